Source: an optimization exercise on an open RTL-to-GDS flow (aim: small area, a short achievable clock period and few clock cycles). Production flows keep margins and buffers that such runs may drop.
RTL that was checked went through simulation tests only; none was proved equivalent to the original.
Runs are listed by start time; runs that overlapped did not see each other's results, and the first one shown may already differ from the original design.
Not every run is shown, and edits may drop behaviour that the tests do not exercise.
For runs 2 to 7, 12, 13, 15, 16 and 26, only the layout was checked, not whether the RTL still works.
Power and IR drop assume default switching activity.

[flow/config.mk]
export PLATFORM = sky130hd
export DESIGN_NAME = zig_zag_traversal
export DESIGN_NICKNAME = zig_zag_traversal
export VERILOG_FILES = /design/flow/design.v
export SDC_FILE = /design/flow/constraint.sdc
export NUM_CORES = 4
export LEC_CHECK = 0
export CAP_MARGIN = 20
export CORE_MARGIN = 2
export CORE_UTILIZATION = 40
export SLEW_MARGIN = 20
[flow/design.v]
`timescale 1ns / 1ps
module zig_zag_traversal (
    input clk,
    input reset,
    output reg done,
    input [5:0] ram_read_addr,       
    output [7:0] ram_read_data,
    output [5:0] rom_addr,            
    input  [7:0] rom_data             
);
  reg [5:0] ram_write_addr;   
  reg [7:0] ram [0:63];
  assign ram_read_data = ram[ram_read_addr]; 
  reg [3:0] diag;
  reg [3:0] r;      
  parameter S_INIT    = 2'b00;
  parameter S_PROCESS = 2'b01;
  parameter S_DONE    = 2'b10;
  reg [1:0] state;
  reg [3:0] r_min;
  reg [3:0] r_max;
  assign rom_addr = r * 8 + (diag - r);
  always @(posedge clk or posedge reset) begin
    if (reset) begin
      state           <= S_INIT;
      diag            <= 0;
      ram_write_addr  <= 0;
      done            <= 0;
    end else begin
      case (state)
        S_INIT: begin
          if (diag < 8) begin
            r_min <= 0;
            r_max <= diag;
          end else begin
            r_min <= diag - 7;
            r_max <= 7;
          end
          if (diag[0] == 1) begin
            r <= (diag < 8) ? diag : 4'd7;
          end else begin
            r <= (diag < 8) ? 4'd0 : diag - 4'd7;
          end
          state <= S_PROCESS;
        end
        S_PROCESS: begin
          ram[ram_write_addr] <= rom_data;
          ram_write_addr <= ram_write_addr + 1;
          if (diag[0] == 1) begin
            if (r > r_min) begin
              r <= r - 1;
            end else begin
              if (diag < 14) begin
                diag <= diag + 1;
                state <= S_INIT;
              end else begin
                state <= S_DONE;
              end
            end
          end else begin
            if (r < r_max) begin
              r <= r + 1;
            end else begin
              if (diag < 14) begin
                diag <= diag + 1;
                state <= S_INIT;
              end else begin
                state <= S_DONE;
              end
            end
          end
        end
        S_DONE: begin
          done <= 1;
        end
        default: state <= S_INIT;
      endcase
    end
  end
endmodule
[flow/constraint.sdc]
create_clock -name core_clock -period 7.5 [get_ports {clk}]
set_input_delay 1.5000 -clock core_clock [delete_from_list [all_inputs] [get_ports {clk}]]
set_output_delay 1.5000 -clock core_clock [all_outputs]
set_load 0.01 [all_outputs]
[flow/run.sh]
#!/bin/bash
# synth_recipe.tcl (not shown) runs the flow's synth.tcl, then flattens the netlist and writes it again
# the make line also repeats each setting of config.mk as NAME=value (left out here)
make -C /OpenROAD-flow-scripts/flow DESIGN_CONFIG=/design/flow/config.mk WORK_HOME=/design/flow/orfs CLKGATE_MAP_FILE= SYNTH_SCRIPT=/design/flow/synth_recipe.tcl finish
==> impl_metrics.env, run 1 <==
export IMPL_track_usage_pct=29.8
export IMPL_max_cap_violations=0
export IMPL_drt_pass1_iter_count=6
export IMPL_synth_cells=1335
export IMPL_synth_edf_count=524
export IMPL_worst_slew_margin_rel_pct=17.4
export IMPL_sw_frac_of_total_pct=26.5
export IMPL_timing_fmax_mhz=140
export IMPL_clock_tree_from_tritoncts="built"
export IMPL_syn_cell_area_mm2=0.0212
export IMPL_yosys_cell_count_top_type="edfxtp_1"
export IMPL_yosysUniqueCellTypes=64
export IMPL_cts_setup_buffers=0
export IMPL_finalCriticalPeriod_ns=7.14
export IMPL_die_w_um=234
export IMPL_cts_htree_levels=2
export IMPL_worstPathRequired_ns=6.00
export IMPL_vertical_die_dimension_um=234
export IMPL_synth_largest_type_area_fraction_pct=74.2
export IMPL_switching_power_summed_over_all_nets_mw=1.97
export IMPL_resized_gates_after_cts=0
export IMPL_pwr_density_cell_mw_per_mm2=302
export IMPL_power_frac_comb_pct=14.8
export IMPL_setup_worst_path_start_class="input pin"
export IMPL_setup_repair_after_global_routing_missed_its_margin="false"
export IMPL_drt_total_wl_um=81300
export IMPL_synth_top_cells_by_area="edfxtp_1 74%, a32oi_1 3.9%, a22oi_1 2.5%"
export IMPL_layout_cells_non_filler=2158
export IMPL_antenna_violating_nets_post_route=0
export IMPL_worst_pin_slew_ns=1.24
export IMPL_detailed_place_hpwl_um=53100
export IMPL_count_of_state_elements_after_synthesis=537
export IMPL_grt_pass1_wl_um=111000
export IMPL_clockPowerShare_pct=37.5
export IMPL_area_growth_syn_to_layout_pct=16.5
export IMPL_setup_violations_final=0
export IMPL_path_buf_inv=3
export IMPL_rows=84
export IMPL_cts_inserted_buffers=55
export IMPL_cpLargestDelayFamily="simple AND/OR/NAND/NOR gates"
export IMPL_critPathMaxStageDelay_ns=0.66
export IMPL_globalplace_congestion=0.984
export IMPL_grt_pass1_vias=13502
export IMPL_cts_buffer_depth=3
export IMPL_coreArea_mm2=0.0524
export IMPL_critPathCaptureType="output port"
export IMPL_synth_largest_area_cell="edfxtp_1"
export IMPL_sequential_power_share_pct=47.7
export IMPL_placed_cells=2054
export IMPL_initial_antenna_violation_count=6
export IMPL_numClockSinks=537
export IMPL_ios=31
export IMPL_total_number_of_vias=14484
export IMPL_globalRouteMet2Util_pct=42.8
export IMPL_cts_hold_buffers=0
export IMPL_die_area_mm2=0.0549
export IMPL_synth_fp_nets=1374
export IMPL_hp_class="reg -> reg"
export IMPL_grt_busiest_layer="met2"
export IMPL_fill_cell_instance_count_of_the_final_layout=4453
export IMPL_globalRouteOverflowTotal=0
export IMPL_synthesis_warning_total=2
export IMPL_fin_setup_tns_ns=0
export IMPL_timing_hold_violations_final=0
export IMPL_post_route_cells_drive_above_1_share_pct=15.8
export IMPL_worst_path_max_fanout=25
export IMPL_initial_utilization_pct=40.4
export IMPL_power_ir_vdd_worst_v=0.000198
export IMPL_synth_avg_cell_area_um2=15.9
export IMPL_clock_root_buffer="clkbuf_16"
export IMPL_slowest_stage="a2111oi_0"
export IMPL_cp_cell_sequence="clkdlybuf4s50_1, buf_4, and2_2, and2_1, a2111oi_0, nand4_1, nor4_1, a21oi_1, clkdlybuf4s50_1"
export IMPL_ys_seq_area_share_pct=75.7
export IMPL_fin_worst_skew_ns=0.0370
export IMPL_fin_nets=1464
export IMPL_grt_util_met3_pct=9.19
export IMPL_internal_power_mw=5.48
export IMPL_critical_path_class="in -> out"
export IMPL_routedWlPerCell_um=37.7
export IMPL_largest_net_degree_at_the_start_of_global_routing=65
export IMPL_final_max_slew_violation_count=0
export IMPL_drt_iter0_markers=2847
export IMPL_detail_route_vias_per_cell=6.71
export IMPL_postSynth_asyncResetShare_pct=2.42
export IMPL_dominantRegCellSynth="edfxtp_1"
export IMPL_path_clk_slew_ns=0.06
export IMPL_post_route_period_util_pct=95.1
export IMPL_route_detailed_drc=0
export IMPL_synth_top_cells_by_count="524 x edfxtp_1, 94 x a32oi_1, 88 x nor2_1, 72 x a22oi_1, 69 x clkbuf_1"
export IMPL_leakage_nw=8.15
export IMPL_number_of_port_buffers=30
export IMPL_clkLatencyLatePin_ns=0.64
export IMPL_cp_common_cell="clkdlybuf4s50_1"
export IMPL_globalRouteMet1Util_pct=39.8
export IMPL_arrival_ns=5.64
export IMPL_outcome="complete, no violations"
-- cell families after synthesis --
family                   share of synthesized area (%)
adder cells (fa/ha/maj)                           1.46
AO/OA/AOI/OAI                                     9.95
multiplexers                                     0.661
AND/OR/NAND/NOR                                   9.42
XOR/XNOR                                         0.496
flip-flops                                        75.7
buffers and inverters                             2.25
other                                           0.0177
-- through the flow --
stage	utilization, %	hold WS [ns]	power (mW)	instance area, um2	setup slack (ns)
6_report	47.1	0.474	7.46	24700	0.364
5_1_grt	47.1	0.497	7.67	24700	0.348
4_1_cts	47.0	0.483	7.44	24700	0.402
3_5_place_dp	43.6	0.456	4.71	22800	0.400
3_3_place_gp	43.5	0.463	4.68	22800	0.510
2_1_floorplan	-	0.489	4.20	21200	2.55
-- metal layers --
layer	up-vias	share of wire, %
met3	274	14
met5	-	0.031
met4	6	7.2
met1	7279	36
met2	1317	42
li1	5608	-
-- layout make-up --
type                    count  area, um2  area share (%)
flip-flops and latches    537      16100            65.0
well taps                 688        861            3.48
repair buffers            128       1040            4.23
clock inverters            37        378            1.53
inverters                  22       82.6           0.334
diodes                      1       2.50          0.0101
multi-input cells         681       4840            19.6
clock buffers              64       1430            5.79
-- worst paths after layout --
check	from	endpoint	slack [ns]	cells after the start
worst max-delay path	ram_read_addr[5]	ram_read_data[1]	0.36	9
worst min-delay path	done$_DFFE_PP0N_	done$_DFFE_PP0N_	0.47	1
worst max register to register	state[1]$_DFFE_PP0P_	ram[30][6]$_DFFE_PP_	4.11	4
worst min register to register	done$_DFFE_PP0N_	done$_DFFE_PP0N_	0.47	1
max in group asynchronous	reset	ram_write_addr[4]$_DFFE_PP0P_	5.88	2
min in group asynchronous	reset	diag[3]$_DFFE_PP0P_	1.28	2
-- cell usage in the layout, fill, tap and decap left out, drive strengths merged, types with 17 or more instances in the layout --
cell / n
and2: 36
a31oi: 17
nand3: 53
clkinv: 29
a22oi: 72
nand4: 50
nand2: 41
clkdlybuf4s50: 22
inv: 23
ha: 20
edfxtp: 524
clkbuf: 64
buf: 106
and3: 36
nor2: 88
a32oi: 94
-- flip-flops by register name (all words and copies together), names as in the netlist --
register	count
ram	512
state	2
done	1
ram_write_addr	6
r	4
r_max	4
r_min	4
diag	4
-- power groups by stage --
stage | combinational [mW] | sequential [mW] | clock, mW
final | 1.11 | 3.55 | 2.80
after detailed placement | 1.09 | 3.62 | 0
after global placement | 1.06 | 3.61 | 0
after global routing | 1.19 | 3.57 | 2.91
after CTS | 1.10 | 3.55 | 2.79
after floorplan | 0.633 | 3.57 | 0
-- worst reg2reg max path, cell delays in order, from the launching register on --
cell and delay [ns]:
dfrtp_1 0.45, nor2_1 0.26, nand4b_1 0.90, nor2_1 1.15, buf_4 0.31
Testbench counts, summed over its fixed seeds: cycles 15,360.
==> run 2, diff against run 1 <==
==> flow/design.v (replaced) <==
`timescale 1ns / 1ps
module zig_zag_traversal (
    input clk,
    input reset,
    output reg done,
    input [5:0] ram_read_addr,
    output [7:0] ram_read_data,
    output [5:0] rom_addr,            
    input  [7:0] rom_data             
);
  reg [5:0] t;         
  reg       load;      
  function [5:0] zz;
    input [5:0] k;
    integer d, r, n, rmin, rmax;
    begin
      zz = 6'd0;
      n = 0;
      for (d = 0; d < 15; d = d + 1) begin
        rmin = (d < 8) ? 0 : d - 7;
        rmax = (d < 8) ? d : 7;
        for (r = 0; r < 8; r = r + 1) begin
          if (r >= rmin && r <= rmax) begin
            if (n + ((d % 2 == 1) ? (rmax - r) : (r - rmin)) == k)
              zz = r * 8 + (d - r);
          end
        end
        n = n + rmax - rmin + 1;
      end
    end
  endfunction
  assign rom_addr = zz(t);
  reg  [7:0] c [0:63];
  wire [7:0] c_in = load ? rom_data : c[63];
  integer i;
  always @(posedge clk) begin
    c[0] <= c_in;
    for (i = 1; i < 64; i = i + 1)
      c[i] <= c[i-1];
  end
  wire [5:0] p = t + ~ram_read_addr;
  wire [7:0] v [0:63];
  genvar g;
  generate
    for (g = 0; g < 63; g = g + 1) begin : rd
      assign v[g] = c[g];
    end
  endgenerate
  assign v[63] = c_in;
  assign ram_read_data = v[p];
  always @(posedge clk or posedge reset) begin
    if (reset) begin
      t    <= 6'd0;
      done <= 1'b0;
      load <= 1'b1;
    end else begin
      t    <= t + 6'd1;
      done <= done | (t == 6'd62);
      load <= ~done;
    end
  end
endmodule
==> run 2 against run 1 <==
Compared with the run above: still clean; register-to-register slack better by 1.8 ns; clock skew is 0.023 ns lower; sequential share of layout area is 12 points lower; synthesized cell count is 12% higher; combinational power is 58% lower; clock power is 13% lower; area after synthesis is 21% lower; critical path depth is 7 higher.
==> impl_metrics.env, run 2 <==
export IMPL_outcome="complete, no violations"
export IMPL_routedWlPerCell_um=25.3
export IMPL_hp_class="reg -> reg"
export IMPL_sequential_power_share_pct=50.4
export IMPL_power_frac_comb_pct=7.9
export IMPL_synth_cells=1498
export IMPL_finalPower_mw=5.83
export IMPL_dr_wl_met2_um=23400
export IMPL_largest_net_degree_at_the_start_of_global_routing=59
export IMPL_synth_avg_cell_area_um2=11.2
export IMPL_setup_violations_final=0
export IMPL_post_route_period_util_pct=97.8
export IMPL_critical_path_class="in -> out"
export IMPL_fin_setup_tns_ns=0
export IMPL_util_after_layout_pct=48.5
export IMPL_ys_seq_area_share_pct=62.5
export IMPL_final_max_slew_violation_count=0
export IMPL_dpl_instance_area_mm2=0.0183
export IMPL_synth_top_cells_by_count="512 x dfxtp_1, 102 x nand2_1, 72 x a22oi_1, 70 x a21oi_1, 62 x clkbuf_1"
export IMPL_detailed_place_hpwl_um=36800
export IMPL_route_detailed_drc=0
export IMPL_count_of_state_elements_after_synthesis=520
export IMPL_worst_slew_margin_rel_pct=35.1
export IMPL_resized_gates_after_cts=0
export IMPL_arrival_ns=5.83
export IMPL_post_route_worst_setup_slack_ns=0.167
export IMPL_drt_pass1_iter_count=12
export IMPL_initial_utilization_pct=40.8
export IMPL_layout_top_registers="c: 512 flops, t: 6 flops"
export IMPL_number_of_port_buffers=30
export IMPL_synth_fp_nets=1524
export IMPL_post_route_cells_drive_above_1_share_pct=15.0
export IMPL_power_ir_vdd_worst_v=0.000160
export IMPL_m1WireLength_um=24200
export IMPL_die_area_mm2=0.0435
export IMPL_worst_pin_slew_ns=0.974
export IMPL_cts_hold_buffers=0
export IMPL_clock_tree_from_tritoncts="built"
export IMPL_fin_worst_skew_ns=0.0139
export IMPL_synth_largest_area_cell="dfxtp_1"
export IMPL_rows=74
export IMPL_numClockSinks=520
export IMPL_setup_worst_path_start_class="input pin"
export IMPL_layout_cells_non_filler=2155
export IMPL_fill_cell_instance_count_of_the_final_layout=3695
export IMPL_area_growth_syn_to_layout_pct=18.8
export IMPL_switching_power_summed_over_all_nets_mw=1.38
export IMPL_track_usage_pct=24.7
export IMPL_highest_signal_layer="met4"
export IMPL_vertical_die_dimension_um=208
export IMPL_wl_met3_um=5100
export IMPL_timing_fmax_mhz=136
export IMPL_worst_hold_slack_ns=0.340
export IMPL_clock_root_buffer="clkbuf_16"
export IMPL_antenna_violating_nets_post_route=0
export IMPL_drt_iter0_markers=1533
export IMPL_total_number_of_vias=13069
export IMPL_path_clk_slew_ns=0.06
export IMPL_critPathCaptureType="output port"
export IMPL_max_cap_violations=0
export IMPL_synth_top_cells_by_area="dfxtp_1 61%, a22oi_1 3.2%, nand2_1 2.3%"
export IMPL_synth_largest_type_area_fraction_pct=61.3
export IMPL_dominantRegCellSynth="dfxtp_1"
export IMPL_postSynth_asyncResetShare_pct=1.54
export IMPL_clkLatencyLatePin_ns=0.57
export IMPL_initial_antenna_violation_count=0
export IMPL_cts_htree_levels=2
export IMPL_grt_pass1_wl_um=81300
export IMPL_detail_route_vias_per_cell=6.06
export IMPL_yosysUniqueCellTypes=91
export IMPL_synth_edf_count=0
export IMPL_sw_frac_of_total_pct=23.7
export IMPL_worst_path_max_fanout=9
export IMPL_leakage_nw=7.61
export IMPL_pwr_density_cell_mw_per_mm2=293
export IMPL_clockPowerShare_pct=41.7
export IMPL_internal_power_mw=4.45
export IMPL_die_w_um=208
export IMPL_coreArea_mm2=0.0410
export IMPL_syn_cell_area_mm2=0.0167
export IMPL_setup_repair_after_global_routing_missed_its_margin="false"
export IMPL_globalRouteOverflowTotal=0
export IMPL_worstPathRequired_ns=6.00
export IMPL_yosys_cell_count_top_type="dfxtp_1"
export IMPL_ios=31
export IMPL_multi_input_area_mm2=0.00586
export IMPL_drt_total_wl_um=54500
export IMPL_most_common_layout_cells="512 x dfxtp_1, 107 x buf_4, 102 x nand2_1"
export IMPL_timing_hold_violations_final=0
export IMPL_cts_inserted_buffers=49
export IMPL_finalCriticalPeriod_ns=7.33
export IMPL_largest_register_by_flop_count="c"
export IMPL_placed_cells=2072
export IMPL_cts_buffer_depth=3
export IMPL_cts_setup_buffers=0
export IMPL_design_area_mm2=0.0199
export IMPL_fin_nets=1617
export IMPL_register_area_mm2=0.0105
export IMPL_inserted_diodes=0
export IMPL_final_common_cell="dfxtp_1"
export IMPL_globalplace_congestion=0.936
export IMPL_post_place_ws_ns=0.160
export IMPL_grt_pass1_vias=12888
export IMPL_largest_register_ff_count=512
export IMPL_synthesis_warning_total=2
[run 2: changes by cell type in the layout (fill, tap and decap cells not counted), moves of 20 or more]
cell	previous run	this run
a221oi_1	6	26
a21oi_1	15	69
a31oi_1	17	43
nand2_1	41	102
a22o_1	11	38
edfxtp_1	524	0
o21ai_0	6	46
a32oi_1	94	13
and2_1	28	2
nand4_1	50	8
dfxtp_1	0	512
[run 2: layout make-up]
type / instances / area share (%)
timing repair buffer: 144 / 6.26
tap: 532 / 3.35
inverter: 19 / 0.359
clock buffer: 69 / 7.22
multi-input combinational: 857 / 29.5
sequential: 520 / 52.6
clock inverter: 14 / 0.730
[run 2: final timing paths]
kind                                     to              from  slack (ns)  depth (start not counted)
min reg2reg                c[51][6]$_DFF_P_  c[50][6]$_DFF_P_        0.34                          0
min                        c[51][6]$_DFF_P_  c[50][6]$_DFF_P_        0.34                          0
max reg2reg                  done$_DFF_PP0_    t[0]$_DFF_PP0_        5.86                          5
max in group asynchronous    load$_DFF_PP1_             reset        6.03                          2
min in group asynchronous    t[4]$_DFF_PP0_             reset        1.19                          2
max                        ram_read_data[1]  ram_read_addr[0]        0.17                         16
[run 2: per-layer routing]
metal	GRT usage (%)	vias to the layer above
li1	-	5803
met1	35.1	6384
met2	36.7	732
met3	5.57	150
met4	9.25	0
met5	0	-
[run 2: cell families (layout without fill, tap and decap cells)]
kind of cell	after synthesis	count (layout)	share of synthesized area, %
DFF	520	520	62.5
AOI/OAI and AO/OA	462	462	20.8
and+or+nand+nor	347	347	10.5
buffers and inverters	121	246	3.02
muxes	25	25	1.59
xor gates and xnor gates	13	13	0.883
adders and majority gates	10	10	0.793
[run 2: worst max-delay path: stages]
cell and delay (ns):
clkdlybuf4s50_1 0.40, inv_1 0.07, ha_1 0.24, inv_1 0.08
fa_2 0.66, nand2_1 0.22, buf_4 0.22, nor3_4 0.69
buf_4 0.32, buf_4 0.15, nand2_1 0.05, a21o_1 0.17
o221ai_1 0.08, nor4_1 0.09, a41oi_1 0.31, clkdlybuf4s50_1 0.59
[run 2: power by group through the flow]
stage | logic, mW | clock network [mW] | registers (mW)
floorplan | 0.226 | 0 | 2.97
global placement | 0.447 | 0 | 3.00
detailed placement | 0.447 | 0 | 2.99
CTS | 0.450 | 2.45 | 2.94
global route | 0.479 | 2.56 | 2.95
finish | 0.462 | 2.43 | 2.94
==> run 3, diff against run 2 <==
--- a/flow/design.v
+++ b/flow/design.v
@@ -40,6 +40,13 @@
   end
   wire [5:0] p = t + ~ram_read_addr;
+  wire [7:0] lo_sel, hi_sel;
+  genvar g, b;
+  generate
+    for (g = 0; g < 8; g = g + 1) begin : dec
+      assign lo_sel[g] = (p[2:0] == g);
+      assign hi_sel[g] = (p[5:3] == g);
+    end
+  endgenerate
   wire [7:0] v [0:63];
-  genvar g;
   generate
     for (g = 0; g < 63; g = g + 1) begin : rd
@@ -48,5 +55,21 @@
   endgenerate
   assign v[63] = c_in;
-  assign ram_read_data = v[p];
+  wire [7:0] grp [0:7];
+  generate
+    for (g = 0; g < 8; g = g + 1) begin : lvl1
+      for (b = 0; b < 8; b = b + 1) begin : bt
+        zz_sel8 u (.s(lo_sel),
+                   .d({v[8*g+7][b], v[8*g+6][b], v[8*g+5][b], v[8*g+4][b],
+                       v[8*g+3][b], v[8*g+2][b], v[8*g+1][b], v[8*g][b]}),
+                   .y(grp[g][b]));
+      end
+    end
+    for (b = 0; b < 8; b = b + 1) begin : lvl2
+      zz_sel8 u (.s(hi_sel),
+                 .d({grp[7][b], grp[6][b], grp[5][b], grp[4][b],
+                     grp[3][b], grp[2][b], grp[1][b], grp[0][b]}),
+                 .y(ram_read_data[b]));
+    end
+  endgenerate
   always @(posedge clk or posedge reset) begin
     if (reset) begin
@@ -61,2 +84,22 @@
   end
 endmodule
+module zz_sel8 (
+    input  [7:0] s,
+    input  [7:0] d,
+    output       y
+);
+  wire n0, n1, n2;
+  zz_aoi222 u0 (.a1(s[0]), .a2(d[0]), .b1(s[1]), .b2(d[1]), .c1(s[2]), .c2(d[2]), .y(n0));
+  zz_aoi222 u1 (.a1(s[3]), .a2(d[3]), .b1(s[4]), .b2(d[4]), .c1(s[5]), .c2(d[5]), .y(n1));
+  zz_aoi22  u2 (.a1(s[6]), .a2(d[6]), .b1(s[7]), .b2(d[7]), .y(n2));
+  zz_nand3  u3 (.a(n0), .b(n1), .c(n2), .y(y));
+endmodule
+module zz_aoi222 (input a1, a2, b1, b2, c1, c2, output y);
+  assign y = ~((a1 & a2) | (b1 & b2) | (c1 & c2));
+endmodule
+module zz_aoi22 (input a1, a2, b1, b2, output y);
+  assign y = ~((a1 & a2) | (b1 & b2));
+endmodule
+module zz_nand3 (input a, b, c, output y);
+  assign y = ~(a & b & c);
+endmodule
--- a/flow/config.mk
+++ b/flow/config.mk
@@ -6,6 +6,12 @@
 export NUM_CORES = 4
 export LEC_CHECK = 0
+export ABC_AREA = 1
 export CAP_MARGIN = 20
 export CORE_MARGIN = 2
-export CORE_UTILIZATION = 40
+export CORE_UTILIZATION = 55
+export CTS_BUF_LIST = sky130_fd_sc_hd__clkbuf_8
+export CTS_CLUSTER_SIZE = 30
+export SETUP_SLACK_MARGIN = 2.5
 export SLEW_MARGIN = 20
+export SYNTH_HIERARCHICAL = 1
+export SYNTH_MINIMUM_KEEP_SIZE = 0
==> run 3 against run 2 <==
Compared with the run above: global-route usage up 2.4 points; clock power fell by 2%; final area is 12% higher; wire length is 16% lower; clock-buffer cell count is 38 higher; sequential power hardly changed; area after synthesis increased by 3.9%; maximum frequency grew 30%; total power up 0.38%; sequential share of layout area down 5.8 points; largest cell class unchanged; highest routed layer unchanged.
==> impl_metrics.env, run 3 <==
export IMPL_outcome="complete, no violations"
export IMPL_drt_total_wl_um=45900
export IMPL_rows=65
export IMPL_total_number_of_vias=13595
export IMPL_synth_avg_cell_area_um2=8.12
export IMPL_synth_top_cells_by_area="dfxtp_1 59%, nand2_1 19%, inv_1 6.4%"
export IMPL_cts_inserted_buffers=81
export IMPL_setup_repair_after_global_routing_missed_its_margin="true"
export IMPL_inserted_diodes=0
export IMPL_synth_largest_area_cell="dfxtp_1"
export IMPL_multi_input_area_mm2=0.00634
export IMPL_dominantRegCellSynth="dfxtp_1"
export IMPL_critPathMaxStageDelay_ns=0.47
export IMPL_route_detailed_drc=0
export IMPL_timing_hold_violations_final=0
export IMPL_detail_route_vias_per_cell=4.78
export IMPL_syn_cell_area_mm2=0.0174
export IMPL_worst_pin_slew_ns=0.485
export IMPL_layout_top_registers="c: 512 flops, t: 6 flops"
export IMPL_clock_root_buffer="clkbuf_8"
export IMPL_hp_class="reg -> reg"
export IMPL_drt_iter0_markers=741
export IMPL_numClockSinks=520
export IMPL_antenna_violating_nets_post_route=0
export IMPL_fin_nets=2407
export IMPL_pwr_density_cell_mw_per_mm2=262
export IMPL_largest_net_degree_at_the_start_of_global_routing=44
export IMPL_vertical_die_dimension_um=182
export IMPL_leakage_nw=11.7
export IMPL_slowest_stage="dfrtp_2"
export IMPL_util_after_layout_pct=71.3
export IMPL_finalCriticalPeriod_ns=5.63
export IMPL_finalPower_mw=5.85
export IMPL_synth_largest_type_area_fraction_pct=59.0
export IMPL_grt_pass1_wl_um=69200
export IMPL_hold_depth=0
export IMPL_synthesis_warning_total=9
export IMPL_worst_r2r_path_depth=9
export IMPL_drt_pass1_iter_count=5
export IMPL_reg2reg_from="t[0]$_DFF_PP0_"
export IMPL_critical_path_class="reg -> out"
export IMPL_globalRouteOverflowTotal=0
export IMPL_coreArea_mm2=0.0313
export IMPL_worstPathRequired_ns=6.00
export IMPL_most_common_layout_cells="854 x nand2_1, 512 x dfxtp_1, 287 x inv_1"
export IMPL_post_route_cells_drive_above_1_share_pct=23.4
export IMPL_count_of_state_elements_after_synthesis=520
export IMPL_worst_path_max_fanout=4
export IMPL_dpl_instance_area_mm2=0.0185
export IMPL_cts_htree_levels=3
export IMPL_die_w_um=182
export IMPL_number_of_port_buffers=30
export IMPL_setup_violations_final=0
export IMPL_routedWlPerCell_um=16.1
export IMPL_synth_cells=2141
export IMPL_critPathCaptureType="output port"
export IMPL_arrival_ns=4.13
export IMPL_clock_tree_from_tritoncts="built"
export IMPL_synth_top_cells_by_count="898 x nand2_1, 512 x dfxtp_1, 294 x inv_1, 149 x nor2_2, 94 x nor2_1"
export IMPL_worst_slew_margin_rel_pct=67.6
export IMPL_initial_utilization_pct=55.5
export IMPL_setup_worst_path_start_class="flip-flop"
export IMPL_yosysUniqueCellTypes=39
export IMPL_clkLatencyLatePin_ns=0.61
export IMPL_path_clk_slew_ns=0.07
export IMPL_track_usage_pct=27.2
export IMPL_register_area_mm2=0.0105
export IMPL_timing_fmax_mhz=178
export IMPL_final_common_cell="nand2_1"
export IMPL_grt_pass1_vias=13109
export IMPL_fill_cell_instance_count_of_the_final_layout=2446
export IMPL_detailed_place_hpwl_um=21100
export IMPL_die_area_mm2=0.0330
export IMPL_largest_register_ff_count=512
export IMPL_design_area_mm2=0.0223
export IMPL_largest_register_by_flop_count="c"
export IMPL_fin_setup_tns_ns=0
export IMPL_synth_fp_nets=2167
export IMPL_timing_hold_worst_endpoint="c[32][6]$_DFF_P_"
export IMPL_initial_antenna_violation_count=0
export IMPL_cpLargestDelayFamily="simple AND/OR/NAND/NOR gates"
export IMPL_max_cap_violations=0
export IMPL_yosys_cell_count_top_type="nand2_1"
export IMPL_final_max_slew_violation_count=0
export IMPL_ios=31
export IMPL_cts_buffer_depth=3
export IMPL_globalplace_congestion=0.882
export IMPL_path_buf_inv=4
export IMPL_regToRegSetupSlack_ns=5.90
export IMPL_area_growth_syn_to_layout_pct=28.6
export IMPL_post_route_period_util_pct=75.1
export IMPL_ys_seq_area_share_pct=60.1
export IMPL_postSynth_asyncResetShare_pct=1.54
export IMPL_power_ir_vdd_worst_v=0.000220
export IMPL_fin_worst_skew_ns=0.0224
export IMPL_cts_hold_buffers=0
export IMPL_min_from="c[31][6]$_DFF_P_"
export IMPL_reg2reg_to="done$_DFF_PP0_"
export IMPL_synth_edf_count=0
export IMPL_cp_common_cell="nand2_1"
## run 3: cell count changes after synthesis, sizes merged, moves of 37 or more
cell,delta
buf,-37
nand2,+798
a31oi,-42
nor2,+188
a22o,-38
a22oi,-72
inv,+286
a21oi,-66
o21ai,-39
clkbuf,-60
## run 3: cells by family after synthesis
group,count (synthesis),synth area share (%)
XOR/XNOR,9,0.454
flip-flops,520,60.1
AO/OA/AOI/OAI,25,0.922
buffers and inverters,308,6.68
adder cells (fa/ha/maj),10,0.763
multiplexers,8,0.518
AND/OR/NAND/NOR,1261,30.5
## run 3: where the power goes
group	total, mW	internal [mW]	switching (mW)
Sequential	2.93	2.88	0.0540
Combinational	0.539	0.242	0.297
Clock	2.38	1.31	1.07
## run 3: cell type report
type | instances | area share, %
clock buffers | 107 | 6.59
clock inverters | 39 | 0.857
inverters | 303 | 5.20
well taps | 402 | 2.25
repair buffers | 162 | 9.90
flip-flops and latches | 520 | 46.8
multi-input cells | 1313 | 28.4
## run 3: worst max-delay path by stage
stage | from | to | slack, ns | cells after the start
5_1_grt | t[0]$_DFF_PP0_ | rom_addr[0] | 1.46 | 53
2_1_floorplan | ram_read_addr[0] | ram_read_data[0] | 1.58 | 14
6_report | t[0]$_DFF_PP0_ | rom_addr[3] | 1.87 | 44
4_1_cts | ram_read_addr[0] | ram_read_data[4] | 1.92 | 22
3_3_place_gp | ram_read_addr[2] | ram_read_data[4] | 1.0 | 17
3_5_place_dp | ram_read_addr[2] | ram_read_data[4] | 0.91 | 17
## run 3: through the flow
stage	setup WS [ns]	hold WS, ns	cells
finish	1.87	0.332	2846
global route	1.46	0.341	2846
CTS	1.92	0.327	2805
detailed placement	0.910	0.334	2586
global placement	0.998	0.332	2586
floorplan	1.58	0.331	2141
## run 3: layer usage
metal	global-route usage (%)	routed length [um]	share of wire (%)
met1	35.7	20500	45
met2	44.3	21100	46
met3	4.91	2600	5.7
met4	11.4	1760	3.8
met5	0	0	0
## run 3: timing repair
action / CTS / global route
gates cloned: 19 / 5
hold endpoints to repair: 0 / 0
setup endpoints to repair: 12 / 13
pin swaps: 54 / 87
setup buffers: 54 / 36
resized for setup: 180 / 112
## run 3: per-module statistics from Yosys (local to each module, per instance), excerpt
module,flip-flops and latches,times used,cells inside,area [um2]
zig_zag_traversal,520,1,917,12300
zz_aoi222,0,144,6,25.0
zz_aoi22,0,72,4,15.0
zz_nand3,0,72,1,5.00
==> run 4, diff against run 3 <==
--- a/flow/config.mk
+++ b/flow/config.mk
@@ -6,11 +6,7 @@
 export NUM_CORES = 4
 export LEC_CHECK = 0
-export ABC_AREA = 1
 export CAP_MARGIN = 20
 export CORE_MARGIN = 2
-export CORE_UTILIZATION = 55
-export CTS_BUF_LIST = sky130_fd_sc_hd__clkbuf_8
-export CTS_CLUSTER_SIZE = 30
-export SETUP_SLACK_MARGIN = 2.5
+export CORE_UTILIZATION = 40
 export SLEW_MARGIN = 20
 export SYNTH_HIERARCHICAL = 1
==> run 4 against run 3 <==
Compared with the run above: final area decreased by 19%; total power fell by 3.3%; clock skew down 0.0069 ns; first-iteration DRC count rose by 79%; cell count decreased by 37%.
==> impl_metrics.env, run 4 <==
export IMPL_fin_nets=1261
export IMPL_path_clk_slew_ns=0.06
export IMPL_pwr_density_cell_mw_per_mm2=313
export IMPL_ys_seq_area_share_pct=68.4
export IMPL_cp_cell_sequence="clkdlybuf4s50_1, inv_1, ha_1, inv_1, fa_1, nand2b_1, nor2_4, buf_4, a222oi_1, nand3_1, a222oi_1, nand3_1, clkdlybuf4s50_1"
export IMPL_grt_pass1_vias=10397
export IMPL_critical_path_class="in -> out"
export IMPL_critPathMaxStageDelay_ns=0.65
export IMPL_ios=31
export IMPL_leakage_nw=6.82
export IMPL_cts_setup_buffers=0
export IMPL_timing_hold_violations_final=0
export IMPL_synth_avg_cell_area_um2=13.3
export IMPL_regToRegSetupSlack_ns=5.89
export IMPL_dominantRegCellSynth="dfxtp_1"
export IMPL_routedWlPerCell_um=20.8
export IMPL_postSynth_asyncResetShare_pct=1.54
export IMPL_clkLatencyLatePin_ns=0.55
export IMPL_globalplace_congestion=0.909
export IMPL_cpLargestDelayFamily="buffers and inverters"
export IMPL_detailed_place_hpwl_um=21600
export IMPL_synth_xor_area_share_pct=0.631
export IMPL_slowest_stage="fa_1"
export IMPL_layout_top_registers="c: 512 flops, t: 6 flops"
export IMPL_reg2reg_to="t[4]$_DFF_PP0_"
export IMPL_antenna_violating_nets_post_route=0
export IMPL_synthMuxAreaShare_pct=0.655
export IMPL_initial_utilization_pct=40.5
export IMPL_synth_top_cells_by_area="dfxtp_1 67%, a222oi_1 9.4%, a22oi_2 5.9%"
export IMPL_placed_cells=1696
export IMPL_grt_pass1_wl_um=59100
export IMPL_vertical_die_dimension_um=199
export IMPL_hp_class="reg -> reg"
export IMPL_resized_gates_after_cts=0
export IMPL_timing_fmax_mhz=149
export IMPL_setup_violations_final=0
export IMPL_post_route_period_util_pct=89.2
export IMPL_worst_r2r_path_depth=4
export IMPL_synthesis_warning_total=9
export IMPL_rows=71
export IMPL_yosysUniqueCellTypes=68
export IMPL_synth_top_cells_by_count="512 x dfxtp_1, 144 x a222oi_1, 83 x nand3_1, 72 x a22oi_2, 32 x nor2_1"
export IMPL_most_common_layout_cells="512 x dfxtp_1, 144 x a222oi_1, 83 x nand3_1"
export IMPL_critPathCaptureType="output port"
export IMPL_drt_total_wl_um=37000
export IMPL_detail_route_vias_per_cell=5.81
export IMPL_worstSetupEndpoint="ram_read_data[6]"
export IMPL_fin_worst_skew_ns=0.0155
export IMPL_inserted_diodes=0
export IMPL_die_area_mm2=0.0398
export IMPL_arrival_ns=5.19
export IMPL_worst_pin_slew_ns=0.954
export IMPL_clock_root_buffer="clkbuf_16"
export IMPL_cts_buffer_depth=3
export IMPL_synth_edf_count=0
export IMPL_largest_register_by_flop_count="c"
export IMPL_largest_net_degree_at_the_start_of_global_routing=65
export IMPL_synth_cells=1147
export IMPL_complex_gate_fraction_of_the_synthesized_area_pct=21.4
export IMPL_reg2reg_from="t[2]$_DFF_PP0_"
export IMPL_total_number_of_vias=10340
export IMPL_layout_cells_non_filler=1780
export IMPL_largest_register_ff_count=512
export IMPL_cts_htree_levels=2
export IMPL_syn_cell_area_mm2=0.0153
export IMPL_post_route_cells_drive_above_1_share_pct=16.5
export IMPL_post_synth_and_or_nand_nor_area_fraction_pct=6.24
export IMPL_synth_largest_area_cell="dfxtp_1"
export IMPL_yosys_cell_count_top_type="dfxtp_1"
export IMPL_count_of_state_elements_after_synthesis=520
export IMPL_track_usage_pct=18.8
export IMPL_drt_iter0_markers=1323
export IMPL_hold_depth=0
export IMPL_synth_fp_nets=1173
export IMPL_globalRouteOverflowTotal=0
export IMPL_final_common_cell="dfxtp_1"
export IMPL_route_detailed_drc=0
export IMPL_numClockSinks=520
export IMPL_worst_path_max_fanout=21
export IMPL_max_cap_violations=0
export IMPL_number_of_port_buffers=30
export IMPL_coreArea_mm2=0.0377
export IMPL_path_buf_inv=5
export IMPL_final_max_slew_violation_count=0
export IMPL_fill_cell_instance_count_of_the_final_layout=3397
export IMPL_initial_antenna_violation_count=0
export IMPL_finalCriticalPeriod_ns=6.69
export IMPL_synth_largest_type_area_fraction_pct=67.1
export IMPL_fin_setup_tns_ns=0
export IMPL_cts_inserted_buffers=48
export IMPL_power_ir_vdd_worst_v=0.000177
export IMPL_worst_slew_margin_rel_pct=36.4
export IMPL_drt_pass1_iter_count=8
export IMPL_clock_tree_from_tritoncts="built"
export IMPL_worstPathRequired_ns=6.00
export IMPL_synth_adder_area_share_pct=0.868
export IMPL_synth_top_family_by_area="compound AO/OA/AOI/OAI gates"
export IMPL_setup_worst_path_start_class="input pin"
export IMPL_cp_startpoint="ram_read_addr[0]"
export IMPL_die_w_um=199
export IMPL_cts_hold_buffers=0
export IMPL_worst_path_stages=13
export IMPL_outcome="complete, no violations"
export IMPL_setup_repair_after_global_routing_missed_its_margin="false"
export IMPL_area_growth_syn_to_layout_pct=18.2
-- run 4: cell types whose count changed in the layout (fill, tap and decap cells not counted), moves of 36 or more --
| cell | previous run | this run |
|---|---|---|
| inv_2 | 36 | 0 |
| clkbuf_8 | 107 | 4 |
| a22oi_2 | 0 | 72 |
| clkbuf_16 | 4 | 50 |
| nor2_1 | 78 | 26 |
| nor2_2 | 153 | 0 |
| a222oi_1 | 0 | 144 |
| nand2_1 | 854 | 29 |
| inv_1 | 287 | 18 |
-- run 4: routing by layer --
metal  share of wire, %  global-route usage [%]
met2                 44                    29.1
met5                  0                       0
met3                7.8                    2.70
met4                2.4                    5.82
met1                 46                    27.0
-- run 4: area by class of cell --
type | instances | area [um2] | share of cell area [%]
clock buffers | 67 | 1360 | 7.51
well taps | 511 | 639 | 3.54
flip-flops and latches | 520 | 10500 | 57.9
multi-input cells | 573 | 4620 | 25.6
clock inverters | 17 | 211 | 1.17
repair buffers | 74 | 706 | 3.91
inverters | 18 | 67.6 | 0.374
-- run 4: per-module statistics from Yosys, one instance, submodules excluded, a selection --
module,cells inside,copies in the design
zig_zag_traversal,859,1
zz_aoi22,1,72
zz_aoi222,1,144
zz_nand3,1,72
-- run 4: power breakdown --
part | internal, mW | leakage, nW | total, mW | switching [mW]
Combinational | 0.134 | 1.69 | 0.321 | 0.186
Clock | 1.40 | 0.763 | 2.41 | 1.00
Sequential | 2.87 | 4.37 | 2.93 | 0.0575
Total | 4.41 | 6.82 | 5.66 | 1.25
-- run 4: metrics by stage --
| step | hold slack (ns) | cell area, um2 | worst slack (ns) | power, mW | util, % |
|---|---|---|---|---|---|
| after floorplan | 0.330 | 15300 | 0.822 | 3.15 | - |
| after global placement | 0.332 | 16500 | 0.711 | 3.31 | 43.8 |
| after detailed placement | 0.335 | 16500 | 0.713 | 3.31 | 43.8 |
| after CTS | 0.335 | 18000 | 0.735 | 5.71 | 47.9 |
| after global routing | 0.340 | 18000 | 0.522 | 5.86 | 47.9 |
| final | 0.339 | 18000 | 0.808 | 5.66 | 47.9 |
-- run 4: kinds of logic after synthesis --
| family | count (synthesis) |
|---|---|
| DFF | 520 |
| AOI/OAI and AO/OA | 353 |
| xor gates and xnor gates | 11 |
| and+or+nand+nor | 190 |
| buffers and inverters | 54 |
| adders and majority gates | 10 |
| muxes | 9 |
-- run 4: worst min path at each step --
stage	start	to	slack, ns
4_1_cts	c[36][5]$_DFF_P_	c[37][5]$_DFF_P_	0.34
6_report	c[36][5]$_DFF_P_	c[37][5]$_DFF_P_	0.34
3_5_place_dp	c[60][1]$_DFF_P_	c[61][1]$_DFF_P_	0.34
5_1_grt	c[36][5]$_DFF_P_	c[37][5]$_DFF_P_	0.34
2_1_floorplan	c[11][0]$_DFF_P_	c[12][0]$_DFF_P_	0.33
3_3_place_gp	c[26][0]$_DFF_P_	c[27][0]$_DFF_P_	0.33
==> run 5, diff against run 4 <==
--- a/flow/config.mk
+++ b/flow/config.mk
@@ -9,4 +9,5 @@
 export CORE_MARGIN = 2
 export CORE_UTILIZATION = 40
+export SETUP_SLACK_MARGIN = 2.0
 export SLEW_MARGIN = 20
 export SYNTH_HIERARCHICAL = 1
==> run 5 against run 4 <==
Compared with the run above: still clean; via count is 1.5% higher; setup slack better by 1.1 ns; critical path depth is 2 higher; synthesized cell count stayed put; utilization is 1.9 points higher; total power is 3.3% higher; clock skew is 0.020 ns higher; non-clock buffer count is 13 higher; sequential cell count stayed put; sequential share of layout area is 2.2 points lower; critical endpoint is now ram_read_data[2].
==> impl_metrics.env, run 5 <==
export IMPL_drt_iter0_markers=1352
export IMPL_initial_utilization_pct=40.5
export IMPL_ios=31
export IMPL_fin_worst_skew_ns=0.0358
export IMPL_setup_worst_path_start_class="input pin"
export IMPL_routedWlPerCell_um=23.0
export IMPL_path_clk_slew_ns=0.06
export IMPL_antenna_violating_nets_post_route=0
export IMPL_placed_cells=1680
export IMPL_critPathMaxStageDelay_ns=0.38
export IMPL_detailed_place_hpwl_um=19000
export IMPL_cp_cell_sequence="buf_8, inv_12, ha_4, inv_2, fa_2, buf_6, xor2_4, buf_12, nor2_4, clkbuf_16, a222oi_1, nand3_1, a222oi_1, nand3_2, buf_6"
export IMPL_setup_repair_after_global_routing_missed_its_margin="true"
export IMPL_largest_register_by_flop_count="c"
export IMPL_grt_pass1_wl_um=63100
export IMPL_initial_antenna_violation_count=0
export IMPL_cpLargestDelayFamily="buffers and inverters"
export IMPL_layout_cells_non_filler=1793
export IMPL_dominantRegCellSynth="dfxtp_1"
export IMPL_synth_largest_area_cell="dfxtp_1"
export IMPL_die_area_mm2=0.0398
export IMPL_route_detailed_drc=0
export IMPL_outcome="complete, no violations"
export IMPL_largest_net_degree_at_the_start_of_global_routing=65
export IMPL_globalplace_congestion=0.878
export IMPL_synth_top_cells_by_area="dfxtp_1 67%, a222oi_1 9.4%, a22oi_2 5.9%"
export IMPL_clockPowerShare_pct=43.2
export IMPL_clock_tree_from_tritoncts="built"
export IMPL_timing_hold_worst_endpoint="c[43][4]$_DFF_P_"
export IMPL_rows=71
export IMPL_regToRegSetupSlack_ns=5.61
export IMPL_yosys_cell_count_top_type="dfxtp_1"
export IMPL_most_common_layout_cells="512 x dfxtp_1, 144 x a222oi_1, 76 x nand3_1"
export IMPL_synth_top_cells_by_count="512 x dfxtp_1, 144 x a222oi_1, 83 x nand3_1, 72 x a22oi_2, 32 x nor2_1"
export IMPL_track_usage_pct=20.7
export IMPL_synth_avg_cell_area_um2=13.3
export IMPL_fill_cell_instance_count_of_the_final_layout=3278
export IMPL_drt_pass1_iter_count=7
export IMPL_synth_edf_count=0
export IMPL_arrival_ns=4.11
export IMPL_max_cap_violations=0
export IMPL_fin_setup_tns_ns=0
export IMPL_path_buf_inv=7
export IMPL_finalCriticalPeriod_ns=5.61
export IMPL_total_number_of_vias=10491
export IMPL_min_from="c[42][4]$_DFF_P_"
export IMPL_hp_class="reg -> reg"
export IMPL_slowest_stage="a222oi_1"
export IMPL_worst_slew_margin_rel_pct=49.2
export IMPL_worst_path_max_fanout=32
export IMPL_synth_cells=1147
export IMPL_area_growth_syn_to_layout_pct=22.8
export IMPL_detail_route_vias_per_cell=5.85
export IMPL_sequential_power_share_pct=50.2
export IMPL_reg2reg_to="t[4]$_DFF_PP0_"
export IMPL_timing_hold_violations_final=0
export IMPL_synthesis_warning_total=9
export IMPL_setup_violations_final=0
export IMPL_finalPower_mw=5.84
export IMPL_layout_top_registers="c: 512 flops, t: 6 flops"
export IMPL_grt_pass1_vias=10450
export IMPL_numClockSinks=520
export IMPL_timing_fmax_mhz=178
export IMPL_post_route_cells_drive_above_1_share_pct=20.4
export IMPL_sw_frac_of_total_pct=22.5
export IMPL_critical_path_class="in -> out"
export IMPL_yosysUniqueCellTypes=68
export IMPL_drt_total_wl_um=41200
export IMPL_worst_pin_slew_ns=0.761
export IMPL_count_of_state_elements_after_synthesis=520
export IMPL_cts_buffer_depth=3
export IMPL_critPathCaptureType="output port"
export IMPL_worst_hold_slack_ns=0.322
export IMPL_vertical_die_dimension_um=199
export IMPL_postSynth_asyncResetShare_pct=1.54
export IMPL_clkLatencyLatePin_ns=0.58
export IMPL_number_of_port_buffers=30
export IMPL_final_max_slew_violation_count=0
export IMPL_worst_r2r_path_depth=4
export IMPL_final_common_cell="dfxtp_1"
export IMPL_syn_cell_area_mm2=0.0153
export IMPL_worstPathRequired_ns=6.00
export IMPL_hold_depth=0
export IMPL_switching_power_summed_over_all_nets_mw=1.31
export IMPL_internal_power_mw=4.53
export IMPL_synth_largest_type_area_fraction_pct=67.1
export IMPL_inserted_diodes=0
export IMPL_synth_fp_nets=1173
export IMPL_power_frac_comb_pct=6.6
export IMPL_pwr_density_cell_mw_per_mm2=312
export IMPL_leakage_nw=7.14
export IMPL_cts_htree_levels=2
export IMPL_reg2reg_from="t[0]$_DFF_PP0_"
export IMPL_clock_root_buffer="clkbuf_16"
export IMPL_post_route_period_util_pct=74.8
export IMPL_largest_register_ff_count=512
export IMPL_ys_seq_area_share_pct=68.4
export IMPL_die_w_um=199
export IMPL_fin_nets=1274
export IMPL_coreArea_mm2=0.0377
export IMPL_cts_inserted_buffers=48
export IMPL_globalRouteOverflowTotal=0
export IMPL_power_ir_vdd_worst_v=0.000188
run 5: worst max-delay path by stage:
stage | slack [ns] | end | start | depth (start not counted)
6_report | 1.89 | ram_read_data[2] | ram_read_addr[0] | 15
2_1_floorplan | 1.01 | ram_read_data[0] | ram_read_addr[0] | 10
3_3_place_gp | 0.71 | ram_read_data[2] | ram_read_addr[0] | 13
4_1_cts | 1.89 | ram_read_data[7] | ram_read_addr[0] | 15
5_1_grt | 1.76 | ram_read_data[3] | ram_read_addr[0] | 15
3_5_place_dp | 0.66 | ram_read_data[7] | ram_read_addr[0] | 13
run 5: cells by family (layout without fill, tap and decap cells):
| group | after synthesis | in the layout | share of synthesized area, % |
|---|---|---|---|
| AO/OA/AOI/OAI | 353 | 353 | 21.4 |
| AND/OR/NAND/NOR | 190 | 190 | 6.24 |
| buffers and inverters | 54 | 189 | 1.76 |
| flip-flops | 520 | 520 | 68.4 |
| adder cells (fa/ha/maj) | 10 | 10 | 0.869 |
| XOR/XNOR | 11 | 11 | 0.631 |
| multiplexers | 9 | 9 | 0.655 |
run 5: power groups by stage:
stage / sequential, mW / clock, mW / combinational [mW]
floorplan: 2.97 / 0 / 0.187
global placement: 2.99 / 0 / 0.319
detailed placement: 2.99 / 0 / 0.320
CTS: 2.93 / 2.56 / 0.384
global route: 2.94 / 2.69 / 0.408
finish: 2.93 / 2.52 / 0.387
run 5: what timing repair did:
item / in CTS / in global routing
resized for setup: 79 / 3
gates cloned: 12 / 0
pin swaps: 74 / 22
hold endpoints to repair: 0 / 0
setup buffers: 16 / 1
setup endpoints to repair: 8 / 8
hold buffers: 0 / 0
run 5: modules after synthesis (local to each module, per instance), excerpt:
module             flops+latches  cells inside
zig_zag_traversal            520           859
zz_aoi22                       0             1
zz_aoi222                      0             1
zz_nand3                       0             1
run 5: final cells by class:
type,instances,area (um2),area share (%)
sequential,520,10500,55.7
multi-input combinational,573,4760,25.4
clock buffer,67,1400,7.48
timing repair buffer,87,1150,6.11
tap,511,639,3.41
clock inverter,17,274,1.46
inverter,18,80.1,0.427
run 5: layer usage:
metal  track usage, %  wire length (um)  up-vias  share of wire (%)
met2             32.0             18300      496                 44
met1             29.2             18000     5138                 44
li1                 -                 -     4768                  -
met5                0                 0        -                  0
met3             3.88              3680       89                8.9
met4             7.08              1140        0                2.8
run 5: per-stage QoR:
step	util (%)	setup slack [ns]	instance area [um2]
after detailed placement	43.7	0.659	16500
final	49.8	1.89	18800
after floorplan	-	1.01	15400
after CTS	49.8	1.89	18700
after global routing	49.8	1.76	18800
after global placement	43.7	0.708	16500
==> run 6, diff against run 5 <==
--- a/flow/config.mk
+++ b/flow/config.mk
@@ -8,5 +8,7 @@
 export CAP_MARGIN = 20
 export CORE_MARGIN = 2
-export CORE_UTILIZATION = 40
+export CORE_UTILIZATION = 55
+export CTS_BUF_LIST = sky130_fd_sc_hd__clkbuf_8
+export CTS_CLUSTER_SIZE = 30
 export SETUP_SLACK_MARGIN = 2.0
 export SLEW_MARGIN = 20
==> run 6 against run 5 <==
Compared with the run above: still clean; clock power is 5% lower; critical path depth is 1 lower; register-to-register slack better by 0.32 ns; largest cell class unchanged.
==> impl_metrics.env, run 6 <==
export IMPL_inserted_diodes=0
export IMPL_hp_class="reg -> reg"
export IMPL_dr_wl_met2_um=17600
export IMPL_fill_cell_instance_count_of_the_final_layout=1929
export IMPL_clkLatencyLatePin_ns=0.62
export IMPL_numClockSinks=520
export IMPL_register_area_mm2=0.0105
export IMPL_total_number_of_vias=10750
export IMPL_final_common_cell="dfxtp_1"
export IMPL_initial_antenna_violation_count=0
export IMPL_vertical_die_dimension_um=171
export IMPL_largest_register_by_flop_count="c"
export IMPL_fin_nets=1310
export IMPL_post_route_cells_drive_above_1_share_pct=23.1
export IMPL_yosys_cell_count_top_type="dfxtp_1"
export IMPL_coreArea_mm2=0.0271
export IMPL_util_after_layout_pct=68.7
export IMPL_dominantRegCellSynth="dfxtp_1"
export IMPL_synth_avg_cell_area_um2=13.3
export IMPL_synth_largest_area_cell="dfxtp_1"
export IMPL_track_usage_pct=27.5
export IMPL_final_max_slew_violation_count=0
export IMPL_multi_input_area_mm2=0.00479
export IMPL_grt_pass1_wl_um=61500
export IMPL_initial_utilization_pct=56.3
export IMPL_most_common_layout_cells="512 x dfxtp_1, 144 x a222oi_1, 108 x clkbuf_8"
export IMPL_die_w_um=171
export IMPL_m1WireLength_um=18400
export IMPL_cts_inserted_buffers=78
export IMPL_fin_worst_skew_ns=0.0385
export IMPL_syn_cell_area_mm2=0.0153
export IMPL_synth_top_cells_by_area="dfxtp_1 67%, a222oi_1 9.4%, a22oi_2 5.9%"
export IMPL_die_area_mm2=0.0291
export IMPL_regToRegSetupSlack_ns=5.93
export IMPL_synth_cells=1147
export IMPL_synth_top_cells_by_count="512 x dfxtp_1, 144 x a222oi_1, 83 x nand3_1, 72 x a22oi_2, 32 x nor2_1"
export IMPL_timing_hold_violations_final=0
export IMPL_setup_worst_path_start_class="input pin"
export IMPL_rows=60
export IMPL_pwr_density_cell_mw_per_mm2=307
export IMPL_route_detailed_drc=0
export IMPL_setup_violations_final=0
export IMPL_fin_setup_tns_ns=0
export IMPL_finalCriticalPeriod_ns=5.74
export IMPL_ys_seq_area_share_pct=68.4
export IMPL_highest_signal_layer="met4"
export IMPL_layout_top_registers="c: 512 flops, t: 6 flops"
export IMPL_cts_buffer_depth=3
export IMPL_design_area_mm2=0.0186
export IMPL_drt_pass1_iter_count=8
export IMPL_drt_iter0_markers=1802
export IMPL_largest_net_degree_at_the_start_of_global_routing=53
export IMPL_power_ir_vdd_worst_v=0.000223
export IMPL_synthesis_warning_total=9
export IMPL_postSynth_asyncResetShare_pct=1.54
export IMPL_clock_root_buffer="clkbuf_8"
export IMPL_globalplace_congestion=0.919
export IMPL_worst_pin_slew_ns=0.839
export IMPL_timing_fmax_mhz=174
export IMPL_count_of_state_elements_after_synthesis=520
export IMPL_dpl_instance_area_mm2=0.0163
export IMPL_worst_path_max_fanout=16
export IMPL_worst_slew_margin_rel_pct=44.0
export IMPL_ios=31
export IMPL_cts_hold_buffers=0
export IMPL_yosysUniqueCellTypes=68
export IMPL_synth_fp_nets=1173
export IMPL_clock_tree_from_tritoncts="built"
export IMPL_detailed_place_hpwl_um=20100
export IMPL_critPathCaptureType="output port"
export IMPL_path_clk_slew_ns=0.06
export IMPL_arrival_ns=4.24
export IMPL_antenna_violating_nets_post_route=0
export IMPL_critical_path_class="in -> out"
export IMPL_outcome="complete, no violations"
export IMPL_post_route_period_util_pct=76.5
export IMPL_synth_edf_count=0
export IMPL_drt_total_wl_um=39900
export IMPL_grt_pass1_vias=10725
export IMPL_setup_repair_after_global_routing_missed_its_margin="true"
export IMPL_area_growth_syn_to_layout_pct=22.0
export IMPL_wl_met3_um=3160
export IMPL_number_of_port_buffers=30
export IMPL_globalRouteOverflowTotal=0
export IMPL_leakage_nw=7.27
export IMPL_routedWlPerCell_um=23.3
export IMPL_max_cap_violations=0
export IMPL_largest_register_ff_count=512
export IMPL_cts_htree_levels=3
export IMPL_synth_largest_type_area_fraction_pct=67.1
export IMPL_worstPathRequired_ns=6.00
export IMPL_detail_route_vias_per_cell=6.28
[run 6: cell counts after synthesis]
No cell type changed its count.
[run 6: final cells by class]
class                           count  area share [%]
Clock buffer                      108            7.98
Sequential cell                   520            56.1
Timing Repair Buffer               91            6.12
Clock inverter                     27            1.13
Inverter                           18           0.430
Multi-Input combinational cell    575            25.7
Tap cell                          372            2.50
[run 6: layer usage]
layer	GRT usage, %	vias to the layer above
li1	-	4869
met1	39.7	5299
met2	41.5	516
met3	4.74	66
met4	10.0	0
met5	0	-
[run 6: cells by family (layout without fill, tap and decap cells)]
family / Yosys count / count (layout) / synth area share (%)
fa+ha+maj: 10 / 10 / 0.869
buf+inv: 54 / 244 / 1.76
mux: 9 / 9 / 0.655
xor+xnor: 11 / 11 / 0.631
simple gates: 190 / 192 / 6.24
compound gates: 353 / 353 / 21.4
flops: 520 / 520 / 68.4
[run 6: worst paths after layout]
path	from	end	cells after the start
setup reg to reg	t[0]$_DFF_PP0_	t[4]$_DFF_PP0_	5
hold reg to reg	c[28][7]$_DFF_P_	c[29][7]$_DFF_P_	0
setup / recovery	ram_read_addr[0]	ram_read_data[3]	14
hold / removal	c[28][7]$_DFF_P_	c[29][7]$_DFF_P_	0
max in group asynchronous	reset	load$_DFF_PP1_	2
min in group asynchronous	reset	t[5]$_DFF_PP0_	2
[run 6: worst max-delay path, cell delays in order]
cell and delay (ns):
buf_8 0.11, inv_12 0.04, ha_4 0.12, inv_2 0.04
fa_2 0.44, xor2_4 0.23, buf_4 0.15, nor2_4 0.10
buf_12 0.19, a222oi_1 0.34, nand3_1 0.18, a222oi_1 0.44
nand3_2 0.17, buf_6 0.16
[run 6: what timing repair did]
action                     4_1_cts  5_1_grt
setup endpoints to repair        8        8
gates cloned                    12        0
resized for setup               88        0
pin swaps                       71        6
buffers inserted                17        0
[run 6: Yosys stat by module, one instance, submodules excluded, a selection]
module,cell area (um2),times used,flip-flops and latches
zig_zag_traversal,12600,1,520
zz_aoi22,12.5,72,0
zz_aoi222,10.0,144,0
zz_nand3,5.00,72,0
[run 6: stage by stage]
step / power (mW) / hold slack [ns] / worst slack (ns) / std cells
floorplan: 3.16 / 0.330 / 1.01 / 1147
global route: 5.91 / 0.338 / 1.68 / 1711
detailed placement: 3.31 / 0.335 / 0.412 / 1547
global placement: 3.31 / 0.332 / 0.444 / 1547
finish: 5.72 / 0.326 / 1.76 / 1711
CTS: 5.75 / 0.327 / 1.88 / 1711
[run 6: power by group]
part           internal [mW]  leakage (nW)  switching [mW]  total, mW
Sequential              2.88          4.37          0.0594       2.94
Clock                   1.36         0.935            1.04       2.40
Combinational          0.169          1.97           0.214      0.383
Total                   4.40          7.27            1.32       5.72
==> run 7, diff against run 6 <==
--- a/flow/design.v
+++ b/flow/design.v
@@ -11,24 +11,25 @@
   reg [5:0] t;         
   reg       load;      
-  function [5:0] zz;
-    input [5:0] k;
-    integer d, r, n, rmin, rmax;
-    begin
-      zz = 6'd0;
-      n = 0;
-      for (d = 0; d < 15; d = d + 1) begin
-        rmin = (d < 8) ? 0 : d - 7;
-        rmax = (d < 8) ? d : 7;
-        for (r = 0; r < 8; r = r + 1) begin
-          if (r >= rmin && r <= rmax) begin
-            if (n + ((d % 2 == 1) ? (rmax - r) : (r - rmin)) == k)
-              zz = r * 8 + (d - r);
-          end
-        end
-        n = n + rmax - rmin + 1;
+  reg [2:0] row, col;
+  wire odd = row[0] ^ col[0];
+  assign rom_addr = {row, col};
+  always @(posedge clk or posedge reset) begin
+    if (reset) begin
+      row <= 3'd0;
+      col <= 3'd0;
+    end else if (!odd) begin
+      if (row == 3'd7) col <= col + 3'd1;
+      else begin
+        row <= row + 3'd1;
+        if (col != 3'd0) col <= col - 3'd1;
+      end
+    end else begin
+      if (col == 3'd7) row <= row + 3'd1;
+      else begin
+        col <= col + 3'd1;
+        if (row != 3'd0) row <= row - 3'd1;
       end
     end
-  endfunction
-  assign rom_addr = zz(t);
+  end
   reg  [7:0] c [0:63];
   wire [7:0] c_in = load ? rom_data : c[63];
@@ -39,11 +40,15 @@
       c[i] <= c[i-1];
   end
-  wire [5:0] p = t + ~ram_read_addr;
+  wire [2:0] a_lo = ram_read_addr[2:0];
+  wire [2:0] t_lo = t[2:0];
+  wire       borrow = (t_lo <= a_lo);           
+  wire [2:0] p_hi = t[5:3] - ram_read_addr[5:3] - borrow;
   wire [7:0] lo_sel, hi_sel;
   genvar g, b;
   generate
     for (g = 0; g < 8; g = g + 1) begin : dec
-      assign lo_sel[g] = (p[2:0] == g);
-      assign hi_sel[g] = (p[5:3] == g);
+      wire [2:0] k = t_lo - 3'd1 - g;
+      assign lo_sel[g] = (a_lo == k);
+      assign hi_sel[g] = (p_hi == g);
     end
   endgenerate
--- a/flow/config.mk
+++ b/flow/config.mk
@@ -8,8 +8,6 @@
 export CAP_MARGIN = 20
 export CORE_MARGIN = 2
-export CORE_UTILIZATION = 55
-export CTS_BUF_LIST = sky130_fd_sc_hd__clkbuf_8
-export CTS_CLUSTER_SIZE = 30
-export SETUP_SLACK_MARGIN = 2.0
+export CORE_UTILIZATION = 40
+export SETUP_SLACK_MARGIN = 2.5
 export SLEW_MARGIN = 20
 export SYNTH_HIERARCHICAL = 1
==> run 7 against run 6 <==
Compared with the run above: global-route usage shrank 10 points; sequential share of layout area increased by 4.9 points; clock skew fell by 0.021 ns; critical path depth up 6; utilization shrank 20 points.
==> impl_metrics.env, run 7 <==
export IMPL_count_of_state_elements_after_synthesis=526
export IMPL_cts_hold_buffers=0
export IMPL_path_buf_inv=7
export IMPL_hp_class="reg -> reg"
export IMPL_critPathCaptureType="output port"
export IMPL_detailed_place_hpwl_um=17300
export IMPL_largest_register_ff_count=512
export IMPL_synth_top_cells_by_area="dfxtp_1 72%, a222oi_1 10%, a22oi_2 6.3%"
export IMPL_synth_largest_type_area_fraction_pct=71.8
export IMPL_coreArea_mm2=0.0353
export IMPL_worst_pin_slew_ns=0.956
export IMPL_synth_edf_count=0
export IMPL_setup_worst_path_start_class="input pin"
export IMPL_design_area_mm2=0.0174
export IMPL_finalCriticalPeriod_ns=6.66
export IMPL_track_usage_pct=17.4
export IMPL_path_clk_slew_ns=0.06
export IMPL_numClockSinks=526
export IMPL_power_ir_vdd_worst_v=0.000231
export IMPL_cts_buffer_depth=3
export IMPL_clkLatencyLatePin_ns=0.54
export IMPL_postSynth_asyncResetShare_pct=2.66
export IMPL_arrival_ns=5.16
export IMPL_leakage_nw=6.78
export IMPL_most_common_layout_cells="512 x dfxtp_1, 144 x a222oi_1, 77 x nand3_1"
export IMPL_layout_top_registers="c: 512 flops, t: 6 flops"
export IMPL_dominantRegCellSynth="dfxtp_1"
export IMPL_synth_fp_nets=971
export IMPL_yosysUniqueCellTypes=36
export IMPL_area_growth_syn_to_layout_pct=21.7
export IMPL_inserted_diodes=0
export IMPL_reg2reg_from="row[0]$_DFFE_PP0P_"
export IMPL_initial_utilization_pct=40.4
export IMPL_cts_inserted_buffers=48
export IMPL_ys_seq_area_share_pct=74.3
export IMPL_largest_net_degree_at_the_start_of_global_routing=65
export IMPL_route_detailed_drc=0
export IMPL_outcome="complete, no violations"
export IMPL_timing_fmax_mhz=150
export IMPL_detail_route_vias_per_cell=5.52
export IMPL_synthesis_warning_total=9
export IMPL_yosys_cell_count_top_type="dfxtp_1"
export IMPL_synth_top_cells_by_count="512 x dfxtp_1, 144 x a222oi_1, 77 x nand3_1, 72 x a22oi_2, 20 x ha_1"
export IMPL_post_route_worst_setup_slack_ns=0.838
export IMPL_globalRouteOverflowTotal=0
export IMPL_die_area_mm2=0.0372
export IMPL_worstPathRequired_ns=6.00
export IMPL_die_w_um=193
export IMPL_critical_path_class="in -> out"
export IMPL_drt_iter0_markers=1036
export IMPL_globalplace_congestion=0.734
export IMPL_worst_slew_margin_rel_pct=36.3
export IMPL_final_max_slew_violation_count=0
export IMPL_fin_worst_skew_ns=0.0176
export IMPL_timing_hold_violations_final=0
export IMPL_drt_total_wl_um=31700
export IMPL_syn_cell_area_mm2=0.0143
export IMPL_fin_nets=1079
export IMPL_setup_violations_final=0
export IMPL_routedWlPerCell_um=20.6
export IMPL_regToRegSetupSlack_ns=5.82
export IMPL_synth_cells=933
export IMPL_total_number_of_vias=8505
export IMPL_worst_path_max_fanout=4
export IMPL_dpl_instance_area_mm2=0.0156
export IMPL_grt_pass1_wl_um=50000
export IMPL_initial_antenna_violation_count=0
export IMPL_ios=31
export IMPL_post_route_period_util_pct=88.8
export IMPL_slowest_stage="fa_1"
export IMPL_clock_root_buffer="clkbuf_16"
export IMPL_drt_pass1_iter_count=7
export IMPL_critPathMaxStageDelay_ns=0.53
export IMPL_synth_avg_cell_area_um2=15.3
export IMPL_setup_repair_after_global_routing_missed_its_margin="true"
export IMPL_max_cap_violations=0
export IMPL_fin_setup_tns_ns=0
export IMPL_antenna_violating_nets_post_route=0
export IMPL_cp_cell_sequence="buf_8, inv_8, ha_4, nor2b_1, o21ai_1, a32oi_1, buf_4, fa_1, inv_1, ha_2, or2_4, fa_2, xnor2_4, buf_6, xnor2_4, nor3_4, buf_6, a222oi_1, nand3_1, buf_2"
export IMPL_rows=69
export IMPL_number_of_port_buffers=30
export IMPL_post_route_cells_drive_above_1_share_pct=21.2
export IMPL_cp_startpoint="ram_read_addr[1]"
export IMPL_largest_register_by_flop_count="c"
export IMPL_final_common_cell="dfxtp_1"
export IMPL_cpLargestDelayFamily="adder cells"
export IMPL_grt_pass1_vias=8716
export IMPL_post_place_ws_ns=-0.315
export IMPL_pwr_density_cell_mw_per_mm2=334
export IMPL_synth_largest_area_cell="dfxtp_1"
export IMPL_cts_htree_levels=2
export IMPL_vertical_die_dimension_um=193
export IMPL_clock_tree_from_tritoncts="built"
export IMPL_min_from="c[41][5]$_DFF_P_"
[run 7: cell count changes after synthesis, moves of 11 or more]
cell / delta
ha_1: +11
nor2_1: -22
o21ai_0: -22
buf_2: -26
a21oi_1: -30
nand2_1: -25
[run 7: per-stage QoR]
step	cells	power [mW]	hold slack, ns	utilization [%]
4_1_cts	1541	5.84	0.339	49.2
3_5_place_dp	1441	3.31	0.336	44.1
3_3_place_gp	1441	3.31	0.331	44.1
2_1_floorplan	933	3.17	0.330	-
5_1_grt	1541	6.00	0.346	49.2
6_report	1541	5.79	0.339	49.2
[run 7: logic make-up (layout without fill, tap and decap cells)]
logic type / count (synthesis) / after routing / share of synthesized area, %
muxes: 14 / 14 / 1.05
xor gates and xnor gates: 15 / 15 / 1.17
adders and majority gates: 22 / 22 / 2.03
AOI/OAI and AO/OA: 227 / 227 / 17.0
DFF: 526 / 526 / 74.3
and+or+nand+nor: 111 / 111 / 3.95
buffers and inverters: 18 / 165 / 0.473
[run 7: timing repair]
action,in CTS,in global routing
buffers inserted,11,0
gates cloned,0,0
resized for setup,57,2
setup endpoints to repair,8,8
pin swaps,29,12
endpoints found under the hold margin,0,0
[run 7: area by class of cell]
class / count / area [um2]
Multi-Input combinational cell: 389 / 3830
Fill cell: 2990 / 17900
Clock buffer: 72 / 1410
Inverter: 17 / 71.3
Tap cell: 461 / 577
Clock inverter: 17 / 255
Sequential cell: 526 / 10600
Timing Repair Buffer: 59 / 623
[run 7: worst paths after layout]
path / end / cells after the start
max in group asynchronous: t[0]$_DFF_PP0_ / 2
setup reg to reg: col[0]$_DFFE_PP0P_ / 5
setup / recovery: ram_read_data[7] / 20
hold / removal: c[42][5]$_DFF_P_ / 0
hold reg to reg: c[42][5]$_DFF_P_ / 0
min in group asynchronous: row[0]$_DFFE_PP0P_ / 2
[run 7: report_power, final]
group | switching [mW] | total, mW | internal (mW)
registers | 0.0566 | 2.96 | 2.91
logic | 0.177 | 0.297 | 0.120
clock network | 1.02 | 2.53 | 1.52
[run 7: routing by layer]
layer,up-vias,GRT usage (%),wire length [um]
met4,0,4.32,467
met5,-,0,0
met3,42,3.35,2260
met2,287,26.6,13800
li1,3956,-,-
met1,4220,25.2,15100
[run 7: Yosys stat by module, one instance, submodules excluded, excerpt]
module,flops+latches,times used,cells inside
zz_aoi222,0,144,1
zig_zag_traversal,526,1,645
zz_nand3,0,72,1
zz_aoi22,0,72,1
==> run 8, diff against run 7 <==
--- a/flow/design.v
+++ b/flow/design.v
@@ -41,14 +41,24 @@
   end
   wire [2:0] a_lo = ram_read_addr[2:0];
+  wire [2:0] a_hi = ram_read_addr[5:3];
   wire [2:0] t_lo = t[2:0];
-  wire       borrow = (t_lo <= a_lo);           
-  wire [2:0] p_hi = t[5:3] - ram_read_addr[5:3] - borrow;
+  wire [2:0] t_hi = t[5:3];
+  wire [7:0] ge;         
+  wire [7:0] eq_hi;      
   wire [7:0] lo_sel, hi_sel;
   genvar g, b;
   generate
     for (g = 0; g < 8; g = g + 1) begin : dec
-      wire [2:0] k = t_lo - 3'd1 - g;
-      assign lo_sel[g] = (a_lo == k);
-      assign hi_sel[g] = (p_hi == g);
+      wire [2:0] k_lo = t_lo - 3'd1 - g;
+      wire [2:0] k_hi = t_hi - g;
+      assign lo_sel[g] = (a_lo == k_lo);
+      assign eq_hi[g]  = (a_hi == k_hi);
+      assign ge[g]     = (t_lo <= g);
+    end
+  endgenerate
+  wire borrow = ge[a_lo];
+  generate
+    for (g = 0; g < 8; g = g + 1) begin : dech
+      assign hi_sel[g] = borrow ? eq_hi[(g + 1) % 8] : eq_hi[g];
     end
   endgenerate
==> run 8 against run 7 <==
Compared with the run above: still clean on timing, DRC and antenna; first-iteration DRC count rose by 9.7%; clock power fell by 6%; critical path depth fell by 8; clock skew rose by 0.0011 ns; critical path type unchanged; critical endpoint is now ram_read_data[6].
==> impl_metrics.env, run 8 <==
export IMPL_outcome="complete, no violations"
export IMPL_hp_class="reg -> reg"
export IMPL_largest_net_degree_at_the_start_of_global_routing=65
export IMPL_detail_route_vias_per_cell=5.58
export IMPL_post_route_period_util_pct=72.1
export IMPL_worst_slew_margin_rel_pct=57.1
export IMPL_setup_violations_final=0
export IMPL_pwr_density_cell_mw_per_mm2=313
export IMPL_synth_adder_area_share_pct=1.91
export IMPL_critical_path_class="in -> out"
export IMPL_sw_frac_of_total_pct=21.7
export IMPL_fin_setup_tns_ns=0
export IMPL_leakage_nw=7.06
export IMPL_drt_iter0_markers=1136
export IMPL_cts_htree_levels=2
export IMPL_largest_register_by_flop_count="c"
export IMPL_final_max_slew_violation_count=0
export IMPL_timing_hold_violations_final=0
export IMPL_clock_tree_from_tritoncts="built"
export IMPL_layout_top_registers="c: 512 flops, t: 6 flops"
export IMPL_cp_startpoint="ram_read_addr[2]"
export IMPL_globalplace_congestion=0.753
export IMPL_arrival_ns=3.91
export IMPL_post_synth_and_or_nand_nor_area_fraction_pct=4.04
export IMPL_cts_inserted_buffers=49
export IMPL_setup_worst_path_start_class="input pin"
export IMPL_detailed_place_hpwl_um=16600
export IMPL_critPathCaptureType="output port"
export IMPL_synth_top_family_by_area="compound AO/OA/AOI/OAI gates"
export IMPL_dpl_instance_area_mm2=0.0156
export IMPL_synth_cells=961
export IMPL_syn_cell_area_mm2=0.0144
export IMPL_cts_buffer_depth=3
export IMPL_power_frac_comb_pct=4.6
export IMPL_synth_avg_cell_area_um2=15.0
export IMPL_cts_hold_buffers=0
export IMPL_yosysUniqueCellTypes=41
export IMPL_rows=69
export IMPL_initial_antenna_violation_count=0
export IMPL_post_place_ws_ns=0.844
export IMPL_routedWlPerCell_um=21.8
export IMPL_synthesis_warning_total=9
export IMPL_sequential_power_share_pct=53.0
export IMPL_track_usage_pct=18.5
export IMPL_worst_pin_slew_ns=0.642
export IMPL_clockPowerShare_pct=42.4
export IMPL_die_w_um=194
export IMPL_largest_register_ff_count=512
export IMPL_power_ir_vdd_worst_v=0.000234
export IMPL_ys_seq_area_share_pct=73.5
export IMPL_synth_top_cells_by_count="512 x dfxtp_1, 144 x a222oi_1, 76 x nand3_1, 72 x a22oi_2, 22 x ha_1"
export IMPL_path_clk_slew_ns=0.06
export IMPL_clkLatencyLatePin_ns=0.57
export IMPL_post_route_cells_drive_above_1_share_pct=23.0
export IMPL_yosys_cell_count_top_type="dfxtp_1"
export IMPL_dominantRegCellSynth="dfxtp_1"
export IMPL_finalPower_mw=5.60
export IMPL_most_common_layout_cells="512 x dfxtp_1, 144 x a222oi_1, 72 x a22oi_2"
export IMPL_initial_utilization_pct=40.5
export IMPL_setup_repair_after_global_routing_missed_its_margin="true"
export IMPL_synth_fp_nets=999
export IMPL_grt_pass1_wl_um=54400
export IMPL_design_area_mm2=0.0179
export IMPL_synth_largest_type_area_fraction_pct=71.1
export IMPL_reg2reg_from="col[0]$_DFFE_PP0P_"
export IMPL_die_area_mm2=0.0376
export IMPL_postSynth_asyncResetShare_pct=2.66
export IMPL_area_growth_syn_to_layout_pct=24.0
export IMPL_number_of_port_buffers=30
export IMPL_worstPathRequired_ns=6.00
export IMPL_switching_power_summed_over_all_nets_mw=1.21
export IMPL_antenna_violating_nets_post_route=0
export IMPL_synth_edf_count=0
export IMPL_ios=31
export IMPL_synth_xor_area_share_pct=1.33
export IMPL_numClockSinks=526
export IMPL_fin_worst_skew_ns=0.0187
export IMPL_fin_nets=1140
export IMPL_clock_root_buffer="clkbuf_16"
export IMPL_route_detailed_drc=0
export IMPL_inserted_diodes=0
export IMPL_grt_pass1_vias=9055
export IMPL_synthMuxAreaShare_pct=1.34
export IMPL_complex_gate_fraction_of_the_synthesized_area_pct=17.2
export IMPL_drt_total_wl_um=34900
export IMPL_drt_pass1_iter_count=7
export IMPL_coreArea_mm2=0.0356
export IMPL_synth_largest_area_cell="dfxtp_1"
export IMPL_finalCriticalPeriod_ns=5.41
export IMPL_worst_path_max_fanout=7
export IMPL_vertical_die_dimension_um=194
export IMPL_internal_power_mw=4.39
export IMPL_timing_fmax_mhz=185
export IMPL_post_route_worst_setup_slack_ns=2.09
export IMPL_final_common_cell="dfxtp_1"
export IMPL_count_of_state_elements_after_synthesis=526
export IMPL_synth_top_cells_by_area="dfxtp_1 71%, a222oi_1 10%, a22oi_2 6.2%"
export IMPL_total_number_of_vias=8925
export IMPL_max_cap_violations=0
export IMPL_min_from="c[26][2]$_DFF_P_"
export IMPL_globalRouteOverflowTotal=0
## run 8: changes by cell type after synthesis, moves of 3 or more
| cell | change |
|---|---|
| nand2_1 | +7 |
| a21oi_1 | +6 |
| nor2_1 | +6 |
| inv_1 | -5 |
| nor3_1 | -4 |
| o21ai_0 | +4 |
| xnor2_1 | +4 |
| xor2_1 | +4 |
| a32oi_1 | -3 |
## run 8: cell type report
class | count | area, um2
Fill cell | 3027 | 17700
Sequential cell | 526 | 10600
Multi-Input combinational cell | 418 | 3960
Clock buffer | 77 | 1440
Timing Repair Buffer | 94 | 1130
Tap cell | 461 | 577
Clock inverter | 11 | 110
Inverter | 13 | 51.3
## run 8: worst max-delay path, cell delays in order
cell,delay [ns]
buf_8,0.11
xor2_4,0.19
xnor2_4,0.18
buf_6,0.14
and3_4,0.19
buf_6,0.15
buf_12,0.13
a222oi_1,0.37
nand3_1,0.12
a222oi_1,0.50
nand3_2,0.16
buf_6,0.15
## run 8: per-module statistics from Yosys (local to each module, per instance), excerpt
module,flops+latches,cells
zig_zag_traversal,526,673
zz_aoi22,0,1
zz_aoi222,0,1
zz_nand3,0,1
## run 8: cell families after synthesis
kind of cell / Yosys count
flip-flops: 526
AO/OA/AOI/OAI: 237
AND/OR/NAND/NOR: 118
adder cells (fa/ha/maj): 22
XOR/XNOR: 21
buffers and inverters: 20
multiplexers: 17
## run 8: final timing paths
kind                                       to  slack, ns  cells after the start
setup reg to reg           col[2]$_DFFE_PP0P_       5.77                      5
hold / removal               c[27][2]$_DFF_P_       0.34                      0
max in group asynchronous      t[0]$_DFF_PP0_       5.81                      2
setup / recovery             ram_read_data[6]       2.09                     12
min in group asynchronous      t[1]$_DFF_PP0_       1.29                      2
hold reg to reg              c[27][2]$_DFF_P_       0.34                      0
## run 8: per-stage QoR
stage          hold WS, ns  cells  utilization, %
4_1_cts              0.341   1592            50.0
5_1_grt              0.346   1600            50.3
3_3_place_gp         0.331   1469            44.0
6_report             0.342   1600            50.3
2_1_floorplan        0.330    961               -
3_5_place_dp         0.335   1469            44.0
## run 8: what timing repair did
action / CTS / global route
buffers inserted: 25 / 7
pin swaps: 61 / 31
setup endpoints to repair: 8 / 8
resized for setup: 85 / 4
gates cloned: 10 / 1
## run 8: power groups by stage
stage | sequential, mW | clock, mW | combinational [mW]
finish | 2.97 | 2.38 | 0.258
global route | 2.98 | 2.55 | 0.274
CTS | 2.97 | 2.42 | 0.255
detailed placement | 3.02 | 0 | 0.219
global placement | 3.02 | 0 | 0.218
floorplan | 3.01 | 0 | 0.130
## run 8: routing by layer
metal | GRT usage, % | part of all wire, %
met2 | 28.2 | 44
met3 | 3.11 | 7.4
met4 | 4.88 | 1.8
met1 | 27.1 | 47
met5 | 0 | 0
Testbench counts for the RTL of run 8, summed over its fixed seeds: cycles 12,096.
==> run 9, diff against run 8 <==
--- a/flow/config.mk
+++ b/flow/config.mk
@@ -9,4 +9,6 @@
 export CORE_MARGIN = 2
 export CORE_UTILIZATION = 40
+export CTS_CLUSTER_DIAMETER = 100
+export CTS_CLUSTER_SIZE = 30
 export SETUP_SLACK_MARGIN = 2.5
 export SLEW_MARGIN = 20
==> run 9 against run 8 <==
Compared with the run above: still clean; final area shrank 5.5%; critical path depth did not move; utilization fell by 2.8 points; via count is 2.1% lower.
==> impl_metrics.env, run 9 <==
export IMPL_clock_root_buffer="clkbuf_16"
export IMPL_timing_fmax_mhz=186
export IMPL_fin_worst_skew_ns=0.0113
export IMPL_routedWlPerCell_um=22.2
export IMPL_synth_largest_area_cell="dfxtp_1"
export IMPL_rows=69
export IMPL_layout_cells_non_filler=1546
export IMPL_synth_edf_count=0
export IMPL_dominantRegCellSynth="dfxtp_1"
export IMPL_synth_largest_type_area_fraction_pct=71.1
export IMPL_count_of_state_elements_after_synthesis=526
export IMPL_dpl_instance_area_mm2=0.0156
export IMPL_cts_inserted_buffers=21
export IMPL_finalCriticalPeriod_ns=5.37
export IMPL_most_common_layout_cells="512 x dfxtp_1, 144 x a222oi_1, 72 x a22oi_2"
export IMPL_timing_hold_violations_final=0
export IMPL_area_growth_syn_to_layout_pct=17.1
export IMPL_synth_fp_nets=999
export IMPL_synth_top_cells_by_area="dfxtp_1 71%, a222oi_1 10%, a22oi_2 6.2%"
export IMPL_detail_route_vias_per_cell=5.65
export IMPL_drt_iter0_markers=1160
export IMPL_post_route_period_util_pct=71.6
export IMPL_drt_total_wl_um=34300
export IMPL_setup_repair_after_global_routing_missed_its_margin="true"
export IMPL_fin_nets=1122
export IMPL_grt_util_met3_pct=2.16
export IMPL_largest_register_by_flop_count="c"
export IMPL_cts_htree_levels=1
export IMPL_drt_pass1_iter_count=6
export IMPL_globalRouteMet1Util_pct=26.1
export IMPL_max_cap_violations=0
export IMPL_synth_cells=961
export IMPL_worst_slew_margin_rel_pct=59.8
export IMPL_post_route_cells_drive_above_1_share_pct=20.9
export IMPL_grt_busiest_layer="met2"
export IMPL_util_after_layout_pct=47.5
export IMPL_grt_pass1_wl_um=52200
export IMPL_numClockSinks=526
export IMPL_initial_antenna_violation_count=0
export IMPL_synth_top_cells_by_count="512 x dfxtp_1, 144 x a222oi_1, 76 x nand3_1, 72 x a22oi_2, 22 x ha_1"
export IMPL_worstPathRequired_ns=6.00
export IMPL_ys_seq_area_share_pct=73.5
export IMPL_clock_tree_from_tritoncts="built"
export IMPL_ios=31
export IMPL_syn_cell_area_mm2=0.0144
export IMPL_power_ir_vdd_worst_v=0.000212
export IMPL_die_area_mm2=0.0376
export IMPL_setup_worst_path_start_class="input pin"
export IMPL_largest_net_degree_at_the_start_of_global_routing=65
export IMPL_detailed_place_hpwl_um=16600
export IMPL_cts_buffer_depth=3
export IMPL_yosysUniqueCellTypes=41
export IMPL_post_route_worst_setup_slack_ns=2.13
export IMPL_globalRouteMet2Util_pct=27.9
export IMPL_arrival_ns=3.87
export IMPL_worst_path_max_fanout=7
export IMPL_leakage_nw=6.59
export IMPL_final_common_cell="dfxtp_1"
export IMPL_placed_cells=1469
export IMPL_vertical_die_dimension_um=194
export IMPL_total_number_of_vias=8739
export IMPL_route_detailed_drc=0
export IMPL_cts_hold_buffers=0
export IMPL_pwr_density_cell_mw_per_mm2=269
export IMPL_critPathCaptureType="output port"
export IMPL_die_w_um=194
export IMPL_critical_path_class="in -> out"
export IMPL_initial_utilization_pct=40.5
export IMPL_synth_avg_cell_area_um2=15.0
export IMPL_largest_register_ff_count=512
export IMPL_yosys_cell_count_top_type="dfxtp_1"
export IMPL_worst_pin_slew_ns=0.602
export IMPL_number_of_port_buffers=30
export IMPL_synthesis_warning_total=9
export IMPL_fin_setup_tns_ns=0
export IMPL_antenna_violating_nets_post_route=0
export IMPL_final_max_slew_violation_count=0
export IMPL_globalRouteOverflowTotal=0
export IMPL_hp_class="reg -> reg"
export IMPL_layout_top_registers="c: 512 flops, t: 6 flops"
export IMPL_setup_violations_final=0
export IMPL_fill_cell_instance_count_of_the_final_layout=3103
export IMPL_clkLatencyLatePin_ns=0.55
export IMPL_coreArea_mm2=0.0356
export IMPL_outcome="complete, no violations"
export IMPL_postSynth_asyncResetShare_pct=2.66
export IMPL_grt_pass1_vias=8696
export IMPL_path_clk_slew_ns=0.11
export IMPL_post_place_ws_ns=0.844
export IMPL_track_usage_pct=17.6
export IMPL_design_area_mm2=0.0169
export IMPL_globalplace_congestion=0.753
export IMPL_inserted_diodes=0
[run 9: cell counts after synthesis]
Identical to the previous run, type by type.
[run 9: cell families (layout without fill, tap and decap cells)]
| group | count (synthesis) | in the layout | share of synthesized area [%] |
|---|---|---|---|
| buffers and inverters | 20 | 140 | 0.677 |
| adders and majority gates | 22 | 22 | 1.91 |
| DFF | 526 | 526 | 73.5 |
| muxes | 17 | 17 | 1.34 |
| and+or+nand+nor | 118 | 121 | 4.04 |
| xor gates and xnor gates | 21 | 21 | 1.33 |
| AOI/OAI and AO/OA | 237 | 238 | 17.2 |
[run 9: final timing paths]
| path | start | to | slack [ns] | cells past startpoint |
|---|---|---|---|---|
| max in group asynchronous | reset | t[0]$_DFF_PP0_ | 5.79 | 2 |
| max reg2reg | col[0]$_DFFE_PP0P_ | col[2]$_DFFE_PP0P_ | 5.76 | 5 |
| min in group asynchronous | reset | t[2]$_DFF_PP0_ | 1.30 | 2 |
| min reg2reg | c[18][3]$_DFF_P_ | c[19][3]$_DFF_P_ | 0.35 | 0 |
| min | c[18][3]$_DFF_P_ | c[19][3]$_DFF_P_ | 0.35 | 0 |
| max | ram_read_addr[2] | ram_read_data[6] | 2.13 | 12 |
[run 9: per-module statistics from Yosys, one instance, submodules excluded, a selection]
module | copies in the design | cell area (um2)
zig_zag_traversal | 1 | 11700
zz_aoi22 | 72 | 12.5
zz_aoi222 | 144 | 10.0
zz_nand3 | 72 | 5.00
[run 9: power breakdown]
group / switching, mW / internal [mW] / total [mW]
Clock: 0.800 / 0.515 / 1.32
Combinational: 0.141 / 0.117 / 0.258
Sequential: 0.0589 / 2.90 / 2.96
Total: 1.00 / 3.54 / 4.54
[run 9: what timing repair did]
item / CTS / global route
setup endpoints to repair: 8 / 8
pin swaps: 62 / 43
resized for setup: 89 / 9
hold endpoints to repair: 0 / 0
buffers inserted: 22 / 20
gates cloned: 8 / 3
[run 9: final cells by class]
cell class              instances  area, um2  share of cell area [%]
clock buffers                  21        526                    3.11
clock inverters                 3       26.3                   0.156
inverters                      13       51.3                   0.304
multi-input cells             419       3970                    23.5
flip-flops and latches        526      10600                    62.8
well taps                     461        577                    3.42
repair buffers                103       1130                    6.71
[run 9: layer usage]
| layer | wire length (um) | part of all wire (%) |
|---|---|---|
| met1 | 16600 | 49 |
| met2 | 15000 | 44 |
| met3 | 2030 | 5.9 |
| met4 | 594 | 1.7 |
| met5 | 0 | 0 |
[run 9: metrics by stage]
stage,hold slack (ns),total power [mW]
4_1_cts,0.353,4.56
5_1_grt,0.358,4.70
2_1_floorplan,0.330,3.14
3_5_place_dp,0.335,3.24
6_report,0.348,4.54
3_3_place_gp,0.331,3.24
[run 9: critical path: stages]
cell and delay [ns]:
buf_8 0.11, xor2_4 0.19, xnor2_4 0.18, buf_6 0.14, and3_4 0.18, buf_12 0.14, buf_12 0.13, a222oi_1 0.37
nand3_1 0.12, a222oi_1 0.50, nand3_2 0.15, buf_6 0.16
==> run 10, diff against run 9 <==
--- a/flow/design.v
+++ b/flow/design.v
@@ -52,6 +52,6 @@
       wire [2:0] k_lo = t_lo - 3'd1 - g;
       wire [2:0] k_hi = t_hi - g;
-      assign lo_sel[g] = (a_lo == k_lo);
-      assign eq_hi[g]  = (a_hi == k_hi);
+      zz_eq3 ul (.a(a_lo), .k(k_lo), .y(lo_sel[g]));
+      zz_eq3 uh (.a(a_hi), .k(k_hi), .y(eq_hi[g]));
       assign ge[g]     = (t_lo <= g);
     end
@@ -81,5 +81,5 @@
     end
     for (b = 0; b < 8; b = b + 1) begin : lvl2
-      zz_sel8 u (.s(hi_sel),
+      zz_sel8f u (.s(hi_sel),
                  .d({grp[7][b], grp[6][b], grp[5][b], grp[4][b],
                      grp[3][b], grp[2][b], grp[1][b], grp[0][b]}),
@@ -110,4 +110,22 @@
   zz_nand3  u3 (.a(n0), .b(n1), .c(n2), .y(y));
 endmodule
+module zz_sel8f (
+    input  [7:0] s,
+    input  [7:0] d,
+    output       y
+);
+  wire n0, n1, n2, n3;
+  zz_aoi22 u0 (.a1(s[0]), .a2(d[0]), .b1(s[1]), .b2(d[1]), .y(n0));
+  zz_aoi22 u1 (.a1(s[2]), .a2(d[2]), .b1(s[3]), .b2(d[3]), .y(n1));
+  zz_aoi22 u2 (.a1(s[4]), .a2(d[4]), .b1(s[5]), .b2(d[5]), .y(n2));
+  zz_aoi22 u3 (.a1(s[6]), .a2(d[6]), .b1(s[7]), .b2(d[7]), .y(n3));
+  zz_nand4 u4 (.a(n0), .b(n1), .c(n2), .d(n3), .y(y));
+endmodule
+module zz_eq3 (input [2:0] a, input [2:0] k, output y);
+  assign y = (a == k);
+endmodule
+module zz_nand4 (input a, b, c, d, output y);
+  assign y = ~(a & b & c & d);
+endmodule
 module zz_aoi222 (input a1, a2, b1, b2, c1, c2, output y);
   assign y = ~((a1 & a2) | (b1 & b2) | (c1 & c2));
==> run 10 against run 9 <==
Compared with the run above: still clean; global-route usage decreased by 1.1 points; sequential share of layout area decreased by 0.76 points; utilization decreased by 0.88 points; first-iteration DRC count increased by 2.2%; final area increased by 1.3%; non-clock buffer count decreased by 38; sequential power about the same; cell count increased by 0.91%; area after synthesis increased by 3.7%; clock power about the same; critical path type unchanged; critical endpoint is now ram_read_data[7].
==> impl_metrics.env, run 10 <==
export IMPL_clkLatencyLatePin_ns=0.54
export IMPL_dominantRegCellSynth="dfxtp_1"
export IMPL_fin_nets=1128
export IMPL_critPathMaxStageDelay_ns=0.43
export IMPL_power_ir_vdd_worst_v=0.000144
export IMPL_largest_register_ff_count=512
export IMPL_fin_setup_tns_ns=0
export IMPL_fin_worst_skew_ns=0.0122
export IMPL_cp_cell_sequence="buf_6, nand2_1, o21ai_1, a31oi_1, o2111ai_4, buf_12, mux2_4, a22oi_2, nand4_1, buf_2"
export IMPL_numClockSinks=526
export IMPL_post_place_ws_ns=1.12
export IMPL_detail_route_vias_per_cell=5.51
export IMPL_synth_avg_cell_area_um2=14.9
export IMPL_die_w_um=197
export IMPL_layout_top_registers="c: 512 flops, t: 6 flops"
export IMPL_max_cap_violations=0
export IMPL_largest_register_by_flop_count="c"
export IMPL_most_common_layout_cells="512 x dfxtp_1, 128 x a222oi_1, 96 x a22oi_2"
export IMPL_hp_class="reg -> reg"
export IMPL_synth_fp_nets=1043
export IMPL_worst_pin_slew_ns=0.561
export IMPL_final_max_slew_violation_count=0
export IMPL_post_route_worst_setup_slack_ns=2.57
export IMPL_grt_pass1_vias=8835
export IMPL_drt_pass1_iter_count=8
export IMPL_synth_largest_type_area_fraction_pct=68.5
export IMPL_count_of_state_elements_after_synthesis=526
export IMPL_area_growth_syn_to_layout_pct=14.3
export IMPL_globalplace_congestion=0.724
export IMPL_layout_cells_non_filler=1560
export IMPL_post_route_cells_drive_above_1_share_pct=20.8
export IMPL_arrival_ns=3.43
export IMPL_drt_iter0_markers=1185
export IMPL_clock_tree_from_tritoncts="built"
export IMPL_clock_root_buffer="clkbuf_16"
export IMPL_globalRouteOverflowTotal=0
export IMPL_track_usage_pct=16.5
export IMPL_synthesis_warning_total=9
export IMPL_yosys_cell_count_top_type="dfxtp_1"
export IMPL_timing_hold_violations_final=0
export IMPL_postSynth_asyncResetShare_pct=2.66
export IMPL_synth_largest_area_cell="dfxtp_1"
export IMPL_finalPower_mw=4.52
export IMPL_initial_utilization_pct=40.8
export IMPL_worst_path_max_fanout=15
export IMPL_route_detailed_drc=0
export IMPL_finalCriticalPeriod_ns=4.93
export IMPL_cts_buffer_depth=3
export IMPL_ys_seq_area_share_pct=70.9
export IMPL_fill_cell_instance_count_of_the_final_layout=3168
export IMPL_synth_top_cells_by_count="512 x dfxtp_1, 128 x a222oi_1, 96 x a22oi_2, 66 x nand3_1, 51 x xor2_1"
export IMPL_outcome="complete, no violations"
export IMPL_die_area_mm2=0.0390
export IMPL_setup_repair_after_global_routing_missed_its_margin="true"
export IMPL_design_area_mm2=0.0171
export IMPL_post_route_period_util_pct=65.8
export IMPL_multi_input_area_mm2=0.00453
export IMPL_final_common_cell="dfxtp_1"
export IMPL_setup_violations_final=0
export IMPL_critical_path_class="in -> out"
export IMPL_detailed_place_hpwl_um=17700
export IMPL_synth_top_cells_by_area="dfxtp_1 69%, a222oi_1 8.6%, a22oi_2 8.0%"
export IMPL_slowest_stage="mux2_4"
export IMPL_worstPathRequired_ns=6.00
export IMPL_timing_fmax_mhz=203
export IMPL_register_area_mm2=0.0106
export IMPL_number_of_port_buffers=30
export IMPL_coreArea_mm2=0.0367
export IMPL_synth_edf_count=0
export IMPL_drt_total_wl_um=32600
export IMPL_routedWlPerCell_um=20.9
export IMPL_placed_cells=1518
export IMPL_vertical_die_dimension_um=197
export IMPL_pwr_density_cell_mw_per_mm2=265
export IMPL_leakage_nw=6.52
export IMPL_synth_cells=1005
export IMPL_antenna_violating_nets_post_route=0
export IMPL_yosysUniqueCellTypes=33
export IMPL_inserted_diodes=0
export IMPL_critPathCaptureType="output port"
export IMPL_path_clk_slew_ns=0.11
export IMPL_dpl_instance_area_mm2=0.0161
export IMPL_ios=31
export IMPL_largest_net_degree_at_the_start_of_global_routing=65
export IMPL_initial_antenna_violation_count=0
export IMPL_cts_htree_levels=1
export IMPL_syn_cell_area_mm2=0.0150
export IMPL_worst_hold_slack_ns=0.346
export IMPL_setup_worst_path_start_class="input pin"
export IMPL_total_number_of_vias=8599
export IMPL_grt_pass1_wl_um=50700
export IMPL_util_after_layout_pct=46.6
export IMPL_worst_slew_margin_rel_pct=62.6
export IMPL_cts_inserted_buffers=21
export IMPL_rows=70
==> run 10: metal layers <==
layer | track usage [%] | up-vias | routed length, um
li1 | - | 4053 | -
met1 | 23.5 | 4316 | 15600
met2 | 27.2 | 202 | 15000
met3 | 1.91 | 28 | 1500
met4 | 3.51 | 0 | 502
met5 | 0 | - | 0
==> run 10: cell families (layout without fill, tap and decap cells) <==
logic type / after synthesis / after routing / synth area share (%)
AOI/OAI and AO/OA: 244 / 244 / 17.6
xor gates and xnor gates: 60 / 60 / 3.51
adders and majority gates: 22 / 22 / 1.84
buffers and inverters: 27 / 114 / 0.703
DFF: 526 / 526 / 70.9
muxes: 16 / 16 / 1.20
and+or+nand+nor: 110 / 110 / 4.27
==> run 10: cell type report <==
type | instances | area share [%]
Clock inverter | 2 | 0.146
Clock buffer | 23 | 3.12
Timing Repair Buffer | 65 | 4.24
Sequential cell | 526 | 62.0
Inverter | 24 | 0.571
Tap cell | 468 | 3.42
Multi-Input combinational cell | 452 | 26.5
==> run 10: path summary, 6_finish.rpt <==
path                                    start                 end  slack (ns)  cells past startpoint
max                          ram_read_addr[0]    ram_read_data[7]        2.57                     10
min                          c[41][7]$_DFF_P_    c[42][7]$_DFF_P_        0.35                      0
max reg2reg                row[0]$_DFFE_PP0P_  row[2]$_DFFE_PP0P_        5.62                      7
min reg2reg                  c[41][7]$_DFF_P_    c[42][7]$_DFF_P_        0.35                      0
max in group asynchronous               reset      t[2]$_DFF_PP0_        5.80                      2
min in group asynchronous               reset  row[0]$_DFFE_PP0P_        1.29                      2
==> run 10: repair_timing <==
action                     CTS  global route
gates resized for setup     86            21
setup endpoints to repair    8             8
gates cloned                 0             2
hold endpoints to repair     0             0
buffers inserted            12             3
hold buffers                 0             0
pin swaps                   42            36
==> run 10: Yosys stat by module (local to each module, per instance), excerpt <==
module | times used | cell area (um2) | cells | flip-flops and latches
zz_nand3 | 64 | 5.00 | 1 | 0
zz_eq3 | 16 | 36.3 | 4 | 0
zig_zag_traversal | 1 | 11500 | 645 | 526
zz_aoi22 | 96 | 12.5 | 1 | 0
zz_aoi222 | 128 | 10.0 | 1 | 0
zz_nand4 | 8 | 6.26 | 1 | 0
==> run 10: where the power goes <==
group	total, mW	internal, mW	leakage, nW	switching [mW]
sequential	2.96	2.90	4.43	0.0579
clock	1.32	0.520	0.273	0.801
combinational	0.239	0.0977	1.83	0.142
total	4.52	3.52	6.52	1.00
==> run 10: worst max-delay path: cells and delay by family <==
family	cells	cell delay (ns)
buffers and inverters	3	0.53
AND/OR/NAND/NOR	2	0.29
multiplexers	1	0.43
AO/OA/AOI/OAI	4	0.66
Testbench counts for the RTL of run 10, summed over its fixed seeds: cycles 12,096.
==> run 11, diff against run 10 <==
--- a/flow/config.mk
+++ b/flow/config.mk
@@ -11,5 +11,5 @@
 export CTS_CLUSTER_DIAMETER = 100
 export CTS_CLUSTER_SIZE = 30
-export SETUP_SLACK_MARGIN = 2.5
+export SETUP_SLACK_MARGIN = 3.0
 export SLEW_MARGIN = 20
 export SYNTH_HIERARCHICAL = 1
==> run 11 against run 10 <==
Compared with the run above: still clean; utilization about the same; sequential power about the same; setup slack worse by 0.043 ns; maximum frequency decreased by 0.87%; synthesized cell count did not move; final area barely moved; via count did not move; register-to-register slack about the same; sequential cell count did not move; die area did not move; critical path depth decreased by 1; critical path type unchanged; largest cell class unchanged; largest power group unchanged.
==> impl_metrics.env, run 11 <==
export IMPL_path_clk_slew_ns=0.11
export IMPL_layout_top_registers="c: 512 flops, t: 6 flops"
export IMPL_rows=70
export IMPL_finalCriticalPeriod_ns=4.98
export IMPL_initial_antenna_violation_count=0
export IMPL_globalplace_congestion=0.724
export IMPL_number_of_port_buffers=30
export IMPL_die_w_um=197
export IMPL_drt_iter0_markers=1178
export IMPL_ios=31
export IMPL_largest_register_ff_count=512
export IMPL_initial_utilization_pct=40.8
export IMPL_grt_pass1_vias=8821
export IMPL_yosysUniqueCellTypes=33
export IMPL_max_cap_violations=0
export IMPL_syn_cell_area_mm2=0.0150
export IMPL_numClockSinks=526
export IMPL_fin_nets=1128
export IMPL_critPathCaptureType="output port"
export IMPL_drt_total_wl_um=32500
export IMPL_cp_cell_sequence="buf_6, xor2_2, nor3_4, buf_12, a222oi_1, nand3_1, a22oi_2, nand4_1, buf_2"
export IMPL_slowest_stage="a222oi_1"
export IMPL_count_of_state_elements_after_synthesis=526
export IMPL_area_growth_syn_to_layout_pct=14.4
export IMPL_routedWlPerCell_um=20.8
export IMPL_worstPathRequired_ns=6.00
export IMPL_post_route_cells_drive_above_1_share_pct=20.9
export IMPL_total_number_of_vias=8599
export IMPL_clkLatencyLatePin_ns=0.54
export IMPL_yosys_cell_count_top_type="dfxtp_1"
export IMPL_post_route_period_util_pct=66.4
export IMPL_synthesis_warning_total=9
export IMPL_largest_register_by_flop_count="c"
export IMPL_globalRouteOverflowTotal=0
export IMPL_synth_cells=1005
export IMPL_timing_fmax_mhz=201
export IMPL_ys_seq_area_share_pct=70.9
export IMPL_postSynth_asyncResetShare_pct=2.66
export IMPL_synth_largest_area_cell="dfxtp_1"
export IMPL_dpl_instance_area_mm2=0.0161
export IMPL_synth_edf_count=0
export IMPL_arrival_ns=3.48
export IMPL_leakage_nw=6.53
export IMPL_setup_repair_after_global_routing_missed_its_margin="true"
export IMPL_timing_hold_violations_final=0
export IMPL_cts_htree_levels=1
export IMPL_synth_largest_type_area_fraction_pct=68.5
export IMPL_critPathMaxStageDelay_ns=0.40
export IMPL_outcome="complete, no violations"
export IMPL_die_area_mm2=0.0390
export IMPL_vertical_die_dimension_um=197
export IMPL_power_ir_vdd_worst_v=0.000144
export IMPL_final_max_slew_violation_count=0
export IMPL_final_common_cell="dfxtp_1"
export IMPL_hp_class="reg -> reg"
export IMPL_cts_buffer_depth=3
export IMPL_detailed_place_hpwl_um=17700
export IMPL_clock_tree_from_tritoncts="built"
export IMPL_worst_path_max_fanout=64
export IMPL_antenna_violating_nets_post_route=0
export IMPL_route_detailed_drc=0
export IMPL_cts_inserted_buffers=21
export IMPL_design_area_mm2=0.0171
export IMPL_pwr_density_cell_mw_per_mm2=264
export IMPL_grt_pass1_wl_um=50800
export IMPL_synth_top_cells_by_count="512 x dfxtp_1, 128 x a222oi_1, 96 x a22oi_2, 66 x nand3_1, 51 x xor2_1"
export IMPL_fin_setup_tns_ns=0
export IMPL_setup_violations_final=0
export IMPL_worst_slew_margin_rel_pct=62.7
export IMPL_largest_net_degree_at_the_start_of_global_routing=65
export IMPL_synth_avg_cell_area_um2=14.9
export IMPL_clock_root_buffer="clkbuf_16"
export IMPL_detail_route_vias_per_cell=5.51
export IMPL_setup_worst_path_start_class="input pin"
export IMPL_dominantRegCellSynth="dfxtp_1"
export IMPL_synth_top_cells_by_area="dfxtp_1 69%, a222oi_1 8.6%, a22oi_2 8.0%"
export IMPL_critical_path_class="in -> out"
export IMPL_fin_worst_skew_ns=0.0113
export IMPL_most_common_layout_cells="512 x dfxtp_1, 128 x a222oi_1, 96 x a22oi_2"
export IMPL_fill_cell_instance_count_of_the_final_layout=3170
export IMPL_worst_pin_slew_ns=0.560
export IMPL_synth_fp_nets=1043
export IMPL_coreArea_mm2=0.0367
export IMPL_inserted_diodes=0
export IMPL_drt_pass1_iter_count=8
export IMPL_track_usage_pct=16.5
## run 11: cell counts after synthesis
Identical to the previous run, type by type.
## run 11: final cells by class
class	count	area, um2	share of cell area [%]
clock buffers	23	533	3.11
clock inverters	2	25.0	0.146
inverters	24	97.6	0.570
multi-input cells	452	4530	26.5
flip-flops and latches	526	10600	62.0
well taps	468	586	3.42
repair buffers	65	733	4.28
## run 11: final timing paths
kind | from | endpoint | slack (ns) | cells after the start
max in group asynchronous | reset | t[2]$_DFF_PP0_ | 5.80 | 2
setup reg to reg | row[0]$_DFFE_PP0P_ | row[2]$_DFFE_PP0P_ | 5.62 | 7
hold reg to reg | c[49][7]$_DFF_P_ | c[50][7]$_DFF_P_ | 0.34 | 0
min in group asynchronous | reset | row[0]$_DFFE_PP0P_ | 1.29 | 2
hold / removal | c[49][7]$_DFF_P_ | c[50][7]$_DFF_P_ | 0.34 | 0
setup / recovery | ram_read_addr[2] | ram_read_data[7] | 2.52 | 9
## run 11: cells by family (layout without fill, tap and decap cells)
family	count (synthesis)	after routing	share of synthesized area, %
compound gates	244	244	17.6
mux	16	16	1.20
flops	526	526	70.9
simple gates	110	110	4.27
buf+inv	27	114	0.703
xor+xnor	60	60	3.51
fa+ha+maj	22	22	1.84
## run 11: worst max-delay path: cells and delay by family
kind,cells,cell delay (ns)
AND/OR/NAND/NOR,3,0.46
AO/OA/AOI/OAI,2,0.61
buffers and inverters,3,0.60
XOR/XNOR,1,0.21
## run 11: layer usage
| metal | track usage (%) | vias up | share of wire, % | wire length, um |
|---|---|---|---|---|
| met1 | 23.6 | 4327 | 49 | 15900 |
| met2 | 27.2 | 194 | 46 | 14900 |
| li1 | - | 4050 | - | - |
| met4 | 3.34 | 0 | 1.5 | 483 |
| met5 | 0 | - | 0 | 0 |
| met3 | 1.90 | 28 | 4.0 | 1290 |
## run 11: power breakdown
| group | internal, mW | switching (mW) |
|---|---|---|
| clock | 0.520 | 0.802 |
| sequential | 2.90 | 0.0579 |
| combinational | 0.0980 | 0.142 |
| total | 3.52 | 1.00 |
## run 11: what timing repair did
action,in CTS,in global routing
gates cloned,0,2
setup endpoints to repair,8,8
hold buffers,0,0
resized for setup,87,23
buffers inserted,12,3
pin swaps,68,31
hold endpoints to repair,0,0
## run 11: Yosys stat by module, one instance, submodules excluded, excerpt
module / times used / cell area [um2] / cells
zz_nand3: 64 / 5.00 / 1
zig_zag_traversal: 1 / 11500 / 645
zz_aoi222: 128 / 10.0 / 1
zz_aoi22: 96 / 12.5 / 1
zz_nand4: 8 / 6.26 / 1
zz_eq3: 16 / 36.3 / 4
## run 11: stage by stage
step	instances	utilization [%]	hold WS [ns]	worst slack, ns	power (mW)
final	1560	46.6	0.345	2.52	4.52
after global routing	1560	46.6	0.357	2.40	4.70
after CTS	1555	46.1	0.342	2.48	4.56
after detailed placement	1518	44.0	0.335	1.12	3.26
after global placement	1518	44.0	0.331	1.18	3.26
after floorplan	1005	-	0.330	1.74	3.15
==> run 12, diff against run 11 <==
--- a/flow/design.v
+++ b/flow/design.v
@@ -44,5 +44,4 @@
   wire [2:0] t_lo = t[2:0];
   wire [2:0] t_hi = t[5:3];
-  wire [7:0] ge;         
   wire [7:0] eq_hi;      
   wire [7:0] lo_sel, hi_sel;
@@ -54,11 +53,11 @@
       zz_eq3 ul (.a(a_lo), .k(k_lo), .y(lo_sel[g]));
       zz_eq3 uh (.a(a_hi), .k(k_hi), .y(eq_hi[g]));
-      assign ge[g]     = (t_lo <= g);
     end
   endgenerate
-  wire borrow = ge[a_lo];
+  wire borrow;
+  zz_ge3 ub (.a(a_lo), .t(t_lo), .y(borrow));
   generate
     for (g = 0; g < 8; g = g + 1) begin : dech
-      assign hi_sel[g] = borrow ? eq_hi[(g + 1) % 8] : eq_hi[g];
+      zz_mux2 um (.s(borrow), .d1(eq_hi[(g + 1) % 8]), .d0(eq_hi[g]), .y(hi_sel[g]));
     end
   endgenerate
@@ -125,4 +124,12 @@
   assign y = (a == k);
 endmodule
+module zz_ge3 (input [2:0] a, input [2:0] t, output y);
+  assign y = (a[2] & ~t[2]) |
+             ((a[2] | ~t[2]) & ((a[1] & ~t[1]) |
+                                ((a[1] | ~t[1]) & (a[0] | ~t[0]))));
+endmodule
+module zz_mux2 (input s, d1, d0, output y);
+  assign y = s ? d1 : d0;
+endmodule
 module zz_nand4 (input a, b, c, d, output y);
   assign y = ~(a & b & c & d);
==> flow/flow/run.sh (new file) <==
#!/bin/bash
# Own flow: the standard layout, with one change after synthesis.
# Yosys's mapper gives the first-level AND-OR gates of the read
# multiplexer (a22oi) drive strength 2; they drive a single nand3 next to
# them, so they are set back to drive strength 1 before floorplanning, and
# the layout's timing repair sizes up whatever needs it.
set -euo pipefail
cd "$(dirname "$0")/.."
bash standard.sh synth > synth.log 2>&1
openroad -no_init -exit flow/resize.tcl > resize.log 2>&1
bash standard.sh > layout.log 2>&1
==> flow/flow/resize.tcl (new file) <==
# Set the read multiplexer's first-level a22oi gates to drive strength 1.
set odb orfs/results/sky130hd/zig_zag_traversal/base/1_synth.odb
read_db $odb
set block [ord::get_db_block]
set db [ord::get_db]
set m1 [$db findMaster sky130_fd_sc_hd__a22oi_1]
set n 0
foreach inst [$block getInsts] {
  if {[[$inst getMaster] getName] ne "sky130_fd_sc_hd__a22oi_2"} { continue }
  set y [$inst findITerm Y]
  set net [$y getNet]
  if {$net eq "NULL"} { continue }
  if {[string match {lvl1*} [$net getName]]} {
    $inst swapMaster $m1
    incr n
  }
}
puts "resized $n a22oi gates to drive strength 1"
write_db $odb
==> flow/standard.sh (new file) <==
#!/bin/bash
# synth_recipe.tcl (not shown) runs the flow's synth.tcl, then flattens the netlist and writes it again
# the make line also repeats each setting of config.mk as NAME=value (left out here)
make -C /OpenROAD-flow-scripts/flow DESIGN_CONFIG=/design/flow/config.mk WORK_HOME=/design/flow/orfs CLKGATE_MAP_FILE= SYNTH_SCRIPT=/design/flow/synth_recipe.tcl "${@:-finish}"
--- a/flow/config.mk
+++ b/flow/config.mk
@@ -11,5 +11,5 @@
 export CTS_CLUSTER_DIAMETER = 100
 export CTS_CLUSTER_SIZE = 30
-export SETUP_SLACK_MARGIN = 3.0
+export SETUP_SLACK_MARGIN = 2.5
 export SLEW_MARGIN = 20
 export SYNTH_HIERARCHICAL = 1
removed: flow/run.sh
==> run 12 against run 11 <==
Compared with the run above: still clean on timing, DRC and antenna; first-iteration DRC count down 18%; global-route usage about the same; clock-buffer cell count down 1; total power about the same; wire length up 3.4%; register-to-register slack better by 0.12 ns; clock skew up 0.0054 ns; sequential share of layout area up 1.4 points; final area down 2.2%; maximum frequency down 2.5%; critical endpoint is now ram_read_data[1]; largest power group unchanged.
==> impl_metrics.env, run 12 <==
export IMPL_max_cap_violations=0
export IMPL_final_common_cell="dfxtp_1"
export IMPL_cts_hold_buffers=0
export IMPL_syn_cell_area_mm2=0.0146
export IMPL_slowest_stage="maj3_4"
export IMPL_sequential_power_share_pct=65.4
export IMPL_detailed_place_hpwl_um=16700
export IMPL_internal_power_mw=3.52
export IMPL_setup_violations_final=0
export IMPL_fin_setup_tns_ns=0
export IMPL_largest_net_degree_at_the_start_of_global_routing=65
export IMPL_coreArea_mm2=0.0363
export IMPL_critical_path_class="in -> out"
export IMPL_path_clk_slew_ns=0.11
export IMPL_cts_inserted_buffers=21
export IMPL_die_w_um=195
export IMPL_numClockSinks=526
export IMPL_arrival_ns=3.60
export IMPL_timing_fmax_mhz=196
export IMPL_number_of_port_buffers=30
export IMPL_setup_worst_path_start_class="input pin"
export IMPL_outcome="complete, no violations"
export IMPL_leakage_nw=6.54
export IMPL_path_buf_inv=3
export IMPL_total_number_of_vias=8616
export IMPL_drt_iter0_markers=965
export IMPL_cpLargestDelayFamily="adder cells"
export IMPL_fin_worst_skew_ns=0.0167
export IMPL_initial_utilization_pct=40.3
export IMPL_detail_route_vias_per_cell=5.55
export IMPL_largest_register_by_flop_count="c"
export IMPL_antenna_violating_nets_post_route=0
export IMPL_synth_fp_nets=1026
export IMPL_synthesis_warning_total=9
export IMPL_most_common_layout_cells="512 x dfxtp_1, 128 x a222oi_1, 66 x nand3_1"
export IMPL_worst_slew_margin_rel_pct=63.9
export IMPL_track_usage_pct=16.5
export IMPL_switching_power_summed_over_all_nets_mw=1.00
export IMPL_clkLatencyLatePin_ns=0.55
export IMPL_layout_top_registers="c: 512 flops, t: 6 flops"
export IMPL_clock_root_buffer="clkbuf_16"
export IMPL_sw_frac_of_total_pct=22.2
export IMPL_worstPathRequired_ns=6.00
export IMPL_cp_cell_sequence="buf_12, nand2b_4, maj3_2, maj3_4, mux2_4, buf_4, a22oi_2, nand4_1, buf_2"
export IMPL_power_frac_comb_pct=5.3
export IMPL_clock_tree_from_tritoncts="built"
export IMPL_worst_pin_slew_ns=0.540
export IMPL_critPathMaxStageDelay_ns=0.42
export IMPL_vertical_die_dimension_um=195
export IMPL_hp_class="reg -> reg"
export IMPL_initial_antenna_violation_count=0
export IMPL_grt_pass1_vias=8795
export IMPL_drt_total_wl_um=33600
export IMPL_fill_cell_instance_count_of_the_final_layout=3272
export IMPL_globalRouteOverflowTotal=0
export IMPL_cp_startpoint="ram_read_addr[0]"
export IMPL_final_max_slew_violation_count=0
export IMPL_finalCriticalPeriod_ns=5.10
export IMPL_post_route_period_util_pct=68.0
export IMPL_clockPowerShare_pct=29.3
export IMPL_setup_repair_after_global_routing_missed_its_margin="true"
export IMPL_reg2reg_from="col[0]$_DFFE_PP0P_"
export IMPL_area_growth_syn_to_layout_pct=14.6
export IMPL_fin_nets=1118
export IMPL_min_from="c[38][5]$_DFF_P_"
export IMPL_pwr_density_cell_mw_per_mm2=270
export IMPL_cts_htree_levels=1
export IMPL_finalPower_mw=4.52
export IMPL_post_route_cells_drive_above_1_share_pct=15.4
export IMPL_timing_hold_violations_final=0
export IMPL_regToRegSetupSlack_ns=5.74
export IMPL_drt_pass1_iter_count=8
export IMPL_synth_cells=992
export IMPL_inserted_diodes=0
export IMPL_worst_path_max_fanout=8
export IMPL_ios=31
export IMPL_routedWlPerCell_um=21.7
export IMPL_globalplace_congestion=0.730
export IMPL_largest_register_ff_count=512
export IMPL_grt_pass1_wl_um=50000
export IMPL_rows=70
export IMPL_cts_buffer_depth=3
export IMPL_critPathCaptureType="output port"
export IMPL_synth_avg_cell_area_um2=14.7
export IMPL_die_area_mm2=0.0381
export IMPL_power_ir_vdd_worst_v=0.000119
export IMPL_route_detailed_drc=0
[run 12: worst paths after layout]
path,endpoint,cells past startpoint
worst max-delay path,ram_read_data[1],9
worst min-delay path,c[39][5]$_DFF_P_,0
worst max register to register,row[2]$_DFFE_PP0P_,5
worst min register to register,c[39][5]$_DFF_P_,0
max in group asynchronous,t[0]$_DFF_PP0_,2
min in group asynchronous,col[1]$_DFFE_PP0P_,2
[run 12: power by group through the flow]
stage | registers [mW] | logic, mW | clock network (mW)
6_report | 2.96 | 0.240 | 1.32
5_1_grt | 2.97 | 0.257 | 1.45
4_1_cts | 2.96 | 0.231 | 1.35
3_5_place_dp | 3.02 | 0.227 | 0
3_3_place_gp | 3.02 | 0.228 | 0
2_1_floorplan | 3.00 | 0.130 | 0
[run 12: worst register-to-register path, delay by kind of cell, from the launching register on]
kind,cells,cell delay [ns]
AO/OA/AOI/OAI,1,0.26
adder cells (fa/ha/maj),1,0.42
buffers and inverters,1,0.12
flip-flops,1,0.42
AND/OR/NAND/NOR,2,0.44
[run 12: per-layer routing]
metal | vias to the layer above | routed length, um | part of all wire, % | global-route usage [%]
li1 | 4027 | - | - | -
met1 | 4317 | 16500 | 49 | 24.5
met2 | 234 | 14800 | 44 | 26.2
met3 | 38 | 1770 | 5.3 | 1.93
met4 | 0 | 544 | 1.6 | 3.14
met5 | - | 0 | 0 | 0
[run 12: final cells by class]
class / count / area [um2] / area share, %
repair buffers: 72 / 793 / 4.74
clock buffers: 22 / 529 / 3.16
flip-flops and latches: 526 / 10600 / 63.3
inverters: 26 / 101 / 0.605
clock inverters: 2 / 25.0 / 0.149
multi-input cells: 437 / 4110 / 24.5
well taps: 468 / 586 / 3.50
[run 12: through the flow]
step	std cells	setup slack [ns]	hold WS [ns]	cell area (um2)	util, %
floorplan	992	2.50	0.330	14700	-
detailed placement	1495	1.44	0.335	15700	43.3
CTS	1541	2.43	0.344	16500	45.6
global placement	1495	1.41	0.331	15700	43.3
global route	1553	2.35	0.340	16700	46.2
finish	1553	2.40	0.342	16700	46.2
[run 12: timing repair]
item                                    CTS  global route
pin swaps                                27            32
gates resized for setup                  75            18
buffers inserted                         22             5
endpoints found under the setup margin    8             8
cloned                                    0             7
endpoints found under the hold margin     0             0
==> run 13, diff against run 12 <==
==> flow/run.sh (new file) <==
#!/bin/bash
# synth_recipe.tcl (not shown) runs the flow's synth.tcl, then flattens the netlist and writes it again
# the make line also repeats each setting of config.mk as NAME=value (left out here)
make -C /OpenROAD-flow-scripts/flow DESIGN_CONFIG=/design/flow/config.mk WORK_HOME=/design/flow/orfs CLKGATE_MAP_FILE= SYNTH_SCRIPT=/design/flow/synth_recipe.tcl finish
removed: flow/flow/run.sh
removed: flow/flow/resize.tcl
removed: flow/standard.sh
==> run 13 against run 12 <==
Compared with the run above: critical path depth is the same; register-to-register slack better by 0.05 ns; area after synthesis up 2.2%; sequential power about the same; final area grew 3.6%; worst hold slack better by 0.0044 ns; still clean; clock skew decreased by 0.0031 ns.
==> impl_metrics.env, run 13 <==
export IMPL_layout_top_registers="c: 512 flops, t: 6 flops"
export IMPL_timing_fmax_mhz=199
export IMPL_synth_avg_cell_area_um2=15.1
export IMPL_final_max_slew_violation_count=0
export IMPL_synth_largest_area_cell="dfxtp_1"
export IMPL_cts_htree_levels=1
export IMPL_synthesis_warning_total=9
export IMPL_clkLatencyLatePin_ns=0.54
export IMPL_synth_edf_count=0
export IMPL_cts_buffer_depth=3
export IMPL_largest_register_by_flop_count="c"
export IMPL_finalCriticalPeriod_ns=5.03
export IMPL_die_w_um=197
export IMPL_most_common_layout_cells="512 x dfxtp_1, 128 x a222oi_1, 96 x a22oi_2"
export IMPL_synth_top_cells_by_area="dfxtp_1 69%, a222oi_1 8.6%, a22oi_2 8.0%"
export IMPL_fill_cell_instance_count_of_the_final_layout=3203
export IMPL_setup_violations_final=0
export IMPL_regToRegSetupSlack_ns=5.79
export IMPL_vertical_die_dimension_um=197
export IMPL_detail_route_vias_per_cell=5.53
export IMPL_die_area_mm2=0.0389
export IMPL_coreArea_mm2=0.0367
export IMPL_dominantRegCellSynth="dfxtp_1"
export IMPL_syn_cell_area_mm2=0.0149
export IMPL_worst_path_max_fanout=8
export IMPL_fin_setup_tns_ns=0
export IMPL_clock_tree_from_tritoncts="built"
export IMPL_leakage_nw=6.69
export IMPL_critPathCaptureType="output port"
export IMPL_cts_inserted_buffers=21
export IMPL_initial_utilization_pct=40.7
export IMPL_track_usage_pct=16.3
export IMPL_detailed_place_hpwl_um=17400
export IMPL_synth_fp_nets=1026
export IMPL_numClockSinks=526
export IMPL_slowest_stage="maj3_4"
export IMPL_largest_register_ff_count=512
export IMPL_hp_class="reg -> reg"
export IMPL_postSynth_asyncResetShare_pct=2.66
export IMPL_fin_worst_skew_ns=0.0136
export IMPL_antenna_violating_nets_post_route=0
export IMPL_grt_pass1_vias=8855
export IMPL_final_common_cell="dfxtp_1"
export IMPL_largest_net_degree_at_the_start_of_global_routing=65
export IMPL_synth_top_cells_by_count="512 x dfxtp_1, 128 x a222oi_1, 96 x a22oi_2, 66 x nand3_1, 50 x xor2_1"
export IMPL_globalplace_congestion=0.743
export IMPL_yosys_cell_count_top_type="dfxtp_1"
export IMPL_inserted_diodes=0
export IMPL_post_route_period_util_pct=67.1
export IMPL_pwr_density_cell_mw_per_mm2=262
export IMPL_critPathMaxStageDelay_ns=0.42
export IMPL_drt_iter0_markers=1015
export IMPL_power_ir_vdd_worst_v=0.000138
export IMPL_rows=70
export IMPL_max_cap_violations=0
export IMPL_cp_cell_sequence="buf_12, nand2b_4, maj3_2, maj3_4, mux2_4, buf_4, a22oi_2, nand4_1, buf_2"
export IMPL_drt_pass1_iter_count=6
export IMPL_setup_repair_after_global_routing_missed_its_margin="true"
export IMPL_total_number_of_vias=8689
export IMPL_fin_nets=1134
export IMPL_setup_worst_path_start_class="input pin"
export IMPL_ios=31
export IMPL_outcome="complete, no violations"
export IMPL_clock_root_buffer="clkbuf_16"
export IMPL_placed_cells=1508
export IMPL_post_route_cells_drive_above_1_share_pct=22.7
export IMPL_synth_largest_type_area_fraction_pct=68.6
export IMPL_synth_cells=992
export IMPL_arrival_ns=3.53
export IMPL_initial_antenna_violation_count=0
export IMPL_yosysUniqueCellTypes=37
export IMPL_grt_pass1_wl_um=50100
export IMPL_timing_hold_violations_final=0
export IMPL_routedWlPerCell_um=20.5
export IMPL_ys_seq_area_share_pct=71.0
export IMPL_route_detailed_drc=0
export IMPL_number_of_port_buffers=30
export IMPL_worst_pin_slew_ns=0.552
export IMPL_critical_path_class="in -> out"
export IMPL_count_of_state_elements_after_synthesis=526
export IMPL_globalRouteOverflowTotal=0
export IMPL_worst_slew_margin_rel_pct=63.2
export IMPL_layout_cells_non_filler=1570
export IMPL_area_growth_syn_to_layout_pct=16.2
export IMPL_path_clk_slew_ns=0.11
export IMPL_drt_total_wl_um=32100
export IMPL_cts_hold_buffers=0
export IMPL_worstPathRequired_ns=6.00
==> run 13: logic make-up after synthesis <==
family | Yosys count | synth area share [%]
multiplexers | 20 | 1.68
AND/OR/NAND/NOR | 103 | 4.14
AO/OA/AOI/OAI | 235 | 17.2
XOR/XNOR | 59 | 3.56
flip-flops | 526 | 71.0
adder cells (fa/ha/maj) | 20 | 1.66
buffers and inverters | 29 | 0.762
==> run 13: through the flow <==
stage / setup WS, ns / util (%) / instance area [um2] / power, mW / hold slack, ns
after floorplan: 1.75 / - / 15000 / 3.15 / 0.330
after global placement: 1.18 / 44.0 / 16100 / 3.25 / 0.332
after CTS: 2.48 / 46.7 / 17200 / 4.59 / 0.342
final: 2.47 / 47.3 / 17400 / 4.55 / 0.346
after global routing: 2.42 / 47.3 / 17400 / 4.72 / 0.358
after detailed placement: 1.15 / 44.0 / 16100 / 3.26 / 0.335
==> run 13: repair_timing <==
action	4_1_cts	5_1_grt
gates resized for setup	72	23
pin swaps	17	30
buffers inserted	32	4
setup endpoints to repair	8	8
cloned	0	1
==> run 13: modules after synthesis, one instance, submodules excluded, a selection <==
module,flops+latches,copies in the design,cell area (um2),cells
zz_eq3,0,16,36.3,4
zig_zag_traversal,526,1,11300,619
zz_nand3,0,64,5.00,1
zz_ge3,0,1,36.3,5
zz_aoi22,0,96,12.5,1
zz_mux2,0,8,15.0,1
zz_aoi222,0,128,10.0,1
zz_nand4,0,8,6.26,1
==> run 13: final timing paths <==
kind / from / endpoint / cells past startpoint
setup / recovery: ram_read_addr[0] / ram_read_data[5] / 9
hold / removal: c[29][3]$_DFF_P_ / c[30][3]$_DFF_P_ / 0
setup reg to reg: col[0]$_DFFE_PP0P_ / row[2]$_DFFE_PP0P_ / 5
hold reg to reg: c[29][3]$_DFF_P_ / c[30][3]$_DFF_P_ / 0
max in group asynchronous: reset / t[1]$_DFF_PP0_ / 2
min in group asynchronous: reset / row[1]$_DFFE_PP0P_ / 2
==> run 13: layout make-up <==
class / instances / area, um2 / share of cell area (%)
flip-flops and latches: 526 / 10600 / 61.1
multi-input cells: 437 / 4470 / 25.8
repair buffers: 88 / 1010 / 5.82
well taps: 468 / 586 / 3.37
clock buffers: 22 / 529 / 3.05
inverters: 26 / 101 / 0.584
clock inverters: 3 / 50.0 / 0.288
==> run 13: power by group <==
part / switching [mW] / internal [mW]
Clock: 0.790 / 0.551
Sequential: 0.0579 / 2.90
Combinational: 0.139 / 0.110
Total: 0.987 / 3.57
==> run 13: metal layers <==
metal	part of all wire (%)	global-route usage (%)	up-vias
met5	0	0	-
met4	1.3	2.84	0
met3	5.7	2.29	25
met2	45	25.4	230
met1	48	24.2	4365
li1	-	-	4069
==> run 13: critical path, delay by kind of cell <==
family          cells  cell delay [ns]
compound gates      1             0.19
fa+ha+maj           2             0.73
buf+inv             3             0.46
mux                 1             0.38
simple gates        2             0.26
==> run 14, diff against run 13 <==
--- a/flow/design.v
+++ b/flow/design.v
@@ -33,55 +33,54 @@
   end
   reg  [7:0] c [0:63];
-  wire [7:0] c_in = load ? rom_data : c[63];
-  integer i;
+  wire [7:0] c_in [0:7];
+  genvar g, h, b;
+  generate
+    for (h = 0; h < 8; h = h + 1) begin : ring
+      assign c_in[h] = (load && t[5:3] == h) ? rom_data : c[8*h+7];
+    end
+  endgenerate
+  integer i, j;
   always @(posedge clk) begin
-    c[0] <= c_in;
-    for (i = 1; i < 64; i = i + 1)
-      c[i] <= c[i-1];
+    for (i = 0; i < 8; i = i + 1) begin
+      c[8*i] <= c_in[i];
+      for (j = 1; j < 8; j = j + 1)
+        c[8*i+j] <= c[8*i+j-1];
+    end
   end
+  wire [7:0] v [0:63];
+  generate
+    for (h = 0; h < 8; h = h + 1) begin : rd
+      for (g = 0; g < 7; g = g + 1) begin : pos
+        assign v[8*h+g] = c[8*h+g];
+      end
+      assign v[8*h+7] = c_in[h];
+    end
+  endgenerate
   wire [2:0] a_lo = ram_read_addr[2:0];
   wire [2:0] a_hi = ram_read_addr[5:3];
   wire [2:0] t_lo = t[2:0];
-  wire [2:0] t_hi = t[5:3];
-  wire [7:0] eq_hi;      
-  wire [7:0] lo_sel, hi_sel;
-  genvar g, b;
+  wire [7:0] ring_sel, pos_sel;
   generate
     for (g = 0; g < 8; g = g + 1) begin : dec
       wire [2:0] k_lo = t_lo - 3'd1 - g;
-      wire [2:0] k_hi = t_hi - g;
-      zz_eq3 ul (.a(a_lo), .k(k_lo), .y(lo_sel[g]));
-      zz_eq3 uh (.a(a_hi), .k(k_hi), .y(eq_hi[g]));
+      zz_eq3 ul (.a(a_lo), .k(k_lo), .y(pos_sel[g]));
+      assign ring_sel[g] = (a_hi == g);
     end
   endgenerate
-  wire borrow;
-  zz_ge3 ub (.a(a_lo), .t(t_lo), .y(borrow));
-  generate
-    for (g = 0; g < 8; g = g + 1) begin : dech
-      zz_mux2 um (.s(borrow), .d1(eq_hi[(g + 1) % 8]), .d0(eq_hi[g]), .y(hi_sel[g]));
-    end
-  endgenerate
-  wire [7:0] v [0:63];
-  generate
-    for (g = 0; g < 63; g = g + 1) begin : rd
-      assign v[g] = c[g];
-    end
-  endgenerate
-  assign v[63] = c_in;
-  wire [7:0] grp [0:7];
+  wire [7:0] pos [0:7];
   generate
     for (g = 0; g < 8; g = g + 1) begin : lvl1
       for (b = 0; b < 8; b = b + 1) begin : bt
-        zz_sel8 u (.s(lo_sel),
-                   .d({v[8*g+7][b], v[8*g+6][b], v[8*g+5][b], v[8*g+4][b],
-                       v[8*g+3][b], v[8*g+2][b], v[8*g+1][b], v[8*g][b]}),
-                   .y(grp[g][b]));
+        zz_sel8 u (.s(ring_sel),
+                   .d({v[56+g][b], v[48+g][b], v[40+g][b], v[32+g][b],
+                       v[24+g][b], v[16+g][b], v[8+g][b],  v[g][b]}),
+                   .y(pos[g][b]));
       end
     end
     for (b = 0; b < 8; b = b + 1) begin : lvl2
-      zz_sel8f u (.s(hi_sel),
-                 .d({grp[7][b], grp[6][b], grp[5][b], grp[4][b],
-                     grp[3][b], grp[2][b], grp[1][b], grp[0][b]}),
-                 .y(ram_read_data[b]));
+      zz_sel8f u (.s(pos_sel),
+                  .d({pos[7][b], pos[6][b], pos[5][b], pos[4][b],
+                      pos[3][b], pos[2][b], pos[1][b], pos[0][b]}),
+                  .y(ram_read_data[b]));
     end
   endgenerate
@@ -124,15 +123,4 @@
   assign y = (a == k);
 endmodule
-module zz_ge3 (input [2:0] a, input [2:0] t, output y);
-  assign y = (a[2] & ~t[2]) |
-             ((a[2] | ~t[2]) & ((a[1] & ~t[1]) |
-                                ((a[1] | ~t[1]) & (a[0] | ~t[0]))));
-endmodule
-module zz_mux2 (input s, d1, d0, output y);
-  assign y = s ? d1 : d0;
-endmodule
-module zz_nand4 (input a, b, c, d, output y);
-  assign y = ~(a & b & c & d);
-endmodule
 module zz_aoi222 (input a1, a2, b1, b2, c1, c2, output y);
   assign y = ~((a1 & a2) | (b1 & b2) | (c1 & c2));
@@ -144,2 +132,5 @@
   assign y = ~(a & b & c);
 endmodule
+module zz_nand4 (input a, b, c, d, output y);
+  assign y = ~(a & b & c & d);
+endmodule
==> run 14 against run 13 <==
Compared with the run above: still clean; cell count rose by 3.9%; first-iteration DRC count rose by 19%; sequential power barely moved; setup slack got worse by 0.0066 ns; final area rose by 0.12%; worst hold slack barely moved; clock power barely moved; non-clock buffer count fell by 8; largest cell class unchanged; highest routed layer unchanged.
==> impl_metrics.env, run 14 <==
export IMPL_synth_fp_nets=1048
export IMPL_leakage_nw=6.66
export IMPL_worstPathRequired_ns=6.00
export IMPL_number_of_port_buffers=30
export IMPL_vertical_die_dimension_um=199
export IMPL_postSynth_asyncResetShare_pct=2.66
export IMPL_critical_path_class="in -> out"
export IMPL_largest_register_ff_count=512
export IMPL_fill_cell_instance_count_of_the_final_layout=3320
export IMPL_path_clk_slew_ns=0.11
export IMPL_reg2reg_to="c[32][7]$_DFF_P_"
export IMPL_fin_worst_skew_ns=0.0306
export IMPL_clock_tree_from_tritoncts="built"
export IMPL_globalplace_congestion=0.766
export IMPL_detail_route_vias_per_cell=5.45
export IMPL_detailed_place_hpwl_um=20800
export IMPL_post_place_ws_ns=1.40
export IMPL_clkLatencyLatePin_ns=0.56
export IMPL_util_after_layout_pct=46.2
export IMPL_finalCriticalPeriod_ns=5.04
export IMPL_dpl_instance_area_mm2=0.0164
export IMPL_finalPower_mw=4.54
export IMPL_synthesis_warning_total=9
export IMPL_timing_hold_violations_final=0
export IMPL_reg2reg_from="load$_DFF_PP1_"
export IMPL_cts_htree_levels=1
export IMPL_post_route_period_util_pct=67.1
export IMPL_synth_largest_area_cell="dfxtp_1"
export IMPL_critPathCaptureType="output port"
export IMPL_final_max_slew_violation_count=0
export IMPL_worst_hold_slack_ns=0.346
export IMPL_setup_repair_after_global_routing_missed_its_margin="true"
export IMPL_design_area_mm2=0.0174
export IMPL_drt_pass1_iter_count=9
export IMPL_track_usage_pct=17.9
export IMPL_die_area_mm2=0.0397
export IMPL_post_route_worst_setup_slack_ns=2.46
export IMPL_antenna_violating_nets_post_route=0
export IMPL_worst_path_max_fanout=16
export IMPL_initial_antenna_violation_count=0
export IMPL_most_common_layout_cells="512 x dfxtp_1, 128 x a222oi_1, 96 x a22oi_2"
export IMPL_max_cap_violations=0
export IMPL_sw_frac_of_total_pct=22.2
export IMPL_worst_r2r_path_depth=4
export IMPL_area_growth_syn_to_layout_pct=14.0
export IMPL_total_number_of_vias=8890
export IMPL_power_ir_vdd_worst_v=0.000176
export IMPL_synth_avg_cell_area_um2=15.0
export IMPL_hp_class="reg -> reg"
export IMPL_layout_cells_non_filler=1631
export IMPL_syn_cell_area_mm2=0.0152
export IMPL_routedWlPerCell_um=21.8
export IMPL_count_of_state_elements_after_synthesis=526
export IMPL_largest_register_by_flop_count="c"
export IMPL_ys_seq_area_share_pct=69.6
export IMPL_worst_pin_slew_ns=0.599
export IMPL_setup_violations_final=0
export IMPL_largest_net_degree_at_the_start_of_global_routing=65
export IMPL_yosysUniqueCellTypes=39
export IMPL_synth_largest_type_area_fraction_pct=67.2
export IMPL_initial_utilization_pct=40.6
export IMPL_route_detailed_drc=0
export IMPL_internal_power_mw=3.53
export IMPL_numClockSinks=526
export IMPL_dominantRegCellSynth="dfxtp_1"
export IMPL_clockPowerShare_pct=29.3
export IMPL_fin_nets=1150
export IMPL_synth_cells=1016
export IMPL_drt_total_wl_um=35500
export IMPL_clock_root_buffer="clkbuf_16"
export IMPL_synth_top_cells_by_count="512 x dfxtp_1, 128 x a222oi_1, 96 x a22oi_2, 67 x nand3_1, 62 x mux2_2"
export IMPL_rows=71
export IMPL_min_from="c[29][5]$_DFF_P_"
export IMPL_final_common_cell="dfxtp_1"
export IMPL_regToRegSetupSlack_ns=5.77
export IMPL_timing_fmax_mhz=199
export IMPL_layout_top_registers="c: 512 flops, t: 6 flops"
export IMPL_die_w_um=199
export IMPL_fin_setup_tns_ns=0
export IMPL_outcome="complete, no violations"
export IMPL_arrival_ns=3.54
export IMPL_synth_edf_count=0
export IMPL_timing_hold_worst_endpoint="c[30][5]$_DFF_P_"
export IMPL_hold_depth=0
export IMPL_cts_inserted_buffers=21
export IMPL_worst_slew_margin_rel_pct=60.1
export IMPL_setup_worst_path_start_class="input pin"
export IMPL_grt_pass1_vias=8790
export IMPL_inserted_diodes=0
export IMPL_cts_buffer_depth=3
export IMPL_switching_power_summed_over_all_nets_mw=1.01
export IMPL_synth_top_cells_by_area="dfxtp_1 67%, a222oi_1 8.4%, a22oi_2 7.9%"
export IMPL_drt_iter0_markers=1208
export IMPL_power_frac_comb_pct=5.4
export IMPL_globalRouteOverflowTotal=0
export IMPL_ios=31
export IMPL_sequential_power_share_pct=65.3
export IMPL_post_route_cells_drive_above_1_share_pct=24.2
export IMPL_pwr_density_cell_mw_per_mm2=261
export IMPL_yosys_cell_count_top_type="dfxtp_1"
export IMPL_coreArea_mm2=0.0376
export IMPL_placed_cells=1568
export IMPL_grt_pass1_wl_um=53600
run 14: cell types whose count changed in the layout (fill, tap and decap cells not counted), moves of 4 or more:
cell             delta
buf_4               +4
buf_2               -8
buf_12              -9
xor2_1              -8
clkdlybuf4s50_1     -6
mux2_4              -6
mux2_2             +53
xor2_4              -5
inv_1              -10
dlygate4sd2_1      +10
xor2_2             -10
nand2_1             +4
nor3b_4             +5
run 14: per-layer routing:
layer	global-route usage [%]	wire (um)
met5	0	0
met2	28.2	16000
met1	26.3	17000
met4	3.68	663
met3	2.38	1880
run 14: worst max-delay path by stage:
stage / startpoint / end
floorplan: ram_read_addr[4] / ram_read_data[0]
global placement: ram_read_addr[5] / ram_read_data[2]
detailed placement: ram_read_addr[5] / ram_read_data[2]
CTS: ram_read_addr[4] / ram_read_data[2]
global route: ram_read_addr[3] / ram_read_data[2]
finish: ram_read_addr[3] / ram_read_data[2]
run 14: cell families after synthesis:
kind of cell,share of synthesized area [%]
fa+ha+maj,1.31
flops,69.6
xor+xnor,1.95
simple gates,4.79
compound gates,16.7
mux,5.04
buf+inv,0.673
run 14: critical path: stages:
cell	delay (ns)
buf_6	0.16
nand2_4	0.11
nor2_4	0.07
buf_4	0.14
buf_4	0.19
a222oi_1	0.39
nand3_1	0.14
a22oi_2	0.19
nand4_1	0.14
clkdlybuf4s50_1	0.50
run 14: Yosys stat by module (local to each module, per instance), excerpt:
| module | times used | cell area [um2] | flops+latches |
|---|---|---|---|
| zz_nand3 | 64 | 5.00 | 0 |
| zz_nand4 | 8 | 6.26 | 0 |
| zz_aoi22 | 96 | 12.5 | 0 |
| zz_aoi222 | 128 | 10.0 | 0 |
| zz_eq3 | 8 | 36.3 | 0 |
| zig_zag_traversal | 1 | 12100 | 526 |
run 14: area by class of cell:
type                       instances  area, um2  area share, %
sequential                       526      10600           61.0
tap                              511        639           3.68
clock inverter                     2       25.0          0.144
timing repair buffer              80        831           4.78
multi-input combinational        474       4680           26.9
clock buffer                      23        533           3.07
inverter                          15       60.1          0.346
run 14: what timing repair did:
| action | 4_1_cts | 5_1_grt |
|---|---|---|
| buffers inserted | 33 | 0 |
| pin swaps | 26 | 11 |
| hold buffers | 0 | 0 |
| cloned | 5 | 0 |
| endpoints found under the setup margin | 8 | 7 |
| gates resized for setup | 56 | 7 |
run 14: power by group through the flow:
stage | registers [mW] | clock network, mW | logic [mW]
final | 2.96 | 1.33 | 0.245
after floorplan | 3.01 | 0 | 0.143
after global placement | 3.02 | 0 | 0.233
after detailed placement | 3.03 | 0 | 0.234
after CTS | 2.96 | 1.36 | 0.246
after global routing | 2.98 | 1.46 | 0.262
Testbench counts for the RTL of run 14, summed over its fixed seeds: cycles 12,096.
==> run 15, diff against run 14 <==
==> flow/design.v (replaced) <==
`timescale 1ns / 1ps
module zig_zag_traversal (
    input clk,
    input reset,
    output reg done,
    input [5:0] ram_read_addr,
    output [7:0] ram_read_data,
    output [5:0] rom_addr,            
    input  [7:0] rom_data             
);
  reg [5:0] t;         
  reg       load;      
  reg [2:0] row, col;
  wire odd = row[0] ^ col[0];
  assign rom_addr = {row, col};
  always @(posedge clk or posedge reset) begin
    if (reset) begin
      row <= 3'd0;
      col <= 3'd0;
    end else if (!odd) begin
      if (row == 3'd7) col <= col + 3'd1;
      else begin
        row <= row + 3'd1;
        if (col != 3'd0) col <= col - 3'd1;
      end
    end else begin
      if (col == 3'd7) row <= row + 3'd1;
      else begin
        col <= col + 3'd1;
        if (row != 3'd0) row <= row - 3'd1;
      end
    end
  end
  reg  [7:0] c [0:63];
  wire [7:0] c_in = load ? rom_data : c[63];
  integer i;
  always @(posedge clk) begin
    c[0] <= c_in;
    for (i = 1; i < 64; i = i + 1)
      c[i] <= c[i-1];
  end
  wire [2:0] a_lo = ram_read_addr[2:0];
  wire [2:0] a_hi = ram_read_addr[5:3];
  wire [2:0] t_lo = t[2:0];
  wire [2:0] t_hi = t[5:3];
  wire [7:0] eq_hi;      
  wire [7:0] lo_sel, hi_sel;
  genvar g, b;
  generate
    for (g = 0; g < 8; g = g + 1) begin : dec
      wire [2:0] k_lo = t_lo - 3'd1 - g;
      wire [2:0] k_hi = t_hi - g;
      zz_eq3 ul (.a(a_lo), .k(k_lo), .y(lo_sel[g]));
      zz_eq3 uh (.a(a_hi), .k(k_hi), .y(eq_hi[g]));
    end
  endgenerate
  wire borrow;
  zz_ge3 ub (.a(a_lo), .t(t_lo), .y(borrow));
  generate
    for (g = 0; g < 8; g = g + 1) begin : dech
      zz_mux2 um (.s(borrow), .d1(eq_hi[(g + 1) % 8]), .d0(eq_hi[g]), .y(hi_sel[g]));
    end
  endgenerate
  wire [7:0] v [0:63];
  generate
    for (g = 0; g < 63; g = g + 1) begin : rd
      assign v[g] = c[g];
    end
  endgenerate
  assign v[63] = c_in;
  wire [7:0] grp [0:7];
  generate
    for (g = 0; g < 8; g = g + 1) begin : lvl1
      for (b = 0; b < 8; b = b + 1) begin : bt
        zz_sel8f u (.s(lo_sel),
                   .d({v[8*g+7][b], v[8*g+6][b], v[8*g+5][b], v[8*g+4][b],
                       v[8*g+3][b], v[8*g+2][b], v[8*g+1][b], v[8*g][b]}),
                   .y(grp[g][b]));
      end
    end
    for (b = 0; b < 8; b = b + 1) begin : lvl2
      zz_sel8f u (.s(hi_sel),
                 .d({grp[7][b], grp[6][b], grp[5][b], grp[4][b],
                     grp[3][b], grp[2][b], grp[1][b], grp[0][b]}),
                 .y(ram_read_data[b]));
    end
  endgenerate
  always @(posedge clk or posedge reset) begin
    if (reset) begin
      t    <= 6'd0;
      done <= 1'b0;
      load <= 1'b1;
    end else begin
      t    <= t + 6'd1;
      done <= done | (t == 6'd62);
      load <= ~done;
    end
  end
endmodule
module zz_sel8f (
    input  [7:0] s,
    input  [7:0] d,
    output       y
);
  wire n0, n1, n2, n3;
  zz_aoi22 u0 (.a1(s[0]), .a2(d[0]), .b1(s[1]), .b2(d[1]), .y(n0));
  zz_aoi22 u1 (.a1(s[2]), .a2(d[2]), .b1(s[3]), .b2(d[3]), .y(n1));
  zz_aoi22 u2 (.a1(s[4]), .a2(d[4]), .b1(s[5]), .b2(d[5]), .y(n2));
  zz_aoi22 u3 (.a1(s[6]), .a2(d[6]), .b1(s[7]), .b2(d[7]), .y(n3));
  zz_nand4 u4 (.a(n0), .b(n1), .c(n2), .d(n3), .y(y));
endmodule
module zz_eq3 (input [2:0] a, input [2:0] k, output y);
  assign y = (a == k);
endmodule
module zz_ge3 (input [2:0] a, input [2:0] t, output y);
  assign y = (a[2] & ~t[2]) |
             ((a[2] | ~t[2]) & ((a[1] & ~t[1]) |
                                ((a[1] | ~t[1]) & (a[0] | ~t[0]))));
endmodule
module zz_mux2 (input s, d1, d0, output y);
  assign y = s ? d1 : d0;
endmodule
module zz_nand4 (input a, b, c, d, output y);
  assign y = ~(a & b & c & d);
endmodule
module zz_aoi22 (input a1, a2, b1, b2, output y);
  assign y = ~((a1 & a2) | (b1 & b2));
endmodule
==> flow/flow/run.sh (new file) <==
#!/bin/bash
# Own flow: the standard layout, with one change after synthesis.
# Yosys's mapper gives the first-level AND-OR gates of the read
# multiplexer (a22oi) drive strength 2; they drive a single nand3 next to
# them, so they are set back to drive strength 1 before floorplanning, and
# the layout's timing repair sizes up whatever needs it.
set -euo pipefail
cd "$(dirname "$0")/.."
bash standard.sh synth > synth.log 2>&1
openroad -no_init -exit flow/resize.tcl > resize.log 2>&1
bash standard.sh > layout.log 2>&1
==> flow/flow/resize.tcl (new file) <==
# Set the read multiplexer's first-level a22oi gates to drive strength 1.
set odb orfs/results/sky130hd/zig_zag_traversal/base/1_synth.odb
read_db $odb
set block [ord::get_db_block]
set db [ord::get_db]
set m1 [$db findMaster sky130_fd_sc_hd__a22oi_1]
set n 0
foreach inst [$block getInsts] {
  if {[[$inst getMaster] getName] ne "sky130_fd_sc_hd__a22oi_2"} { continue }
  set y [$inst findITerm Y]
  set net [$y getNet]
  if {$net eq "NULL"} { continue }
  if {[string match {lvl1*} [$net getName]]} {
    $inst swapMaster $m1
    incr n
  }
}
puts "resized $n a22oi gates to drive strength 1"
write_db $odb
==> flow/standard.sh (new file) <==
#!/bin/bash
# synth_recipe.tcl (not shown) runs the flow's synth.tcl, then flattens the netlist and writes it again
# the make line also repeats each setting of config.mk as NAME=value (left out here)
make -C /OpenROAD-flow-scripts/flow DESIGN_CONFIG=/design/flow/config.mk WORK_HOME=/design/flow/orfs CLKGATE_MAP_FILE= SYNTH_SCRIPT=/design/flow/synth_recipe.tcl "${@:-finish}"
removed: flow/run.sh
==> run 15 against run 14 <==
Compared with the run above: total power decreased by 0.38%; synthesized cell count increased by 3.9%; area after synthesis decreased by 2.5%; cell count decreased by 0.31%; sequential share of layout area increased by 1.1 points.
==> impl_metrics.env, run 15 <==
export IMPL_critPathCaptureType="output port"
export IMPL_synth_avg_cell_area_um2=14.1
export IMPL_cp_common_cell="buf_12"
export IMPL_most_common_layout_cells="512 x dfxtp_1, 253 x a22oi_1, 73 x nand4_1"
export IMPL_numClockSinks=526
export IMPL_synth_cells=1056
export IMPL_die_w_um=197
export IMPL_placed_cells=1567
export IMPL_timing_fmax_mhz=198
export IMPL_worst_path_max_fanout=8
export IMPL_synthesis_warning_total=9
export IMPL_post_route_period_util_pct=67.5
export IMPL_clkLatencyLatePin_ns=0.55
export IMPL_clock_tree_from_tritoncts="built"
export IMPL_antenna_violating_nets_post_route=0
export IMPL_worst_hold_slack_ns=0.341
export IMPL_number_of_port_buffers=30
export IMPL_finalCriticalPeriod_ns=5.06
export IMPL_dpl_instance_area_mm2=0.0160
export IMPL_final_max_slew_violation_count=0
export IMPL_area_growth_syn_to_layout_pct=14.8
export IMPL_power_ir_vdd_worst_v=0.000140
export IMPL_globalplace_congestion=0.737
export IMPL_cts_htree_levels=1
export IMPL_cts_buffer_depth=3
export IMPL_detailed_place_hpwl_um=17600
export IMPL_route_detailed_drc=0
export IMPL_grt_pass1_vias=8970
export IMPL_setup_repair_after_global_routing_missed_its_margin="true"
export IMPL_max_cap_violations=0
export IMPL_fin_setup_tns_ns=0
export IMPL_fin_nets=1190
export IMPL_initial_utilization_pct=40.6
export IMPL_design_area_mm2=0.0171
export IMPL_setup_worst_path_start_class="input pin"
export IMPL_inserted_diodes=0
export IMPL_cts_inserted_buffers=21
export IMPL_setup_violations_final=0
export IMPL_largest_register_by_flop_count="c"
export IMPL_arrival_ns=3.56
export IMPL_timing_hold_violations_final=0
export IMPL_die_area_mm2=0.0387
export IMPL_grt_pass1_wl_um=50900
export IMPL_layout_top_registers="c: 512 flops, t: 6 flops"
export IMPL_path_clk_slew_ns=0.11
export IMPL_worst_pin_slew_ns=0.568
export IMPL_synth_fp_nets=1090
export IMPL_pwr_density_cell_mw_per_mm2=265
export IMPL_initial_antenna_violation_count=0
export IMPL_worstPathRequired_ns=6.00
export IMPL_drt_total_wl_um=32600
export IMPL_worst_slew_margin_rel_pct=62.1
export IMPL_slowest_stage="maj3_4"
export IMPL_cts_hold_buffers=0
export IMPL_detail_route_vias_per_cell=5.34
export IMPL_coreArea_mm2=0.0366
export IMPL_total_number_of_vias=8683
export IMPL_globalRouteOverflowTotal=0
export IMPL_fin_worst_skew_ns=0.0209
export IMPL_layout_cells_non_filler=1626
export IMPL_largest_register_ff_count=512
export IMPL_vertical_die_dimension_um=197
export IMPL_critPathMaxStageDelay_ns=0.43
export IMPL_rows=70
export IMPL_leakage_nw=6.53
export IMPL_clock_root_buffer="clkbuf_16"
export IMPL_ios=31
export IMPL_outcome="complete, no violations"
export IMPL_drt_iter0_markers=635
export IMPL_cp_cell_sequence="buf_12, nand2b_4, maj3_2, maj3_4, mux2_4, buf_12, a22oi_2, nand4_1, buf_2"
export IMPL_critical_path_class="in -> out"
export IMPL_post_route_cells_drive_above_1_share_pct=15.3
export IMPL_largest_net_degree_at_the_start_of_global_routing=65
export IMPL_routedWlPerCell_um=20.1
export IMPL_hp_class="reg -> reg"
export IMPL_syn_cell_area_mm2=0.0149
export IMPL_track_usage_pct=16.6
export IMPL_final_common_cell="dfxtp_1"
export IMPL_drt_pass1_iter_count=4
run 15: cell types whose count changed in the layout (fill, tap and decap cells not counted), sizes merged, moves of 6 or more:
cell,previous run,this run
a222oi,128,0
a22oi,96,288
and3b,6,0
buf,53,59
clkdlybuf4s50,10,16
dlygate4sd2,13,3
inv,16,27
mux2,64,17
nand3,67,2
nand4,9,73
xor2,28,51
run 15: repair_timing:
| item | 4_1_cts | 5_1_grt |
|---|---|---|
| endpoints found under the setup margin | 8 | 8 |
| buffers inserted | 29 | 3 |
| gates cloned | 0 | 2 |
| pin swaps | 19 | 25 |
| resized for setup | 71 | 22 |
run 15: layout make-up:
class / instances / area [um2]
fill: 3276 / 19600
sequential: 526 / 10600
multi-input combinational: 501 / 4320
timing repair buffer: 80 / 880
tap: 468 / 586
clock buffer: 23 / 533
inverter: 26 / 101
clock inverter: 2 / 25.0
run 15: path summary, 6_finish.rpt:
check / slack [ns] / startpoint / end / cells past startpoint
min in group asynchronous: 1.29 / reset / row[0]$_DFFE_PP0P_ / 2
hold reg to reg: 0.34 / c[38][6]$_DFF_P_ / c[39][6]$_DFF_P_ / 0
hold / removal: 0.34 / c[38][6]$_DFF_P_ / c[39][6]$_DFF_P_ / 0
setup reg to reg: 5.79 / col[0]$_DFFE_PP0P_ / row[2]$_DFFE_PP0P_ / 5
max in group asynchronous: 5.79 / reset / t[1]$_DFF_PP0_ / 2
setup / recovery: 2.44 / ram_read_addr[0] / ram_read_data[1] / 9
run 15: where the power goes:
group	internal [mW]	switching (mW)
combinational	0.0963	0.143
sequential	2.90	0.0527
clock	0.520	0.806
total	3.52	1.00
run 15: worst max-delay path: cells and delay by family:
| family | cells | cell delay [ns] |
|---|---|---|
| and+or+nand+nor | 2 | 0.32 |
| adders and majority gates | 2 | 0.74 |
| muxes | 1 | 0.39 |
| AOI/OAI and AO/OA | 1 | 0.16 |
| buffers and inverters | 3 | 0.45 |
run 15: per-layer routing:
| metal | up-vias | share of wire [%] | GRT usage, % |
|---|---|---|---|
| met2 | 139 | 44 | 25.8 |
| met1 | 4321 | 51 | 25.0 |
| li1 | 4196 | - | - |
| met3 | 27 | 3.6 | 2.19 |
| met4 | 0 | 1.3 | 3.09 |
| met5 | - | 0 | 0 |
run 15: stage by stage:
stage	setup WS [ns]	util [%]	total power, mW
after floorplan	2.51	-	3.13
after global placement	1.17	43.7	3.24
after detailed placement	1.15	43.7	3.24
after CTS	2.44	46.2	4.55
after global routing	2.39	46.6	4.68
final	2.44	46.6	4.52
==> run 16, diff against run 15 <==
==> flow/design.v (replaced) <==
`timescale 1ns / 1ps
module zig_zag_traversal (
    input clk,
    input reset,
    output reg done,
    input [5:0] ram_read_addr,
    output [7:0] ram_read_data,
    output [5:0] rom_addr,            
    input  [7:0] rom_data             
);
  reg [5:0] t;         
  reg       load;      
  reg [2:0] row, col;
  wire odd = row[0] ^ col[0];
  assign rom_addr = {row, col};
  always @(posedge clk or posedge reset) begin
    if (reset) begin
      row <= 3'd0;
      col <= 3'd0;
    end else if (!odd) begin
      if (row == 3'd7) col <= col + 3'd1;
      else begin
        row <= row + 3'd1;
        if (col != 3'd0) col <= col - 3'd1;
      end
    end else begin
      if (col == 3'd7) row <= row + 3'd1;
      else begin
        col <= col + 3'd1;
        if (row != 3'd0) row <= row - 3'd1;
      end
    end
  end
  reg  [7:0] c [0:63];
  wire [7:0] c_in [0:7];
  genvar g, h, b;
  generate
    for (h = 0; h < 8; h = h + 1) begin : ring
      assign c_in[h] = (load && t[5:3] == h) ? rom_data : c[8*h+7];
    end
  endgenerate
  integer i, j;
  always @(posedge clk) begin
    for (i = 0; i < 8; i = i + 1) begin
      c[8*i] <= c_in[i];
      for (j = 1; j < 8; j = j + 1)
        c[8*i+j] <= c[8*i+j-1];
    end
  end
  wire [7:0] v [0:63];
  generate
    for (h = 0; h < 8; h = h + 1) begin : rd
      for (g = 0; g < 7; g = g + 1) begin : pos
        assign v[8*h+g] = c[8*h+g];
      end
      assign v[8*h+7] = c_in[h];
    end
  endgenerate
  wire [2:0] a_lo = ram_read_addr[2:0];
  wire [2:0] a_hi = ram_read_addr[5:3];
  wire [2:0] t_lo = t[2:0];
  wire [7:0] ring_sel, pos_sel;
  generate
    for (g = 0; g < 8; g = g + 1) begin : dec
      wire [2:0] k_lo = t_lo - 3'd1 - g;
      zz_eq3 ul (.a(a_lo), .k(k_lo), .y(pos_sel[g]));
      assign ring_sel[g] = (a_hi == g);
    end
  endgenerate
  wire [7:0] pos [0:7];
  generate
    for (g = 0; g < 8; g = g + 1) begin : lvl1
      for (b = 0; b < 8; b = b + 1) begin : bt
        zz_sel8f u (.s(ring_sel),
                    .d({v[56+g][b], v[48+g][b], v[40+g][b], v[32+g][b],
                        v[24+g][b], v[16+g][b], v[8+g][b],  v[g][b]}),
                    .y(pos[g][b]));
      end
    end
    for (b = 0; b < 8; b = b + 1) begin : lvl2
      zz_sel8f u (.s(pos_sel),
                  .d({pos[7][b], pos[6][b], pos[5][b], pos[4][b],
                      pos[3][b], pos[2][b], pos[1][b], pos[0][b]}),
                  .y(ram_read_data[b]));
    end
  endgenerate
  always @(posedge clk or posedge reset) begin
    if (reset) begin
      t    <= 6'd0;
      done <= 1'b0;
      load <= 1'b1;
    end else begin
      t    <= t + 6'd1;
      done <= done | (t == 6'd62);
      load <= ~done;
    end
  end
endmodule
module zz_sel8f (
    input  [7:0] s,
    input  [7:0] d,
    output       y
);
  wire n0, n1, n2, n3;
  zz_aoi22 u0 (.a1(s[0]), .a2(d[0]), .b1(s[1]), .b2(d[1]), .y(n0));
  zz_aoi22 u1 (.a1(s[2]), .a2(d[2]), .b1(s[3]), .b2(d[3]), .y(n1));
  zz_aoi22 u2 (.a1(s[4]), .a2(d[4]), .b1(s[5]), .b2(d[5]), .y(n2));
  zz_aoi22 u3 (.a1(s[6]), .a2(d[6]), .b1(s[7]), .b2(d[7]), .y(n3));
  zz_nand4 u4 (.a(n0), .b(n1), .c(n2), .d(n3), .y(y));
endmodule
module zz_eq3 (input [2:0] a, input [2:0] k, output y);
  assign y = (a == k);
endmodule
module zz_aoi22 (input a1, a2, b1, b2, output y);
  assign y = ~((a1 & a2) | (b1 & b2));
endmodule
module zz_nand4 (input a, b, c, d, output y);
  assign y = ~(a & b & c & d);
endmodule
==> flow/flow/run.sh (replaced) <==
#!/bin/bash
# Own flow: the standard layout, with these changes:
# - after synthesis, the read multiplexer's first-level a22oi gates, which
#   Yosys's mapper gives drive strength 2, are set to drive strength 1
#   (each drives one gate next to it); timing repair sizes up what needs it;
# - the port buffers are buf_4 cells, not the slow delay-buffer cells that
#   buffer_ports picks by default;
# - timing repair may size a cell to any strength, not just to cells of the
#   same footprint.
set -euo pipefail
cd "$(dirname "$0")/.."
bash standard.sh synth > synth.log 2>&1
openroad -no_init -exit flow/resize.tcl > resize.log 2>&1
bash standard.sh "BUFFER_PORTS_ARGS=-buffer_cell sky130_fd_sc_hd__buf_4" \
  MATCH_CELL_FOOTPRINT=0 finish > layout.log 2>&1
==> run 16 against run 15 <==
Compared with the run above: sequential share of layout area increased by 0.72 points; worst hold slack improved by 0.0071 ns; area after synthesis increased by 2.1%; non-clock buffer count decreased by 23; via count increased by 3.7%; setup slack improved by 0.13 ns; cell count increased by 2.6%; critical path type unchanged; global-route usage increased by 1.1 points; total power decreased by 0.21%; sequential cell count unchanged.
==> impl_metrics.env, run 16 <==
export IMPL_outcome="complete, no violations"
export IMPL_coreArea_mm2=0.0375
export IMPL_highest_signal_layer="met4"
export IMPL_fin_nets=1189
export IMPL_switching_power_summed_over_all_nets_mw=0.998
export IMPL_clock_root_buffer="clkbuf_16"
export IMPL_cp_common_cell="buf_4"
export IMPL_synth_avg_cell_area_um2=14.0
export IMPL_final_max_slew_violation_count=0
export IMPL_final_common_cell="dfxtp_1"
export IMPL_cpLargestDelayFamily="buffers and inverters"
export IMPL_hold_depth=0
export IMPL_die_w_um=199
export IMPL_critical_path_class="in -> out"
export IMPL_vertical_die_dimension_um=199
export IMPL_worst_pin_slew_ns=0.870
export IMPL_sequential_power_share_pct=65.6
export IMPL_worst_hold_slack_ns=0.348
export IMPL_fin_worst_skew_ns=0.0199
export IMPL_setup_repair_after_global_routing_missed_its_margin="true"
export IMPL_critPathMaxStageDelay_ns=0.61
export IMPL_ios=31
export IMPL_post_route_worst_setup_slack_ns=2.57
export IMPL_post_route_period_util_pct=65.8
export IMPL_path_buf_inv=3
export IMPL_routedWlPerCell_um=21.4
export IMPL_synth_fp_nets=1112
export IMPL_cts_inserted_buffers=21
export IMPL_critPathCaptureType="output port"
export IMPL_syn_cell_area_mm2=0.0152
export IMPL_largest_net_degree_at_the_start_of_global_routing=65
export IMPL_worst_r2r_path_depth=3
export IMPL_path_clk_slew_ns=0.11
export IMPL_finalPower_mw=4.51
export IMPL_drt_total_wl_um=35800
export IMPL_numClockSinks=526
export IMPL_leakage_nw=6.38
export IMPL_globalRouteOverflowTotal=0
export IMPL_globalplace_congestion=0.758
export IMPL_grt_pass1_wl_um=52800
export IMPL_layout_top_registers="c: 512 flops, t: 6 flops"
export IMPL_synthesis_warning_total=9
export IMPL_wl_met3_um=1410
export IMPL_cts_hold_buffers=0
export IMPL_finalCriticalPeriod_ns=4.93
export IMPL_power_frac_comb_pct=5.0
export IMPL_worstPathRequired_ns=6.00
export IMPL_detailed_place_hpwl_um=21500
export IMPL_min_from="c[21][5]$_DFF_P_"
export IMPL_largest_register_by_flop_count="c"
export IMPL_initial_antenna_violation_count=0
export IMPL_grt_pass1_vias=8864
export IMPL_power_ir_vdd_worst_v=0.000172
export IMPL_cp_cell_sequence="buf_4, nor3_4, buf_4, a22oi_1, nand4_1, a22oi_2, nand4_1, buf_4"
export IMPL_largest_register_ff_count=512
export IMPL_clock_tree_from_tritoncts="built"
export IMPL_initial_utilization_pct=40.4
export IMPL_arrival_ns=3.43
export IMPL_post_place_ws_ns=2.27
export IMPL_worst_slew_margin_rel_pct=41.8
export IMPL_drt_pass1_iter_count=5
export IMPL_regToRegSetupSlack_ns=5.53
export IMPL_pwr_density_cell_mw_per_mm2=268
export IMPL_timing_hold_violations_final=0
export IMPL_area_growth_syn_to_layout_pct=11.2
export IMPL_reg2reg_to="c[0][2]$_DFF_P_"
export IMPL_timing_hold_worst_endpoint="c[22][5]$_DFF_P_"
export IMPL_internal_power_mw=3.51
export IMPL_m1WireLength_um=16900
export IMPL_drt_iter0_markers=684
export IMPL_worst_path_max_fanout=64
export IMPL_fin_setup_tns_ns=0
export IMPL_detail_route_vias_per_cell=5.39
export IMPL_max_cap_violations=0
export IMPL_rows=71
export IMPL_clockPowerShare_pct=29.4
export IMPL_antenna_violating_nets_post_route=0
export IMPL_route_detailed_drc=0
export IMPL_number_of_port_buffers=30
export IMPL_clkLatencyLatePin_ns=0.55
export IMPL_cts_buffer_depth=3
export IMPL_reg2reg_from="load$_DFF_PP1_"
export IMPL_die_area_mm2=0.0395
export IMPL_track_usage_pct=17.7
export IMPL_hp_class="reg -> reg"
export IMPL_post_route_cells_drive_above_1_share_pct=17.5
export IMPL_inserted_diodes=0
export IMPL_setup_violations_final=0
export IMPL_timing_fmax_mhz=203
export IMPL_cts_htree_levels=1
export IMPL_dr_wl_met2_um=16800
export IMPL_most_common_layout_cells="512 x dfxtp_1, 256 x a22oi_1, 73 x nand4_1"
export IMPL_setup_worst_path_start_class="input pin"
export IMPL_slowest_stage="buf_4"
export IMPL_sw_frac_of_total_pct=22.1
export IMPL_total_number_of_vias=9002
export IMPL_synth_cells=1080
==> run 16: layer usage <==
layer	vias up	track usage, %
li1	4266	-
met4	0	3.59
met1	4523	25.0
met3	38	2.09
met2	175	29.4
met5	-	0
==> run 16: stage by stage <==
| step | instances | instance area [um2] | util [%] |
|---|---|---|---|
| 5_1_grt | 1669 | 16900 | 45.0 |
| 6_report | 1669 | 16900 | 45.0 |
| 3_5_place_dp | 1631 | 16200 | 43.1 |
| 2_1_floorplan | 1080 | 15200 | - |
| 3_3_place_gp | 1631 | 16200 | 43.1 |
| 4_1_cts | 1657 | 16700 | 44.6 |
==> run 16: worst reg2reg max path, cell delays in order, from the launching register on <==
cell and delay, ns:
dfstp_2 0.62, nand2b_4 0.11, nor3_4 0.67, mux2_2 0.47
==> run 16: worst max-delay path by stage <==
stage / from / to / slack, ns / cells after the start
2_1_floorplan: ram_read_addr[5] / ram_read_data[0] / 2.61 / 5
3_3_place_gp: ram_read_addr[4] / ram_read_data[0] / 2.30 / 9
3_5_place_dp: ram_read_addr[3] / ram_read_data[0] / 2.27 / 9
4_1_cts: t[3]$_DFF_PP0_ / ram_read_data[0] / 2.42 / 7
5_1_grt: ram_read_addr[5] / ram_read_data[0] / 2.50 / 8
6_report: ram_read_addr[5] / ram_read_data[0] / 2.57 / 8
==> run 16: repair_timing <==
action	CTS	global route
pin swaps	2	3
setup endpoints to repair	7	8
setup buffers	1	10
gates resized for setup	3	6
cloned	1	2
==> run 16: area by class of cell <==
class | instances | area, um2
flip-flops and latches | 526 | 10600
fillers | 3421 | 20600
clock buffers | 22 | 529
inverters | 15 | 60.1
multi-input cells | 536 | 4550
well taps | 511 | 639
repair buffers | 57 | 444
clock inverters | 2 | 25.0
==> run 16: power groups by stage <==
stage / sequential, mW / clock, mW / combinational (mW)
2_1_floorplan: 3.01 / 0 / 0.134
3_3_place_gp: 3.02 / 0 / 0.216
3_5_place_dp: 3.03 / 0 / 0.218
4_1_cts: 2.96 / 1.36 / 0.222
5_1_grt: 2.98 / 1.45 / 0.241
6_report: 2.96 / 1.33 / 0.223
==> run 17, diff against run 16 <==
--- a/flow/design.v
+++ b/flow/design.v
@@ -72,8 +72,8 @@
     for (g = 0; g < 8; g = g + 1) begin : lvl1
       for (b = 0; b < 8; b = b + 1) begin : bt
-        zz_sel8f u (.s(ring_sel),
-                    .d({v[56+g][b], v[48+g][b], v[40+g][b], v[32+g][b],
-                        v[24+g][b], v[16+g][b], v[8+g][b],  v[g][b]}),
-                    .y(pos[g][b]));
+        zz_sel8 u (.s(ring_sel),
+                   .d({v[56+g][b], v[48+g][b], v[40+g][b], v[32+g][b],
+                       v[24+g][b], v[16+g][b], v[8+g][b],  v[g][b]}),
+                   .y(pos[g][b]));
       end
     end
@@ -97,4 +97,15 @@
   end
 endmodule
+module zz_sel8 (
+    input  [7:0] s,
+    input  [7:0] d,
+    output       y
+);
+  wire n0, n1, n2;
+  zz_aoi222 u0 (.a1(s[0]), .a2(d[0]), .b1(s[1]), .b2(d[1]), .c1(s[2]), .c2(d[2]), .y(n0));
+  zz_aoi222 u1 (.a1(s[3]), .a2(d[3]), .b1(s[4]), .b2(d[4]), .c1(s[5]), .c2(d[5]), .y(n1));
+  zz_aoi22  u2 (.a1(s[6]), .a2(d[6]), .b1(s[7]), .b2(d[7]), .y(n2));
+  zz_nand3  u3 (.a(n0), .b(n1), .c(n2), .y(y));
+endmodule
 module zz_sel8f (
     input  [7:0] s,
@@ -112,6 +123,12 @@
   assign y = (a == k);
 endmodule
+module zz_aoi222 (input a1, a2, b1, b2, c1, c2, output y);
+  assign y = ~((a1 & a2) | (b1 & b2) | (c1 & c2));
+endmodule
 module zz_aoi22 (input a1, a2, b1, b2, output y);
   assign y = ~((a1 & a2) | (b1 & b2));
+endmodule
+module zz_nand3 (input a, b, c, output y);
+  assign y = ~(a & b & c);
 endmodule
 module zz_nand4 (input a, b, c, d, output y);
==> run 17 against run 16 <==
Compared with the run above: critical path type unchanged; final area down 0.99%; utilization rose by 0.51 points; sequential cell count is the same; sequential share of layout area increased by 0.64 points; highest routed layer unchanged; largest cell class unchanged; clock skew decreased by 0.0092 ns; global-route usage down 0.29 points; die area shrank 1.5%; wire length is 3.3% lower.
==> impl_metrics.env, run 17 <==
export IMPL_hold_depth=0
export IMPL_grt_pass1_vias=8821
export IMPL_layout_top_registers="c: 512 flops, t: 6 flops"
export IMPL_worst_slew_margin_rel_pct=44.2
export IMPL_dr_wl_met2_um=15700
export IMPL_cpLargestDelayFamily="buffers and inverters"
export IMPL_total_number_of_vias=8851
export IMPL_final_max_slew_violation_count=0
export IMPL_post_route_worst_setup_slack_ns=2.60
export IMPL_outcome="complete, no violations"
export IMPL_syn_cell_area_mm2=0.0149
export IMPL_worst_path_stages=8
export IMPL_vertical_die_dimension_um=197
export IMPL_drt_pass1_iter_count=9
export IMPL_antenna_violating_nets_post_route=0
export IMPL_cts_hold_buffers=0
export IMPL_coreArea_mm2=0.0367
export IMPL_hp_class="reg -> reg"
export IMPL_synth_cells=1016
export IMPL_clkLatencyLatePin_ns=0.53
export IMPL_cp_common_cell="buf_4"
export IMPL_clock_root_buffer="clkbuf_16"
export IMPL_cts_htree_levels=1
export IMPL_largest_register_by_flop_count="c"
export IMPL_timing_fmax_mhz=204
export IMPL_final_common_cell="dfxtp_1"
export IMPL_path_clk_slew_ns=0.11
export IMPL_die_area_mm2=0.0389
export IMPL_initial_antenna_violation_count=0
export IMPL_max_cap_violations=0
export IMPL_number_of_port_buffers=30
export IMPL_largest_net_degree_at_the_start_of_global_routing=65
export IMPL_path_buf_inv=3
export IMPL_design_area_mm2=0.0167
export IMPL_leakage_nw=6.48
export IMPL_initial_utilization_pct=40.7
export IMPL_numClockSinks=526
export IMPL_most_common_layout_cells="512 x dfxtp_1, 128 x a222oi_1, 67 x nand3_1"
export IMPL_post_place_ws_ns=2.34
export IMPL_detail_route_vias_per_cell=5.65
export IMPL_finalCriticalPeriod_ns=4.90
export IMPL_clock_tree_from_tritoncts="built"
export IMPL_fin_nets=1131
export IMPL_globalplace_congestion=0.747
export IMPL_fill_cell_instance_count_of_the_final_layout=3280
export IMPL_worst_r2r_path_depth=3
export IMPL_largest_register_ff_count=512
export IMPL_critPathCaptureType="output port"
export IMPL_grt_pass1_wl_um=52100
export IMPL_setup_repair_after_global_routing_missed_its_margin="true"
export IMPL_pwr_density_cell_mw_per_mm2=270
export IMPL_globalRouteOverflowTotal=0
export IMPL_worst_path_max_fanout=64
export IMPL_m1WireLength_um=15900
export IMPL_dpl_instance_area_mm2=0.0159
export IMPL_timing_hold_violations_final=0
export IMPL_routedWlPerCell_um=22.1
export IMPL_cp_cell_sequence="buf_4, and3b_2, buf_6, a222oi_1, nand3_1, a22oi_2, nand4_1, buf_4"
export IMPL_critical_path_class="in -> out"
export IMPL_worstPathRequired_ns=6.00
export IMPL_critPathMaxStageDelay_ns=0.40
export IMPL_post_route_period_util_pct=65.3
export IMPL_inserted_diodes=0
export IMPL_setup_violations_final=0
export IMPL_synth_fp_nets=1048
export IMPL_wl_met3_um=1760
export IMPL_synthesis_warning_total=9
export IMPL_ios=31
export IMPL_setup_worst_path_start_class="input pin"
export IMPL_power_ir_vdd_worst_v=0.000158
export IMPL_die_w_um=197
export IMPL_slowest_stage="a222oi_1"
export IMPL_arrival_ns=3.40
export IMPL_post_route_cells_drive_above_1_share_pct=18.9
export IMPL_drt_total_wl_um=34600
export IMPL_worst_pin_slew_ns=0.837
export IMPL_fin_setup_tns_ns=0
export IMPL_track_usage_pct=17.4
export IMPL_synth_avg_cell_area_um2=14.7
export IMPL_detailed_place_hpwl_um=20600
export IMPL_area_growth_syn_to_layout_pct=11.8
export IMPL_route_detailed_drc=0
export IMPL_fin_worst_skew_ns=0.0107
export IMPL_drt_iter0_markers=1082
export IMPL_cts_inserted_buffers=21
export IMPL_rows=70
export IMPL_highest_signal_layer="met4"
export IMPL_cts_buffer_depth=3
## run 17: what timing repair did
item	4_1_cts	5_1_grt
gates resized for setup	3	6
hold endpoints to repair	0	0
pin swaps	5	3
gates cloned	0	1
endpoints found under the setup margin	8	8
setup buffers	14	6
## run 17: per-stage QoR
stage	util [%]	hold slack, ns	power (mW)	instances
2_1_floorplan	-	0.330	3.14	1016
3_3_place_gp	43.2	0.331	3.24	1523
3_5_place_dp	43.2	0.335	3.25	1523
4_1_cts	45.2	0.351	4.53	1560
5_1_grt	45.5	0.355	4.66	1567
6_report	45.5	0.349	4.51	1567
## run 17: worst paths after layout
| check | start | to | slack (ns) |
|---|---|---|---|
| max in group asynchronous | reset | t[3]$_DFF_PP0_ | 6.07 |
| min in group asynchronous | reset | t[0]$_DFF_PP0_ | 1.02 |
| min reg2reg | c[28][2]$_DFF_P_ | c[29][2]$_DFF_P_ | 0.35 |
| max | ram_read_addr[4] | ram_read_data[1] | 2.60 |
| max reg2reg | load$_DFF_PP1_ | c[32][0]$_DFF_P_ | 5.63 |
| min | c[28][2]$_DFF_P_ | c[29][2]$_DFF_P_ | 0.35 |
## run 17: area by class of cell
cell class | instances | area, um2 | area share (%)
Sequential cell | 526 | 10600 | 63.5
Clock buffer | 22 | 529 | 3.17
Multi-Input combinational cell | 470 | 4300 | 25.8
Inverter | 15 | 60.1 | 0.360
Tap cell | 468 | 586 | 3.51
Clock inverter | 1 | 16.3 | 0.0975
Timing Repair Buffer | 65 | 591 | 3.54
## run 17: layer usage
metal | track usage, % | up-vias
met4 | 6.60 | 0
met3 | 2.08 | 63
li1 | - | 4143
met2 | 27.5 | 261
met1 | 24.6 | 4384
met5 | 0 | -
## run 17: where the power goes
part           switching (mW)  leakage (nW)  total (mW)  internal, mW
Combinational           0.134          1.77       0.227        0.0922
Sequential             0.0530          4.44        2.96          2.91
Clock                   0.802         0.267        1.32         0.516
Testbench counts for the RTL of run 17, summed over its fixed seeds: cycles 12,096.
==> run 18, diff against run 17 <==
--- a/flow/config.mk
+++ b/flow/config.mk
@@ -11,5 +11,5 @@
 export CTS_CLUSTER_DIAMETER = 100
 export CTS_CLUSTER_SIZE = 30
-export SETUP_SLACK_MARGIN = 2.5
+export SETUP_SLACK_MARGIN = 3.5
 export SLEW_MARGIN = 20
 export SYNTH_HIERARCHICAL = 1
==> run 18 against run 17 <==
Compared with the run above: global-route usage is 1.2 points higher; clock-buffer cell count did not move; largest power group unchanged; highest routed layer unchanged; setup slack improved by 0.14 ns; area after synthesis did not move.
==> impl_metrics.env, run 18 <==
export IMPL_power_ir_vdd_worst_v=0.000169
export IMPL_largest_net_degree_at_the_start_of_global_routing=65
export IMPL_cts_inserted_buffers=21
export IMPL_syn_cell_area_mm2=0.0149
export IMPL_synth_avg_cell_area_um2=14.7
export IMPL_detail_route_vias_per_cell=5.68
export IMPL_fin_setup_tns_ns=0
export IMPL_critical_path_class="in -> out"
export IMPL_critPathCaptureType="output port"
export IMPL_outcome="complete, no violations"
export IMPL_worst_pin_slew_ns=0.581
export IMPL_hold_depth=0
export IMPL_synthesis_warning_total=9
export IMPL_antenna_violating_nets_post_route=0
export IMPL_cp_cell_sequence="buf_12, and3b_2, buf_12, clkbuf_16, a222oi_1, nand3_1, a22oi_2, nand4_1, buf_4"
export IMPL_die_area_mm2=0.0389
export IMPL_slowest_stage="a222oi_1"
export IMPL_dr_wl_met2_um=16400
export IMPL_ios=31
export IMPL_routedWlPerCell_um=22.8
export IMPL_timing_hold_worst_endpoint="c[38][0]$_DFF_P_"
export IMPL_total_number_of_vias=9042
export IMPL_fill_cell_instance_count_of_the_final_layout=3220
export IMPL_initial_antenna_violation_count=0
export IMPL_worst_slew_margin_rel_pct=61.2
export IMPL_post_route_cells_drive_above_1_share_pct=21.2
export IMPL_synth_cells=1016
export IMPL_grt_pass1_wl_um=54800
export IMPL_worst_path_max_fanout=8
export IMPL_numClockSinks=526
export IMPL_synth_fp_nets=1048
export IMPL_largest_register_ff_count=512
export IMPL_cpLargestDelayFamily="buffers and inverters"
export IMPL_m1WireLength_um=16900
export IMPL_inserted_diodes=0
export IMPL_highest_signal_layer="met4"
export IMPL_coreArea_mm2=0.0367
export IMPL_final_max_slew_violation_count=0
export IMPL_drt_iter0_markers=1177
export IMPL_pwr_density_cell_mw_per_mm2=265
export IMPL_initial_utilization_pct=40.7
export IMPL_vertical_die_dimension_um=197
export IMPL_drt_pass1_iter_count=9
export IMPL_most_common_layout_cells="512 x dfxtp_1, 128 x a222oi_1, 67 x nand3_1"
export IMPL_number_of_port_buffers=30
export IMPL_track_usage_pct=18.7
export IMPL_clkLatencyLatePin_ns=0.55
export IMPL_placed_cells=1523
export IMPL_timing_hold_violations_final=0
export IMPL_reg2reg_to="row[2]$_DFFE_PP0P_"
export IMPL_hp_class="reg -> reg"
export IMPL_timing_fmax_mhz=210
export IMPL_layout_top_registers="c: 512 flops, t: 6 flops"
export IMPL_min_from="c[37][0]$_DFF_P_"
export IMPL_route_detailed_drc=0
export IMPL_max_cap_violations=0
export IMPL_globalplace_congestion=0.741
export IMPL_fin_nets=1156
export IMPL_regToRegSetupSlack_ns=5.76
export IMPL_globalRouteOverflowTotal=0
export IMPL_setup_repair_after_global_routing_missed_its_margin="true"
export IMPL_fin_worst_skew_ns=0.0200
export IMPL_cts_htree_levels=1
export IMPL_arrival_ns=3.25
export IMPL_largest_register_by_flop_count="c"
export IMPL_setup_worst_path_start_class="input pin"
export IMPL_clock_root_buffer="clkbuf_16"
export IMPL_finalCriticalPeriod_ns=4.75
export IMPL_grt_pass1_vias=8950
export IMPL_worst_hold_slack_ns=0.344
export IMPL_cts_buffer_depth=3
export IMPL_rows=70
export IMPL_wl_met3_um=2250
export IMPL_finalPower_mw=4.53
export IMPL_reg2reg_from="row[0]$_DFFE_PP0P_"
export IMPL_worst_r2r_path_depth=5
export IMPL_die_w_um=197
export IMPL_cp_common_cell="buf_12"
export IMPL_layout_cells_non_filler=1593
export IMPL_setup_violations_final=0
export IMPL_critPathMaxStageDelay_ns=0.31
export IMPL_path_buf_inv=4
export IMPL_drt_total_wl_um=36300
export IMPL_path_clk_slew_ns=0.11
export IMPL_area_growth_syn_to_layout_pct=14.6
export IMPL_final_common_cell="dfxtp_1"
export IMPL_cts_hold_buffers=0
export IMPL_post_route_period_util_pct=63.4
export IMPL_leakage_nw=6.68
export IMPL_clock_tree_from_tritoncts="built"
export IMPL_detailed_place_hpwl_um=20600
export IMPL_worstPathRequired_ns=6.00
## run 18: final cells by class
type	instances	area [um2]	share of cell area, %
clock buffer	22	529	3.09
clock inverter	2	25.0	0.146
inverter	15	60.1	0.351
multi-input combinational	470	4310	25.2
sequential	526	10600	62.0
tap	468	586	3.42
timing repair buffer	90	992	5.80
## run 18: how the worst max path moves through the flow
stage	slack, ns	start	cells after the start	end
6_report	2.75	ram_read_addr[3]	9	ram_read_data[5]
5_1_grt	2.66	ram_read_addr[4]	9	ram_read_data[1]
4_1_cts	2.76	ram_read_addr[3]	8	ram_read_data[5]
3_5_place_dp	2.21	ram_read_addr[4]	9	ram_read_data[5]
3_3_place_gp	2.27	ram_read_addr[3]	9	ram_read_data[5]
2_1_floorplan	2.65	ram_read_addr[4]	5	ram_read_data[0]
## run 18: repair_timing
action | 4_1_cts | 5_1_grt
buffers inserted | 38 | 0
gates resized for setup | 38 | 0
pin swaps | 62 | 6
setup endpoints to repair | 8 | 8
gates cloned | 8 | 0
## run 18: per-stage QoR
step	util, %	area [um2]	setup WS (ns)
detailed placement	43.3	15900	2.21
global placement	43.3	15900	2.27
finish	46.6	17100	2.75
CTS	46.6	17100	2.76
global route	46.6	17100	2.66
floorplan	-	15000	2.65
## run 18: per-layer routing
| layer | GRT usage [%] | up-vias |
|---|---|---|
| met5 | 0 | - |
| met4 | 4.09 | 0 |
| met3 | 2.24 | 44 |
| met2 | 29.9 | 291 |
| met1 | 27.1 | 4504 |
| li1 | - | 4203 |
## run 18: where the power goes
part / internal [mW] / switching [mW]
logic: 0.104 / 0.140
registers: 2.91 / 0.0530
clock network: 0.518 / 0.810
total: 3.53 / 1.00
## run 18: worst register-to-register path, delay by kind of cell, from the launching register on
kind	cells	cell delay, ns
AO/OA/AOI/OAI	2	0.46
AND/OR/NAND/NOR	1	0.18
adder cells (fa/ha/maj)	1	0.43
buffers and inverters	1	0.14
flip-flops	1	0.43
==> run 19, diff against run 18 <==
--- a/flow/config.mk
+++ b/flow/config.mk
@@ -11,5 +11,5 @@
 export CTS_CLUSTER_DIAMETER = 100
 export CTS_CLUSTER_SIZE = 30
-export SETUP_SLACK_MARGIN = 3.5
+export SETUP_SLACK_MARGIN = 3.0
 export SLEW_MARGIN = 20
 export SYNTH_HIERARCHICAL = 1
==> run 19 against run 18 <==
Compared with the run above: critical path type unchanged; synthesized cell count unchanged; worst hold slack unchanged; sequential share of layout area unchanged.
==> impl_metrics.env, run 19 <==
export IMPL_clock_tree_from_tritoncts="built"
export IMPL_cp_startpoint="ram_read_addr[3]"
export IMPL_fin_worst_skew_ns=0.0200
export IMPL_drt_iter0_markers=1177
export IMPL_min_from="c[37][0]$_DFF_P_"
export IMPL_post_route_period_util_pct=63.4
export IMPL_globalRouteOverflowTotal=0
export IMPL_design_area_mm2=0.0171
export IMPL_drt_total_wl_um=36300
export IMPL_timing_hold_violations_final=0
export IMPL_detailed_place_hpwl_um=20600
export IMPL_post_route_cells_drive_above_1_share_pct=21.2
export IMPL_final_max_slew_violation_count=0
export IMPL_setup_repair_after_global_routing_missed_its_margin="true"
export IMPL_cts_inserted_buffers=21
export IMPL_grt_pass1_vias=8950
export IMPL_regToRegSetupSlack_ns=5.76
export IMPL_cts_hold_buffers=0
export IMPL_arrival_ns=3.25
export IMPL_coreArea_mm2=0.0367
export IMPL_cts_htree_levels=1
export IMPL_fill_cell_instance_count_of_the_final_layout=3220
export IMPL_leakage_nw=6.68
export IMPL_worst_pin_slew_ns=0.581
export IMPL_initial_antenna_violation_count=0
export IMPL_track_usage_pct=18.7
export IMPL_area_growth_syn_to_layout_pct=14.6
export IMPL_synth_cells=1016
export IMPL_largest_register_ff_count=512
export IMPL_util_after_layout_pct=46.6
export IMPL_numClockSinks=526
export IMPL_power_ir_vdd_worst_v=0.000169
export IMPL_path_clk_slew_ns=0.11
export IMPL_finalCriticalPeriod_ns=4.75
export IMPL_largest_register_by_flop_count="c"
export IMPL_synth_fp_nets=1048
export IMPL_worstPathRequired_ns=6.00
export IMPL_worst_slew_margin_rel_pct=61.2
export IMPL_max_cap_violations=0
export IMPL_die_area_mm2=0.0389
export IMPL_drt_pass1_iter_count=9
export IMPL_reg2reg_to="row[2]$_DFFE_PP0P_"
export IMPL_layout_cells_non_filler=1593
export IMPL_worst_path_max_fanout=8
export IMPL_detail_route_vias_per_cell=5.68
export IMPL_syn_cell_area_mm2=0.0149
export IMPL_ios=31
export IMPL_initial_utilization_pct=40.7
export IMPL_synth_avg_cell_area_um2=14.7
export IMPL_rows=70
export IMPL_total_number_of_vias=9042
export IMPL_worst_r2r_path_depth=5
export IMPL_reg2reg_from="row[0]$_DFFE_PP0P_"
export IMPL_worstSetupEndpoint="ram_read_data[5]"
export IMPL_number_of_port_buffers=30
export IMPL_critPathCaptureType="output port"
export IMPL_routedWlPerCell_um=22.8
export IMPL_antenna_violating_nets_post_route=0
export IMPL_placed_cells=1523
export IMPL_grt_pass1_wl_um=54800
export IMPL_route_detailed_drc=0
export IMPL_largest_net_degree_at_the_start_of_global_routing=65
export IMPL_inserted_diodes=0
export IMPL_timing_fmax_mhz=210
export IMPL_fin_nets=1156
export IMPL_cts_buffer_depth=3
export IMPL_globalplace_congestion=0.741
export IMPL_clkLatencyLatePin_ns=0.55
export IMPL_fin_setup_tns_ns=0
export IMPL_final_common_cell="dfxtp_1"
export IMPL_layout_top_registers="c: 512 flops, t: 6 flops"
export IMPL_critical_path_class="in -> out"
export IMPL_outcome="complete, no violations"
export IMPL_vertical_die_dimension_um=197
export IMPL_most_common_layout_cells="512 x dfxtp_1, 128 x a222oi_1, 67 x nand3_1"
export IMPL_clock_root_buffer="clkbuf_16"
export IMPL_dpl_instance_area_mm2=0.0159
export IMPL_setup_worst_path_start_class="input pin"
export IMPL_synthesis_warning_total=9
export IMPL_pwr_density_cell_mw_per_mm2=265
export IMPL_die_w_um=197
export IMPL_setup_violations_final=0
export IMPL_hp_class="reg -> reg"
run 19: power breakdown:
part           leakage (nW)  switching (mW)  internal [mW]  total, mW
clock                 0.272           0.810          0.518       1.33
combinational          1.96           0.140          0.104      0.244
sequential             4.44          0.0530           2.91       2.96
total                  6.67            1.00           3.53       4.53
run 19: cell type report:
type	instances	area, um2	share of cell area [%]
clock buffer	22	529	3.09
clock inverter	2	25.0	0.146
inverter	15	60.1	0.351
multi-input combinational	470	4310	25.2
sequential	526	10600	62.0
tap	468	586	3.42
timing repair buffer	90	992	5.80
run 19: metrics by stage:
step / hold WS (ns) / total power, mW / worst slack [ns]
after floorplan: 0.330 / 3.14 / 2.65
after global placement: 0.332 / 3.24 / 2.27
after detailed placement: 0.335 / 3.24 / 2.21
after CTS: 0.350 / 4.56 / 2.76
after global routing: 0.356 / 4.70 / 2.66
final: 0.344 / 4.53 / 2.75
run 19: how the worst min path moves through the flow:
stage,endpoint,cells after the start
2_1_floorplan,c[1][0]$_DFF_P_,0
3_3_place_gp,c[51][5]$_DFF_P_,0
3_5_place_dp,c[29][7]$_DFF_P_,0
4_1_cts,c[38][0]$_DFF_P_,0
5_1_grt,c[47][1]$_DFF_P_,0
6_report,c[38][0]$_DFF_P_,0
run 19: repair_timing:
action,CTS,global route
endpoints found under the setup margin,8,8
cloned,8,0
pin swaps,62,6
setup buffers,38,0
resized for setup,38,0
run 19: per-layer routing:
metal  up-vias  share of wire (%)  track usage [%]
met5         -                  0                0
met4         0                2.1             4.09
met3        44                6.2             2.24
met2       291                 45             29.9
met1      4504                 47             27.1
li1       4203                  -                -
run 19: critical path, cell delays in order:
cell and delay (ns):
buf_12 0.11, and3b_2 0.27, buf_12 0.16, clkbuf_16 0.16
a222oi_1 0.31, nand3_1 0.13, a22oi_2 0.15, nand4_1 0.22
buf_4 0.22
==> run 20, diff against run 19 <==
==> flow/design.v: back to that of run 10 <==
==> run 20 against run 19 <==
Compared with the run above: maximum frequency is 2.6% lower; sequential share of layout area is 0.81 points higher; critical path depth stayed put; clock power hardly changed; combinational power is 2% lower; critical endpoint unchanged; largest cell class unchanged.
==> impl_metrics.env, run 20 <==
export IMPL_outcome="complete, no violations"
export IMPL_design_area_mm2=0.0169
export IMPL_cts_buffer_depth=3
export IMPL_routedWlPerCell_um=22.5
export IMPL_final_max_slew_violation_count=0
export IMPL_drt_iter0_markers=1209
export IMPL_pwr_density_cell_mw_per_mm2=268
export IMPL_die_area_mm2=0.0381
export IMPL_leakage_nw=6.55
export IMPL_max_cap_violations=0
export IMPL_cts_inserted_buffers=21
export IMPL_fin_nets=1129
export IMPL_critical_path_class="in -> out"
export IMPL_die_w_um=195
export IMPL_arrival_ns=3.38
export IMPL_setup_repair_after_global_routing_missed_its_margin="true"
export IMPL_layout_top_registers="c: 512 flops, t: 6 flops"
export IMPL_slowest_stage="a222oi_1"
export IMPL_grt_pass1_vias=8882
export IMPL_synth_fp_nets=1043
export IMPL_synthesis_warning_total=9
export IMPL_worst_path_max_fanout=64
export IMPL_power_ir_vdd_worst_v=0.000152
export IMPL_globalRouteOverflowTotal=0
export IMPL_initial_utilization_pct=40.3
export IMPL_numClockSinks=526
export IMPL_setup_worst_path_start_class="input pin"
export IMPL_post_route_period_util_pct=65.1
export IMPL_largest_register_by_flop_count="c"
export IMPL_timing_hold_violations_final=0
export IMPL_timing_fmax_mhz=205
export IMPL_initial_antenna_violation_count=0
export IMPL_syn_cell_area_mm2=0.0146
export IMPL_worst_slew_margin_rel_pct=52.2
export IMPL_finalCriticalPeriod_ns=4.88
export IMPL_largest_net_degree_at_the_start_of_global_routing=65
export IMPL_worst_hold_slack_ns=0.334
export IMPL_worst_pin_slew_ns=0.717
export IMPL_largest_register_ff_count=512
export IMPL_cts_htree_levels=1
export IMPL_clock_root_buffer="clkbuf_16"
export IMPL_antenna_violating_nets_post_route=0
export IMPL_clock_tree_from_tritoncts="built"
export IMPL_total_number_of_vias=8763
export IMPL_critPathMaxStageDelay_ns=0.42
export IMPL_route_detailed_drc=0
export IMPL_post_route_cells_drive_above_1_share_pct=17.5
export IMPL_finalPower_mw=4.52
export IMPL_detail_route_vias_per_cell=5.61
export IMPL_synth_avg_cell_area_um2=14.6
export IMPL_drt_total_wl_um=35100
export IMPL_path_clk_slew_ns=0.10
export IMPL_critPathCaptureType="output port"
export IMPL_path_buf_inv=3
export IMPL_ios=31
export IMPL_grt_pass1_wl_um=54000
export IMPL_track_usage_pct=18.3
export IMPL_fin_worst_skew_ns=0.0236
export IMPL_fin_setup_tns_ns=0
export IMPL_inserted_diodes=0
export IMPL_area_growth_syn_to_layout_pct=15.4
export IMPL_coreArea_mm2=0.0363
export IMPL_clkLatencyLatePin_ns=0.54
export IMPL_globalplace_congestion=0.711
export IMPL_final_common_cell="dfxtp_1"
export IMPL_hp_class="reg -> reg"
export IMPL_vertical_die_dimension_um=195
export IMPL_detailed_place_hpwl_um=15800
export IMPL_setup_violations_final=0
export IMPL_cpLargestDelayFamily="compound AO/OA/AOI/OAI gates"
export IMPL_drt_pass1_iter_count=8
export IMPL_number_of_port_buffers=30
export IMPL_most_common_layout_cells="512 x dfxtp_1, 128 x a222oi_1, 66 x nand3_1"
export IMPL_cp_cell_sequence="buf_6, xor2_2, nor3_4, buf_12, a222oi_1, nand3_1, a22oi_2, nand4_1, buf_4"
export IMPL_worstPathRequired_ns=6.00
export IMPL_synth_cells=1005
export IMPL_util_after_layout_pct=46.4
export IMPL_rows=70
export IMPL_dpl_instance_area_mm2=0.0156
==> run 20: final timing paths <==
check / startpoint / to / slack (ns) / cells past startpoint
worst max-delay path: ram_read_addr[2] / ram_read_data[5] / 2.62 / 9
worst min-delay path: c[5][5]$_DFF_P_ / c[6][5]$_DFF_P_ / 0.33 / 0
worst max register to register: col[0]$_DFFE_PP0P_ / row[2]$_DFFE_PP0P_ / 5.53 / 7
worst min register to register: c[5][5]$_DFF_P_ / c[6][5]$_DFF_P_ / 0.33 / 0
max in group asynchronous: reset / t[1]$_DFF_PP0_ / 6.03 / 2
min in group asynchronous: reset / col[2]$_DFFE_PP0P_ / 1.03 / 2
==> run 20: power breakdown <==
group	internal, mW	total (mW)	switching (mW)
clock	0.527	1.33	0.800
combinational	0.0973	0.239	0.142
sequential	2.90	2.96	0.0532
total	3.53	4.52	0.996
==> run 20: through the flow <==
step / std cells / setup WS [ns]
after floorplan: 1005 / 2.55
after global placement: 1509 / 2.32
after detailed placement: 1509 / 2.30
after CTS: 1559 / 2.59
after global routing: 1561 / 2.44
final: 1561 / 2.62
==> run 20: what timing repair did <==
item,in CTS,in global routing
gates cloned,10,1
endpoints found under the setup margin,8,8
buffers inserted,15,1
resized for setup,84,9
pin swaps,43,33
hold buffers,0,0
==> run 20: area by class of cell <==
cell class,count,area (um2)
Fill cell,3168,19500
Sequential cell,526,10600
Multi-Input combinational cell,452,4230
Timing Repair Buffer,66,795
Tap cell,468,586
Clock buffer,23,543
Inverter,24,101
Clock inverter,2,25.0
==> run 20: metal layers <==
metal  up-vias  track usage, %  wire (um)
li1       4058               -          -
met1      4452            25.5      16200
met2       230            30.5      16400
met3        23            2.75       2030
met4         0            3.68        480
met5         -               0          0
==> run 20: worst register-to-register path, stage by stage (launching register included) <==
cell and delay, ns:
dfrtp_1 0.45, inv_1 0.13, ha_1 0.38, nand2b_1 0.18
nor3_1 0.06, a22oi_1 0.18, o21ai_0 0.12, a221o_1 0.35
Testbench counts for the RTL of run 20, summed over its fixed seeds: cycles 12,096.
==> run 21, diff against run 20 <==
==> flow/design.v: back to that of run 14 <==
--- a/flow/config.mk
+++ b/flow/config.mk
@@ -8,5 +8,5 @@
 export CAP_MARGIN = 20
 export CORE_MARGIN = 2
-export CORE_UTILIZATION = 40
+export CORE_UTILIZATION = 55
 export CTS_CLUSTER_DIAMETER = 100
 export CTS_CLUSTER_SIZE = 30
==> run 21 against run 20 <==
Compared with the run above: still clean on timing, DRC and antenna; sequential power is essentially flat; total power grew 0.33%; combinational power grew 8.4%; worst hold slack gained 0.014 ns; synthesized cell count grew 1.1%; critical path depth is the same; area after synthesis grew 2.0%; clock power is essentially flat; clock-buffer cell count shrank 1; maximum frequency grew 4.2%; setup slack gained 0.20 ns; critical endpoint is now ram_read_data[1]; highest routed layer unchanged.
==> impl_metrics.env, run 21 <==
export IMPL_initial_utilization_pct=55.7
export IMPL_pwr_density_cell_mw_per_mm2=266
export IMPL_drt_total_wl_um=38400
export IMPL_area_growth_syn_to_layout_pct=14.5
export IMPL_globalplace_congestion=0.754
export IMPL_globalRouteOverflowTotal=0
export IMPL_number_of_port_buffers=30
export IMPL_power_ir_vdd_worst_v=0.000181
export IMPL_path_buf_inv=4
export IMPL_grt_pass1_vias=9132
export IMPL_power_frac_comb_pct=5.7
export IMPL_sequential_power_share_pct=65.2
export IMPL_worst_path_max_fanout=8
export IMPL_worst_pin_slew_ns=0.576
export IMPL_most_common_layout_cells="512 x dfxtp_1, 128 x a222oi_1, 67 x nand3_1"
export IMPL_internal_power_mw=3.54
export IMPL_route_detailed_drc=0
export IMPL_synth_fp_nets=1048
export IMPL_largest_register_by_flop_count="c"
export IMPL_largest_net_degree_at_the_start_of_global_routing=65
export IMPL_ios=31
export IMPL_setup_worst_path_start_class="input pin"
export IMPL_fin_worst_skew_ns=0.0208
export IMPL_fin_nets=1153
export IMPL_syn_cell_area_mm2=0.0149
export IMPL_switching_power_summed_over_all_nets_mw=1.00
export IMPL_cts_inserted_buffers=21
export IMPL_multi_input_area_mm2=0.00437
export IMPL_register_area_mm2=0.0106
export IMPL_path_clk_slew_ns=0.10
export IMPL_worstPathRequired_ns=6.00
export IMPL_detail_route_vias_per_cell=6.25
export IMPL_outcome="complete, no violations"
export IMPL_inserted_diodes=0
export IMPL_largest_register_ff_count=512
export IMPL_detailed_place_hpwl_um=20000
export IMPL_synth_cells=1016
export IMPL_cp_common_cell="buf_12"
export IMPL_setup_repair_after_global_routing_missed_its_margin="true"
export IMPL_track_usage_pct=26.8
export IMPL_util_after_layout_pct=63.8
export IMPL_max_cap_violations=0
export IMPL_sw_frac_of_total_pct=22.1
export IMPL_antenna_violating_nets_post_route=0
export IMPL_setup_violations_final=0
export IMPL_drt_iter0_markers=1290
export IMPL_cts_htree_levels=1
export IMPL_clockPowerShare_pct=29.1
export IMPL_fill_cell_instance_count_of_the_final_layout=2038
export IMPL_cpLargestDelayFamily="buffers and inverters"
export IMPL_routedWlPerCell_um=26.2
export IMPL_slowest_stage="a222oi_1"
export IMPL_cp_cell_sequence="buf_12, nor3b_4, buf_12, clkbuf_16, a222oi_1, nand3_1, a22oi_2, nand4_1, buf_4"
export IMPL_clock_tree_from_tritoncts="built"
export IMPL_total_number_of_vias=9153
export IMPL_timing_fmax_mhz=214
export IMPL_regToRegSetupSlack_ns=5.75
export IMPL_cts_buffer_depth=3
export IMPL_clkLatencyLatePin_ns=0.55
export IMPL_grt_pass1_wl_um=56700
export IMPL_synthesis_warning_total=9
export IMPL_drt_pass1_iter_count=7
export IMPL_coreArea_mm2=0.0268
export IMPL_leakage_nw=6.73
export IMPL_final_common_cell="dfxtp_1"
export IMPL_die_area_mm2=0.0285
export IMPL_worst_slew_margin_rel_pct=61.6
export IMPL_rows=60
export IMPL_final_max_slew_violation_count=0
export IMPL_fin_setup_tns_ns=0
export IMPL_clock_root_buffer="clkbuf_16"
export IMPL_post_route_cells_drive_above_1_share_pct=21.6
export IMPL_layout_top_registers="c: 512 flops, t: 6 flops"
export IMPL_finalCriticalPeriod_ns=4.68
export IMPL_synth_avg_cell_area_um2=14.7
export IMPL_critPathMaxStageDelay_ns=0.29
export IMPL_post_route_period_util_pct=62.4
export IMPL_finalPower_mw=4.54
export IMPL_die_w_um=169
export IMPL_numClockSinks=526
export IMPL_cts_hold_buffers=0
export IMPL_arrival_ns=3.18
export IMPL_initial_antenna_violation_count=0
export IMPL_critPathCaptureType="output port"
export IMPL_vertical_die_dimension_um=169
export IMPL_critical_path_class="in -> out"
export IMPL_timing_hold_violations_final=0
export IMPL_hp_class="reg -> reg"
run 21: cell types whose count changed in the layout (fill, tap and decap cells not counted), sizes merged, moves of 5 or more:
cell,previous run,this run
ha,22,16
o21ai,9,2
nor3,17,12
and3b,0,5
mux2,16,64
xor2,51,28
buf,61,77
inv,23,15
run 21: power groups by stage:
stage               sequential [mW]  combinational, mW  clock (mW)
floorplan                      3.01              0.136           0
global placement               3.02              0.216           0
detailed placement             3.02              0.216           0
CTS                            2.96              0.253        1.35
global route                   2.98              0.273        1.45
finish                         2.96              0.259        1.32
run 21: cell type report:
type | instances | area share (%)
Tap cell | 341 | 2.50
Clock buffer | 22 | 3.10
Timing Repair Buffer | 86 | 6.24
Multi-Input combinational cell | 471 | 25.6
Sequential cell | 526 | 62.1
Clock inverter | 3 | 0.176
Inverter | 15 | 0.351
run 21: stage by stage:
| step | cells | hold slack [ns] | instance area, um2 | setup slack, ns |
|---|---|---|---|---|
| finish | 1464 | 0.347 | 17100 | 2.82 |
| global route | 1464 | 0.355 | 17100 | 2.79 |
| CTS | 1461 | 0.350 | 17000 | 2.91 |
| detailed placement | 1400 | 0.335 | 15700 | 2.47 |
| global placement | 1399 | 0.332 | 15700 | 2.49 |
| floorplan | 1016 | 0.330 | 15000 | 2.65 |
run 21: worst register-to-register path, stage by stage, from the launching register on:
cell	delay [ns]
dfrtp_1	0.43
inv_1	0.13
ha_1	0.44
nor2b_1	0.25
nor2_1	0.09
a221o_1	0.29
run 21: repair_timing:
action	CTS	global route
cloned	15	1
setup buffers	21	2
endpoints found under the setup margin	8	8
pin swaps	65	16
gates resized for setup	55	5
run 21: routing by layer:
layer	up-vias	part of all wire, %	GRT usage, %	routed length, um
met5	-	0	0	0
met4	0	3.1	8.21	1200
met3	62	8.4	4.86	3240
met2	357	44	40.9	16700
met1	4532	45	39.0	17200
li1	4202	-	-	-
run 21: final timing paths:
path / start / to / depth (start not counted)
max in group asynchronous: reset / t[0]$_DFF_PP0_ / 2
max: ram_read_addr[3] / ram_read_data[1] / 9
max reg2reg: row[0]$_DFFE_PP0P_ / row[2]$_DFFE_PP0P_ / 5
min in group asynchronous: reset / col[2]$_DFFE_PP0P_ / 2
min: c[8][4]$_DFF_P_ / c[9][4]$_DFF_P_ / 0
min reg2reg: c[8][4]$_DFF_P_ / c[9][4]$_DFF_P_ / 0
Testbench counts for the RTL of run 21, summed over its fixed seeds: cycles 12,096.
==> run 22, diff against run 21 <==
--- a/flow/config.mk
+++ b/flow/config.mk
@@ -8,7 +8,8 @@
 export CAP_MARGIN = 20
 export CORE_MARGIN = 2
-export CORE_UTILIZATION = 55
+export CORE_UTILIZATION = 40
 export CTS_CLUSTER_DIAMETER = 100
 export CTS_CLUSTER_SIZE = 30
+export GPL_TIMING_DRIVEN = 1
 export SETUP_SLACK_MARGIN = 3.0
 export SLEW_MARGIN = 20
==> run 22 against run 21 <==
Compared with the run above: register-to-register slack about the same; utilization decreased by 17 points; clock power about the same; total power decreased by 0.12%; sequential share of layout area about the same; sequential power about the same; sequential cell count unchanged; cell count increased by 8.8%; non-clock buffer count increased by 4; die area increased by 37%; combinational power decreased by 6%; worst hold slack got worse by 0.0029 ns; critical endpoint is now ram_read_data[5].
==> impl_metrics.env, run 22 <==
export IMPL_fin_nets=1156
export IMPL_clock_root_buffer="clkbuf_16"
export IMPL_reg2reg_to="row[2]$_DFFE_PP0P_"
export IMPL_drt_iter0_markers=1177
export IMPL_largest_net_degree_at_the_start_of_global_routing=65
export IMPL_cts_htree_levels=1
export IMPL_die_area_mm2=0.0389
export IMPL_most_common_layout_cells="512 x dfxtp_1, 128 x a222oi_1, 67 x nand3_1"
export IMPL_worst_path_max_fanout=8
export IMPL_synthesis_warning_total=9
export IMPL_globalplace_congestion=0.741
export IMPL_min_from="c[37][0]$_DFF_P_"
export IMPL_fill_cell_instance_count_of_the_final_layout=3220
export IMPL_arrival_ns=3.25
export IMPL_post_route_period_util_pct=63.4
export IMPL_timing_hold_worst_endpoint="c[38][0]$_DFF_P_"
export IMPL_track_usage_pct=18.7
export IMPL_rows=70
export IMPL_fin_worst_skew_ns=0.0200
export IMPL_initial_utilization_pct=40.7
export IMPL_grt_pass1_vias=8950
export IMPL_regToRegSetupSlack_ns=5.76
export IMPL_finalCriticalPeriod_ns=4.75
export IMPL_clkLatencyLatePin_ns=0.55
export IMPL_globalRouteOverflowTotal=0
export IMPL_clock_tree_from_tritoncts="built"
export IMPL_final_common_cell="dfxtp_1"
export IMPL_initial_antenna_violation_count=0
export IMPL_coreArea_mm2=0.0367
export IMPL_largest_register_by_flop_count="c"
export IMPL_path_clk_slew_ns=0.11
export IMPL_inserted_diodes=0
export IMPL_synth_cells=1016
export IMPL_route_detailed_drc=0
export IMPL_final_max_slew_violation_count=0
export IMPL_antenna_violating_nets_post_route=0
export IMPL_drt_pass1_iter_count=9
export IMPL_critical_path_class="in -> out"
export IMPL_worst_r2r_path_depth=5
export IMPL_fin_setup_tns_ns=0
export IMPL_drt_total_wl_um=36300
export IMPL_timing_hold_violations_final=0
export IMPL_vertical_die_dimension_um=197
export IMPL_worstPathRequired_ns=6.00
export IMPL_syn_cell_area_mm2=0.0149
export IMPL_grt_pass1_wl_um=54800
export IMPL_hp_class="reg -> reg"
export IMPL_finalPower_mw=4.53
export IMPL_area_growth_syn_to_layout_pct=14.6
export IMPL_max_cap_violations=0
export IMPL_worst_slew_margin_rel_pct=61.2
export IMPL_die_w_um=197
export IMPL_detail_route_vias_per_cell=5.68
export IMPL_power_ir_vdd_worst_v=0.000169
export IMPL_numClockSinks=526
export IMPL_routedWlPerCell_um=22.8
export IMPL_layout_top_registers="c: 512 flops, t: 6 flops"
export IMPL_timing_fmax_mhz=210
export IMPL_worst_pin_slew_ns=0.581
export IMPL_pwr_density_cell_mw_per_mm2=265
export IMPL_setup_worst_path_start_class="input pin"
export IMPL_setup_violations_final=0
export IMPL_detailed_place_hpwl_um=20600
export IMPL_hold_depth=0
export IMPL_total_number_of_vias=9042
export IMPL_cts_inserted_buffers=21
export IMPL_synth_avg_cell_area_um2=14.7
export IMPL_outcome="complete, no violations"
export IMPL_cts_buffer_depth=3
export IMPL_post_route_cells_drive_above_1_share_pct=21.2
export IMPL_reg2reg_from="row[0]$_DFFE_PP0P_"
export IMPL_critPathCaptureType="output port"
export IMPL_setup_repair_after_global_routing_missed_its_margin="true"
export IMPL_number_of_port_buffers=30
export IMPL_leakage_nw=6.68
export IMPL_ios=31
export IMPL_largest_register_ff_count=512
export IMPL_synth_fp_nets=1048
[run 22: through the flow]
stage / utilization, % / hold slack (ns) / cells / area (um2) / setup slack, ns
after floorplan: - / 0.330 / 1016 / 15000 / 2.65
after global placement: 43.3 / 0.332 / 1523 / 15900 / 2.27
after detailed placement: 43.3 / 0.335 / 1523 / 15900 / 2.21
after CTS: 46.6 / 0.350 / 1593 / 17100 / 2.76
after global routing: 46.6 / 0.356 / 1593 / 17100 / 2.66
final: 46.6 / 0.344 / 1593 / 17100 / 2.75
[run 22: report_power, final]
part / internal, mW / total [mW] / switching, mW
clock network: 0.518 / 1.33 / 0.810
registers: 2.91 / 2.96 / 0.0530
logic: 0.104 / 0.244 / 0.140
total: 3.53 / 4.53 / 1.00
[run 22: timing repair]
action	in CTS	in global routing
hold buffers	0	0
pin swaps	62	6
gates cloned	8	0
resized for setup	38	0
setup buffers	38	0
endpoints found under the setup margin	8	8
[run 22: worst max path at each step]
stage                startpoint               end  slack [ns]  cells past startpoint
3_3_place_gp   ram_read_addr[3]  ram_read_data[5]        2.27                      9
6_report       ram_read_addr[3]  ram_read_data[5]        2.75                      9
2_1_floorplan  ram_read_addr[4]  ram_read_data[0]        2.65                      5
5_1_grt        ram_read_addr[4]  ram_read_data[1]        2.66                      9
3_5_place_dp   ram_read_addr[4]  ram_read_data[5]        2.21                      9
4_1_cts        ram_read_addr[3]  ram_read_data[5]        2.76                      8
[run 22: cell type report]
cell class / count / area [um2] / share of cell area, %
Clock buffer: 22 / 529 / 3.09
Clock inverter: 2 / 25.0 / 0.146
Inverter: 15 / 60.1 / 0.351
Multi-Input combinational cell: 470 / 4310 / 25.2
Sequential cell: 526 / 10600 / 62.0
Tap cell: 468 / 586 / 3.42
Timing Repair Buffer: 90 / 992 / 5.80
[run 22: critical path, cell delays in order]
cell       delay (ns)
buf_12           0.11
and3b_2          0.27
buf_12           0.16
clkbuf_16        0.16
a222oi_1         0.31
nand3_1          0.13
a22oi_2          0.15
nand4_1          0.22
buf_4            0.22
[run 22: metal layers]
layer,track usage [%],vias up,part of all wire (%)
li1,-,4203,-
met1,27.1,4504,47
met2,29.9,291,45
met3,2.24,44,6.2
met4,4.09,0,2.1
met5,0,-,0
==> run 23, diff against run 22 <==
--- a/flow/config.mk
+++ b/flow/config.mk
@@ -8,8 +8,7 @@
 export CAP_MARGIN = 20
 export CORE_MARGIN = 2
-export CORE_UTILIZATION = 40
+export CORE_UTILIZATION = 65
 export CTS_CLUSTER_DIAMETER = 100
 export CTS_CLUSTER_SIZE = 30
-export GPL_TIMING_DRIVEN = 1
 export SETUP_SLACK_MARGIN = 3.0
 export SLEW_MARGIN = 20
==> run 23 against run 22 <==
Compared with the run above: utilization up 28 points; total power up 0.10%; critical endpoint is now ram_read_data[4]; setup slack better by 0.083 ns; final area down 1.1%; sequential power about the same; critical path type unchanged; die area down 38%; critical path depth down 1.
==> impl_metrics.env, run 23 <==
export IMPL_largest_register_ff_count=512
export IMPL_syn_cell_area_mm2=0.0149
export IMPL_drt_total_wl_um=36300
export IMPL_setup_worst_path_start_class="input pin"
export IMPL_grt_pass1_vias=8975
export IMPL_max_cap_violations=0
export IMPL_post_route_period_util_pct=62.2
export IMPL_arrival_ns=3.17
export IMPL_initial_antenna_violation_count=0
export IMPL_globalRouteOverflowTotal=0
export IMPL_path_clk_slew_ns=0.11
export IMPL_antenna_violating_nets_post_route=0
export IMPL_rows=55
export IMPL_area_growth_syn_to_layout_pct=13.4
export IMPL_hp_class="reg -> reg"
export IMPL_detail_route_vias_per_cell=6.56
export IMPL_fin_worst_skew_ns=0.0148
export IMPL_numClockSinks=526
export IMPL_dpl_instance_area_mm2=0.0156
export IMPL_ios=31
export IMPL_total_number_of_vias=9220
export IMPL_clkLatencyLatePin_ns=0.54
export IMPL_cts_htree_levels=1
export IMPL_inserted_diodes=0
export IMPL_drt_iter0_markers=1244
export IMPL_largest_register_by_flop_count="c"
export IMPL_cts_buffer_depth=3
export IMPL_power_frac_comb_pct=5.6
export IMPL_routedWlPerCell_um=25.8
export IMPL_cts_inserted_buffers=21
export IMPL_pwr_density_cell_mw_per_mm2=268
export IMPL_clock_root_buffer="clkbuf_16"
export IMPL_synth_avg_cell_area_um2=14.7
export IMPL_final_common_cell="dfxtp_1"
export IMPL_switching_power_summed_over_all_nets_mw=1.00
export IMPL_timing_hold_violations_final=0
export IMPL_synth_fp_nets=1048
export IMPL_sw_frac_of_total_pct=22.0
export IMPL_internal_power_mw=3.54
export IMPL_die_area_mm2=0.0242
export IMPL_multi_input_area_mm2=0.00438
export IMPL_timing_fmax_mhz=214
export IMPL_setup_repair_after_global_routing_missed_its_margin="true"
export IMPL_synthesis_warning_total=9
export IMPL_sequential_power_share_pct=65.3
export IMPL_worst_slew_margin_rel_pct=62.6
export IMPL_setup_violations_final=0
export IMPL_grt_pass1_wl_um=53400
export IMPL_number_of_port_buffers=30
export IMPL_outcome="complete, no violations"
export IMPL_initial_utilization_pct=66.1
export IMPL_fin_setup_tns_ns=0
export IMPL_layout_top_registers="c: 512 flops, t: 6 flops"
export IMPL_drt_pass1_iter_count=9
export IMPL_largest_net_degree_at_the_start_of_global_routing=65
export IMPL_fill_cell_instance_count_of_the_final_layout=1473
export IMPL_final_max_slew_violation_count=0
export IMPL_die_w_um=156
export IMPL_most_common_layout_cells="512 x dfxtp_1, 128 x a222oi_1, 67 x nand3_1"
export IMPL_clock_tree_from_tritoncts="built"
export IMPL_route_detailed_drc=0
export IMPL_track_usage_pct=29.5
export IMPL_finalCriticalPeriod_ns=4.67
export IMPL_post_route_cells_drive_above_1_share_pct=21.3
export IMPL_critical_path_class="in -> out"
export IMPL_detailed_place_hpwl_um=19100
export IMPL_clockPowerShare_pct=29.1
export IMPL_design_area_mm2=0.0169
export IMPL_globalplace_congestion=0.794
export IMPL_leakage_nw=6.68
export IMPL_coreArea_mm2=0.0226
export IMPL_synth_cells=1016
export IMPL_worst_path_max_fanout=16
export IMPL_fin_nets=1151
export IMPL_worstPathRequired_ns=6.00
export IMPL_critPathCaptureType="output port"
export IMPL_power_ir_vdd_worst_v=0.000268
export IMPL_register_area_mm2=0.0106
export IMPL_worst_pin_slew_ns=0.561
export IMPL_vertical_die_dimension_um=156
[run 23: changes by cell type in the layout (fill, tap and decap cells not counted), sizes merged]
cell    before  now
buf         86   75
and3b        3    5
and3         1    2
clkbuf      26   30
nor3        12   13
nor2         8    7
[run 23: final timing paths]
kind / depth (start not counted) / startpoint / slack [ns] / to
setup reg to reg: 5 / row[0]$_DFFE_PP0P_ / 5.78 / row[2]$_DFFE_PP0P_
min in group asynchronous: 2 / reset / 0.99 / row[2]$_DFFE_PP0P_
setup / recovery: 8 / ram_read_addr[3] / 2.83 / ram_read_data[4]
max in group asynchronous: 2 / reset / 6.11 / t[3]$_DFF_PP0_
hold / removal: 0 / c[34][5]$_DFF_P_ / 0.34 / c[35][5]$_DFF_P_
hold reg to reg: 0 / c[34][5]$_DFF_P_ / 0.34 / c[35][5]$_DFF_P_
[run 23: power by group through the flow]
stage | clock network [mW] | logic, mW | registers (mW)
final | 1.32 | 0.255 | 2.96
after global routing | 1.43 | 0.268 | 2.98
after CTS | 1.33 | 0.248 | 2.96
after detailed placement | 0 | 0.215 | 3.02
after global placement | 0 | 0.213 | 3.02
after floorplan | 0 | 0.136 | 3.01
[run 23: layer usage]
layer | vias to the layer above | wire length [um] | part of all wire, % | track usage [%]
li1 | 4197 | - | - | -
met3 | 57 | 2660 | 7.3 | 3.43
met5 | - | 0 | 0 | 0
met2 | 371 | 17100 | 47 | 48.6
met4 | 0 | 869 | 2.4 | 7.47
met1 | 4595 | 15600 | 43 | 41.9
[run 23: cell type report]
cell class	count	area share [%]
clock buffer	23	3.15
multi-input combinational	473	25.9
inverter	15	0.355
sequential	526	62.7
timing repair buffer	82	5.66
tap	285	2.11
clock inverter	2	0.148
[run 23: critical path, cell delays in order]
cell       delay (ns)
buf_16           0.11
and3b_4          0.25
clkbuf_16        0.23
a222oi_1         0.42
nand3_1          0.18
a22oi_2          0.16
nand4_1          0.13
buf_4            0.17
[run 23: timing repair]
| action | CTS | global route |
|---|---|---|
| endpoints found under the setup margin | 8 | 8 |
| gates cloned | 11 | 2 |
| buffers inserted | 27 | 1 |
| resized for setup | 54 | 1 |
| pin swaps | 51 | 13 |
| hold buffers | 0 | 0 |
[run 23: through the flow]
step                      total power, mW  instances  worst slack [ns]  hold slack [ns]  utilization (%)
after floorplan                      3.14       1016              2.65            0.330                -
after global placement               3.23       1340              2.14            0.332             69.3
after detailed placement             3.24       1340              2.12            0.335             69.3
after CTS                            4.54       1403              2.85            0.341             74.8
after global routing                 4.67       1406              2.77            0.341             75.0
final                                4.54       1406              2.83            0.336             75.0
==> run 24, diff against run 23 <==
--- a/flow/config.mk
+++ b/flow/config.mk
@@ -8,5 +8,5 @@
 export CAP_MARGIN = 20
 export CORE_MARGIN = 2
-export CORE_UTILIZATION = 65
+export CORE_UTILIZATION = 72
 export CTS_CLUSTER_DIAMETER = 100
 export CTS_CLUSTER_SIZE = 30
==> run 24 against run 23 <==
Compared with the run above: global-route usage up 3.7 points; critical path depth up 1; register-to-register slack worse by 0.03 ns; die area down 9.5%; utilization up 8.9 points; total power about the same; clock power about the same; critical endpoint is now ram_read_data[3]; area after synthesis unchanged.
==> impl_metrics.env, run 24 <==
export IMPL_outcome="complete, no violations"
export IMPL_detailed_place_hpwl_um=20000
export IMPL_util_after_layout_pct=83.9
export IMPL_arrival_ns=3.22
export IMPL_globalplace_congestion=0.815
export IMPL_cts_buffer_depth=3
export IMPL_hp_class="reg -> reg"
export IMPL_fill_cell_instance_count_of_the_final_layout=1043
export IMPL_post_route_cells_drive_above_1_share_pct=22.2
export IMPL_cts_inserted_buffers=21
export IMPL_die_area_mm2=0.0219
export IMPL_fin_setup_tns_ns=0
export IMPL_placed_cells=1328
export IMPL_inserted_diodes=0
export IMPL_rows=52
export IMPL_design_area_mm2=0.0170
export IMPL_globalRouteMet2Util_pct=53.4
export IMPL_setup_repair_after_global_routing_missed_its_margin="true"
export IMPL_initial_utilization_pct=73.5
export IMPL_hold_depth=0
export IMPL_final_common_cell="dfxtp_1"
export IMPL_vertical_die_dimension_um=148
export IMPL_path_clk_slew_ns=0.10
export IMPL_grt_pass1_vias=9348
export IMPL_detail_route_vias_per_cell=6.79
export IMPL_dpl_instance_area_mm2=0.0156
export IMPL_route_detailed_drc=0
export IMPL_grt_busiest_layer="met2"
export IMPL_grt_util_met3_pct=5.80
export IMPL_fin_nets=1163
export IMPL_clkLatencyLatePin_ns=0.54
export IMPL_synthesis_warning_total=9
export IMPL_grt_pass1_wl_um=54600
export IMPL_max_cap_violations=0
export IMPL_post_route_period_util_pct=63.0
export IMPL_layout_cells_non_filler=1402
export IMPL_worst_pin_slew_ns=0.810
export IMPL_coreArea_mm2=0.0203
export IMPL_most_common_layout_cells="512 x dfxtp_1, 128 x a222oi_1, 67 x nand3_1"
export IMPL_track_usage_pct=33.2
export IMPL_cts_htree_levels=1
export IMPL_final_max_slew_violation_count=0
export IMPL_area_growth_syn_to_layout_pct=14.1
export IMPL_clock_root_buffer="clkbuf_16"
export IMPL_worst_r2r_path_depth=5
export IMPL_clock_tree_from_tritoncts="built"
export IMPL_post_place_ws_ns=2.29
export IMPL_routedWlPerCell_um=26.6
export IMPL_largest_register_ff_count=512
export IMPL_setup_worst_path_start_class="input pin"
export IMPL_number_of_port_buffers=30
export IMPL_drt_pass1_iter_count=8
export IMPL_fin_worst_skew_ns=0.00912
export IMPL_post_route_worst_setup_slack_ns=2.78
export IMPL_synth_fp_nets=1048
export IMPL_die_w_um=148
export IMPL_globalRouteMet1Util_pct=44.8
export IMPL_cts_hold_buffers=0
export IMPL_worstPathRequired_ns=6.00
export IMPL_synth_avg_cell_area_um2=14.7
export IMPL_largest_register_by_flop_count="c"
export IMPL_initial_antenna_violation_count=0
export IMPL_critPathCaptureType="output port"
export IMPL_drt_iter0_markers=1241
export IMPL_ios=31
export IMPL_antenna_violating_nets_post_route=0
export IMPL_timing_hold_violations_final=0
export IMPL_worst_path_max_fanout=23
export IMPL_syn_cell_area_mm2=0.0149
export IMPL_synth_cells=1016
export IMPL_finalCriticalPeriod_ns=4.72
export IMPL_globalRouteOverflowTotal=0
export IMPL_worst_slew_margin_rel_pct=45.9
export IMPL_total_number_of_vias=9523
export IMPL_timing_fmax_mhz=212
export IMPL_power_ir_vdd_worst_v=0.000250
export IMPL_setup_violations_final=0
export IMPL_drt_total_wl_um=37400
export IMPL_leakage_nw=6.75
export IMPL_pwr_density_cell_mw_per_mm2=267
export IMPL_numClockSinks=526
export IMPL_layout_top_registers="c: 512 flops, t: 6 flops"
export IMPL_critical_path_class="in -> out"
export IMPL_largest_net_degree_at_the_start_of_global_routing=65
[run 24: worst paths after layout]
path / startpoint / to / slack (ns)
min in group asynchronous: reset / done$_DFF_PP0_ / 1.01
max in group asynchronous: reset / t[4]$_DFF_PP0_ / 6.08
setup / recovery: ram_read_addr[3] / ram_read_data[3] / 2.78
setup reg to reg: row[0]$_DFFE_PP0P_ / row[1]$_DFFE_PP0P_ / 5.75
hold / removal: c[5][2]$_DFF_P_ / c[6][2]$_DFF_P_ / 0.35
hold reg to reg: c[5][2]$_DFF_P_ / c[6][2]$_DFF_P_ / 0.35
[run 24: per-stage QoR]
stage / hold WS, ns / total power, mW
after detailed placement: 0.335 / 3.24
final: 0.349 / 4.54
after floorplan: 0.330 / 3.14
after CTS: 0.336 / 4.52
after global routing: 0.346 / 4.67
after global placement: 0.332 / 3.23
[run 24: critical path: stages]
cell and delay (ns):
buf_12 0.15, nor3_4 0.07, buf_12 0.14, buf_8 0.16, a222oi_1 0.46, nand3_1 0.20
a22oi_2 0.20, nand4_1 0.15, buf_4 0.18
[run 24: layer usage]
metal / wire length [um] / share of wire, % / vias to the layer above
li1: - / - / 4228
met1: 14800 / 40 / 4684
met2: 17700 / 47 / 528
met3: 3500 / 9.4 / 83
met4: 1440 / 3.8 / 0
met5: 0 / 0 / -
[run 24: final cells by class]
| type | count | area, um2 | area share [%] |
|---|---|---|---|
| clock buffer | 22 | 529 | 3.11 |
| timing repair buffer | 91 | 1050 | 6.16 |
| sequential | 526 | 10600 | 62.3 |
| tap | 270 | 338 | 1.98 |
| multi-input combinational | 476 | 4430 | 26.0 |
| clock inverter | 2 | 17.5 | 0.103 |
| inverter | 15 | 60.1 | 0.353 |
[run 24: what timing repair did]
item	CTS	global route
endpoints found under the setup margin	8	8
buffers inserted	25	12
pin swaps	29	31
gates resized for setup	50	18
gates cloned	10	3
[run 24: where the power goes]
group          switching, mW  leakage, nW  internal (mW)
Combinational          0.148         2.04          0.114
Clock                  0.797        0.270          0.516
Sequential            0.0585         4.44           2.91
Total                   1.00         6.75           3.54
==> run 25, diff against run 24 <==
--- a/flow/config.mk
+++ b/flow/config.mk
@@ -8,8 +8,8 @@
 export CAP_MARGIN = 20
 export CORE_MARGIN = 2
-export CORE_UTILIZATION = 72
+export CORE_UTILIZATION = 65
 export CTS_CLUSTER_DIAMETER = 100
 export CTS_CLUSTER_SIZE = 30
-export SETUP_SLACK_MARGIN = 3.0
+export SETUP_SLACK_MARGIN = 2.5
 export SLEW_MARGIN = 20
 export SYNTH_HIERARCHICAL = 1
==> run 25 against run 24 <==
Compared with the run above: non-clock buffer count fell by 30; largest power group unchanged; first-iteration DRC count shrank 13%; critical path depth decreased by 1; sequential power about the same; via count shrank 7.8%; cell count decreased by 1.6%; synthesized cell count unchanged; setup slack got worse by 0.18 ns; die area grew 10%; clock skew increased by 0.0062 ns.
==> impl_metrics.env, run 25 <==
export IMPL_initial_antenna_violation_count=0
export IMPL_synthesis_warning_total=9
export IMPL_vertical_die_dimension_um=156
export IMPL_ios=31
export IMPL_post_place_ws_ns=2.40
export IMPL_power_frac_comb_pct=4.9
export IMPL_switching_power_summed_over_all_nets_mw=0.962
export IMPL_globalRouteOverflowTotal=0
export IMPL_fin_setup_tns_ns=0
export IMPL_drt_iter0_markers=1084
export IMPL_detailed_place_hpwl_um=19500
export IMPL_initial_utilization_pct=66.1
export IMPL_cpLargestDelayFamily="compound AO/OA/AOI/OAI gates"
export IMPL_detail_route_vias_per_cell=6.36
export IMPL_timing_fmax_mhz=204
export IMPL_critical_path_class="in -> out"
export IMPL_layout_cells_non_filler=1380
export IMPL_design_area_mm2=0.0164
export IMPL_post_route_cells_drive_above_1_share_pct=18.8
export IMPL_grt_pass1_wl_um=49100
export IMPL_dpl_instance_area_mm2=0.0156
export IMPL_rows=55
export IMPL_drt_pass1_iter_count=6
export IMPL_clkLatencyLatePin_ns=0.53
export IMPL_post_route_worst_setup_slack_ns=2.59
export IMPL_internal_power_mw=3.52
export IMPL_worst_slew_margin_rel_pct=43.1
export IMPL_timing_hold_violations_final=0
export IMPL_most_common_layout_cells="512 x dfxtp_1, 128 x a222oi_1, 67 x nand3_1"
export IMPL_cts_hold_buffers=0
export IMPL_post_route_period_util_pct=65.4
export IMPL_finalCriticalPeriod_ns=4.91
export IMPL_total_number_of_vias=8778
export IMPL_reg2reg_to="c[48][1]$_DFF_P_"
export IMPL_largest_register_by_flop_count="c"
export IMPL_worst_r2r_path_depth=2
export IMPL_coreArea_mm2=0.0226
export IMPL_finalPower_mw=4.48
export IMPL_routedWlPerCell_um=23.3
export IMPL_cp_common_cell="buf_4"
export IMPL_hp_class="reg -> reg"
export IMPL_final_max_slew_violation_count=0
export IMPL_track_usage_pct=26.5
export IMPL_leakage_nw=6.44
export IMPL_setup_violations_final=0
export IMPL_final_common_cell="dfxtp_1"
export IMPL_clock_root_buffer="clkbuf_16"
export IMPL_inserted_diodes=0
export IMPL_cts_htree_levels=1
export IMPL_pwr_density_cell_mw_per_mm2=274
export IMPL_regToRegSetupSlack_ns=5.38
export IMPL_worstPathRequired_ns=6.00
export IMPL_clockPowerShare_pct=29.0
export IMPL_largest_register_ff_count=512
export IMPL_timing_hold_worst_endpoint="c[30][2]$_DFF_P_"
export IMPL_min_from="c[29][2]$_DFF_P_"
export IMPL_synth_cells=1016
export IMPL_cts_inserted_buffers=21
export IMPL_critPathMaxStageDelay_ns=0.55
export IMPL_fill_cell_instance_count_of_the_final_layout=1543
export IMPL_outcome="complete, no violations"
export IMPL_setup_repair_after_global_routing_missed_its_margin="true"
export IMPL_hold_depth=0
export IMPL_syn_cell_area_mm2=0.0149
export IMPL_synth_fp_nets=1048
export IMPL_worst_pin_slew_ns=0.853
export IMPL_fin_nets=1127
export IMPL_placed_cells=1342
export IMPL_arrival_ns=3.41
export IMPL_power_ir_vdd_worst_v=0.000218
export IMPL_cp_cell_sequence="buf_4, nor3b_4, buf_4, a222oi_1, nand3_1, a22oi_2, nand4_1, buf_4"
export IMPL_util_after_layout_pct=72.4
export IMPL_slowest_stage="a222oi_1"
export IMPL_critPathCaptureType="output port"
export IMPL_sw_frac_of_total_pct=21.5
export IMPL_drt_total_wl_um=32200
export IMPL_synth_avg_cell_area_um2=14.7
export IMPL_largest_net_degree_at_the_start_of_global_routing=65
export IMPL_layout_top_registers="c: 512 flops, t: 6 flops"
export IMPL_setup_worst_path_start_class="input pin"
export IMPL_route_detailed_drc=0
export IMPL_sequential_power_share_pct=66.1
export IMPL_path_clk_slew_ns=0.10
export IMPL_clock_tree_from_tritoncts="built"
export IMPL_die_w_um=156
export IMPL_cts_buffer_depth=3
export IMPL_max_cap_violations=0
export IMPL_globalplace_congestion=0.761
export IMPL_die_area_mm2=0.0242
export IMPL_area_growth_syn_to_layout_pct=9.58
export IMPL_antenna_violating_nets_post_route=0
export IMPL_worst_path_max_fanout=64
export IMPL_reg2reg_from="t[4]$_DFF_PP0_"
export IMPL_worst_hold_slack_ns=0.346
export IMPL_fin_worst_skew_ns=0.0153
export IMPL_path_buf_inv=3
export IMPL_grt_pass1_vias=8623
export IMPL_number_of_port_buffers=30
export IMPL_numClockSinks=526
-- run 25: worst max-delay path by stage --
| stage | from | end | slack (ns) | depth (start not counted) |
|---|---|---|---|---|
| 6_report | ram_read_addr[4] | ram_read_data[7] | 2.59 | 8 |
| 5_1_grt | ram_read_addr[3] | ram_read_data[4] | 2.49 | 8 |
| 4_1_cts | ram_read_addr[5] | ram_read_data[0] | 2.50 | 8 |
| 3_5_place_dp | ram_read_addr[3] | ram_read_data[4] | 2.40 | 9 |
| 3_3_place_gp | ram_read_addr[3] | ram_read_data[4] | 2.44 | 9 |
| 2_1_floorplan | ram_read_addr[4] | ram_read_data[0] | 2.59 | 6 |
-- run 25: metal layers --
metal	up-vias	share of wire (%)	track usage (%)
li1	4130	-	-
met1	4350	45	37.1
met2	242	46	42.6
met3	56	5.9	4.54
met4	0	2.5	7.99
met5	-	0	0
-- run 25: layout make-up --
class / instances / area, um2 / area share [%]
Clock buffer: 22 / 539 / 3.30
Clock inverter: 1 / 16.3 / 0.0995
Inverter: 15 / 60.1 / 0.367
Multi-Input combinational cell: 470 / 4310 / 26.3
Sequential cell: 526 / 10600 / 64.8
Tap cell: 285 / 357 / 2.18
Timing Repair Buffer: 61 / 470 / 2.88
-- run 25: power by group through the flow --
stage / combinational, mW / sequential [mW] / clock [mW]
5_1_grt: 0.236 / 2.98 / 1.42
4_1_cts: 0.218 / 2.96 / 1.32
2_1_floorplan: 0.136 / 3.01 / 0
6_report: 0.219 / 2.96 / 1.30
3_5_place_dp: 0.214 / 3.02 / 0
3_3_place_gp: 0.213 / 3.02 / 0
-- run 25: worst reg2reg max path, cell delays in order (launching register included) --
cell,delay (ns)
dfrtp_1,0.64
nand4b_1,0.76
mux2_2,0.60
-- run 25: what timing repair did --
action	in CTS	in global routing
hold endpoints to repair	0	0
cloned	1	0
gates resized for setup	4	3
buffers inserted	8	6
pin swaps	3	3
setup endpoints to repair	8	8
==> run 26, diff against run 25 <==
--- a/flow/design.v
+++ b/flow/design.v
@@ -37,5 +37,9 @@
   generate
     for (h = 0; h < 8; h = h + 1) begin : ring
-      assign c_in[h] = (load && t[5:3] == h) ? rom_data : c[8*h+7];
+      wire fill = load && t[5:3] == h;
+      for (b = 0; b < 8; b = b + 1) begin : bt
+        zz_ao22 u (.a1(fill), .a2(rom_data[b]), .b1(~fill), .b2(c[8*h+7][b]),
+                   .y(c_in[h][b]));
+      end
     end
   endgenerate
@@ -126,4 +130,7 @@
   assign y = ~((a1 & a2) | (b1 & b2) | (c1 & c2));
 endmodule
+module zz_ao22 (input a1, a2, b1, b2, output y);
+  assign y = (a1 & a2) | (b1 & b2);
+endmodule
 module zz_aoi22 (input a1, a2, b1, b2, output y);
   assign y = ~((a1 & a2) | (b1 & b2));
--- a/flow/config.mk
+++ b/flow/config.mk
@@ -11,5 +11,5 @@
 export CTS_CLUSTER_DIAMETER = 100
 export CTS_CLUSTER_SIZE = 30
-export SETUP_SLACK_MARGIN = 2.5
+export SETUP_SLACK_MARGIN = 3.0
 export SLEW_MARGIN = 20
 export SYNTH_HIERARCHICAL = 1
==> run 26 against run 25 <==
Compared with the run above: clock-buffer cell count up 2; critical endpoint is now ram_read_data[2]; non-clock buffer count up 44; global-route usage up 5.5 points; worst hold slack worse by 0.0084 ns; cell count up 4.5%; synthesized cell count up 0.49%; total power up 1.5%; clock power about the same; area after synthesis down 1.5%; setup slack better by 0.18 ns; utilization up 3.8 points; register-to-register slack better by 0.16 ns.
==> impl_metrics.env, run 26 <==
export IMPL_outcome="complete, no violations"
export IMPL_worst_pin_slew_ns=0.789
export IMPL_drt_pass1_iter_count=8
export IMPL_clock_root_buffer="clkbuf_16"
export IMPL_antenna_violating_nets_post_route=0
export IMPL_worst_slew_margin_rel_pct=47.3
export IMPL_leakage_nw=6.95
export IMPL_worst_path_max_fanout=8
export IMPL_critical_path_class="in -> out"
export IMPL_synthesis_warning_total=9
export IMPL_die_area_mm2=0.0238
export IMPL_vertical_die_dimension_um=154
export IMPL_timing_hold_violations_final=0
export IMPL_largest_register_ff_count=512
export IMPL_cts_hold_buffers=0
export IMPL_cts_inserted_buffers=21
export IMPL_number_of_port_buffers=30
export IMPL_detail_route_vias_per_cell=6.85
export IMPL_max_cap_violations=0
export IMPL_critPathCaptureType="output port"
export IMPL_die_w_um=154
export IMPL_hp_class="reg -> reg"
export IMPL_initial_antenna_violation_count=1
export IMPL_synth_cells=1021
export IMPL_ios=31
export IMPL_post_route_period_util_pct=63.0
export IMPL_clockPowerShare_pct=29.0
export IMPL_finalCriticalPeriod_ns=4.72
export IMPL_clock_tree_from_tritoncts="built"
export IMPL_globalplace_congestion=0.843
export IMPL_cp_common_cell="clkbuf_16"
export IMPL_setup_worst_path_start_class="input pin"
export IMPL_clkLatencyLatePin_ns=0.55
export IMPL_syn_cell_area_mm2=0.0147
export IMPL_fin_worst_skew_ns=0.0160
export IMPL_slowest_stage="a222oi_1"
export IMPL_setup_repair_after_global_routing_missed_its_margin="true"
export IMPL_coreArea_mm2=0.0224
export IMPL_grt_pass1_vias=9553
export IMPL_post_route_cells_drive_above_1_share_pct=18.2
export IMPL_critPathMaxStageDelay_ns=0.36
export IMPL_setup_violations_final=0
export IMPL_sw_frac_of_total_pct=22.1
export IMPL_worst_hold_slack_ns=0.337
export IMPL_area_growth_syn_to_layout_pct=16.5
export IMPL_cts_buffer_depth=3
export IMPL_route_detailed_drc=0
export IMPL_most_common_layout_cells="512 x dfxtp_1, 128 x a222oi_1, 67 x nand3_1, 67 x buf_4"
export IMPL_final_max_slew_violation_count=0
export IMPL_power_frac_comb_pct=6.0
export IMPL_grt_pass1_wl_um=56900
export IMPL_largest_register_by_flop_count="c"
export IMPL_drt_total_wl_um=39700
export IMPL_layout_top_registers="c: 512 flops, t: 6 flops"
export IMPL_track_usage_pct=32.0
export IMPL_numClockSinks=526
export IMPL_sequential_power_share_pct=65.0
export IMPL_initial_utilization_pct=65.5
export IMPL_total_number_of_vias=9884
export IMPL_pwr_density_cell_mw_per_mm2=266
export IMPL_final_common_cell="dfxtp_1"
export IMPL_worstPathRequired_ns=6.00
export IMPL_design_area_mm2=0.0171
export IMPL_fin_nets=1186
export IMPL_cts_htree_levels=1
export IMPL_detailed_place_hpwl_um=21200
export IMPL_timing_fmax_mhz=212
export IMPL_power_ir_vdd_worst_v=0.000213
export IMPL_largest_net_degree_at_the_start_of_global_routing=65
export IMPL_synth_fp_nets=1052
export IMPL_drt_iter0_markers=1541
export IMPL_synth_avg_cell_area_um2=14.4
export IMPL_rows=55
export IMPL_internal_power_mw=3.54
export IMPL_fill_cell_instance_count_of_the_final_layout=1412
export IMPL_globalRouteOverflowTotal=0
export IMPL_inserted_diodes=0
export IMPL_arrival_ns=3.22
export IMPL_routedWlPerCell_um=27.6
export IMPL_path_clk_slew_ns=0.11
export IMPL_switching_power_summed_over_all_nets_mw=1.01
export IMPL_fin_setup_tns_ns=0
export IMPL_cp_cell_sequence="clkbuf_16, nor3b_4, clkbuf_16, a222oi_1, nand3_1, a22oi_2, nand4_1, buf_4"
export IMPL_dpl_instance_area_mm2=0.0155
==> run 26: routing by layer <==
metal,wire [um],vias to the layer above,share of wire [%],GRT usage (%)
li1,-,4346,-,-
met1,16500,4847,41,46.4
met2,17400,581,44,49.0
met3,4320,110,11,4.74
met4,1550,0,3.9,12.3
met5,0,-,0,0
==> run 26: layout make-up <==
class                           instances  area, um2  area share, %
Clock buffer                           24        537           3.14
Multi-Input combinational cell        476       4270           24.9
Timing Repair Buffer                  105       1220           7.13
Clock inverter                          1       16.3         0.0950
Inverter                               25        113          0.658
Tap cell                              285        357           2.08
Sequential cell                       526      10600           62.0
==> run 26: power groups by stage <==
stage / registers [mW] / logic, mW / clock network, mW
global route: 2.97 / 0.285 / 1.42
finish: 2.96 / 0.273 / 1.32
detailed placement: 3.02 / 0.213 / 0
global placement: 3.02 / 0.211 / 0
floorplan: 3.00 / 0.133 / 0
CTS: 2.96 / 0.255 / 1.32
==> run 26: path summary, 6_finish.rpt <==
check | from | end | slack (ns) | depth (start not counted)
worst min-delay path | c[45][7]$_DFF_P_ | c[46][7]$_DFF_P_ | 0.34 | 0
worst max-delay path | ram_read_addr[4] | ram_read_data[2] | 2.78 | 8
worst min register to register | c[45][7]$_DFF_P_ | c[46][7]$_DFF_P_ | 0.34 | 0
max in group asynchronous | reset | t[5]$_DFF_PP0_ | 6.08 | 2
worst max register to register | load$_DFF_PP1_ | c[24][3]$_DFF_P_ | 5.54 | 4
min in group asynchronous | reset | t[1]$_DFF_PP0_ | 1.00 | 2
==> run 26: critical path, delay by kind of cell <==
family | cells | cell delay (ns)
AO/OA/AOI/OAI | 2 | 0.61
buffers and inverters | 3 | 0.53
AND/OR/NAND/NOR | 3 | 0.57
==> run 26: what timing repair did <==
| item | CTS | global route |
|---|---|---|
| resized for setup | 67 | 12 |
| endpoints found under the setup margin | 8 | 8 |
| pin swaps | 23 | 44 |
| cloned | 15 | 5 |
| buffers inserted | 37 | 11 |
==> run 26: metrics by stage <==
stage          util, %  power, mW  setup slack, ns  std cells
2_1_floorplan        -       3.13             2.65       1021
4_1_cts           75.1       4.53             2.85       1426
5_1_grt           76.3       4.68             2.79       1442
3_3_place_gp      69.0       3.23             2.30       1349
3_5_place_dp      69.0       3.23             2.25       1349
6_report          76.3       4.55             2.78       1442
==> run 27, diff against run 26 <==
--- a/flow/design.v
+++ b/flow/design.v
@@ -65,8 +65,9 @@
   wire [2:0] t_lo = t[2:0];
   wire [7:0] ring_sel, pos_sel;
+  wire [2:0] p_lo;
+  zz_pos3 up (.a(a_lo), .t(t_lo), .p(p_lo));
   generate
     for (g = 0; g < 8; g = g + 1) begin : dec
-      wire [2:0] k_lo = t_lo - 3'd1 - g;
-      zz_eq3 ul (.a(a_lo), .k(k_lo), .y(pos_sel[g]));
+      assign pos_sel[g]  = (p_lo == g);
       assign ring_sel[g] = (a_hi == g);
     end
@@ -124,6 +125,11 @@
   zz_nand4 u4 (.a(n0), .b(n1), .c(n2), .d(n3), .y(y));
 endmodule
-module zz_eq3 (input [2:0] a, input [2:0] k, output y);
-  assign y = (a == k);
+module zz_pos3 (input [2:0] a, input [2:0] t, output [2:0] p);
+  wire [2:0] n = ~a;
+  wire c1 = t[0] & n[0];
+  wire c2 = (t[1] & n[1]) | (c1 & (t[1] | n[1]));
+  assign p[0] = t[0] ^ n[0];
+  assign p[1] = t[1] ^ n[1] ^ c1;
+  assign p[2] = t[2] ^ n[2] ^ c2;
 endmodule
 module zz_aoi222 (input a1, a2, b1, b2, c1, c2, output y);
==> run 27 against run 26 <==
Compared with the run above: highest routed layer unchanged; register-to-register slack got worse by 0.14 ns; cell count down 5.8%; setup slack worse by 0.14 ns; critical endpoint is now ram_read_data[0].
==> impl_metrics.env, run 27 <==
export IMPL_outcome="complete, no violations"
export IMPL_fin_nets=1109
export IMPL_cp_common_cell="buf_6"
export IMPL_detailed_place_hpwl_um=21200
export IMPL_syn_cell_area_mm2=0.0145
export IMPL_die_area_mm2=0.0235
export IMPL_cts_buffer_depth=3
export IMPL_power_ir_vdd_worst_v=0.000205
export IMPL_register_area_mm2=0.0106
export IMPL_worst_path_stages=11
export IMPL_finalCriticalPeriod_ns=4.87
export IMPL_pwr_density_cell_mw_per_mm2=280
export IMPL_track_usage_pct=29.7
export IMPL_regToRegSetupSlack_ns=5.40
export IMPL_worstSetupEndpoint="ram_read_data[0]"
export IMPL_number_of_port_buffers=30
export IMPL_reg2reg_to="c[8][6]$_DFF_P_"
export IMPL_inserted_diodes=0
export IMPL_numClockSinks=526
export IMPL_largest_net_degree_at_the_start_of_global_routing=65
export IMPL_largest_register_by_flop_count="c"
export IMPL_util_after_layout_pct=74.0
export IMPL_path_clk_slew_ns=0.10
export IMPL_synthesis_warning_total=9
export IMPL_critical_path_class="in -> out"
export IMPL_arrival_ns=3.37
export IMPL_globalplace_congestion=0.828
export IMPL_most_common_layout_cells="512 x dfxtp_1, 128 x a222oi_1, 67 x nand3_1"
export IMPL_worstPathRequired_ns=6.00
export IMPL_worst_path_max_fanout=8
export IMPL_worst_pin_slew_ns=0.588
export IMPL_final_max_slew_violation_count=0
export IMPL_fin_worst_skew_ns=0.0153
export IMPL_clkLatencyLatePin_ns=0.54
export IMPL_timing_hold_violations_final=0
export IMPL_final_common_cell="dfxtp_1"
export IMPL_cts_htree_levels=1
export IMPL_cts_hold_buffers=0
export IMPL_worst_r2r_path_depth=4
export IMPL_drt_pass1_iter_count=8
export IMPL_post_route_cells_drive_above_1_share_pct=14.9
export IMPL_grt_pass1_wl_um=54200
export IMPL_layout_top_registers="c: 512 flops, t: 6 flops"
export IMPL_synth_fp_nets=1024
export IMPL_fill_cell_instance_count_of_the_final_layout=1461
export IMPL_total_number_of_vias=9233
export IMPL_drt_iter0_markers=1469
export IMPL_multi_input_area_mm2=0.00399
export IMPL_antenna_violating_nets_post_route=0
export IMPL_critPathCaptureType="output port"
export IMPL_slowest_stage="xnor3_2"
export IMPL_critPathMaxStageDelay_ns=0.39
export IMPL_timing_fmax_mhz=205
export IMPL_grt_pass1_vias=9164
export IMPL_synth_avg_cell_area_um2=14.6
export IMPL_cp_startpoint="ram_read_addr[0]"
export IMPL_setup_violations_final=0
export IMPL_setup_worst_path_start_class="input pin"
export IMPL_cpLargestDelayFamily="buffers and inverters"
export IMPL_cp_cell_sequence="buf_6, inv_4, ha_4, fa_2, xnor3_2, buf_6, nor3b_4, buf_6, a22oi_2, nand4_1, buf_4"
export IMPL_leakage_nw=6.48
export IMPL_die_w_um=153
export IMPL_clock_tree_from_tritoncts="built"
export IMPL_route_detailed_drc=0
export IMPL_fin_setup_tns_ns=0
export IMPL_largest_register_ff_count=512
export IMPL_area_growth_syn_to_layout_pct=11.6
export IMPL_synth_cells=993
export IMPL_hp_class="reg -> reg"
export IMPL_path_buf_inv=5
export IMPL_drt_total_wl_um=36000
export IMPL_setup_repair_after_global_routing_missed_its_margin="true"
export IMPL_cts_inserted_buffers=21
export IMPL_clock_root_buffer="clkbuf_16"
export IMPL_worst_slew_margin_rel_pct=60.8
export IMPL_coreArea_mm2=0.0218
export IMPL_reg2reg_from="load$_DFF_PP1_"
export IMPL_detail_route_vias_per_cell=6.79
export IMPL_max_cap_violations=0
export IMPL_initial_utilization_pct=66.3
export IMPL_ios=31
export IMPL_vertical_die_dimension_um=153
export IMPL_rows=54
export IMPL_routedWlPerCell_um=26.5
export IMPL_globalRouteOverflowTotal=0
export IMPL_initial_antenna_violation_count=0
export IMPL_post_route_period_util_pct=64.9
[run 27: cell count changes in the layout (fill, tap and decap cells not counted), moves of 4 or more]
| cell | before | now |
|---|---|---|
| buf_12 | 16 | 2 |
| nor3_4 | 7 | 1 |
| nand2_1 | 2 | 6 |
| buf_4 | 67 | 42 |
| clkbuf_16 | 28 | 21 |
| xor2_1 | 25 | 2 |
[run 27: per-stage QoR]
stage	area (um2)	hold WS [ns]	std cells	total power [mW]	setup slack, ns
4_1_cts	16000	0.344	1351	4.53	2.65
3_3_place_gp	15200	0.332	1315	3.25	2.27
6_report	16100	0.339	1359	4.52	2.63
3_5_place_dp	15200	0.336	1315	3.25	2.22
5_1_grt	16100	0.343	1359	4.66	2.62
2_1_floorplan	14500	0.330	993	3.14	2.65
[run 27: final cells by class]
cell class | count | area share, %
repair buffers | 61 | 3.48
clock inverters | 2 | 0.155
clock buffers | 22 | 3.28
inverters | 19 | 0.504
multi-input cells | 449 | 24.7
well taps | 280 | 2.17
flip-flops and latches | 526 | 65.7
[run 27: what timing repair did]
action	4_1_cts	5_1_grt
pin swaps	32	27
gates cloned	3	1
setup endpoints to repair	8	8
resized for setup	41	21
buffers inserted	9	7
[run 27: layer usage]
| metal | vias to the layer above | share of wire, % | routed length, um | GRT usage, % |
|---|---|---|---|---|
| met2 | 470 | 46 | 16400 | 46.2 |
| li1 | 4140 | - | - | - |
| met3 | 57 | 8.9 | 3190 | 5.27 |
| met4 | 0 | 2.0 | 729 | 9.22 |
| met1 | 4566 | 44 | 15700 | 42.9 |
| met5 | - | 0 | 0 | 0 |
[run 27: power breakdown]
group / switching (mW) / internal, mW
logic: 0.151 / 0.106
registers: 0.0571 / 2.90
clock network: 0.789 / 0.518
[run 27: worst min path at each step]
stage / start / endpoint / depth (start not counted)
6_report: c[3][1]$_DFF_P_ / c[4][1]$_DFF_P_ / 0
5_1_grt: c[18][1]$_DFF_P_ / c[19][1]$_DFF_P_ / 0
4_1_cts: c[3][1]$_DFF_P_ / c[4][1]$_DFF_P_ / 0
3_5_place_dp: c[3][6]$_DFF_P_ / c[4][6]$_DFF_P_ / 0
3_3_place_gp: c[52][5]$_DFF_P_ / c[53][5]$_DFF_P_ / 0
2_1_floorplan: c[0][0]$_DFF_P_ / c[1][0]$_DFF_P_ / 0
[run 27: worst register-to-register path: stages, from the launching register on]
cell and delay [ns]:
dfstp_2 0.61, nor2b_2 0.33, nand2_2 0.29, inv_1 0.51
a22o_1 0.29
Testbench counts for the RTL of run 27, summed over its fixed seeds: cycles 12,096.
==> run 28, diff against run 27 <==
--- a/flow/config.mk
+++ b/flow/config.mk
@@ -8,5 +8,5 @@
 export CAP_MARGIN = 20
 export CORE_MARGIN = 2
-export CORE_UTILIZATION = 65
+export CORE_UTILIZATION = 55
 export CTS_CLUSTER_DIAMETER = 100
 export CTS_CLUSTER_SIZE = 30
==> run 28 against run 27 <==
Compared with the run above: clock-buffer cell count increased by 1; wire length increased by 2.8%; total power increased by 0.23%; critical path depth unchanged; setup slack got worse by 0.0065 ns; final area increased by 0.92%; worst hold slack improved by 0.0071 ns; clock power about the same; sequential cell count unchanged; critical endpoint is now ram_read_data[6]; largest cell class unchanged.
==> impl_metrics.env, run 28 <==
export IMPL_post_route_period_util_pct=65.0
export IMPL_track_usage_pct=26.5
export IMPL_placed_cells=1366
export IMPL_timing_hold_violations_final=0
export IMPL_fin_worst_skew_ns=0.0145
export IMPL_path_clk_slew_ns=0.10
export IMPL_critical_path_class="in -> out"
export IMPL_finalPower_mw=4.53
export IMPL_die_w_um=166
export IMPL_initial_utilization_pct=55.8
export IMPL_multi_input_area_mm2=0.00401
export IMPL_synth_fp_nets=1024
export IMPL_total_number_of_vias=9076
export IMPL_post_route_cells_drive_above_1_share_pct=15.0
export IMPL_register_area_mm2=0.0106
export IMPL_hp_class="reg -> reg"
export IMPL_globalplace_congestion=0.774
export IMPL_coreArea_mm2=0.0259
export IMPL_final_max_slew_violation_count=0
export IMPL_number_of_port_buffers=30
export IMPL_worst_pin_slew_ns=0.791
export IMPL_synth_avg_cell_area_um2=14.6
export IMPL_grt_pass1_wl_um=56300
export IMPL_setup_violations_final=0
export IMPL_clock_root_buffer="clkbuf_16"
export IMPL_clock_tree_from_tritoncts="built"
export IMPL_final_common_cell="dfxtp_1"
export IMPL_fin_setup_tns_ns=0
export IMPL_timing_fmax_mhz=205
export IMPL_worst_slew_margin_rel_pct=47.2
export IMPL_fin_nets=1111
export IMPL_pwr_density_cell_mw_per_mm2=278
export IMPL_leakage_nw=6.52
export IMPL_route_detailed_drc=0
export IMPL_post_place_ws_ns=1.95
export IMPL_grt_pass1_vias=9058
export IMPL_largest_register_by_flop_count="c"
export IMPL_worst_r2r_path_depth=3
export IMPL_cts_htree_levels=1
export IMPL_clkLatencyLatePin_ns=0.54
export IMPL_detail_route_vias_per_cell=6.41
export IMPL_detailed_place_hpwl_um=21400
export IMPL_synth_cells=993
export IMPL_rows=59
export IMPL_area_growth_syn_to_layout_pct=12.6
export IMPL_drt_pass1_iter_count=7
export IMPL_outcome="complete, no violations"
export IMPL_globalRouteOverflowTotal=0
export IMPL_layout_cells_non_filler=1416
export IMPL_initial_antenna_violation_count=0
export IMPL_post_route_worst_setup_slack_ns=2.63
export IMPL_ios=31
export IMPL_drt_iter0_markers=1388
export IMPL_vertical_die_dimension_um=166
export IMPL_setup_repair_after_global_routing_missed_its_margin="true"
export IMPL_syn_cell_area_mm2=0.0145
export IMPL_hold_depth=0
export IMPL_numClockSinks=526
export IMPL_fill_cell_instance_count_of_the_final_layout=1987
export IMPL_setup_worst_path_start_class="input pin"
export IMPL_util_after_layout_pct=62.9
export IMPL_arrival_ns=3.37
export IMPL_cts_hold_buffers=0
export IMPL_die_area_mm2=0.0276
export IMPL_largest_register_ff_count=512
export IMPL_routedWlPerCell_um=26.1
export IMPL_power_ir_vdd_worst_v=0.000307
export IMPL_worst_path_max_fanout=8
export IMPL_synthesis_warning_total=9
export IMPL_inserted_diodes=0
export IMPL_critPathCaptureType="output port"
export IMPL_cts_buffer_depth=3
export IMPL_worstPathRequired_ns=6.00
export IMPL_layout_top_registers="c: 512 flops, t: 6 flops"
export IMPL_antenna_violating_nets_post_route=0
export IMPL_finalCriticalPeriod_ns=4.87
export IMPL_cts_inserted_buffers=21
export IMPL_drt_total_wl_um=37000
export IMPL_most_common_layout_cells="512 x dfxtp_1, 128 x a222oi_1, 67 x nand3_1"
export IMPL_max_cap_violations=0
export IMPL_largest_net_degree_at_the_start_of_global_routing=65
[run 28: report_power, final]
part	internal, mW	switching (mW)
registers	2.90	0.0541
clock network	0.517	0.789
logic	0.112	0.158
[run 28: per-layer routing]
metal  up-vias  track usage [%]  share of wire [%]
li1       4150                -                  -
met1      4523             38.7                 45
met2       347             41.5                 45
met3        56             4.34                7.9
met4         0             6.50                2.4
met5         -                0                  0
[run 28: cell type report]
type                    count  share of cell area, %
clock inverters             1                 0.0999
inverters                  19                  0.499
repair buffers             63                   3.89
flip-flops and latches    526                   65.1
well taps                 335                   2.57
clock buffers              23                   3.27
multi-input cells         449                   24.6
[run 28: critical path: stages]
cell	delay, ns
buf_8	0.07
inv_4	0.03
ha_4	0.14
fa_2	0.32
xnor3_2	0.34
buf_6	0.17
nor3b_4	0.25
buf_6	0.19
a22oi_2	0.09
nand4_1	0.12
buf_4	0.15
[run 28: stage by stage]
step	hold slack (ns)	instance area, um2
detailed placement	0.335	15300
finish	0.346	16300
global placement	0.333	15200
global route	0.356	16300
CTS	0.352	16200
floorplan	0.330	14500
[run 28: repair_timing]
item,4_1_cts,5_1_grt
setup endpoints to repair,8,8
gates resized for setup,44,12
gates cloned,7,0
pin swaps,31,19
setup buffers,13,6
[run 28: path summary, 6_finish.rpt]
kind | start | to | slack (ns)
max | ram_read_addr[0] | ram_read_data[6] | 2.63
max in group asynchronous | reset | load$_DFF_PP1_ | 6.11
min in group asynchronous | reset | col[2]$_DFFE_PP0P_ | 1.00
min reg2reg | c[13][2]$_DFF_P_ | c[14][2]$_DFF_P_ | 0.35
min | c[13][2]$_DFF_P_ | c[14][2]$_DFF_P_ | 0.35
max reg2reg | t[5]$_DFF_PP0_ | c[56][7]$_DFF_P_ | 5.23
==> run 29, diff against run 28 <==
--- a/flow/flow/run.sh
+++ b/flow/flow/run.sh
@@ -1,5 +1,5 @@
 #!/bin/bash
 # Own flow: the standard layout, with these changes:
-# - after synthesis, the read multiplexer's first-level a22oi gates, which
+# - after synthesis, the read multiplexer's a22oi gates, which
 #   Yosys's mapper gives drive strength 2, are set to drive strength 1
 #   (each drives one gate next to it); timing repair sizes up what needs it;
--- a/flow/flow/resize.tcl
+++ b/flow/flow/resize.tcl
@@ -1,3 +1,3 @@
-# Set the read multiplexer's first-level a22oi gates to drive strength 1.
+# Set the read multiplexer's a22oi gates to drive strength 1.
 set odb orfs/results/sky130hd/zig_zag_traversal/base/1_synth.odb
 read_db $odb
@@ -11,5 +11,5 @@
   set net [$y getNet]
   if {$net eq "NULL"} { continue }
-  if {[string match {lvl1*} [$net getName]]} {
+  if {[string match {lvl[12]*} [$net getName]]} {
     $inst swapMaster $m1
     incr n
--- a/flow/config.mk
+++ b/flow/config.mk
@@ -8,5 +8,5 @@
 export CAP_MARGIN = 20
 export CORE_MARGIN = 2
-export CORE_UTILIZATION = 55
+export CORE_UTILIZATION = 65
 export CTS_CLUSTER_DIAMETER = 100
 export CTS_CLUSTER_SIZE = 30
==> run 29 against run 28 <==
Compared with the run above: still clean; die area is 16% lower; clock-buffer cell count down 1; utilization is 11 points higher; clock power about the same; area after synthesis shrank 1.1%; synthesized cell count unchanged; setup slack worse by 0.016 ns; clock skew up 0.0028 ns; sequential cell count unchanged; critical path type unchanged.
==> impl_metrics.env, run 29 <==
export IMPL_outcome="complete, no violations"
export IMPL_synthesis_warning_total=9
export IMPL_critical_path_class="in -> out"
export IMPL_number_of_port_buffers=30
export IMPL_cpLargestDelayFamily="adder cells"
export IMPL_final_max_slew_violation_count=0
export IMPL_setup_worst_path_start_class="input pin"
export IMPL_die_w_um=152
export IMPL_path_clk_slew_ns=0.11
export IMPL_vertical_die_dimension_um=152
export IMPL_antenna_violating_nets_post_route=0
export IMPL_syn_cell_area_mm2=0.0143
export IMPL_rows=54
export IMPL_worst_slew_margin_rel_pct=51.8
export IMPL_power_ir_vdd_worst_v=0.000238
export IMPL_synth_cells=993
export IMPL_numClockSinks=526
export IMPL_detail_route_vias_per_cell=6.62
export IMPL_register_area_mm2=0.0106
export IMPL_grt_pass1_wl_um=52200
export IMPL_total_number_of_vias=8937
export IMPL_fill_cell_instance_count_of_the_final_layout=1476
export IMPL_post_route_cells_drive_above_1_share_pct=12.1
export IMPL_largest_net_degree_at_the_start_of_global_routing=65
export IMPL_drt_iter0_markers=1158
export IMPL_grt_pass1_vias=9138
export IMPL_route_detailed_drc=0
export IMPL_setup_repair_after_global_routing_missed_its_margin="true"
export IMPL_worst_hold_slack_ns=0.337
export IMPL_initial_antenna_violation_count=0
export IMPL_slowest_stage="xnor3_2"
export IMPL_synth_fp_nets=1024
export IMPL_final_common_cell="dfxtp_1"
export IMPL_inserted_diodes=0
export IMPL_largest_register_by_flop_count="c"
export IMPL_die_area_mm2=0.0232
export IMPL_drt_pass1_iter_count=8
export IMPL_post_route_period_util_pct=65.2
export IMPL_timing_fmax_mhz=204
export IMPL_cts_inserted_buffers=21
export IMPL_critPathMaxStageDelay_ns=0.45
export IMPL_worstPathRequired_ns=6.00
export IMPL_hp_class="reg -> reg"
export IMPL_track_usage_pct=28.6
export IMPL_initial_utilization_pct=66.0
export IMPL_util_after_layout_pct=73.5
export IMPL_most_common_layout_cells="512 x dfxtp_1, 128 x a222oi_1, 89 x a22oi_1"
export IMPL_largest_register_ff_count=512
export IMPL_setup_violations_final=0
export IMPL_timing_hold_violations_final=0
export IMPL_ios=31
export IMPL_leakage_nw=6.41
export IMPL_finalCriticalPeriod_ns=4.89
export IMPL_worst_pin_slew_ns=0.720
export IMPL_dpl_instance_area_mm2=0.0150
export IMPL_critPathCaptureType="output port"
export IMPL_synth_avg_cell_area_um2=14.4
export IMPL_finalPower_mw=4.50
export IMPL_routedWlPerCell_um=24.8
export IMPL_worst_path_max_fanout=8
export IMPL_cts_buffer_depth=3
export IMPL_clkLatencyLatePin_ns=0.54
export IMPL_path_buf_inv=4
export IMPL_max_cap_violations=0
export IMPL_fin_worst_skew_ns=0.0173
export IMPL_globalplace_congestion=0.813
export IMPL_clock_tree_from_tritoncts="built"
export IMPL_coreArea_mm2=0.0217
export IMPL_detailed_place_hpwl_um=19900
export IMPL_cts_htree_levels=1
export IMPL_cts_hold_buffers=0
export IMPL_drt_total_wl_um=33500
export IMPL_area_growth_syn_to_layout_pct=11.3
export IMPL_fin_nets=1101
export IMPL_clock_root_buffer="clkbuf_16"
export IMPL_cp_cell_sequence="buf_6, inv_4, ha_4, fa_2, xnor3_2, nor3b_4, buf_12, a22oi_2, nand4_1, buf_4"
export IMPL_globalRouteOverflowTotal=0
export IMPL_multi_input_area_mm2=0.00384
export IMPL_layout_top_registers="c: 512 flops, t: 6 flops"
export IMPL_arrival_ns=3.39
export IMPL_design_area_mm2=0.0159
export IMPL_pwr_density_cell_mw_per_mm2=282
export IMPL_fin_setup_tns_ns=0
-- run 29: cell type report --
class | count | area share, %
Clock buffer | 22 | 3.32
Tap cell | 280 | 2.20
Clock inverter | 1 | 0.102
Multi-Input combinational cell | 445 | 24.1
Inverter | 19 | 0.558
Sequential cell | 526 | 66.5
Timing Repair Buffer | 57 | 3.19
-- run 29: where the power goes --
part	total, mW	switching [mW]	leakage [nW]	internal, mW
Combinational	0.239	0.139	1.71	0.0999
Sequential	2.96	0.0540	4.43	2.90
Clock	1.30	0.785	0.267	0.515
-- run 29: layer usage --
metal	share of wire, %	track usage (%)	wire, um	vias up
met5	0	0	0	-
met4	2.9	8.54	975	0
met3	7.1	3.47	2360	70
met2	46	46.2	15500	346
met1	44	41.1	14700	4410
li1	-	-	-	4111
-- run 29: metrics by stage --
step / setup WS, ns / std cells
2_1_floorplan: 2.70 / 993
3_3_place_gp: 2.00 / 1310
3_5_place_dp: 1.95 / 1310
4_1_cts: 2.60 / 1348
5_1_grt: 2.56 / 1350
6_report: 2.61 / 1350
-- run 29: final timing paths --
check / slack (ns) / depth (start not counted) / endpoint / startpoint
min reg2reg: 0.34 / 0 / c[29][5]$_DFF_P_ / c[28][5]$_DFF_P_
max in group asynchronous: 6.08 / 2 / row[2]$_DFFE_PP0P_ / reset
min: 0.34 / 0 / c[29][5]$_DFF_P_ / c[28][5]$_DFF_P_
max reg2reg: 5.25 / 3 / c[56][0]$_DFF_P_ / t[3]$_DFF_PP0_
max: 2.61 / 10 / ram_read_data[1] / ram_read_addr[0]
min in group asynchronous: 1.01 / 2 / t[0]$_DFF_PP0_ / reset
-- run 29: repair_timing --
| action | 4_1_cts | 5_1_grt |
|---|---|---|
| buffers inserted | 15 | 2 |
| pin swaps | 19 | 13 |
| endpoints found under the setup margin | 8 | 8 |
| gates resized for setup | 40 | 15 |
-- run 29: worst register-to-register path: stages (launching register included) --
cell and delay (ns):
dfrtp_1 0.56, nand4_1 0.65, inv_1 0.65, a22o_1 0.30

-- what the ideal ports hide --
In the flow no input, the clock included, has a driving cell. The finished layouts below were timed again as built, in two steps. Step 1: set_driving_cell puts a clkbuf_16 on clk and a buf_2 on each other input, an assumption about the parent block. Step 2 times the ports against the registers' clock, not the clock port: input delays grow and output delays shrink by t, the midpoint of the rising clock arrivals with the driver on. Slacks: ideal / step 1 / step 2; pairs: ideal / step 1.
| run | t, ns | setup slack, ns | worst data-port slew with drivers (ns) |
|---|---|---|---|
| run 1 | 0.688 | 0.364 / 0.342 / 0.342 | 0.04 |
| run 2 | 0.614 | 0.167 / 0.147 / 0.147 | 0.04 |
| run 3 | 0.652 | 1.866 / 1.815 / 1.857 | 0.04 |
| run 4 | 0.591 | 0.808 / 0.786 / 0.786 | 0.03 |
| run 5 | 0.605 | 1.888 / 1.844 / 1.844 | 0.06 |
| run 6 | 0.645 | 1.760 / 1.721 / 1.721 | 0.05 |
| run 7 | 0.588 | 0.838 / 0.800 / 0.800 | 0.05 |
| run 8 | 0.610 | 2.089 / 2.050 / 2.050 | 0.05 |
| run 9 | 0.594 | 2.127 / 2.089 / 2.089 | 0.05 |
| run 10 | 0.587 | 2.566 / 2.535 / 2.535 | 0.04 |
| run 11 | 0.587 | 2.522 / 2.485 / 2.485 | 0.04 |
| run 12 | 0.593 | 2.397 / 2.348 / 2.348 | 0.06 |
| run 13 | 0.583 | 2.471 / 2.425 / 2.425 | 0.06 |
| run 14 | 0.595 | 2.464 / 2.430 / 2.430 | 0.04 |
| run 15 | 0.593 | 2.440 / 2.394 / 2.394 | 0.06 |
| run 16 | 0.592 | 2.565 / 2.540 / 2.540 | 0.08 |
| run 17 | 0.581 | 2.605 / 2.580 / 2.580 | 0.05 |
| run 18 | 0.597 | 2.748 / 2.685 / 2.685 | 0.06 |
| run 19 | 0.597 | 2.748 / 2.685 / 2.685 | 0.06 |
| run 20 | 0.586 | 2.620 / 2.551 / 2.551 | 0.07 |
| run 21 | 0.592 | 2.818 / 2.699 / 2.699 | 0.14 |
| run 22 | 0.597 | 2.748 / 2.685 / 2.685 | 0.06 |
| run 23 | 0.583 | 2.831 / 2.690 / 2.690 | 0.15 |
| run 24 | 0.585 | 2.777 / 2.648 / 2.648 | 0.15 |
| run 25 | 0.576 | 2.594 / 2.570 / 2.570 | 0.07 |
| run 26 | 0.585 | 2.775 / 2.652 / 2.652 | 0.16 |
| run 27 | 0.586 | 2.632 / 2.592 / 2.592 | 0.05 |
| run 28 | 0.577 | 2.626 / 2.576 / 2.576 | 0.05 |
| run 29 | 0.578 | 2.610 / 2.572 / 2.572 | 0.04 |
After both steps setup and hold are still met in every run listed. The setup slack of run 23, which loses most, moves by -0.141 ns with the drivers and by -0.141 ns with both steps.
